Source: an optimization exercise on an open RTL-to-GDS flow (aim: small area). Production flows keep margins and buffers that such runs may drop. Where RTL was checked, it was by simulation tests only, not by an equivalence proof against the original. Order is by start time. A run may have started before the one above it ended, and the first run may already hold edits. The series may have gaps, and a smaller design here may also do less where the tests do not look. No functional check of the RTL was part of runs 2 and 3. In runs 11 to 19 the design's own scripts or RTL, not TritonCTS, make the clock network. The clock input has no modelled driver; a real chip could not lean on it and would need a root buffer or a full tree.

File: design/flow/design.v
`timescale 1ns / 1ps
module SegmentDisplay(
    input clk,
    input rst,  
    input [3:0] input3, input0,
    output reg [3:0] an, 
    output reg [6:0] seg
    );
    reg [18:0] counter;
    parameter max = 10000;  
    reg currentan;  
    reg [7:0] segoutput0, segoutput1;  
    wire [3:0] twodisplay [1:0];  
    assign twodisplay[0] = input0;
    assign twodisplay[1] = input3;
    parameter zero = 7'b1000000;
    parameter one = 7'b1111001;
    parameter two = 7'b0100100;
    parameter three = 7'b0110000;
    parameter four = 7'b0011001;
    parameter five = 7'b0010010;
    parameter six = 7'b0000010;
    parameter seven = 7'b1111000;
    parameter eight = 7'b0000000;
    parameter nine = 7'b0011000;
    parameter ten = 7'b0001000;
    parameter eleven = 7'b0000011;
    parameter twelve = 7'b1000110; 
    parameter thirteen = 7'b0100001; 
    parameter fourteen = 7'b0000110;
    parameter fifteen = 7'b0001110;
    always @(posedge clk) begin
      if (rst) begin
        counter <= 0;
        currentan <= 0;
        segoutput0 <= 0;
        segoutput1 <= 0;
        an <= 4'b1111;
        seg <= 7'b1111111;
      end else begin
        if (counter < max) begin  
            counter <= counter + 1;
                           end 
        else               begin  
            currentan <= ~currentan;  
            counter <= 0;
                           end
    case (twodisplay[currentan]) 
        0: if (currentan) segoutput1 <= zero;  else segoutput0 <= zero;
        1: if (currentan) segoutput1 <= one;   else segoutput0 <= one; 
        2: if (currentan) segoutput1 <= two;   else segoutput0 <= two;
        3: if (currentan) segoutput1 <= three; else segoutput0 <= three;
        4: if (currentan) segoutput1 <= four;  else segoutput0 <= four;
        5: if (currentan) segoutput1 <= five;  else segoutput0 <= five;
        6: if (currentan) segoutput1 <= six;   else segoutput0 <= six;
        7: if (currentan) segoutput1 <= seven; else segoutput0 <= seven;
        8: if (currentan) segoutput1 <= eight; else segoutput0 <= eight;
        9: if (currentan) segoutput1 <= nine;  else segoutput0 <= nine;
    endcase
    case(currentan)  
        0: begin
            an <= 4'b1110;
            seg <= segoutput0;
           end 
        1: begin
            an <= 4'b0111;
            seg <= segoutput1;
           end
    endcase
      end
  end   
endmodule
`timescale 1ns / 1ps
module stoplightGame #(parameter SECOND = 32_768 - 1)
       (input [15:0] sw,  
        input clk, rst, btnC, btnR, btnL,  
        output [6:0] seg,  
        output [3:0] an,  
        output reg [15:0] led);  
    reg startFlag;  
    reg playingFlag;  
    reg [3:0] d0;
    reg [3:0] d3;
    reg [1:0] blink;
    reg secondwin;
    reg [3:0] state; 
    parameter idle = 4'b0000; 
    parameter pattern1 = 4'b0001;
    parameter pattern2 = 4'b0010;
    parameter pattern3 = 4'b0011;
    parameter victory = 4'b0100;
    parameter defeat = 4'b0101;
    parameter finish = 4'b0110;
    reg [26:0] counter;  
    reg [26:0] counter1;  
    reg [26:0] counter2;  
    reg [26:0] counter3;  
    reg [4:0] x; 
    reg [4:0] y;
    wire playing_now = btnR ? ~playingFlag : playingFlag;
    SegmentDisplay SD (.clk(clk), .rst(rst), .input0(d0), .input3(d3), .an(an), .seg(seg));               
    always @(posedge clk) begin
      if (rst) begin
        startFlag <= 0;
        playingFlag <= 0;
        d0 <= 0;
        d3 <= 0;
        blink <= 0;
        secondwin <= 0;
        state <= idle;
        counter <= 0;
        counter1 <= 0;
        counter2 <= 0;
        counter3 <= 0;
        x <= 1;
        y <= 0;
        led <= 0;
      end else
        case (state) 
            idle: begin
                 d3 <= 0;  
                 d0 <= 0;  
            if (btnC) begin        
                startFlag <= 1; 
                      end
            if (startFlag == 0) begin  
               if (counter < SECOND/2) begin
                        led[0] <= 1;
                        led[2] <= 1;
                        led[4] <= 1;
                        led[6] <= 1;
                        led[8] <= 1;
                        led[10] <= 1;
                        led[12] <= 1;
                        led[14] <= 1;
                        led[1] <= 0;
                        led[3] <= 0;
                        led[5] <= 0;
                        led[7] <= 0;
                        led[9] <= 0;
                        led[11] <= 0;
                        led[13] <= 0;
                        led[15] <= 0;                        
                                          end
                    else begin
                        led[0] <= 0;
                        led[2] <= 0;
                        led[4] <= 0;
                        led[6] <= 0;
                        led[8] <= 0;
                        led[10] <= 0;
                        led[12] <= 0;
                        led[14] <= 0;
                        led[1] <= 1;
                        led[3] <= 1;
                        led[5] <= 1;
                        led[7] <= 1;
                        led[9] <= 1;
                        led[11] <= 1;
                        led[13] <= 1;
                        led[15] <= 1;
                         end
                                end 
                else                  begin
                        state <= pattern1;
                                      end
                if (counter < SECOND) begin
                        counter <= counter + 1;
                                          end
                else begin
                        counter <= 0;
                     end
           end  
        pattern1: begin 
                 d3 <= 8;  
                 d0 <= 1;  
                 playingFlag <= 1;  
             if (btnR) begin 
                if (y == 8) begin  
                    counter <= 0;
                    blink <= 0;
                    secondwin <= 0;
                    state <= victory;
                            end
                else begin         
                    counter <= 0;
                    blink <= 0;
                    state <= defeat;
                     end                   
                                       end
                        led[0] <= 0;
                        led[2] <= 0;
                        led[4] <= 0;
                        led[6] <= 0;
                        led[8] <= 0;
                        led[10] <= 0;
                        led[12] <= 0;
                        led[14] <= 0;
                        led[1] <= 0;
                        led[3] <= 0;
                        led[5] <= 0;
                        led[7] <= 0;
                        led[9] <= 0;
                        led[11] <= 0;
                        led[13] <= 0;
                        led[15] <= 0;
              if (playing_now == 1) begin  
                   if (counter1 < SECOND/8) begin  
                        counter1 <= counter1 + 1;
                        led[y] <= 1;  
                        led[x] <= 0;  
                                              end
                   else                         begin
                        counter1 <= 0;
                        led[y] <= 0;
                        led[x] <= 1;
                        x <= (x + 5'd1 == 5'd16) ? 5'd0 : x + 5'd1;
                        y <= (y + 5'd1 == 5'd16) ? 5'd0 : y + 5'd1;                        
                                                end  
                                   end  
                               end  
          pattern2: begin
                 d3 <= 8;  
                 d0 <= 2;  
                 playingFlag <= 1;  
              if (btnR) begin 
                    if (y == 8) begin
                        counter <= 0;
                        blink <= 0;        
                        secondwin <= 1;            
                        state <= victory;
                                end
                    else begin
                        counter <= 0;
                        blink <= 0; 
                        state <= defeat;
                       end                   
                          end
                        led[0] <= 0;
                        led[2] <= 0;
                        led[4] <= 0;
                        led[6] <= 0;
                        led[8] <= 0;
                        led[10] <= 0;
                        led[12] <= 0;
                        led[14] <= 0;
                        led[1] <= 0;
                        led[3] <= 0;
                        led[5] <= 0;
                        led[7] <= 0;
                        led[9] <= 0;
                        led[11] <= 0;
                        led[13] <= 0;
                        led[15] <= 0;
              if (playing_now == 1) begin  
                   if (counter2 < SECOND/16) begin  
                        counter2 <= counter2 + 1;
                        led[y] <= 1;  
                        led[x] <= 0;  
                                              end
                   else                         begin
                        counter2 <= 0;
                        led[y] <= 0;
                        led[x] <= 1;
                        x <= (x + 5'd1 == 5'd16) ? 5'd0 : x + 5'd1;
                        y <= (y + 5'd1 == 5'd16) ? 5'd0 : y + 5'd1;                        
                                                end  
                                   end  
                               end  
         pattern3: begin 
                 d3 <= 8;  
                 d0 <= 3;  
                 playingFlag <= 1;  
          if (btnR) begin  
                if (y == 8) begin 
                    counter <= 0;
                    blink <= 0;
                    state <= finish;
                            end
              else begin 
                    counter <= 0;
                    blink <= 0;
                    state <= defeat;
                   end                   
                    end
                        led[0] <= 0;
                        led[2] <= 0;
                        led[4] <= 0;
                        led[6] <= 0;
                        led[8] <= 0;
                        led[10] <= 0;
                        led[12] <= 0;
                        led[14] <= 0;
                        led[1] <= 0;
                        led[3] <= 0;
                        led[5] <= 0;
                        led[7] <= 0;
                        led[9] <= 0;
                        led[11] <= 0;
                        led[13] <= 0;
                        led[15] <= 0;
              if (playing_now == 1) begin  
                   if (counter3 < SECOND/24) begin  
                        counter3 <= counter3 + 1;
                        led[y] <= 1;  
                        led[x] <= 0;  
                                              end
                   else                         begin
                        counter3 <= 0;
                        led[y] <= 0;
                        led[x] <= 1;
                        x <= (x + 5'd1 == 5'd16) ? 5'd0 : x + 5'd1;
                        y <= (y + 5'd1 == 5'd16) ? 5'd0 : y + 5'd1;                        
                                                end  
                                   end  
                               end  
          victory: begin
                    if (counter < SECOND/2) begin
                        led[0] <= 1;
                        led[2] <= 1;
                        led[4] <= 1;
                        led[6] <= 1;
                        led[8] <= 1;
                        led[10] <= 1;
                        led[12] <= 1;
                        led[14] <= 1;
                        led[1] <= 1;
                        led[3] <= 1;
                        led[5] <= 1;
                        led[7] <= 1;
                        led[9] <= 1;
                        led[11] <= 1;
                        led[13] <= 1;
                        led[15] <= 1;
                                          end
                    else begin
                        led[0] <= 0;
                        led[2] <= 0;
                        led[4] <= 0;
                        led[6] <= 0;
                        led[8] <= 0;
                        led[10] <= 0;
                        led[12] <= 0;
                        led[14] <= 0;
                        led[1] <= 0;
                        led[3] <= 0;
                        led[5] <= 0;
                        led[7] <= 0;
                        led[9] <= 0;
                        led[11] <= 0;
                        led[13] <= 0;
                        led[15] <= 0;
                         end
                if (counter < SECOND) begin
                        counter <= counter + 1;
                                          end
                else begin
                        counter <= 0;
                        blink <= blink + 1;  
                        if (blink == 2) begin
                            if (secondwin == 1) begin                                
                                state <= pattern3;
                                                end
                          else begin
                                state <= pattern2;
                               end
                                        end
                     end
                                end  
      finish: begin
                  d0 <= 4;
                  if (btnL) begin
                        startFlag <= 0;
                        state <= idle;
                            end
                  if (counter < SECOND/4) begin
                        led[0] <= 1;
                        led[2] <= 1;
                        led[4] <= 1;
                        led[6] <= 1;
                        led[8] <= 1;
                        led[10] <= 1;
                        led[12] <= 1;
                        led[14] <= 1;
                        led[1] <= 1;
                        led[3] <= 1;
                        led[5] <= 1;
                        led[7] <= 1;
                        led[9] <= 1;
                        led[11] <= 1;
                        led[13] <= 1;
                        led[15] <= 1;
                                          end
                    else begin
                        led[0] <= 0;
                        led[2] <= 0;
                        led[4] <= 0;
                        led[6] <= 0;
                        led[8] <= 0;
                        led[10] <= 0;
                        led[12] <= 0;
                        led[14] <= 0;
                        led[1] <= 0;
                        led[3] <= 0;
                        led[5] <= 0;
                        led[7] <= 0;
                        led[9] <= 0;
                        led[11] <= 0;
                        led[13] <= 0;
                        led[15] <= 0;
                         end
                if (counter < SECOND/2) begin
                        counter <= counter + 1;
                                          end
                else begin
                        counter <= 0;
                     end
                                 end  
      defeat: begin
                    if (counter < SECOND/4) begin
                        led[y] <= 1;  
                                          end
                    else begin
                        led[y] <= 0;
                         end
                if (counter < SECOND/2) begin
                        counter <= counter + 1;
                                          end
                else begin
                        counter <= 0;
                        blink <= blink + 1;  
                        if (blink == 3) begin
                            startFlag <= 0;
                            state <= idle;
                                        end
                     end
                            end
                        endcase  
   end   
endmodule
File: design/flow/run.sh
#!/bin/bash
# synth_recipe.tcl (not shown) runs the flow's synth.tcl, then flattens the netlist and writes it again
# the make line also repeats each setting of config.mk as NAME=value (left out here)
make -C /OpenROAD-flow-scripts/flow DESIGN_CONFIG=/design/flow/config.mk WORK_HOME=/design/flow/orfs CLKGATE_MAP_FILE= SYNTH_SCRIPT=/design/flow/synth_recipe.tcl finish
File: design/flow/config.mk
export PLATFORM = sky130hd
export DESIGN_NAME = stoplightGame
export DESIGN_NICKNAME = stoplightGame
export VERILOG_FILES = /design/flow/design.v
export SDC_FILE = /design/flow/constraint.sdc
export NUM_CORES = 4
export LEC_CHECK = 0
export CAP_MARGIN = 20
export CORE_MARGIN = 2
export CORE_UTILIZATION = 40
export SLEW_MARGIN = 20
File: design/flow/constraint.sdc
create_clock -name core_clock -period 10.0 [get_ports {clk}]
set_input_delay 2.0000 -clock core_clock [delete_from_list [all_inputs] [get_ports {clk}]]
set_output_delay 2.0000 -clock core_clock [all_outputs]
set_load 0.01 [all_outputs]
==> results of run 1 <==
==> how the worst max path moves through the flow <==
| stage | end | depth (start not counted) |
|---|---|---|
| finish | led[10]$_SDFFE_PP0P_ | 8 |
| global route | counter2[18]$_SDFFE_PP0P_ | 8 |
| CTS | led[10]$_SDFFE_PP0P_ | 8 |
| detailed placement | counter2[18]$_SDFFE_PP0P_ | 8 |
| global placement | led[10]$_SDFFE_PP0P_ | 8 |
| floorplan | led[2]$_SDFFE_PP0P_ | 9 |
==> synth_stat cells (5+ instances only) <==
cell type	number	share of area, %
dfxtp_1	189	42
nor2_1	180	7.6
nand2_1	103	4.3
a21oi_1	62	3.5
nand3_1	51	2.9
xor2_1	43	4.2
o21ai_0	34	1.9
clkbuf_1	31	1.3
a31oi_1	26	1.8
inv_1	24	1.0
nand4_1	23	1.6
and3_1	22	1.5
a221oi_1	19	1.9
nor4_1	18	1.3
nor3_1	17	0.95
and2_1	16	1.1
xnor2_1	16	1.6
ha_1	15	2.1
mux2i_1	15	1.7
o211ai_1	15	1.3
nor2b_1	13	0.91
or3_1	13	0.91
nand2b_1	9	0.63
and4_1	7	0.69
o31ai_1	7	0.59
a211oi_1	6	0.51
a41oi_1	6	0.59
buf_1	6	0.25
buf_2	6	0.34
buf_4	6	0.51
or2_2	6	0.42
a311oi_1	5	0.49
o21a_1	5	0.42
o21ai_1	5	0.28
==> through the flow <==
stage,instance area [µm²],cells,hold WS [ns],setup slack (ns)
2_1_floorplan,8936,1088,0.4295,6.248
3_3_place_gp,9371,1350,0.4412,5.172
3_5_place_dp,9371,1350,0.4447,5.175
4_1_cts,9980,1382,0.4663,5.614
5_1_grt,9980,1382,0.4765,5.327
6_report,9980,1382,0.4605,5.634
==> flip-flops by register name, indices dropped and copies added, names as in the netlist, 2 cells and up <==
register,count
counter1,27
counter2,27
counter3,27
counter,27
SD.counter,19
led,16
SD.seg,7
SD.segoutput0,7
SD.segoutput1,7
x,5
y,5
d0,3
state,3
SD.an,2
blink,2
==> metal layers <==
layer	vias up	routed length, µm
li1	3870	-
met1	3482	9433
met2	107	8639
met3	23	573
met4	0	295
met5	-	0
==> area by class of cell <==
type	count	area [µm²]	area share (%)
Tap cell	280	350.3	3.511
Multi-Input combinational cell	824	4832	48.42
Sequential cell	189	3784	37.91
Timing Repair Buffer	33	315.3	3.159
Clock buffer	18	439.2	4.401
Clock inverter	14	168.9	1.693
Inverter	24	90.09	0.9027
==> worst max-delay path, cell delays in order <==
cell and delay (ns):
clkdlybuf4s50_1 0.60, xnor2_2 0.26, nor4_2 0.53, o21ai_1 0.28
o211ai_2 0.39, and2_1 0.25, a221oi_1 0.09, a221oi_1 0.30
==> cell families (layout without fill, tap and decap cells) <==
logic type,after synthesis,in the layout,share of synthesized area [%]
DFF,189,189,42.43
muxes,16,16,1.810
buffers and inverters,75,89,3.592
adders and majority gates,15,15,2.105
AOI/OAI and AO/OA,224,224,16.42
xor gates and xnor gates,60,60,5.977
and+or+nand+nor,502,502,27.59
other,2,7,0.08422
==> results.txt, run 1 <==
global-route wire length before repair ~33000 µm; period utilisation layout between 40% and 50%; crit path capture type flop; Async SR Flop Fraction 0%; WL per Instance about 14 µm; RSZ-0062 raised after global routing no; die extent in x 153.3 µm; Initial Utilization 40.86%; max_cap viols 0; post-synthesis instance area a little under 9000 µm²; most frequent cells in the layout dfxtp_1 (189), nor2_1 (180), nand2_1 (103); Hold Startpoint SD.segoutput1[4]$_SDFFE_PP0P_; Ant. Diodes 0; commonest non-fill, non-tap cell in the layout dfxtp_1; CTS H-tree lvls 4; Critical Path Fanout Max 17; Routed WL about 19000 µm; Endpoint, Worst Hold SD.segoutput1[4]$_SDFFE_PP0P_; clk_skew ~0.012 ns; clock transition at the registers of the reported paths 0.08 ns; Distinct cells, synth 72; gr busiest metal met2; Slew headroom between 30% and 40%; clock latency on the worst-skew pair 0.44 ns; Worst Reg-to-Reg Cells 6; Overflow after GRT 0; Core Region 21820 µm²; vias per cell ~5.4; Mapped Cells 1083; achievable frequency between 0.2 and 0.25 GHz; Tightest Pin Transition around 0.97 ns; CP arrival approximately 4.7 ns; Final min period 4.366 ns; CTS root buf clkbuf_16; met1 Usage GRT 22.11%; Final Core Density 45.73%; # setup viols final 0; status timing/DRC/antenna clean; Layout area overhead 11.91%; sequential share of the synthesized area 42.43%; Critical Path RT ~10 ns; max-slew violations 0; met2 usage a little over a quarter; IO buf count 29; worst min path class flop to flop; drc violations 0; First DRT Iteration DRCs 380; CTS tree done; setup bufs post-CTS 0; number of flops mapped to enable cells by yosys 0; Net count, final between 1000 and 1500; die height around 150 µm; total CTS buffers 17; Die ar. between 20000 and 25000 µm²; Reg2Reg Setup Slack 6.77 ns; num rows 54; Vias 7482; vias in the first global route 7097; Clock Path Buffers 2; FF-to-FF End led[3]$_SDFFE_PP0P_; reg2reg start state[2]$_SDFFE_PP0P_; Avg Cell Area, Syn around 8 µm²; Synth warnings 2; layout cell share with drive strength beyond 1 roughly 5.3%; Layout fillers approximately 2200; Post-CTS Resized 0; initial antenna violation count 0; TritonRoute pass-1 iters 5; antenna-violating nets left 0; hold path depth 1; CP startpoint kind input pin; Post-synth top flop dfxtp_1; Crit Path Class input pin to flop; Crit. Startpoint btnR; final setup TNS 0 ns; Final GP Congestion ~0.80; met3 track demand over resource ~3.2%; Final Hold Vio Count 0; clock sink count 189; Post-CTS Hold Fix Bufs 0; synthesized flop and latch total 189; largest net degree at the start of global routing 50; HPWL Detailed 12780 µm; I/O pin total 48; Total Routing Usage GR between 10% and 20%
Power of run 1 is not shown: the default activity estimate is doubtful for this run.
==> run 2, diff against run 1 <==
==> design/flow/design.v (replaced) <==
module SegmentDisplay(
    input clk,
    input rst,  
    input [2:0] d0,  
    output [3:0] an,
    output reg [6:0] seg
    );
    localparam [2:0] D8  = 3'd5;
    localparam [2:0] BLK = 3'd7;
    localparam [13:0] DS0 = 14'd13637, DMASK = 14'd15967, DLAST = 14'd64;
    reg [13:0] counter;
    reg        currentan;
    reg [2:0]  so0;       
    reg        so1;       
    reg [2:0]  s;         
    reg        cap;       
    always @(posedge clk) begin
        if (rst) begin
            counter <= DS0;
            currentan <= 0;
            so0 <= D8;
            so1 <= 1'b1;
            s <= BLK;
        end else begin
            if ((counter & DMASK) == DLAST) begin
                counter <= DS0;
                currentan <= ~currentan;
            end else
                counter <= {counter[12:0], counter[13] ^ counter[0]};
            if (currentan) so1 <= (d0 != 3'd0);
            else           so0 <= d0;
            s <= currentan ? (so1 ? D8 : 3'd0) : so0;
        end
        cap <= currentan;
    end
    wire blank = (s == BLK);
    assign an = {blank | ~cap, 2'b11, blank | cap};
    always @(*) begin
        case (s)
            3'd0: seg = 7'b1000000;
            3'd1: seg = 7'b1111001;
            3'd2: seg = 7'b0100100;
            3'd3: seg = 7'b0110000;
            3'd4: seg = 7'b0011001;
            D8:   seg = 7'b0000000;
            default: seg = 7'b1111111;
        endcase
    end
endmodule
module stoplightGame #(parameter SECOND = 32_768 - 1)
       (input [15:0] sw,
        input clk, rst, btnC, btnR, btnL,
        output [6:0] seg,
        output [3:0] an,
        output [15:0] led);
    localparam [2:0] IDLE0 = 3'd0, IDLE1 = 3'd1, P1 = 3'd2, P2 = 3'd3,
                     P3 = 3'd4, VIC = 3'd5, DEF = 3'd6, FIN = 3'd7;
    reg [2:0]  state;
    reg        pf;         
    reg [2:0]  d0;         
    reg [1:0]  blink;
    localparam [13:0] LS0 = 14'd928, LMASK = 14'd16361, LLAST = 14'd289;
    reg [13:0] L;
    reg [1:0]  H;
    reg [11:0] c1;
    reg [10:0] c2;
    reg [10:0] c3;
    reg [3:0]  y;
    reg        oh, pe, po;  
    wire is_p = (state == P1) | (state == P2) | (state == P3);
    wire playing = btnR ^ pf;
    wire c1max = &c1;
    wire c2max = &c2;
    wire c3max = (c3 == 11'd1365);
    wire step = playing & ((state == P1 & c1max) | (state == P2 & c2max) | (state == P3 & c3max));
    wire last = (L & LMASK) == LLAST;
    wire A = ~H[1] & ~(H[0] & last);    
    wire B = ~H[0] & ~last;             
    wire wrap_full = &H & last;
    wire wrap_half = H[0] & last;
    SegmentDisplay SD (.clk(clk), .rst(rst), .d0(d0), .an(an), .seg(seg));
    always @(posedge clk) begin
        if (rst) begin
            state <= IDLE0;
            pf <= 0;
            d0 <= 0;
            L <= LS0; H <= 0;
            c1 <= 0; c2 <= 0; c3 <= 0;
            y <= 0;
            oh <= 0; pe <= 0; po <= 0;
        end else begin
            L <= last ? LS0 : {L[12:0], L[13] ^ L[0]};
            H <= H + last;
            case (state)
            IDLE0: begin
                d0 <= 0;
                if (btnC) state <= IDLE1;
                oh <= 0; pe <= A; po <= ~A;
            end
            IDLE1: begin
                d0 <= 0;
                state <= P1;
            end
            P1, P2, P3: begin
                d0 <= (state == P1) ? 3'd1 : (state == P2) ? 3'd2 : 3'd3;
                pf <= 1;
                if (btnR) begin
                    L <= LS0; H <= 0;
                    blink <= 0;
                    state <= (y != 4'd8) ? DEF : (state == P3) ? FIN : VIC;
                end
                oh <= playing; pe <= 0; po <= 0;
                if (playing) begin
                    if (state == P1) c1 <= c1 + 1'b1;
                    if (state == P2) c2 <= c2 + 1'b1;
                    if (state == P3) c3 <= c3max ? 11'd0 : c3 + 1'b1;
                end
                if (step) y <= y + 1'b1;
            end
            VIC: begin
                oh <= 0; pe <= A; po <= A;
                if (wrap_full) begin
                    blink <= blink + 1'b1;
                    if (blink == 2'd2) state <= d0[1] ? P3 : P2;
                end
            end
            FIN: begin
                d0 <= 3'd4;
                oh <= 0; pe <= B; po <= B;
                H[1] <= 0;
                if (btnL) state <= IDLE0;
            end
            DEF: begin
                oh <= B; pe <= 0; po <= 0;
                H[1] <= 0;
                if (wrap_half) begin
                    blink <= blink + 1'b1;
                    if (blink == 2'd3) state <= IDLE0;
                end
            end
            endcase
        end
    end
    genvar i;
    generate for (i = 0; i < 16; i = i + 1) begin : g_led
        assign led[i] = (oh & (y == i)) | ((i % 2 == 0) ? pe : po);
    end endgenerate
endmodule
==> run 2 against run 1 <==
  * Register-to-register slack improved by 0.61 ns
  * Still clean
  * Via count fell by 57%
  * Global-route usage fell by 1.8 points
  * First-iteration DRC count fell by 62%
  * Non-clock buffer count fell by 3
  * Final area fell by 53%
  * Clock skew fell by 0.0020 ns
  * Count of clock-buffer cells in the layout fell by 8
  * Cell count fell by 55%
  * Synthesized cell count fell by 57%
  * Worst setup slack improved by 0.30 ns
  * Wire length fell by 57%
==> results.txt, run 2 <==
Crit Path Class input pin to flop; post-synthesis instance area 4204 µm² (-53%); number of flops mapped to enable cells by yosys 2 (+2); max-slew violations 0 (unchanged); Initial Utilization 40.91% (+0.045 points); die extent in x 106.5 µm (-31%); Layout area overhead 12.68%; achievable frequency 0.2457 GHz (+7.3%); Post-CTS Resized 0 (unchanged); vias in the first global route 3000 (-58%); period utilisation layout 40.70% (-3.0 points); Routed WL 8108 µm (-57%); Hold Worst Slack 0.4157 ns (-0.04479 ns); commonest non-fill, non-tap cell in the layout dfxtp_1; clk_skew 0.01019 ns (-0.002027 ns); WL per Instance 13.08 µm (-4.6%); Vias 3202 (-57%); largest registers L: 14 flops, SD.counter: 14 flops, c1: 12 flops; top-area cell type share of the netlist area 41.43% (-1.0 points); Tightest Pin Transition 1.014 ns (+0.04105 ns); Async SR Flop Fraction 0% (unchanged); global-route wire length before repair 13690 µm (-59%); CP arrival 4.36 ns (-0.35 ns); max_cap viols 0 (unchanged); Mapped Cells 464 (-57%); initial antenna violation count 0 (unchanged); I/O pin total 48 (unchanged); Clock Path Buffers 2 (unchanged); First DRT Iteration DRCs 143 (-62%); status timing/DRC/antenna clean; Distinct cells, synth 61 (-15%); clock sink count 89 (-53%); clock transition at the registers of the reported paths 0.09 ns (about the same); layout cell share with drive strength beyond 1 7.851% (+2.6 points); top cells by area, synth dfxtp_1 (41%), nor2_1 (4.7%), xor2_1 (4.2%); Avg Cell Area, Syn 9.060 µm² (+10%); sequential share of the synthesized area 42.86% (+0.43 points); num rows 37 (-31%); CTS H-tree lvls 3 (-1); clock latency on the worst-skew pair 0.36 ns (-0.08 ns); Finished Cell Area 4737 µm² (-53%); crit path capture type flop; most frequent cells after synthesis dfxtp_1 (87), nor2_1 (53), nand2_1 (27), nand3_1 (20), xor2_1 (20); Net count, final 513 (-54%); IO buf count 29 (unchanged); # setup viols final 0 (unchanged); total CTS buffers 9 (-8); Final Hold Vio Count 0 (unchanged); biggest area consumer among synthesized cells dfxtp_1; Synth warnings 2 (unchanged); Final GP Congestion 0.7692 (-4.4%); Post-CTS Hold Fix Bufs 0 (unchanged); TritonRoute pass-1 iters 4 (-1); CTS root buf clkbuf_8; Slew headroom 32.32% (-2.7 points); CP startpoint kind input pin; Critical Path Fanout Max 12 (-5); HPWL Detailed 5629 µm (-56%); Post-synth top flop dfxtp_1; CTS tree done; die height 106.5 µm (-31%); vias per cell 5.165 (-4.6%); setup bufs post-CTS 0 (unchanged); Final min period 4.070 ns (-0.2968 ns); most frequent cells in the layout dfxtp_1 (87), nor2_1 (53), clkdlybuf4s50_1 (28); DP Area 4527 µm² (-52%); antenna-violating nets left 0 (unchanged); worst min path class flop to flop; Critical Path RT 10.29 ns (-0.05 ns); drc violations 0 (unchanged); Total Routing Usage GR 14.86% (-1.8 points); Core Region 10280 µm² (-53%); synthesized flop and latch total 89 (-53%); Die ar. 11350 µm² (-52%); final setup TNS 0 ns (unchanged); Ant. Diodes 0 (unchanged); largest net degree at the start of global routing 51 (+2.0%); Final Core Density 46.09% (+0.36 points); RSZ-0062 raised after global routing no; Overflow after GRT 0 (unchanged); Layout fillers 1009 (-54%); count leader, synth dfxtp_1
## run 2: cell types whose count changed after synthesis, sizes merged, moves of 14 or more
cell | before | now
a21oi | 62 | 14
a221oi | 19 | 0
a31oi | 26 | 3
and3 | 22 | 8
clkbuf | 32 | 14
dfxtp | 189 | 87
nand2 | 103 | 28
nand3 | 51 | 21
nor2 | 181 | 53
nor4 | 22 | 5
o211ai | 16 | 0
o21ai | 40 | 16
xor2 | 43 | 20
## run 2: metal layers
metal / wire length [µm] / up-vias / track usage (%)
met3: 253 / 6 / 5.089
met4: 78 / 0 / 4.082
met5: 0 / - / 0
met1: 3861 / 1507 / 18.54
met2: 3914 / 38 / 24.45
li1: - / 1651 / -
## run 2: kinds of logic (layout without fill, tap and decap cells)
logic type	count (synthesis)	after routing	share of synthesized area, %
AO/OA/AOI/OAI	67	67	11.28
other	1	2	0.08920
XOR/XNOR	35	35	7.470
AND/OR/NAND/NOR	207	207	27.53
multiplexers	8	8	1.964
flip-flops	89	89	42.86
adder cells (fa/ha/maj)	13	13	3.869
buffers and inverters	44	63	4.940
## run 2: cell type report
type,instances,area [µm²],share of cell area (%)
multi-input combinational,332,2198,46.41
timing repair buffer,30,292.8,6.181
inverter,17,63.81,1.347
clock inverter,6,72.57,1.532
tap,136,170.2,3.592
clock buffer,10,137.6,2.905
sequential,89,1802,38.03
## run 2: worst paths after layout
kind / endpoint / depth (start not counted) / slack [ns] / from
worst max register to register: c3[1]$_SDFFE_PP0P_ / 5 / 7.38 / state[2]$_SDFFE_PP0P_
worst max-delay path: c3[1]$_SDFFE_PP0P_ / 6 / 5.93 / btnR
worst min-delay path: SD.counter[6]$_SDFF_PP1_ / 1 / 0.42 / SD.counter[5]$_SDFF_PP0_
worst min register to register: SD.counter[6]$_SDFF_PP1_ / 1 / 0.42 / SD.counter[5]$_SDFF_PP0_
## run 2: per-stage QoR
stage / worst slack (ns) / std cells
floorplan: 6.662 / 465
global placement: 5.579 / 604
detailed placement: 5.495 / 604
CTS: 5.894 / 620
global route: 5.751 / 620
finish: 5.930 / 620
## run 2: critical path: stages
cell and delay [ns]:
clkdlybuf4s50_1 0.60, xnor2_2 0.80, nor3_2 0.24, nand3_2 0.18
nand2_1 0.25, a211oi_1 0.27
Power of run 2 is not shown: the default activity estimate is doubtful for this run.
==> run 3, diff against run 2 <==
--- a/design/flow/design.v
+++ b/design/flow/design.v
@@ -62,16 +62,19 @@
     localparam [13:0] LS0 = 14'd928, LMASK = 14'd16361, LLAST = 14'd289;
     reg [13:0] L;
     reg [1:0]  H;
-    reg [11:0] c1;
-    reg [10:0] c2;
-    reg [10:0] c3;
+    reg [12:0] c1;    
+    wire c1max = (c1 & 13'd6654) == 13'd432;
+    wire c1_fb = ~(c1[0] ^ c1[12]);
+    reg [11:0] c2;    
+    wire c2max = (c2 & 12'd4062) == 12'd976;
+    wire c2_fb = ~(c2[0] ^ c2[11]);
+    reg [10:0] c3;    
+    wire c3max = (c3 & 11'd1471) == 11'd173;
+    wire c3_fb = ~(c3[0] ^ c3[10]);
     reg [3:0]  y;
     reg        oh, pe, po;  
     wire is_p = (state == P1) | (state == P2) | (state == P3);
     wire playing = btnR ^ pf;
-    wire c1max = &c1;
-    wire c2max = &c2;
-    wire c3max = (c3 == 11'd1365);
     wire step = playing & ((state == P1 & c1max) | (state == P2 & c2max) | (state == P3 & c3max));
     wire last = (L & LMASK) == LLAST;
     wire A = ~H[1] & ~(H[0] & last);    
@@ -111,9 +114,9 @@
                 end
                 oh <= playing; pe <= 0; po <= 0;
                 if (playing) begin
-                    if (state == P1) c1 <= c1 + 1'b1;
-                    if (state == P2) c2 <= c2 + 1'b1;
-                    if (state == P3) c3 <= c3max ? 11'd0 : c3 + 1'b1;
+                    if (state == P1) c1 <= c1max ? 13'd0 : {c1[11:0], c1_fb};
+                    if (state == P2) c2 <= c2max ? 12'd0 : {c2[10:0], c2_fb};
+                    if (state == P3) c3 <= c3max ? 11'd0 : {c3[9:0], c3_fb};
                 end
                 if (step) y <= y + 1'b1;
             end
--- a/design/flow/config.mk
+++ b/design/flow/config.mk
@@ -8,4 +8,6 @@
 export CAP_MARGIN = 20
 export CORE_MARGIN = 2
 export CORE_UTILIZATION = 40
+export CTS_CLUSTER_DIAMETER = 100
+export CTS_CLUSTER_SIZE = 30
 export SLEW_MARGIN = 20
==> run 3 against run 2 <==
  * Still clean
  * Sequential share of layout area up 3.3 points
  * Critical path depth unchanged
  * Clock skew up 0.00082 ns
  * Critical endpoint is now c1[0]$_SDFFE_PP0P_
  * Highest routed layer unchanged
==> results.txt, run 3 <==
setup bufs post-CTS 0 (unchanged); antenna-violating nets left 0 (unchanged); WL per Instance 12.33 µm (-5.7%); layout cell share with drive strength beyond 1 6.637% (-1.2 points); vias per cell 4.950 (-4.1%); Core Region 9639 µm² (-6.2%); Final Hold Vio Count 0 (unchanged); total CTS buffers 9 (unchanged); crit path capture type flop; Routed WL 7213 µm (-11%); largest registers L: 14 flops, SD.counter: 14 flops, c1: 13 flops; CTS root buf clkbuf_8; status timing/DRC/antenna clean; Critical Path Fanout Max 14 (+2); Layout fillers 964 (-4.5%); clock latency on the worst-skew pair 0.36 ns (about the same); Layout area overhead 13.46%; Critical Path RT 10.29 ns (about the same); Ant. Diodes 0 (unchanged); Post-CTS Hold Fix Bufs 0 (unchanged); Total Routing Usage GR 14.44% (-0.42 points); clock sink count 91 (+2.2%); CTS tree done; number of flops mapped to enable cells by yosys 2 (unchanged); IO buf count 29 (unchanged); Synth Area in Compound Gates 13.49% (+2.2 points); CP arrival 4.33 ns (-0.03 ns); Finished Cell Area 4452 µm² (-6.0%); simple-gate share of the synthesized area 26.37% (-1.2 points); period utilisation layout 40.43% (-0.27 points); Synth warnings 2 (unchanged); Final min period 4.043 ns (-0.02669 ns); achievable frequency 0.2473 GHz (+0.66%); commonest non-fill, non-tap cell in the layout dfxtp_1; synthesized flop and latch total 91 (+2.2%); post-synthesis instance area 3924 µm² (-6.7%); Clock Path Buffers 2 (unchanged); most frequent cells in the layout dfxtp_1 (89), nor2_1 (54), nand2_1 (52); HPWL Detailed 4863 µm (-14%); I/O pin total 48 (unchanged); DP Area 4279 µm² (-5.5%); largest family of logic cells by synthesized area simple AND/OR/NAND/NOR gates; CTS H-tree lvls 3 (unchanged); Avg Cell Area, Syn 9.146 µm² (+0.95%); Async SR Flop Fraction 0% (unchanged); clock transition at the registers of the reported paths 0.08 ns (about the same); Initial Utilization 40.71% (-0.20 points); num rows 36 (-2.7%); top-area cell type share of the netlist area 45.41% (+4.0 points); Distinct cells, synth 59 (-3.3%); Crit Path Class input pin to flop; Final GP Congestion 0.8034 (+4.4%); Mapped Cells 429 (-7.5%); die extent in x 103.0 µm (-3.3%); Net count, final 477 (-7.0%); First DRT Iteration DRCs 88 (-38%); Slew headroom 33.28% (+0.96 points); mux share of post-synthesis cell area 3.827% (+1.9 points); TritonRoute pass-1 iters 4 (unchanged); max-slew violations 0 (unchanged); worst min path class flop to flop; post-synthesis xor/xnor area fraction 1.977% (-5.5 points); RSZ-0062 raised after global routing no; Tightest Pin Transition 0.9994 ns (-0.01438 ns); die height 103.0 µm (-3.3%); Die ar. 10620 µm² (-6.4%); initial antenna violation count 0 (unchanged); top cells by area, synth dfxtp_1 (45%), nor2_1 (5.2%), nand2_1 (5.0%); biggest area consumer among synthesized cells dfxtp_1; global-route wire length before repair 12030 µm (-12%); Overflow after GRT 0 (unchanged); drc violations 0 (unchanged); Post-CTS Resized 0 (unchanged); largest net degree at the start of global routing 67 (+31%); clk_skew 0.01101 ns (+0.0008203 ns); sequential share of the synthesized area 46.94% (+4.1 points); Vias 2896 (-9.6%); final setup TNS 0 ns (unchanged); # setup viols final 0 (unchanged); vias in the first global route 2661 (-11%); max_cap viols 0 (unchanged); Post-synth top flop dfxtp_1; Final Core Density 46.18% (+0.092 points); most frequent cells after synthesis dfxtp_1 (89), nor2_1 (54), nand2_1 (52), a22oi_1 (20), nand2b_1 (18); Post-Synth Adder-Cell Area 3.125% (-0.74 points); CP startpoint kind input pin; count leader, synth dfxtp_1
==> run 3: changes by cell type after synthesis, sizes merged, moves of 5 or more <==
cell   change
nand3     -18
a22oi     +19
mux2i      +9
nand2     +24
a41o      -10
xnor2      -9
o21ai      -5
xor2      -18
nor3      -13
nand4      -8
a31o       -6
==> run 3: per-stage QoR <==
| step | instances | worst slack (ns) | hold slack (ns) |
|---|---|---|---|
| 2_1_floorplan | 430 | 6.689 | 0.3290 |
| 3_3_place_gp | 569 | 5.599 | 0.3881 |
| 3_5_place_dp | 569 | 5.592 | 0.3925 |
| 4_1_cts | 585 | 5.970 | 0.4129 |
| 5_1_grt | 585 | 5.762 | 0.4389 |
| 6_report | 585 | 5.957 | 0.4099 |
==> run 3: area by class of cell <==
| class | count | area [µm²] | share of cell area, % |
|---|---|---|---|
| Clock inverter | 3 | 23.77 | 0.5340 |
| Inverter | 15 | 56.30 | 1.265 |
| Sequential cell | 91 | 1842 | 41.37 |
| Multi-Input combinational cell | 300 | 1922 | 43.17 |
| Timing Repair Buffer | 30 | 292.8 | 6.577 |
| Clock buffer | 13 | 148.9 | 3.345 |
| Tap cell | 133 | 166.4 | 3.738 |
==> run 3: path summary, 6_finish.rpt <==
path,startpoint,end,slack (ns),depth (start not counted)
setup / recovery,btnR,c1[0]$_SDFFE_PP0P_,5.96,6
hold / removal,SD.counter[5]$_SDFF_PP0_,SD.counter[6]$_SDFF_PP1_,0.41,1
setup reg to reg,state[1]$_SDFFE_PP0P_,c1[0]$_SDFFE_PP0P_,7.26,5
hold reg to reg,SD.counter[5]$_SDFF_PP0_,SD.counter[6]$_SDFF_PP1_,0.41,1
==> run 3: cell families after synthesis <==
group                    Yosys count
adder cells (fa/ha/maj)           10
flip-flops                        91
AND/OR/NAND/NOR                  191
other                              1
multiplexers                      15
XOR/XNOR                           8
AO/OA/AOI/OAI                     74
buffers and inverters             39
==> run 3: per-layer routing <==
layer,track usage [%],vias to the layer above,wire [µm]
met2,23.28,48,3260
met1,18.41,1328,3543
met4,8.502,0,184
li1,-,1509,-
met3,2.034,11,225
met5,0,-,0
==> run 3: worst max-delay path: stages <==
cell and delay [ns]:
clkdlybuf4s50_1 0.66, xor2_2 0.31, nand2_1 0.43, a31oi_4 0.42
or3b_1 0.38, a21oi_1 0.12
Power of run 3 is not shown: the default activity estimate is doubtful for this run.
==> run 4, diff against run 3 <==
==> design/flow/design.v (replaced) <==
module SegmentDisplay(
    input clk,
    input rst,  
    input [2:0] d0,  
    output [3:0] an,
    output reg [6:0] seg
    );
    localparam [2:0] D8  = 3'd5;
    localparam [2:0] BLK = 3'd7;
    localparam [13:0] DS0 = 14'd13637, DMASK = 14'd15967, DLAST = 14'd64;
    reg [13:0] counter;
    reg        currentan;
    reg [2:0]  so0;       
    reg        so1;       
    reg [2:0]  s;         
    reg        cap;       
    always @(posedge clk) begin
        if (rst) begin
            counter <= DS0;
            currentan <= 0;
            so0 <= D8;
            so1 <= 1'b1;
            s <= BLK;
        end else begin
            if ((counter & DMASK) == DLAST) begin
                counter <= DS0;
                currentan <= ~currentan;
            end else
                counter <= {counter[12:0], counter[13] ^ counter[0]};
            if (currentan) so1 <= (d0 != 3'd0);
            else           so0 <= d0;
            s <= currentan ? (so1 ? D8 : 3'd0) : so0;
        end
        cap <= currentan;
    end
    wire blank = (s == BLK);
    assign an = {blank | ~cap, 2'b11, blank | cap};
    always @(*) begin
        case (s)
            3'd0: seg = 7'b1000000;
            3'd1: seg = 7'b1111001;
            3'd2: seg = 7'b0100100;
            3'd3: seg = 7'b0110000;
            3'd4: seg = 7'b0011001;
            D8:   seg = 7'b0000000;
            default: seg = 7'b1111111;
        endcase
    end
endmodule
module stoplightGame #(parameter SECOND = 32_768 - 1)
       (input [15:0] sw,
        input clk, rst, btnC, btnR, btnL,
        output [6:0] seg,
        output [3:0] an,
        output [15:0] led);
    localparam [2:0] IDLE0 = 3'b000, VIC = 3'b001, DEF = 3'b010, FIN = 3'b011,
                     IDLE1 = 3'b100, P1 = 3'b101, P2 = 3'b110, P3 = 3'b111;
    reg [2:0]  state;
    reg        pf;         
    reg [2:0]  d0;
    reg [3:0]  E;
    reg [3:0]  y;
    reg        oh, pe, po;
    localparam [13:0] LS0 = 14'd928, LMASK = 14'd16361, LLAST = 14'd289;
    reg [13:0] L;
    wire last = (L & LMASK) == LLAST;
    reg [12:0] c1;
    reg [11:0] c2;
    reg [10:0] c3;
    wire c1max = (c1 & 13'd6654) == 13'd432;
    wire c2max = (c2 & 12'd4062) == 12'd976;
    wire c3max = (c3 & 11'd1471) == 11'd173;
    wire is_p = state[2] & (state[1] | state[0]);
    wire playing = btnR ^ pf;
    wire en1 = playing & (state == P1);
    wire en2 = playing & (state == P2);
    wire en3 = playing & (state == P3);
    wire step = (en1 & c1max) | (en2 & c2max) | (en3 & c3max);
    wire ld1 = rst | (en1 & c1max), ld2 = rst | (en2 & c2max), ld3 = rst | (en3 & c3max);
    wire h1 = en1 & ~ld1, g1 = ~en1 & ~ld1;
    wire h2 = en2 & ~ld2, g2 = ~en2 & ~ld2;
    wire h3 = en3 & ~ld3, g3 = ~en3 & ~ld3;
    wire [12:0] s1 = {c1[11:0], ~(c1[12] ^ c1[0])};
    wire [11:0] s2 = {c2[10:0], ~(c2[11] ^ c2[0])};
    wire [10:0] s3 = {c3[9:0], ~(c3[10] ^ c3[0])};
    wire [12:0] n1;
    wire [11:0] n2;
    wire [10:0] n3;
    genvar j;
    generate
        for (j = 0; j < 13; j = j + 1) begin : g_c1 sel2 m (.h(h1), .g(g1), .a(s1[j]), .b(c1[j]), .y(n1[j])); end
        for (j = 0; j < 12; j = j + 1) begin : g_c2 sel2 m (.h(h2), .g(g2), .a(s2[j]), .b(c2[j]), .y(n2[j])); end
        for (j = 0; j < 11; j = j + 1) begin : g_c3 sel2 m (.h(h3), .g(g3), .a(s3[j]), .b(c3[j]), .y(n3[j])); end
    endgenerate
    wire A = ~E[1] & ~(E[0] & last);    
    wire B = ~E[0] & ~last;             
    wire done = E[3] & E[1] & E[0] & last;  
    wire press = is_p & btnR;
    SegmentDisplay SD (.clk(clk), .rst(rst), .d0(d0), .an(an), .seg(seg));
    always @(posedge clk) begin
        if (rst | press) begin
            L <= LS0;
            E <= {1'b0, y != 4'd8, 2'b00};
        end else begin
            L <= last ? LS0 : {L[12:0], L[13] ^ L[0]};
            E <= E + last;
            if (state == FIN) E[1] <= 1'b0;
        end
        c1 <= n1; c2 <= n2; c3 <= n3;
        if (rst) y <= 0; else if (step) y <= y + 1'b1;
        if (rst) pf <= 0; else if (is_p) pf <= 1'b1;
        if (rst) begin
            state <= IDLE0;
            d0 <= 0;
            oh <= 0; pe <= 0; po <= 0;
        end else begin
            case (state)
            IDLE0: begin
                d0 <= 0;
                if (btnC) state <= IDLE1;
                oh <= 0; pe <= A; po <= ~A;
            end
            IDLE1: begin
                d0 <= 0;
                state <= P1;
            end
            P1, P2, P3: begin
                d0 <= {1'b0, state[1:0]};
                if (btnR) state <= (y != 4'd8) ? DEF : (state == P3) ? FIN : VIC;
                oh <= playing; pe <= 0; po <= 0;
            end
            VIC: begin
                oh <= 0; pe <= A; po <= A;
                if (done) state <= {2'b11, d0[1]};
            end
            FIN: begin
                d0 <= 3'd4;
                oh <= 0; pe <= B; po <= B;
                if (btnL) state <= IDLE0;
            end
            DEF: begin
                oh <= B; pe <= 0; po <= 0;
                if (done) state <= IDLE0;
            end
            endcase
        end
    end
    genvar i;
    generate for (i = 0; i < 16; i = i + 1) begin : g_led
        assign led[i] = (oh & (y == i)) | ((i % 2 == 0) ? pe : po);
    end endgenerate
endmodule
module sel2(input h, g, a, b, output y);
    assign y = (h & a) | (g & b);
endmodule
--- a/design/flow/config.mk
+++ b/design/flow/config.mk
@@ -8,6 +8,6 @@
 export CAP_MARGIN = 20
 export CORE_MARGIN = 2
 export CORE_UTILIZATION = 40
-export CTS_CLUSTER_DIAMETER = 100
-export CTS_CLUSTER_SIZE = 30
 export SLEW_MARGIN = 20
+export SYNTH_HIERARCHICAL = 1
+export SYNTH_MINIMUM_KEEP_SIZE = 0
==> run 4 against run 3 <==
  * Still clean
  * Synthesized cell count fell by 13%
  * Clock skew fell by 0.0055 ns
  * Sequential share of layout area fell by 0.067 points
  * Die area fell by 3.0%
  * Core utilization rose by 1.5 points
  * Count of clock-buffer cells in the layout fell by 2
  * Hold slack improved by 0.0017 ns
  * Cell count fell by 8.9%
  * Sequential cell count did not move
==> results.txt, run 4 <==
status timing/DRC/antenna clean; CTS H-tree lvls 3 (unchanged); count leader, synth dfxtp_1; Initial Utilization 41.12% (+0.42 points); Tightest Pin Transition 0.7892 ns (-0.2102 ns); Final Hold Vio Count 0 (unchanged); clock transition at the registers of the reported paths 0.09 ns (about the same); TritonRoute pass-1 iters 4 (unchanged); global-route wire length before repair 12210 µm (+1.5%); max_cap viols 0 (unchanged); Final GP Congestion 0.7388 (-8.0%); Post-CTS Resized 0 (unchanged); Avg Cell Area, Syn 10.19 µm² (+11%); Die ar. 10300 µm² (-3.0%); most frequent cells in the layout dfxtp_1 (91), a22o_1 (36), clkdlybuf4s50_1 (29); layout cell share with drive strength beyond 1 9.901% (+3.3 points); Distinct cells, synth 60 (+1.7%); die height 101.5 µm (-1.5%); Core Region 9240 µm² (-4.1%); commonest non-fill, non-tap cell in the layout dfxtp_1; CTS tree done; Vias 2806 (-3.1%); clk_skew 0.005473 ns (-0.005534 ns); top-area cell type share of the netlist area 47.94% (+2.5 points); achievable frequency 0.2458 GHz (-0.62%); number of flops mapped to enable cells by yosys 0 (-2); # setup viols final 0 (unchanged); top cells by area, synth dfxtp_1 (48%), a22o_1 (8.3%), ha_1 (3.3%); Hold Startpoint L[4]$_SDFF_PP0_; clock latency on the worst-skew pair 0.35 ns (about the same); crit path capture type output port; synthesized flop and latch total 91 (unchanged); IO buf count 29 (unchanged); fin worst setup slack 5.932 ns (-0.02512 ns); final setup TNS 0 ns (unchanged); FF-to-FF End c1[3]$_DFF_P_; biggest area consumer among synthesized cells dfxtp_1; num rows 35 (-2.8%); total CTS buffers 9 (unchanged); dpl ws 5.497 ns (-0.09421 ns); largest registers L: 14 flops, SD.counter: 14 flops, c1: 13 flops; Endpoint, Worst Hold L[5]$_SDFF_PP1_; setup bufs post-CTS 0 (unchanged); Async SR Flop Fraction 0% (unchanged); largest net degree at the start of global routing 40 (-40%); Routed WL 7097 µm (-1.6%); most frequent cells after synthesis dfxtp_1 (91), a22o_1 (36), nor2_1 (19), inv_1 (17), and3_1 (15); Worst Reg-to-Reg Cells 4 (-1); CP startpoint kind flop; Clock Path Buffers 2 (unchanged); antenna-violating nets left 0 (unchanged); Critical Path RT 8.00 ns (-2.29 ns); Slew headroom 47.19% (+14 points); Post-CTS Hold Fix Bufs 0 (unchanged); clock sink count 91 (unchanged); Crit. Startpoint y[0]$_SDFFE_PP0P_; WL per Instance 13.32 µm (+8.0%); die extent in x 101.5 µm (-1.5%); max-slew violations 0 (unchanged); post-synthesis instance area 3800 µm² (-3.2%); Crit Path Class flop to output port; Critical Path Fanout Max 5 (-9); worst min path class flop to flop; CP arrival 2.07 ns (-2.26 ns); drc violations 0 (unchanged); vias in the first global route 2663 (+0.075%); Overflow after GRT 0 (unchanged); Final Core Density 47.73% (+1.5 points); Total Routing Usage GR 14.81% (+0.37 points); reg2reg start state[1]$_SDFFE_PP0P_; Post-synth top flop dfxtp_1; HPWL Detailed 4827 µm (-0.74%); initial antenna violation count 0 (unchanged); Net count, final 430 (-9.9%); Ant. Diodes 0 (unchanged); vias per cell 5.265 (+6.3%); CTS root buf clkbuf_8; sequential share of the synthesized area 47.94% (+1.0 points); RSZ-0062 raised after global routing no; Synth warnings 8 (+6); First DRT Iteration DRCs 104 (+18%); Reg2Reg Setup Slack 7.79 ns (+0.53 ns); Layout area overhead 16.07%; Final min period 4.068 ns (+0.02512 ns); period utilisation layout 40.68% (+0.25 points); I/O pin total 48 (unchanged); hold path depth 1 (unchanged); Hold Worst Slack 0.4116 ns (+0.001679 ns); Mapped Cells 373 (-13%)
run 4: worst max-delay path by stage:
stage,to
global placement,c3[6]$_DFF_P_
global route,led[8]
floorplan,c1[0]$_DFF_P_
CTS,c3[0]$_DFF_P_
finish,led[8]
detailed placement,c3[0]$_DFF_P_
run 4: cell type report:
cell class | count | area (µm²)
clock inverters | 5 | 62.56
fillers | 894 | 4830
well taps | 129 | 161.4
inverters | 18 | 67.56
repair buffers | 32 | 312.8
clock buffers | 11 | 141.4
multi-input cells | 247 | 1843
flip-flops and latches | 91 | 1822
run 4: cell families (layout without fill, tap and decap cells):
logic type / Yosys count / count (layout) / synth area share, %
simple gates: 120 / 120 / 20.09
compound gates: 99 / 99 / 20.42
flops: 91 / 91 / 47.94
buf+inv: 36 / 66 / 3.951
fa+ha+maj: 10 / 10 / 3.293
xor+xnor: 9 / 9 / 2.075
mux: 7 / 7 / 2.140
other cells: 1 / 2 / 0.09869
run 4: critical path: stages (launching register included):
cell and delay, ns:
dfxtp_1 0.41, inv_1 0.12, ha_1 0.25, and3_1 0.27, a21o_1 0.20, clkdlybuf4s50_1 0.47
run 4: per-stage QoR:
step / cells / area, µm²
floorplan: 374 / 3804
global placement: 517 / 4195
detailed placement: 517 / 4195
CTS: 533 / 4399
global route: 533 / 4410
finish: 533 / 4410
run 4: Yosys stat by module, one instance, submodules excluded:
module / times used / flops+latches / cells inside / area [µm²]
stoplightGame: 1 / 68 / 253 / 2609
SegmentDisplay: 1 / 23 / 84 / 875.8
sel2: 36 / 0 / 1 / 8.758
run 4: per-layer routing:
metal | global-route usage, % | share of wire, % | vias to the layer above
li1 | - | - | 1424
met4 | 5.925 | 1.5 | 0
met5 | 0 | 0 | -
met2 | 23.84 | 48 | 31
met3 | 3.727 | 2.5 | 10
met1 | 19.08 | 48 | 1341
Power of run 4 is not shown: the default activity estimate is doubtful for this run.
==> run 5, diff against run 4 <==
==> design/flow/flow/run.sh (new file) <==
#!/bin/bash
# Standard layout, with plain buf_1 cells as the port buffers.
export BUFFER_PORTS_ARGS="-buffer_cell sky130_fd_sc_hd__buf_1"
bash standard.sh > standard.log 2>&1
==> design/flow/standard.sh (new file) <==
#!/bin/bash
# synth_recipe.tcl (not shown) runs the flow's synth.tcl, then flattens the netlist and writes it again
# the make line also repeats each setting of config.mk as NAME=value (left out here)
make -C /OpenROAD-flow-scripts/flow DESIGN_CONFIG=/design/flow/config.mk WORK_HOME=/design/flow/orfs CLKGATE_MAP_FILE= SYNTH_SCRIPT=/design/flow/synth_recipe.tcl "${@:-finish}"
removed: design/flow/run.sh
==> run 5 against run 4 <==
  * Still clean on timing, DRC and antenna
  * Wire length down 0.46%
  * Clock skew rose by 0.0030 ns
  * Cell count is the same
  * Maximum frequency increased by 8.9%
  * Sequential share of layout area grew 2.0 points
  * Synthesized area unchanged
  * First-iteration DRC count grew 66%
==> results.txt, run 5 <==
worst min path class flop to flop; Clock Path Buffers 2 (unchanged); Synth warnings 8 (unchanged); largest registers L: 14 flops, SD.counter: 14 flops, c1: 13 flops; synthesized flop and latch total 91 (unchanged); Final min period 3.735 ns (-0.3330 ns); clock transition at the registers of the reported paths 0.10 ns (about the same); Distinct cells, synth 60 (unchanged); Tightest Pin Transition 1.037 ns (+0.2480 ns); status timing/DRC/antenna clean; Final GP Congestion 0.7794 (+5.5%); Core Region 9240 µm² (unchanged); setup bufs post-CTS 0 (unchanged); largest net degree at the start of global routing 40 (unchanged); clock sink count 91 (unchanged); Crit Path Class flop to output port; initial antenna violation count 0 (unchanged); total CTS buffers 9 (unchanged); WL per Instance 13.25 µm (-0.46%); layout cell share with drive strength beyond 1 9.901% (unchanged); num rows 35 (unchanged); Async SR Flop Fraction 0% (unchanged); CP startpoint kind flop; Net count, final 430 (unchanged); Endpoint, Worst Hold L[5]$_SDFF_PP1_; Critical Path RT 8.00 ns (about the same); Slew headroom 30.53% (-17 points); post-synthesis instance area 3800 µm² (unchanged); FF-to-FF End c1[6]$_DFF_P_; TritonRoute pass-1 iters 4 (unchanged); Layout area overhead 10.64%; Vias 2795 (-0.39%); vias per cell 5.244 (-0.39%); reg2reg start state[1]$_SDFFE_PP0P_; global-route wire length before repair 11980 µm (-1.9%); Overflow after GRT 0 (unchanged); RSZ-0062 raised after global routing no; Die ar. 10300 µm² (unchanged); drc violations 0 (unchanged); die height 101.5 µm (unchanged); Final Hold Vio Count 0 (unchanged); CTS root buf clkbuf_8; most frequent cells in the layout dfxtp_1 (91), a22o_1 (36), buf_1 (29); Routed WL 7064 µm (-0.46%); CP arrival 1.74 ns (-0.33 ns); Total Routing Usage GR 14.56% (-0.25 points); period utilisation layout 37.35% (-3.3 points); hold path depth 1 (unchanged); crit path capture type output port; HPWL Detailed 4766 µm (-1.3%); die extent in x 101.5 µm (unchanged); max_cap viols 0 (unchanged); Mapped Cells 373 (unchanged); Worst path slowest cell dfxtp_1; First DRT Iteration DRCs 173 (+66%); clock latency on the worst-skew pair 0.36 ns (about the same); most frequent cells after synthesis dfxtp_1 (91), a22o_1 (36), nor2_1 (19), inv_1 (17), and3_1 (15); max-slew violations 0 (unchanged); sequential share of the synthesized area 47.94% (unchanged); Critical Path Fanout Max 5 (unchanged); vias in the first global route 2597 (-2.5%); Worst Reg-to-Reg Cells 4 (unchanged); clk_skew 0.008474 ns (+0.003000 ns); Hold Startpoint L[4]$_SDFF_PP0_; count leader, synth dfxtp_1; CTS H-tree lvls 3 (unchanged); Avg Cell Area, Syn 10.19 µm² (unchanged); Post-CTS Hold Fix Bufs 0 (unchanged); Initial Utilization 41.12% (unchanged); # setup viols final 0 (unchanged); Reg2Reg Setup Slack 7.80 ns (about the same); achievable frequency 0.2677 GHz (+8.9%); I/O pin total 48 (unchanged); number of flops mapped to enable cells by yosys 0 (unchanged); largest stage delay on the critical path 0.40 ns (-0.07 ns); commonest non-fill, non-tap cell in the layout dfxtp_1; final setup TNS 0 ns (unchanged); top cells by area, synth dfxtp_1 (48%), a22o_1 (8.3%), ha_1 (3.3%); CTS tree done; Post-synth top flop dfxtp_1; crit-path cells inv_1 > ha_1 > and3_1 > a21o_1 > buf_1; Ant. Diodes 0 (unchanged); IO buf count 29 (unchanged); biggest area consumer among synthesized cells dfxtp_1; top-area cell type share of the netlist area 47.94% (unchanged); antenna-violating nets left 0 (unchanged); Post-CTS Resized 0 (unchanged); Hold Worst Slack 0.4167 ns (+0.005130 ns)
-- run 5: cell count changes in the layout (fill, tap and decap cells not counted), sizes merged --
cell           before  now
clkbuf             11    9
bufinv              1    0
clkdlybuf4s50      29    0
inv                17   20
buf                 3   32
-- run 5: metrics by stage --
stage | std cells | setup WS (ns) | utilization, % | area [µm²]
floorplan | 374 | 6.394 | - | 3804
global placement | 517 | 5.934 | 43.44 | 4014
detailed placement | 517 | 5.878 | 43.44 | 4014
CTS | 533 | 6.237 | 45.44 | 4199
global route | 533 | 6.121 | 45.50 | 4204
finish | 533 | 6.265 | 45.50 | 4204
-- run 5: worst max-delay path, delay by kind of cell, from the launching register on --
kind | cells | cell delay, ns
DFF | 1 | 0.40
and+or+nand+nor | 1 | 0.28
adders and majority gates | 1 | 0.26
buffers and inverters | 2 | 0.23
AOI/OAI and AO/OA | 1 | 0.20
-- run 5: per-module statistics from Yosys, one instance, submodules excluded --
module | cell area [µm²] | flip-flops and latches | copies in the design | cells
sel2 | 8.758 | 0 | 36 | 1
SegmentDisplay | 875.8 | 23 | 1 | 84
stoplightGame | 2609 | 68 | 1 | 253
-- run 5: how the worst max path moves through the flow --
stage	from	endpoint	slack, ns	cells past startpoint
after floorplan	btnR	c1[0]$_DFF_P_	6.39	4
after global placement	btnR	c3[6]$_DFF_P_	5.93	6
after CTS	y[0]$_SDFFE_PP0P_	led[8]	6.24	5
after detailed placement	btnR	c3[7]$_DFF_P_	5.88	6
after global routing	y[0]$_SDFFE_PP0P_	led[8]	6.12	5
final	y[0]$_SDFFE_PP0P_	led[8]	6.26	5
-- run 5: area by class of cell --
cell class,instances,area (µm²)
clock inverter,7,61.31
inverter,18,67.56
multi-input combinational,247,1837
sequential,91,1822
tap,129,161.4
clock buffer,9,123.9
timing repair buffer,32,131.4
fill,882,5036
-- run 5: cell families after synthesis --
kind of cell             share of synthesized area (%)
AO/OA/AOI/OAI                                    20.42
XOR/XNOR                                         2.075
adder cells (fa/ha/maj)                          3.293
buffers and inverters                            3.951
flip-flops                                       47.94
multiplexers                                     2.140
other                                          0.09869
AND/OR/NAND/NOR                                  20.09
-- run 5: layer usage --
layer	wire, µm	global-route usage (%)	vias to the layer above
li1	-	-	1423
met1	3526	18.50	1318
met2	3181	22.77	43
met3	242	4.900	11
met4	113	5.925	0
met5	0	0	-
Power of run 5 is not shown: the default activity estimate is doubtful for this run.
==> run 6, diff against run 5 <==
==> design/flow/flow/run.sh (replaced) <==
#!/bin/bash
# Standard layout, with plain buf_1 cells as the port buffers and the
# synthesized logic cells swapped to their smallest drive strength after
# floorplan (the placement repair re-sizes what needs it).
export BUFFER_PORTS_ARGS="-buffer_cell sky130_fd_sc_hd__buf_1"
export POST_FLOORPLAN_TCL="$PWD/flow/downsize.tcl"
bash standard.sh > standard.log 2>&1
==> design/flow/flow/downsize.tcl (new file) <==
# Swap every logic cell to the smallest cell of the same function (same name
# up to the drive-strength suffix). Repair later in the flow re-sizes any cell
# that then breaks slew, capacitance or timing limits.
set db [ord::get_db]
set block [ord::get_db_block]
set masters [dict create]
foreach lib [$db getLibs] {
  foreach m [$lib getMasters] {
    dict set masters [$m getName] $m
  }
}
set dont_use $::env(DONT_USE_CELLS)
set n 0
foreach inst [$block getInsts] {
  set m [$inst getMaster]
  set name [$m getName]
  if {![regexp {^(sky130_fd_sc_hd__[a-z0-9]+)_([0-9]+)$} $name -> base drive]} { continue }
  if {[regexp {^sky130_fd_sc_hd__(df|edf|sdf|dl|tap|fill|decap|conb|clk|diode)} $base]} { continue }
  set best $m
  set barea [expr {[$m getWidth] * [$m getHeight]}]
  foreach d {0 1 2} {
    set cand "${base}_$d"
    if {![dict exists $masters $cand]} { continue }
    set skip 0
    foreach pat $dont_use { if {[string match $pat $cand]} { set skip 1 } }
    if {$skip} { continue }
    set cm [dict get $masters $cand]
    set a [expr {[$cm getWidth] * [$cm getHeight]}]
    if {$a < $barea} { set best $cm; set barea $a }
  }
  if {$best ne $m} {
    $inst swapMaster $best
    incr n
  }
}
puts "downsize: swapped $n cells"
==> run 6 against run 5 <==
  * Still clean on timing, DRC and antenna
  * Cell count unchanged
  * Core utilization shrank 0.83 points
  * Synthesized area unchanged
  * Critical path type unchanged
  * Highest routed layer unchanged
==> results.txt, run 6 <==
status timing/DRC/antenna clean; biggest area consumer among synthesized cells dfxtp_1; post-synthesis instance area 3800 µm² (unchanged); Final min period 3.718 ns (-0.01738 ns); I/O pin total 48 (unchanged); sequential share of the synthesized area 47.94% (unchanged); IO buf count 29 (unchanged); Hold Worst Slack 0.4089 ns (-0.007862 ns); Total Routing Usage GR 14.03% (-0.53 points); Overflow after GRT 0 (unchanged); largest net degree at the start of global routing 40 (unchanged); HPWL Detailed 4513 µm (-5.3%); fin worst setup slack 6.282 ns (+0.01738 ns); clk_skew 0.01626 ns (+0.007789 ns); Crit Path Class flop to output port; top cells by area, synth dfxtp_1 (48%), a22o_1 (8.3%), ha_1 (3.3%); layout cell share with drive strength beyond 1 7.673% (-2.2 points); Post-CTS Hold Fix Bufs 0 (unchanged); Clock Path Buffers 2 (unchanged); antenna-violating nets left 0 (unchanged); CTS root buf clkbuf_8; most frequent cells in the layout dfxtp_1 (91), a22o_1 (36), buf_1 (29); vias per cell 5.285 (+0.79%); crit path capture type output port; RSZ-0062 raised after global routing no; setup bufs post-CTS 0 (unchanged); max_cap viols 0 (unchanged); Multi-input gate area 1764 µm² (-4.0%); CTS H-tree lvls 3 (unchanged); dpl ws 5.870 ns (-0.008070 ns); Vias 2817 (+0.79%); CTS tree done; Layout fillers 896 (+1.6%); max-slew violations 0 (unchanged); CP startpoint kind flop; synthesized flop and latch total 91 (unchanged); total CTS buffers 9 (unchanged); num rows 35 (unchanged); # setup viols final 0 (unchanged); First DRT Iteration DRCs 95 (-45%); clock latency on the worst-skew pair 0.36 ns (about the same); Tightest Pin Transition 0.7751 ns (-0.2622 ns); Reg2Reg Setup Slack 7.77 ns (-0.03 ns); final setup TNS 0 ns (unchanged); Distinct cells, synth 60 (unchanged); die height 101.5 µm (unchanged); initial antenna violation count 0 (unchanged); Async SR Flop Fraction 0% (unchanged); FF+latch area 1822 µm² (unchanged); clock sink count 91 (unchanged); Initial Utilization 41.12% (unchanged); Layout area overhead 8.627%; Critical Path RT 8.00 ns (about the same); drc violations 0 (unchanged); Die ar. 10300 µm² (unchanged); die extent in x 101.5 µm (unchanged); top-area cell type share of the netlist area 47.94% (unchanged); Critical Path Fanout Max 5 (unchanged); most frequent cells after synthesis dfxtp_1 (91), a22o_1 (36), nor2_1 (19), inv_1 (17), and3_1 (15); Slew headroom 48.14% (+18 points); number of flops mapped to enable cells by yosys 0 (unchanged); Routed WL 6763 µm (-4.3%); Net count, final 431 (+0.23%); Core Region 9240 µm² (unchanged); WL per Instance 12.69 µm (-4.3%); Post-CTS Resized 0 (unchanged); worst min path class flop to flop; clock transition at the registers of the reported paths 0.10 ns (about the same); commonest non-fill, non-tap cell in the layout dfxtp_1; CP arrival 1.72 ns (-0.02 ns); Mapped Cells 373 (unchanged); Post-synth top flop dfxtp_1; Synth warnings 8 (unchanged); count leader, synth dfxtp_1; vias in the first global route 2511 (-3.3%); Ant. Diodes 0 (unchanged); TritonRoute pass-1 iters 5 (+1); Final GP Congestion 0.7549 (-3.1%); achievable frequency 0.2690 GHz (+0.47%); Final Hold Vio Count 0 (unchanged); Avg Cell Area, Syn 10.19 µm² (unchanged); global-route wire length before repair 11640 µm (-2.8%); largest registers L: 14 flops, SD.counter: 14 flops, c1: 13 flops; period utilisation layout 37.18% (-0.17 points)
[run 6: cell types whose count changed in the layout (fill, tap and decap cells not counted)]
cell     delta
nor4_1      +3
mux2_1      +2
mux2_4      -2
nor4_4      -2
or4b_1      +2
or4b_4      -2
a31oi_1     +1
a31oi_2     -1
buf_4       +1
inv_8       -1
nor4_2      -1
nor4b_1     +1
nor4b_4     -1
[run 6: path summary, 6_finish.rpt]
check,start,to,cells past startpoint
worst max-delay path,y[0]$_SDFFE_PP0P_,led[8],5
worst min-delay path,SD.counter[5]$_SDFF_PP0_,SD.counter[6]$_SDFF_PP1_,1
worst max register to register,L[0]$_SDFF_PP0_,pe$_SDFFE_PP0P_,9
worst min register to register,SD.counter[5]$_SDFF_PP0_,SD.counter[6]$_SDFF_PP1_,1
[run 6: cells by family after synthesis]
group	count (synthesis)	share of synthesized area, %
AOI/OAI and AO/OA	99	20.42
xor gates and xnor gates	9	2.075
adders and majority gates	10	3.293
buffers and inverters	36	3.951
DFF	91	47.94
muxes	7	2.140
other	1	0.09869
and+or+nand+nor	120	20.09
[run 6: Yosys stat by module (local to each module, per instance)]
module,cell area [µm²],copies in the design,cells inside
stoplightGame,2609,1,253
sel2,8.758,36,1
SegmentDisplay,875.8,1,84
[run 6: critical path, stage by stage (launching register included)]
cell	delay (ns)
dfxtp_1	0.39
inv_1	0.10
ha_1	0.26
and3_1	0.28
a21o_1	0.20
buf_1	0.12
[run 6: metal layers]
layer	share of wire, %	global-route usage (%)	up-vias
li1	-	-	1428
met3	3.7	2.761	11
met5	0	0	-
met4	1.6	6.861	0
met2	43	21.75	52
met1	51	18.71	1326
[run 6: layout make-up]
class | instances | share of cell area (%)
multi-input cells | 247 | 42.74
clock buffers | 9 | 3.001
flip-flops and latches | 91 | 44.13
well taps | 129 | 3.910
clock inverters | 6 | 1.212
inverters | 18 | 1.637
repair buffers | 33 | 3.365
[run 6: through the flow]
stage | cells | area [µm²] | util, %
5_1_grt | 533 | 4128 | 44.67
3_3_place_gp | 518 | 3949 | 42.74
4_1_cts | 533 | 4123 | 44.62
6_report | 533 | 4128 | 44.67
3_5_place_dp | 518 | 3949 | 42.74
2_1_floorplan | 374 | 3804 | -
Power of run 6 is not shown: the default activity estimate is doubtful for this run.
==> run 7, diff against run 6 <==
==> design/flow/flow/run.sh (replaced) <==
#!/bin/bash
# Standard layout, with plain buf_1 cells as the port buffers and a clock tree without dummy loads.
export BUFFER_PORTS_ARGS="-buffer_cell sky130_fd_sc_hd__buf_1"
export CTS_ARGS="-sink_clustering_enable -repair_clock_nets -dont_use_dummy_load -sink_clustering_size 30 -sink_clustering_max_diameter 100"
bash standard.sh > standard.log 2>&1
removed: design/flow/flow/downsize.tcl
==> run 7 against run 6 <==
  * Hold slack lost 0.011 ns
  * Final area grew 0.36%
  * Synthesized area is the same
  * Via count shrank 0.64%
  * Non-clock buffer count shrank 1
  * Maximum frequency is essentially flat
  * First-iteration DRC count grew 120%
  * Synthesized cell count is the same
  * Largest cell class is now multi-input gates
==> results.txt, run 7 <==
status timing/DRC/antenna clean; total CTS buffers 9 (unchanged); max_cap viols 0 (unchanged); clock latency on the worst-skew pair 0.34 ns (-0.02 ns); Avg Cell Area, Syn 10.19 µm² (unchanged); largest stage delay on the critical path 0.39 ns (about the same); vias per cell 5.321 (+0.68%); mux share of post-synthesis cell area 2.140% (unchanged); top cells by area, synth dfxtp_1 (48%), a22o_1 (8.3%), ha_1 (3.3%); Post-CTS Resized 0 (unchanged); CP arrival 1.72 ns (about the same); clock transition at the registers of the reported paths 0.08 ns (-0.02 ns); Hold Startpoint L[4]$_SDFF_PP0_; post-synthesis xor/xnor area fraction 2.074% (unchanged); TritonRoute pass-1 iters 4 (-1); Synth Area in Compound Gates 20.41% (unchanged); Core Region 9240 µm² (unchanged); Async SR Flop Fraction 0% (unchanged); clk_skew 0.01602 ns (-0.0002471 ns); Final Hold Vio Count 0 (unchanged); die height 101.5 µm (unchanged); reg2reg start state[1]$_SDFFE_PP0P_; max-slew violations 0 (unchanged); synthesized flop and latch total 91 (unchanged); Layout area overhead 9.022%; WL per Instance 13.47 µm (+6.1%); number of flops mapped to enable cells by yosys 0 (unchanged); crit-path cells inv_1 > ha_1 > and3_1 > a21o_1 > buf_1; count leader, synth dfxtp_1; Critical Path RT 8.00 ns (about the same); Crit path depth 5 (unchanged); CP delay by family, top flip-flops; layout cell share with drive strength beyond 1 8.312% (+0.64 points); IO buf count 29 (unchanged); CP startpoint kind flop; I/O pin total 48 (unchanged); Endpoint, Worst Hold L[5]$_SDFF_PP1_; Final GP Congestion 0.7794 (+3.2%); most frequent cells after synthesis dfxtp_1 (91), a22o_1 (36), nor2_1 (19), inv_1 (17), and3_1 (15); Critical Path Fanout Max 5 (unchanged); hold path depth 1 (unchanged); achievable frequency 0.2691 GHz (about the same); HPWL Detailed 4766 µm (+5.6%); Post-CTS Hold Fix Bufs 0 (unchanged); Routed WL 7083 µm (+4.7%); CTS tree done; largest registers L: 14 flops, SD.counter: 14 flops, c1: 13 flops; CTS H-tree lvls 3 (unchanged); Net count, final 430 (-0.23%); FF-to-FF End c1[6]$_DFF_P_; simple-gate share of the synthesized area 20.09% (unchanged); Initial Utilization 41.12% (unchanged); vias in the first global route 2613 (+4.1%); antenna-violating nets left 0 (unchanged); drc violations 0 (unchanged); commonest non-fill, non-tap cell in the layout dfxtp_1; Worst path slowest cell dfxtp_1; First DRT Iteration DRCs 206 (+120%); Post-Synth Adder-Cell Area 3.293% (unchanged); largest family of logic cells by synthesized area compound AO/OA/AOI/OAI gates; Mapped Cells 373 (unchanged); Crit Path Class flop to output port; sequential share of the synthesized area 47.94% (unchanged); top-area cell type share of the netlist area 47.94% (unchanged); initial antenna violation count 0 (unchanged); Tightest Pin Transition 1.038 ns (+0.2628 ns); crit path buf inv count 2 (unchanged); largest net degree at the start of global routing 40 (unchanged); final setup TNS 0 ns (unchanged); global-route wire length before repair 12010 µm (+3.1%); Worst Reg-to-Reg Cells 4 (-5); biggest area consumer among synthesized cells dfxtp_1; Ant. Diodes 0 (unchanged); Reg2Reg Setup Slack 7.79 ns (+0.02 ns); Synth warnings 8 (unchanged); Slew headroom 30.48% (-18 points); crit path capture type output port; Total Routing Usage GR 14.59% (+0.56 points); Vias 2799 (-0.64%); die extent in x 101.5 µm (unchanged); Post-synth top flop dfxtp_1; period utilisation layout 37.16% (about the same); Final min period 3.716 ns (-0.001860 ns); setup bufs post-CTS 0 (unchanged); num rows 35 (unchanged); # setup viols final 0 (unchanged); clock sink count 91 (unchanged); worst min path class flop to flop; Die ar. 10300 µm² (unchanged); RSZ-0062 raised after global routing no; post-synthesis instance area 3800 µm² (unchanged); Overflow after GRT 0 (unchanged); CTS root buf clkbuf_8; Clock Path Buffers 2 (unchanged); Distinct cells, synth 60 (unchanged); most frequent cells in the layout dfxtp_1 (91), a22o_1 (36), buf_1 (29)
[run 7: cell types whose count changed in the layout (fill, tap and decap cells not counted), sizes merged]
| cell | delta |
|---|---|
| buf | -1 |
| clkinv | -2 |
| clkinvlp | -2 |
| inv | -2 |
[run 7: area by class of cell]
type                    count  area [µm²]
flip-flops and latches     91        1822
well taps                 129       161.4
inverters                  18       67.56
fillers                   893        5097
clock buffers               9       123.9
multi-input cells         247        1837
repair buffers             32       131.4
[run 7: worst max path at each step]
stage / startpoint / end
after detailed placement: btnR / c3[7]$_DFF_P_
after floorplan: btnR / c1[0]$_DFF_P_
after CTS: btnR / c3[4]$_DFF_P_
after global routing: y[0]$_SDFFE_PP0P_ / led[8]
after global placement: btnR / c3[6]$_DFF_P_
final: y[0]$_SDFFE_PP0P_ / led[8]
[run 7: per-layer routing]
layer	vias up	GRT usage [%]	wire length [µm]
met5	-	0	0
met4	0	6.237	124
met3	9	4.969	284
met2	58	22.62	3219
met1	1321	18.54	3454
li1	1411	-	-
[run 7: Yosys stat by module (local to each module, per instance)]
module          cell area [µm²]  flops+latches  copies in the design
SegmentDisplay            875.8             23                     1
sel2                      8.758              0                    36
stoplightGame              2609             68                     1
[run 7: kinds of logic after synthesis]
logic type,count (synthesis)
flip-flops,91
other,1
AO/OA/AOI/OAI,99
buffers and inverters,36
multiplexers,7
XOR/XNOR,9
adder cells (fa/ha/maj),10
AND/OR/NAND/NOR,120
[run 7: through the flow]
stage | cell area [µm²] | cells | setup slack [ns] | util [%] | hold WS (ns)
after floorplan | 3804 | 374 | 6.394 | - | 0.3612
final | 4143 | 526 | 6.284 | 44.83 | 0.3975
after CTS | 4138 | 526 | 6.226 | 44.78 | 0.3955
after global placement | 4014 | 517 | 5.934 | 43.44 | 0.3904
after global routing | 4143 | 526 | 6.136 | 44.83 | 0.4285
after detailed placement | 4014 | 517 | 5.878 | 43.44 | 0.3936
Power of run 7 is not shown: the default activity estimate is doubtful for this run.
==> run 8, diff against run 7 <==
==> design/flow/flow/run.sh (replaced) <==
#!/bin/bash
# Standard layout, with plain buf_1 cells as the port buffers and a clock tree without dummy loads.
export BUFFER_PORTS_ARGS="-buffer_cell sky130_fd_sc_hd__buf_1"
export CTS_ARGS="-repair_clock_nets -dont_use_dummy_load -root_buf sky130_fd_sc_hd__clkbuf_16 -buf_list sky130_fd_sc_hd__clkbuf_8"
export POST_FLOORPLAN_TCL="$PWD/flow/downsize.tcl"
bash standard.sh > standard.log 2>&1
==> design/flow/flow/downsize.tcl (new file) <==
# Swap every logic cell to the smallest cell of the same function (same name
# up to the drive-strength suffix). Repair later in the flow re-sizes any cell
# that then breaks slew, capacitance or timing limits.
set db [ord::get_db]
set block [ord::get_db_block]
set masters [dict create]
foreach lib [$db getLibs] {
  foreach m [$lib getMasters] {
    dict set masters [$m getName] $m
  }
}
set dont_use $::env(DONT_USE_CELLS)
set n 0
foreach inst [$block getInsts] {
  set m [$inst getMaster]
  set name [$m getName]
  if {![regexp {^(sky130_fd_sc_hd__[a-z0-9]+)_([0-9]+)$} $name -> base drive]} { continue }
  if {[regexp {^sky130_fd_sc_hd__(df|edf|sdf|dl|tap|fill|decap|conb|clk|diode)} $base]} { continue }
  set best $m
  set barea [expr {[$m getWidth] * [$m getHeight]}]
  foreach d {0 1 2} {
    set cand "${base}_$d"
    if {![dict exists $masters $cand]} { continue }
    set skip 0
    foreach pat $dont_use { if {[string match $pat $cand]} { set skip 1 } }
    if {$skip} { continue }
    set cm [dict get $masters $cand]
    set a [expr {[$cm getWidth] * [$cm getHeight]}]
    if {$a < $barea} { set best $cm; set barea $a }
  }
  if {$best ne $m} {
    $inst swapMaster $best
    incr n
  }
}
puts "downsize: swapped $n cells"
==> run 8 against run 7 <==
  * Still clean on timing, DRC and antenna
  * Critical path depth stayed put
  * Core utilization is 0.39 points higher
  * Sequential share of layout area is 0.38 points lower
  * Clock skew is 0.0049 ns higher
  * Sequential cell count stayed put
  * Maximum frequency is 0.71% higher
  * Highest routed layer unchanged
==> results.txt, run 8 <==
CP startpoint kind flop; die extent in x 101.5 µm (unchanged); met2 usage 21.45% (-1.2 points); sequential share of the synthesized area 47.94% (unchanged); WL per Instance 12.81 µm (-4.9%); drc violations 0 (unchanged); CP delay by family, top flip-flops; HPWL Detailed 4513 µm (-5.3%); num rows 35 (unchanged); clock transition at the registers of the reported paths 0.07 ns (about the same); synthesized flop and latch total 91 (unchanged); status timing/DRC/antenna clean; Worst Reg-to-Reg Cells 9 (+5); Layout area overhead 9.977%; largest net degree at the start of global routing 40 (unchanged); vias in the first global route 2505 (-4.1%); count leader, synth dfxtp_1; Die ar. 10300 µm² (unchanged); clock sink count 91 (unchanged); gr busiest metal met2; period utilisation layout 36.90% (-0.26 points); top-area cell type share of the netlist area 47.94% (unchanged); layout cell share with drive strength beyond 1 6.281% (-2.0 points); crit-path cells inv_1 > ha_1 > and3_1 > a21o_1 > buf_1; Critical Path Fanout Max 5 (unchanged); post-synthesis instance area 3800 µm² (unchanged); worst min path class flop to flop; initial antenna violation count 0 (unchanged); top cells by area, synth dfxtp_1 (48%), a22o_1 (8.3%), ha_1 (3.3%); fin worst setup slack 6.310 ns (+0.02603 ns); largest stage delay on the critical path 0.38 ns (about the same); most frequent cells after synthesis dfxtp_1 (91), a22o_1 (36), nor2_1 (19), inv_1 (17), and3_1 (15); RSZ-0062 raised after global routing no; Finished Cell Area 4179 µm² (+0.88%); Post-CTS Hold Fix Bufs 0 (unchanged); Critical Path RT 8.00 ns (about the same); Total Routing Usage GR 14.11% (-0.48 points); Initial Utilization 41.12% (unchanged); Overflow after GRT 0 (unchanged); global-route wire length before repair 11620 µm (-3.2%); CP arrival 1.69 ns (-0.03 ns); number of flops mapped to enable cells by yosys 0 (unchanged); achievable frequency 0.2710 GHz (+0.71%); Routed WL 6751 µm (-4.7%); CTS tree done; Clock Path Buffers 2 (unchanged); biggest area consumer among synthesized cells dfxtp_1; largest registers L: 14 flops, SD.counter: 14 flops, c1: 13 flops; Mapped Cells 373 (unchanged); Final min period 3.690 ns (-0.02603 ns); Hold Startpoint SD.counter[5]$_SDFF_PP0_; final setup TNS 0 ns (unchanged); DP Area 3949 µm² (-1.6%); First DRT Iteration DRCs 105 (-49%); Async SR Flop Fraction 0% (unchanged); TritonRoute pass-1 iters 4 (unchanged); hold path depth 1 (unchanged); clk_skew 0.02091 ns (+0.004897 ns); commonest non-fill, non-tap cell in the layout dfxtp_1; FF-to-FF End pe$_SDFFE_PP0P_; vias per cell 5.307 (-0.26%); Avg Cell Area, Syn 10.19 µm² (unchanged); Distinct cells, synth 60 (unchanged); Final Hold Vio Count 0 (unchanged); met3 track demand over resource 3.382% (-1.6 points); Crit Path Class flop to output port; IO buf count 29 (unchanged); dpl ws 5.870 ns (-0.008070 ns); reg2reg start L[0]$_SDFF_PP0_; Endpoint, Worst Hold SD.counter[6]$_SDFF_PP1_; CTS root buf clkbuf_16; Core Region 9240 µm² (unchanged); Reg2Reg Setup Slack 7.78 ns (about the same); clock latency on the worst-skew pair 0.34 ns (about the same); crit path buf inv count 2 (unchanged); Worst path slowest cell dfxtp_1; Slew headroom 49.07% (+19 points); # setup viols final 0 (unchanged); antenna-violating nets left 0 (unchanged); met1 Usage GRT 18.82% (+0.28 points); Synth warnings 8 (unchanged); die height 101.5 µm (unchanged); I/O pin total 48 (unchanged); max-slew violations 0 (unchanged); Vias 2797 (-0.071%); Final GP Congestion 0.7549 (-3.1%); max_cap viols 0 (unchanged); Post-synth top flop dfxtp_1; Final Core Density 45.23% (+0.39 points); Tightest Pin Transition 0.7611 ns (-0.2768 ns); Net count, final 431 (+0.23%); most frequent cells in the layout dfxtp_1 (91), a22o_1 (36), buf_1 (29); Layout fillers 888 (-0.56%); total CTS buffers 9 (unchanged); CTS H-tree lvls 3 (unchanged); crit path capture type output port; setup bufs post-CTS 0 (unchanged); Ant. Diodes 0 (unchanged); Post-CTS Resized 0 (unchanged)
[run 8: worst max path at each step]
stage	slack, ns	end	startpoint	cells past startpoint
after floorplan	6.39	c1[0]$_DFF_P_	btnR	4
after global placement	5.90	c3[6]$_DFF_P_	btnR	5
after detailed placement	5.87	c3[0]$_DFF_P_	btnR	5
after CTS	6.21	c3[0]$_DFF_P_	btnR	5
after global routing	6.18	led[8]	y[0]$_SDFFE_PP0P_	5
final	6.31	led[8]	y[0]$_SDFFE_PP0P_	5
[run 8: layer usage]
metal  vias to the layer above  share of wire (%)
li1                       1418                  -
met1                      1323                 52
met2                        47                 43
met3                         9                3.3
met4                         0                1.7
met5                         -                  0
[run 8: area by class of cell]
type	instances	area [µm²]	area share, %
multi-input cells	247	1764	42.22
repair buffers	33	138.9	3.323
inverters	18	67.56	1.617
flip-flops and latches	91	1822	43.59
clock buffers	9	225.2	5.389
well taps	129	161.4	3.862
[run 8: kinds of logic after synthesis]
kind of cell / count (synthesis) / synth area share [%]
AO/OA/AOI/OAI: 99 / 20.42
AND/OR/NAND/NOR: 120 / 20.09
buffers and inverters: 36 / 3.951
multiplexers: 7 / 2.140
other: 1 / 0.09869
flip-flops: 91 / 47.94
XOR/XNOR: 9 / 2.075
adder cells (fa/ha/maj): 10 / 3.293
[run 8: per-module statistics from Yosys, one instance, submodules excluded]
module,flip-flops and latches,copies in the design,area [µm²],cells
SegmentDisplay,23,1,875.8,84
sel2,0,36,8.758,1
stoplightGame,68,1,2609,253
[run 8: stage by stage]
stage	hold WS [ns]	instances
after detailed placement	0.3961	518
after floorplan	0.3612	374
final	0.4039	527
after CTS	0.4079	527
after global placement	0.3941	518
after global routing	0.4201	527
Power of run 8 is not shown: the default activity estimate is doubtful for this run.
==> run 9, diff against run 8 <==
==> design/flow/flow/run.sh (replaced) <==
#!/bin/bash
# Standard layout, except: plain buf_1 cells as the port buffers, a clock
# tree without dummy loads, and the synthesized logic cells swapped to their
# smallest drive strength after floorplan (placement repair re-sizes any
# cell that needs it).
export BUFFER_PORTS_ARGS="-buffer_cell sky130_fd_sc_hd__buf_1"
export CTS_ARGS="-sink_clustering_enable -repair_clock_nets -dont_use_dummy_load"
export POST_FLOORPLAN_TCL="$PWD/flow/downsize.tcl"
bash standard.sh > standard.log 2>&1
==> run 9 against run 8 <==
  * Still clean
  * Die area stayed put
  * Global-route usage is 0.21 points lower
  * Via count is 0.18% lower
  * Worst setup slack worse by 0.033 ns
  * Final area is 2.4% lower
  * Sequential share of layout area is 1.1 points higher
==> results.txt, run 9 <==
status timing/DRC/antenna clean; vias in the first global route 2497 (-0.32%); most frequent cells after synthesis dfxtp_1 (91), a22o_1 (36), nor2_1 (19), inv_1 (17), and3_1 (15); Ant. Diodes 0 (unchanged); reg2reg start L[0]$_SDFF_PP0_; CP arrival 1.72 ns (+0.03 ns); Routed WL 6779 µm (+0.41%); Final GP Congestion 0.7549 (unchanged); Mapped Cells 373 (unchanged); Final min period 3.723 ns (+0.03288 ns); num rows 35 (unchanged); RSZ-0062 raised after global routing no; fin worst setup slack 6.277 ns (-0.03288 ns); max_cap viols 0 (unchanged); antenna-violating nets left 0 (unchanged); biggest area consumer among synthesized cells dfxtp_1; clk_skew 0.03222 ns (+0.01130 ns); Crit. Startpoint y[0]$_SDFFE_PP0P_; Core Region 9240 µm² (unchanged); clock transition at the registers of the reported paths 0.10 ns (+0.03 ns); sequential share of the synthesized area 47.94% (unchanged); vias per cell 5.298 (-0.18%); IO buf count 29 (unchanged); top cells by area, synth dfxtp_1 (48%), a22o_1 (8.3%), ha_1 (3.3%); Overflow after GRT 0 (unchanged); Hold Startpoint SD.counter[5]$_SDFF_PP0_; Tightest Pin Transition 0.7812 ns (+0.02016 ns); # setup viols final 0 (unchanged); Net count, final 431 (unchanged); setup bufs post-CTS 0 (unchanged); initial antenna violation count 0 (unchanged); Critical Path Fanout Max 5 (unchanged); clock latency on the worst-skew pair 0.36 ns (+0.02 ns); max-slew violations 0 (unchanged); Async SR Flop Fraction 0% (unchanged); CTS H-tree lvls 3 (unchanged); Post-synth top flop dfxtp_1; die height 101.5 µm (unchanged); most frequent cells in the layout dfxtp_1 (91), a22o_1 (36), buf_1 (29); top-area cell type share of the netlist area 47.94% (unchanged); crit path capture type output port; Total Routing Usage GR 13.90% (-0.21 points); CTS tree done; CTS root buf clkbuf_8; synthesized flop and latch total 91 (unchanged); total CTS buffers 9 (unchanged); Synth warnings 8 (unchanged); TritonRoute pass-1 iters 4 (unchanged); Crit Path Class flop to output port; dpl ws 5.870 ns (unchanged); Final Hold Vio Count 0 (unchanged); Die ar. 10300 µm² (unchanged); commonest non-fill, non-tap cell in the layout dfxtp_1; Distinct cells, synth 60 (unchanged); Post-CTS Hold Fix Bufs 0 (unchanged); First DRT Iteration DRCs 96 (-8.6%); Critical Path RT 8.00 ns (about the same); Clock Path Buffers 2 (unchanged); layout cell share with drive strength beyond 1 6.281% (unchanged); WL per Instance 12.86 µm (+0.41%); largest net degree at the start of global routing 40 (unchanged); Vias 2792 (-0.18%); clock sink count 91 (unchanged); final setup TNS 0 ns (unchanged); post-synthesis instance area 3800 µm² (unchanged); count leader, synth dfxtp_1; die extent in x 101.5 µm (unchanged); I/O pin total 48 (unchanged); drc violations 0 (unchanged); Avg Cell Area, Syn 10.19 µm² (unchanged); Layout Cells excl Fill 527 (unchanged); largest registers L: 14 flops, SD.counter: 14 flops, c1: 13 flops; dpl cells 518 (unchanged); Slew headroom 47.73% (-1.3 points); CP startpoint kind flop; Post-CTS Resized 0 (unchanged); number of flops mapped to enable cells by yosys 0 (unchanged); achievable frequency 0.2686 GHz (-0.88%); global-route wire length before repair 11560 µm (-0.53%); Hold Worst Slack 0.4044 ns (+0.0005390 ns); worst min path class flop to flop; period utilisation layout 37.23% (+0.33 points); HPWL Detailed 4513 µm (unchanged); Layout area overhead 7.310%; Initial Utilization 41.12% (unchanged)
==> run 9: cell types whose count changed in the layout (fill, tap and decap cells not counted) <==
cell and delta:
clkbuf_16 -9, clkbuf_8 +9
==> run 9: cell families (layout without fill, tap and decap cells) <==
| group | after synthesis | after routing | share of synthesized area (%) |
|---|---|---|---|
| AND/OR/NAND/NOR | 120 | 120 | 20.09 |
| AO/OA/AOI/OAI | 99 | 99 | 20.42 |
| flip-flops | 91 | 91 | 47.94 |
| buffers and inverters | 36 | 60 | 3.951 |
| adder cells (fa/ha/maj) | 10 | 10 | 3.293 |
| XOR/XNOR | 9 | 9 | 2.075 |
| multiplexers | 7 | 7 | 2.140 |
| other | 1 | 2 | 0.09869 |
==> run 9: worst max-delay path: stages (launching register included) <==
cell	delay (ns)
dfxtp_1	0.40
inv_1	0.11
ha_1	0.26
and3_1	0.28
a21o_1	0.20
buf_1	0.12
==> run 9: stage by stage <==
stage / area [µm²] / util, %
2_1_floorplan: 3804 / -
6_report: 4078 / 44.13
3_3_place_gp: 3949 / 42.74
4_1_cts: 4073 / 44.08
3_5_place_dp: 3949 / 42.74
5_1_grt: 4078 / 44.13
==> run 9: path summary, 6_finish.rpt <==
check,endpoint,slack [ns],cells past startpoint
worst max-delay path,led[8],6.28,5
worst max register to register,pe$_SDFFE_PP0P_,7.74,9
worst min-delay path,SD.counter[6]$_SDFF_PP1_,0.40,1
worst min register to register,SD.counter[6]$_SDFF_PP1_,0.40,1
==> run 9: area by class of cell <==
cell class              count  area (µm²)
clock buffers               9       123.9
inverters                  18       67.56
well taps                 129       161.4
flip-flops and latches     91        1822
fillers                   899        5162
repair buffers             33       138.9
multi-input cells         247        1764
==> run 9: modules after synthesis (local to each module, per instance) <==
module          copies in the design  flops+latches  area [µm²]  cells inside
sel2                              36              0       8.758             1
SegmentDisplay                     1             23       875.8            84
stoplightGame                      1             68        2609           253
==> run 9: routing by layer <==
metal / global-route usage, % / share of wire (%) / vias to the layer above
li1: - / - / 1418
met1: 18.67 / 52 / 1312
met2: 21.65 / 43 / 51
met3: 2.761 / 3.2 / 11
met4: 6.237 / 1.7 / 0
met5: 0 / 0 / -
Power of run 9 is not shown: the default activity estimate is doubtful for this run.
==> run 10, diff against run 9 <==
==> design/flow/design.v (replaced) <==
module SegmentDisplay(
    input clk,
    input rst,  
    input [2:0] d0,  
    output [3:0] an,
    output [6:0] seg
    );
    reg [13:0] cp;        
    reg        currentan;
    reg [2:0]  so0;       
    reg        so1;       
    reg [2:0]  s;         
    reg        cap;       
    wire [13:0] cp_n;
    wire [2:0] so0_n, s_n;
    wire so1_n, ca_n;
    dcount DC (.rst(rst), .cp(cp), .ca(currentan), .cp_n(cp_n), .ca_n(ca_n));
    dispnext DN (.rst(rst), .ca(currentan), .d0(d0), .so0(so0), .so1(so1),
                 .so0_n(so0_n), .so1_n(so1_n), .s_n(s_n));
    segdec DEC (.s(s), .cap(cap), .seg(seg), .an(an));
    always @(posedge clk) begin
        cp <= cp_n;
        currentan <= ca_n;
        so0 <= so0_n;
        so1 <= so1_n;
        s <= s_n;
        cap <= currentan;
    end
endmodule
module dcount(input rst, input [13:0] cp, input ca, output [13:0] cp_n, output ca_n);
    localparam [13:0] DS0 = 14'd13637, DMASK = 14'd15967, DLAST = 14'd64;
    localparam [13:0] DPOL = 14'b10101010101010;
    wire [13:0] counter = cp ^ DPOL;
    wire dlast = (counter & DMASK) == DLAST;
    assign cp_n = ((rst | dlast) ? DS0 : {counter[12:0], counter[13] ^ counter[0]}) ^ DPOL;
    assign ca_n = ~rst & (ca ^ dlast);
endmodule
module dispnext(input rst, ca, input [2:0] d0, so0, input so1,
                output [2:0] so0_n, s_n, output so1_n);
    assign so0_n = rst ? 3'd5 : ca ? so0 : d0;
    assign so1_n = rst | (ca ? (d0 != 3'd0) : so1);
    assign s_n = rst ? 3'd7 : ca ? (so1 ? 3'd5 : 3'd0) : so0;
endmodule
module segdec(input [2:0] s, input cap, output reg [6:0] seg, output [3:0] an);
    wire blank = (s == 3'd7);
    assign an = {blank | ~cap, 2'b11, blank | cap};
    always @(*) begin
        case (s)
            3'd0: seg = 7'b1000000;
            3'd1: seg = 7'b1111001;
            3'd2: seg = 7'b0100100;
            3'd3: seg = 7'b0110000;
            3'd4: seg = 7'b0011001;
            3'd5: seg = 7'b0000000;
            default: seg = 7'b1111111;
        endcase
    end
endmodule
module stoplightGame #(parameter SECOND = 32_768 - 1)
       (input [15:0] sw,
        input clk, rst, btnC, btnR, btnL,
        output [6:0] seg,
        output [3:0] an,
        output [15:0] led);
    reg [2:0]  state;
    reg        pf;
    reg [2:0]  d0;
    reg [3:0]  E;
    reg [3:0]  y;
    reg        oh, pen, pon;    
    reg [13:0] Lp;
    reg [12:0] c1;
    reg [11:0] c2;
    reg [10:0] c3;
    wire [2:0]  state_n, d0_n;
    wire        pf_n, oh_n, pen_n, pon_n;
    wire [3:0]  E_n, y_n;
    wire [13:0] Lp_n;
    wire [12:0] c1_n;
    wire [11:0] c2_n;
    wire [10:0] c3_n;
    wire last, press, en1, en2, en3, hit1, hit2, hit3;
    lcount  LC (.rst(rst), .press(press), .Lp(Lp), .Lp_n(Lp_n), .last(last));
    stepcnt #(.N(13), .MASK(13'd6654), .LAST(13'd432)) C1 (.rst(rst), .en(en1), .c(c1), .c_n(c1_n), .hit(hit1));
    stepcnt #(.N(12), .MASK(12'd4062), .LAST(12'd976)) C2 (.rst(rst), .en(en2), .c(c2), .c_n(c2_n), .hit(hit2));
    stepcnt #(.N(11), .MASK(11'd1471), .LAST(11'd173)) C3 (.rst(rst), .en(en3), .c(c3), .c_n(c3_n), .hit(hit3));
    control CT (.rst(rst), .btnC(btnC), .btnR(btnR), .btnL(btnL),
                .state(state), .pf(pf), .d0(d0), .E(E), .y(y), .oh(oh), .pen(pen), .pon(pon),
                .last(last), .hit1(hit1), .hit2(hit2), .hit3(hit3),
                .state_n(state_n), .pf_n(pf_n), .d0_n(d0_n), .E_n(E_n), .y_n(y_n),
                .oh_n(oh_n), .pen_n(pen_n), .pon_n(pon_n),
                .press(press), .en1(en1), .en2(en2), .en3(en3));
    leddec  LD (.oh(oh), .pen(pen), .pon(pon), .y(y), .led(led));
    SegmentDisplay SD (.clk(clk), .rst(rst), .d0(d0), .an(an), .seg(seg));
    always @(posedge clk) begin
        state <= state_n;
        pf <= pf_n;
        d0 <= d0_n;
        E <= E_n;
        y <= y_n;
        oh <= oh_n; pen <= pen_n; pon <= pon_n;
        Lp <= Lp_n;
        c1 <= c1_n; c2 <= c2_n; c3 <= c3_n;
    end
endmodule
module control(
    input rst, btnC, btnR, btnL,
    input [2:0] state, input pf, input [2:0] d0, input [3:0] E, input [3:0] y,
    input oh, pen, pon, last, hit1, hit2, hit3,
    output reg [2:0] state_n, output pf_n, output reg [2:0] d0_n, output reg [3:0] E_n,
    output [3:0] y_n, output reg oh_n, output pen_n, pon_n,
    output press, en1, en2, en3);
    localparam [2:0] IDLE0 = 3'b000, VIC = 3'b001, DEF = 3'b010, FIN = 3'b011,
                     IDLE1 = 3'b100, P1 = 3'b101, P2 = 3'b110, P3 = 3'b111;
    wire pe = ~pen, po = ~pon;
    reg pe_n, po_n;
    assign pen_n = ~pe_n, pon_n = ~po_n;
    wire is_p = state[2] & (state[1] | state[0]);
    wire playing = btnR ^ pf;
    assign en1 = playing & (state == P1);
    assign en2 = playing & (state == P2);
    assign en3 = playing & (state == P3);
    wire step = hit1 | hit2 | hit3;
    assign press = is_p & btnR;
    wire A = ~E[1] & ~(E[0] & last);        
    wire B = ~E[0] & ~last;                 
    wire done = E[3] & E[1] & E[0] & last;  
    ynext YN (.rst(rst), .step(step), .y(y), .y_n(y_n));
    wire [3:0] E_n_w;
    enext EN (.rst(rst), .press(press), .fin(state == FIN), .last(last), .y(y), .E(E), .E_n(E_n_w));
    assign pf_n = ~rst & (pf | is_p);
    always @(*) begin
        E_n = E_n_w;
        state_n = state; d0_n = d0; oh_n = oh; pe_n = pe; po_n = po;
        case (state)
        IDLE0: begin
            d0_n = 0;
            if (btnC) state_n = IDLE1;
            oh_n = 0; pe_n = A; po_n = ~A;
        end
        IDLE1: begin
            d0_n = 0;
            state_n = P1;
        end
        VIC: begin
            oh_n = 0; pe_n = A; po_n = A;
            if (done) state_n = {2'b11, d0[1]};
        end
        FIN: begin
            d0_n = 3'd4;
            oh_n = 0; pe_n = B; po_n = B;
            if (btnL) state_n = IDLE0;
        end
        DEF: begin
            oh_n = B; pe_n = 0; po_n = 0;
            if (done) state_n = IDLE0;
        end
        default: begin  
            d0_n = {1'b0, state[1:0]};
            if (btnR) state_n = (y != 4'd8) ? DEF : (state == P3) ? FIN : VIC;
            oh_n = playing; pe_n = 0; po_n = 0;
        end
        endcase
        if (rst) begin
            state_n = IDLE0; d0_n = 0; oh_n = 0; pe_n = 0; po_n = 0;
        end
    end
endmodule
module lcount(input rst, press, input [13:0] Lp, output [13:0] Lp_n, output last);
    localparam [13:0] LS0 = 14'd928, LMASK = 14'd16361, LLAST = 14'd289;
    localparam [13:0] LPOL = 14'b01010101010101;
    wire [13:0] L = Lp ^ LPOL;
    assign last = (L & LMASK) == LLAST;
    assign Lp_n = ((rst | press | last) ? LS0 : {L[12:0], L[13] ^ L[0]}) ^ LPOL;
endmodule
module stepcnt #(parameter N = 13, parameter [N-1:0] MASK = 0, parameter [N-1:0] LAST = 0)
    (input rst, en, input [N-1:0] c, output [N-1:0] c_n, output hit);
    assign hit = en & ((c & MASK) == LAST);
    wire ld = rst | hit;
    wire h = en & ~ld, g = ~en & ~ld;
    wire [N-1:0] s = {c[N-2:0], ~(c[N-1] ^ c[0])};
    genvar j;
    generate for (j = 0; j < N; j = j + 1) begin : g_b
        sel2 m (.h(h), .g(g), .a(s[j]), .b(c[j]), .y(c_n[j]));
    end endgenerate
endmodule
module sel2(input h, g, a, b, output y);
    assign y = (h & a) | (g & b);
endmodule
module leddec(input oh, pen, pon, input [3:0] y, output [15:0] led);
    wire [3:0] lo_n, hi_n;
    genvar i;
    generate for (i = 0; i < 4; i = i + 1) begin : g_pre
        assign lo_n[i] = ~(oh & (y[1:0] == i));
        assign hi_n[i] = ~(y[3:2] == i);
    end
    for (i = 0; i < 16; i = i + 1) begin : g_led
        oai21 m (.a1(lo_n[i % 4]), .a2(hi_n[i / 4]), .b1((i % 2 == 0) ? pen : pon), .y(led[i]));
    end endgenerate
endmodule
module oai21(input a1, a2, b1, output y);
    assign y = ~((a1 | a2) & b1);
endmodule
module ynext(input rst, step, input [3:0] y, output [3:0] y_n);
    assign y_n = rst ? 4'd0 : y + step;
endmodule
module enext(input rst, press, fin, last, input [3:0] y, input [3:0] E, output reg [3:0] E_n);
    always @(*) begin
        if (rst | press) E_n = {1'b0, y != 4'd8, 2'b00};
        else begin
            E_n = E + last;
            if (fin) E_n[1] = 1'b0;
        end
    end
endmodule
==> run 10 against run 9 <==
  * Non-clock buffer count decreased by 1
  * Synthesized area shrank 5.9%
  * Core utilization shrank 0.21 points
  * Sequential share of layout area is 3.1 points higher
  * Maximum frequency rose by 1.8%
  * Global-route usage hardly changed
  * Via count decreased by 8.6%
  * Hold slack worse by 0.036 ns
  * Cell count down 8.5%
  * Synthesized cell count down 8.0%
  * Highest routed layer unchanged
==> results.txt, run 10 <==
clock latency on the worst-skew pair 0.35 ns (about the same); most frequent cells in the layout dfxtp_1 (91), a22o_1 (36), buf_1 (29); CTS H-tree lvls 3 (unchanged); num rows 34 (-2.9%); Multi-input gate area 1562 µm² (-11%); period utilisation layout 36.57% (-0.66 points); WL per Instance 13.12 µm (+2.0%); Tightest Pin Transition 0.9049 ns (+0.1236 ns); Layout area overhead 6.541%; post-synthesis instance area 3577 µm² (-5.9%); Post-synth top flop dfxtp_1; largest registers Lp: 14 flops, SD.cp: 14 flops, c1: 13 flops; achievable frequency 0.2735 GHz (+1.8%); setup bufs post-CTS 0 (unchanged); worst min path class flop to flop; global-route wire length before repair 10980 µm (-5.0%); Ant. Diodes 0 (unchanged); vias in the first global route 2391 (-4.2%); largest net degree at the start of global routing 39 (-2.5%); HPWL Detailed 4285 µm (-5.1%); count leader, synth dfxtp_1; Worst Reg-to-Reg Cells 7 (-2); Final min period 3.657 ns (-0.06619 ns); Critical Path Fanout Max 6 (+1); Post-CTS Resized 0 (unchanged); max-slew violations 0 (unchanged); top cells by area, synth dfxtp_1 (51%), a22o_1 (8.8%), o21ai_1 (2.7%); First DRT Iteration DRCs 154 (+60%); Final Hold Vio Count 0 (unchanged); top-area cell type share of the netlist area 50.93% (+3.0 points); Final GP Congestion 0.7115 (-5.7%); vias per cell 5.297 (about the same); Critical Path RT 10.22 ns (+2.22 ns); Synth warnings 11 (+3); Slew headroom 38.88% (-8.8 points); die height 98.57 µm (-2.9%); Async SR Flop Fraction 0% (unchanged); commonest non-fill, non-tap cell in the layout dfxtp_1; FF-to-FF End y[3]$_DFF_P_; drc violations 0 (unchanged); Layout fillers 864 (-3.9%); sequential share of the synthesized area 50.93% (+3.0 points); crit-path cells buf_1 > xor2_1 > nand2_1 > nor2_1 > and4bb_1 > and4_1 > or3_1 > ha_1 > nand3_1 > mux2_1; max_cap viols 0 (unchanged); Net count, final 401 (-7.0%); Routed WL 6325 µm (-6.7%); CTS tree done; synthesized flop and latch total 91 (unchanged); die extent in x 98.57 µm (-2.9%); Final Core Density 43.92% (-0.21 points); Distinct cells, synth 60 (unchanged); Initial Utilization 41.22% (+0.096 points); gr busiest metal met2; final setup TNS 0 ns (unchanged); # setup viols final 0 (unchanged); RSZ-0062 raised after global routing no; Core Region 8678 µm² (-6.1%); layout cell share with drive strength beyond 1 4.813% (-1.5 points); Clock Path Buffers 2 (unchanged); met1 Usage GRT 18.05% (-0.62 points); Overflow after GRT 0 (unchanged); Layout Cells excl Fill 482 (-8.5%); FF+latch area 1822 µm² (unchanged); TritonRoute pass-1 iters 5 (+1); status timing/DRC/antenna clean; worst setup path endpoint y[3]$_DFF_P_; met3 track demand over resource 5.177% (+2.4 points); clock sink count 91 (unchanged); reg2reg start state[0]$_DFF_P_; CP delay by family, top simple AND/OR/NAND/NOR gates; most frequent cells after synthesis dfxtp_1 (91), a22o_1 (36), nand2_1 (23), nor2_1 (22), o21ai_1 (19); largest stage delay on the critical path 0.32 ns (-0.08 ns); Worst path slowest cell mux2_1; hold path depth 1 (unchanged); clock transition at the registers of the reported paths 0.09 ns (about the same); met2 usage 21.51% (-0.14 points); total CTS buffers 9 (unchanged); Reg2Reg Setup Slack 7.60 ns (-0.14 ns); Crit path depth 10 (+5); CP startpoint kind input pin; dpl cells 473 (-8.7%); Post-CTS Hold Fix Bufs 0 (unchanged); initial antenna violation count 0 (unchanged); IO buf count 29 (unchanged); biggest area consumer among synthesized cells dfxtp_1; CTS root buf clkbuf_8; Crit. Startpoint btnR; Die ar. 9715 µm² (-5.6%); Crit Path Class input pin to flop; crit path buf inv count 1 (-1); I/O pin total 48 (unchanged); clk_skew 0.02556 ns (-0.006654 ns); Vias 2553 (-8.6%); Avg Cell Area, Syn 10.43 µm² (+2.4%); number of flops mapped to enable cells by yosys 0 (unchanged); antenna-violating nets left 0 (unchanged); Total Routing Usage GR 13.87% (-0.021 points); DP Area 3687 µm² (-6.6%); CP arrival 3.88 ns (+2.16 ns); crit path capture type flop; Finished Cell Area 3811 µm² (-6.5%); Mapped Cells 343 (-8.0%)
==> run 10: cell type report <==
| cell class | instances | area share, % |
|---|---|---|
| flip-flops and latches | 91 | 47.80 |
| multi-input cells | 232 | 40.97 |
| inverters | 10 | 0.9849 |
| clock buffers | 9 | 3.250 |
| well taps | 108 | 3.546 |
| repair buffers | 32 | 3.447 |
==> run 10: worst min-delay path by stage <==
| stage | start | to | slack, ns |
|---|---|---|---|
| after CTS | Lp[4]$_DFF_P_ | Lp[5]$_DFF_P_ | 0.37 |
| after global routing | SD.cp[8]$_DFF_P_ | SD.cp[9]$_DFF_P_ | 0.39 |
| after floorplan | SD.cp[5]$_DFF_P_ | SD.cp[6]$_DFF_P_ | 0.34 |
| final | SD.cp[11]$_DFF_P_ | SD.cp[12]$_DFF_P_ | 0.37 |
| after detailed placement | SD.cp[8]$_DFF_P_ | SD.cp[9]$_DFF_P_ | 0.35 |
| after global placement | SD.cp[8]$_DFF_P_ | SD.cp[9]$_DFF_P_ | 0.35 |
==> run 10: logic make-up after synthesis <==
| kind of cell | Yosys count | share of synthesized area, % |
|---|---|---|
| other | 1 | 0.1048 |
| AOI/OAI and AO/OA | 90 | 18.96 |
| adders and majority gates | 4 | 1.399 |
| muxes | 6 | 1.889 |
| buffers and inverters | 21 | 3.288 |
| xor gates and xnor gates | 10 | 2.449 |
| DFF | 91 | 50.93 |
| and+or+nand+nor | 120 | 20.99 |
==> run 10: through the flow <==
step	worst slack, ns	hold WS [ns]
floorplan	6.235	0.3434
global route	6.170	0.3856
CTS	6.328	0.3737
detailed placement	5.972	0.3530
global placement	5.998	0.3462
finish	6.343	0.3685
==> run 10: per-module statistics from Yosys (local to each module, per instance), a selection <==
module / copies in the design / cells inside / flops+latches
leddec: 1 / 8 / 0
enext: 1 / 12 / 0
sel2: 36 / 1 / 0
SegmentDisplay: 1 / 23 / 23
dcount: 1 / 24 / 0
control: 1 / 69 / 0
lcount: 1 / 22 / 0
ynext: 1 / 10 / 0
stoplightGame: 1 / 68 / 68
dispnext: 1 / 17 / 0
oai21: 16 / 1 / 0
segdec: 1 / 15 / 0
==> run 10: routing by layer <==
metal / part of all wire, % / up-vias
met1: 49 / 1208
li1: - / 1309
met4: 1.1 / 0
met3: 3.7 / 8
met5: 0 / -
met2: 46 / 28
Power of run 10 is not shown: the default activity estimate is doubtful for this run.
==> run 11, diff against run 10 <==
==> design/flow/flow/run.sh (replaced) <==
#!/bin/bash
# Standard layout, except: plain buf_1 cells as the port buffers, the
# synthesized logic cells swapped to their smallest drive strength after
# floorplan (placement repair re-sizes any cell that needs it), and a flat
# clock tree of a few clock buffers in place of the one CTS builds.
export BUFFER_PORTS_ARGS="-buffer_cell sky130_fd_sc_hd__buf_1"
export CTS_ARGS="-sink_clustering_enable -repair_clock_nets -dont_use_dummy_load"
export POST_FLOORPLAN_TCL="$PWD/flow/downsize.tcl"
export MY_CLK_TARGET_PS=115
export POST_CTS_TCL="$PWD/flow/clocktree.tcl"
bash standard.sh > standard.log 2>&1
==> design/flow/flow/clocktree.tcl (new file) <==
# Replace the clock tree that CTS built with a flatter one: the clock port
# drives NLEAF clock buffers, each driving the flip-flops of one region of the
# die (the flip-flops split into NLEAF groups of equal size by position).
set block [ord::get_db_block]
set db [ord::get_db]
set nleaf 4
set leafcell sky130_fd_sc_hd__clkbuf_4
if {[info exists ::env(MY_CLK_NLEAF)]} { set nleaf $::env(MY_CLK_NLEAF) }
if {[info exists ::env(MY_CLK_LEAF)]} { set leafcell $::env(MY_CLK_LEAF) }
set target 110.0
if {[info exists ::env(MY_CLK_TARGET_PS)]} { set target $::env(MY_CLK_TARGET_PS) }
set sizes {sky130_fd_sc_hd__clkbuf_2 sky130_fd_sc_hd__clkbuf_4 sky130_fd_sc_hd__clkbuf_8 sky130_fd_sc_hd__clkbuf_16}
set clknet [$block findNet clk]

# flip-flop clock pins
set sinks {}
foreach inst [$block getInsts] {
  set mname [[$inst getMaster] getName]
  if {[string match "sky130_fd_sc_hd__df*" $mname] || [string match "sky130_fd_sc_hd__edf*" $mname]} {
    set it [$inst findITerm CLK]
    set bb [$inst getBBox]
    lappend sinks [list $it [expr {([$bb xMin] + [$bb xMax]) / 2}] [expr {([$bb yMin] + [$bb yMax]) / 2}]]
  }
}
puts "clocktree: [llength $sinks] flip-flops"

# remove the CTS buffers and their nets
set old {}
foreach inst [$block getInsts] {
  set n [$inst getName]
  if {[string match "clkbuf_*" $n] || [string match "clkload*" $n]} { lappend old $inst }
}
foreach s $sinks { [lindex $s 0] disconnect }
set oldnets {}
foreach inst $old {
  foreach it [$inst getITerms] {
    set net [$it getNet]
    if {$net ne "NULL" && $net ne "" && [$net getName] ne "clk"} { lappend oldnets $net }
    $it disconnect
  }
  odb::dbInst_destroy $inst
}
foreach net [lsort -unique $oldnets] {
  if {[llength [$net getITerms]] == 0} { odb::dbNet_destroy $net }
}
puts "clocktree: removed [llength $old] buffers"

# split the sinks: first by x into columns, then each column by y
proc split_groups {items key n} {
  set items [lsort -integer -index $key $items]
  set res {}
  set total [llength $items]
  for {set i 0} {$i < $n} {incr i} {
    set a [expr {$i * $total / $n}]
    set b [expr {($i + 1) * $total / $n - 1}]
    lappend res [lrange $items $a $b]
  }
  return $res
}
set ncol [expr {$nleaf >= 4 ? 2 : 1}]
set nrow [expr {$nleaf / $ncol}]
set groups {}
foreach col [split_groups $sinks 1 $ncol] {
  foreach g [split_groups $col 2 $nrow] { lappend groups $g }
}

# optional root buffer between the clock port and the leaf buffers
set leafin $clknet
if {[info exists ::env(MY_CLK_ROOT)]} {
  set sx 0; set sy 0
  foreach s $sinks { incr sx [lindex $s 1]; incr sy [lindex $s 2] }
  set root [odb::dbInst_create $block [$db findMaster $::env(MY_CLK_ROOT)] "clkbuf_root"]
  $root setLocation [expr {$sx / [llength $sinks]}] [expr {$sy / [llength $sinks]}]
  $root setPlacementStatus PLACED
  set leafin [odb::dbNet_create $block "clknet_root"]
  $leafin setSigType CLOCK
  [$root findITerm A] connect $clknet
  [$root findITerm X] connect $leafin
}
set master [$db findMaster $leafcell]
set i 0
foreach g $groups {
  set sx 0; set sy 0
  foreach s $g { incr sx [lindex $s 1]; incr sy [lindex $s 2] }
  set cx [expr {$sx / [llength $g]}]
  set cy [expr {$sy / [llength $g]}]
  set buf [odb::dbInst_create $block $master "clkbuf_leaf_$i"]
  $buf setLocation $cx $cy
  $buf setPlacementStatus PLACED
  set net [odb::dbNet_create $block "clknet_leaf_$i"]
  $net setSigType CLOCK
  [$buf findITerm A] connect $leafin
  [$buf findITerm X] connect $net
  foreach s $g { [lindex $s 0] connect $net }
  puts "clocktree: buffer $i drives [llength $g] flip-flops"
  incr i
}
global_connect
detailed_placement

# worst slew (ps) at the flip-flop clock pins on a net
proc net_worst_slew {netname} {
  set w 0.0
  foreach pin [get_pins -of_objects [get_nets $netname] -filter "direction == input"] {
    foreach e {rise fall} { foreach a {max min} {
      set s [get_property $pin slew_${a}_$e]
      if {[string is double -strict $s] && $s > $w} { set w $s }
    }}
  }
  return [expr {$w * 1000.0}]
}
# size each leaf buffer: the smallest whose estimated sink slew meets the target
set_propagated_clock [all_clocks]
for {set k 0} {$k < $i} {incr k} {
  foreach sz $sizes {
    replace_cell clkbuf_leaf_$k $sz
    estimate_parasitics -placement
    set w [net_worst_slew clknet_leaf_$k]
    if {$w <= $target} { break }
  }
  puts "clocktree: leaf $k $sz slew [format %.1f $w] ps"
}
detailed_placement
check_placement -verbose
estimate_parasitics -placement
report_clock_skew
--- a/design/flow/config.mk
+++ b/design/flow/config.mk
@@ -7,7 +7,7 @@
 export LEC_CHECK = 0
 export CAP_MARGIN = 20
 export CORE_MARGIN = 2
-export CORE_UTILIZATION = 40
+export CORE_UTILIZATION = 65
 export SLEW_MARGIN = 20
 export SYNTH_HIERARCHICAL = 1
 export SYNTH_MINIMUM_KEEP_SIZE = 0
==> run 11 against run 10 <==
  * Global-route usage grew 6.6 points
  * Register-to-register slack better by 0.10 ns
  * Synthesized area did not move
  * Critical path depth unchanged
  * Hold slack gained 0.0020 ns
  * Clock skew shrank 0.019 ns
  * Core utilization rose by 25 points
  * Critical endpoint unchanged
  * Worst setup slack got worse by 0.19 ns
  * Maximum frequency is 4.9% lower
  * Die area shrank 37%
  * Cell count decreased by 8.5%
  * Highest routed layer unchanged
  * Sequential share of layout area grew 0.88 points
==> results.txt, run 11 <==
Die ar. 6113 µm² (-37%); Finished Cell Area 3742 µm² (-1.8%); Synth warnings 11 (unchanged); CP delay by family, top simple AND/OR/NAND/NOR gates; DP Area 3642 µm² (-1.2%); HPWL Detailed 4145 µm (-3.3%); Final min period 3.846 ns (+0.1896 ns); post-synthesis instance area 3577 µm² (unchanged); Slew headroom 38.93% (+0.046 points); sequential share of the synthesized area 50.93% (unchanged); Critical Path Fanout Max 6 (unchanged); Critical Path RT 10.04 ns (-0.18 ns); global-route wire length before repair 10400 µm (-5.3%); biggest area consumer among synthesized cells dfxtp_1; Avg Cell Area, Syn 10.43 µm² (unchanged); clock sink count 91 (unchanged); max_cap viols 0 (unchanged); largest net degree at the start of global routing 39 (unchanged); top cells by area, synth dfxtp_1 (51%), a22o_1 (8.8%), o21ai_1 (2.7%); Vias 2551 (-0.078%); synthesized flop and latch total 91 (unchanged); Ant. Diodes 0 (unchanged); vias in the first global route 2357 (-1.4%); clock latency on the worst-skew pair 0.15 ns (-0.20 ns); drc violations 0 (unchanged); Crit path depth 10 (unchanged); initial antenna violation count 0 (unchanged); Tightest Pin Transition 0.9042 ns (-0.0006881 ns); largest registers Lp: 14 flops, SD.cp: 14 flops, c1: 13 flops; Core Region 5405 µm² (-38%); Distinct cells, synth 60 (unchanged); worst min path class flop to flop; Routed WL 5909 µm (-6.6%); hold path depth 1 (unchanged); TritonRoute pass-1 iters 4 (-1); First DRT Iteration DRCs 113 (-27%); count leader, synth dfxtp_1; Crit Path Class input pin to flop; crit path buf inv count 1 (unchanged); antenna-violating nets left 0 (unchanged); vias per cell 5.785 (+9.2%); final setup TNS 0 ns (unchanged); Async SR Flop Fraction 0% (unchanged); crit-path cells buf_1 > xor2_1 > nand2_1 > nor2_1 > and4bb_1 > and4_1 > or3_1 > ha_1 > nand3_1 > mux2_1; Post-synth top flop dfxtp_1; Overflow after GRT 0 (unchanged); clock transition at the registers of the reported paths 0.08 ns (about the same); IO buf count 29 (unchanged); Total Routing Usage GR 20.47% (+6.6 points); num rows 27 (-21%); commonest non-fill, non-tap cell in the layout dfxtp_1; Layout area overhead 4.617%; Worst path slowest cell mux2_1; RSZ-0062 raised after global routing no; die extent in x 78.19 µm (-21%); Worst Reg-to-Reg Cells 8 (+1); # setup viols final 0 (unchanged); Mapped Cells 343 (unchanged); Initial Utilization 66.18% (+25 points); WL per Instance 13.40 µm (+2.1%); most frequent cells in the layout dfxtp_1 (91), a22o_1 (36), buf_1 (29); layout cell share with drive strength beyond 1 3.523% (-1.3 points); achievable frequency 0.2600 GHz (-4.9%); CP arrival 3.89 ns (about the same); crit path capture type flop; Hold Worst Slack 0.3705 ns (+0.001987 ns); die height 78.19 µm (-21%); period utilisation layout 38.46% (+1.9 points); most frequent cells after synthesis dfxtp_1 (91), a22o_1 (36), nand2_1 (23), nor2_1 (22), o21ai_1 (19); max-slew violations 0 (unchanged); dpl cells 437 (-7.6%); clk_skew 0.006882 ns (-0.01868 ns); CP startpoint kind input pin; status timing/DRC/antenna clean; Net count, final 396 (-1.2%); top-area cell type share of the netlist area 50.93% (unchanged); number of flops mapped to enable cells by yosys 0 (unchanged); I/O pin total 48 (unchanged); Final Hold Vio Count 0 (unchanged); largest stage delay on the critical path 0.31 ns (about the same); Layout fillers 456 (-47%); Final GP Congestion 0.7998 (+12%); Layout Cells excl Fill 441 (-8.5%)
[run 11: cell counts after synthesis]
Identical to the previous run, type by type.
[run 11: layout make-up]
class	count	area, µm²	area share, %
Buffer	4	100.1	2.675
Inverter	10	37.54	1.003
Multi-Input combinational cell	232	1562	41.73
Sequential cell	91	1822	48.68
Tap cell	72	90.09	2.407
Timing Repair Buffer	32	131.4	3.511
[run 11: final timing paths]
path                     from               end  slack [ns]
max                      btnR      y[3]$_DFF_P_        6.15
min          SD.cp[8]$_DFF_P_  SD.cp[9]$_DFF_P_        0.37
max reg2reg  state[0]$_DFF_P_      y[2]$_DFF_P_        7.70
min reg2reg  SD.cp[8]$_DFF_P_  SD.cp[9]$_DFF_P_        0.37
[run 11: cells by family (layout without fill, tap and decap cells)]
| logic type | Yosys count | after routing | synth area share (%) |
|---|---|---|---|
| compound gates | 90 | 90 | 18.96 |
| xor+xnor | 10 | 10 | 2.449 |
| fa+ha+maj | 4 | 4 | 1.399 |
| buf+inv | 21 | 46 | 3.288 |
| flops | 91 | 91 | 50.93 |
| mux | 6 | 6 | 1.889 |
| other cells | 1 | 2 | 0.1048 |
| simple gates | 120 | 120 | 20.99 |
[run 11: Yosys stat by module (local to each module, per instance), excerpt]
module	flops+latches	cells	times used
dispnext	0	17	1
sel2	0	1	36
stoplightGame	68	68	1
lcount	0	22	1
leddec	0	8	1
control	0	69	1
SegmentDisplay	23	23	1
[run 11: through the flow]
stage	setup WS (ns)	util [%]
2_1_floorplan	6.235	-
3_3_place_gp	6.034	67.38
3_5_place_dp	6.000	67.38
5_1_grt	5.909	69.24
6_report	6.154	69.24
[run 11: worst reg2reg max path: stages (launching register included)]
cell and delay, ns:
dfxtp_1 0.64, nor2b_1 0.19, and3_1 0.24, and4_1 0.15, or3_1 0.36, ha_1 0.20
ha_1 0.19, xnor2_1 0.16, nor2_1 0.05
[run 11: routing by layer]
layer	vias up	GRT usage, %	part of all wire [%]
li1	1306	-	-
met1	1207	27.23	48
met2	31	34.40	48
met3	7	3.218	2.7
met5	-	0	0
met4	0	6.491	1.4
Power of run 11 is not shown: the default activity estimate is doubtful for this run.
==> run 12, diff against run 11 <==
--- a/design/flow/config.mk
+++ b/design/flow/config.mk
@@ -7,7 +7,7 @@
 export LEC_CHECK = 0
 export CAP_MARGIN = 20
 export CORE_MARGIN = 2
-export CORE_UTILIZATION = 65
+export CORE_UTILIZATION = 40
 export SLEW_MARGIN = 20
 export SYNTH_HIERARCHICAL = 1
 export SYNTH_MINIMUM_KEEP_SIZE = 0
==> run 12 against run 11 <==
  * Maximum frequency rose by 0.20%
  * Critical path depth stayed put
  * Worst setup slack improved by 0.0078 ns
  * Sequential share of layout area shrank 0.58 points
  * Synthesized area stayed put
  * Clock skew decreased by 0.0014 ns
==> results.txt, run 12 <==
clk_skew 0.005441 ns (-0.001441 ns); top sig layer met4; antenna-violating nets left 0 (unchanged); Crit Path Class input pin to flop; count leader, synth dfxtp_1; drc violations 0 (unchanged); Endpoint, Worst Hold SD.cp[9]$_DFF_P_; die extent in x 98.57 µm (+26%); Initial Utilization 41.22% (-25 points); Overflow after GRT 0 (unchanged); Slew headroom 38.65% (-0.28 points); sequential share of the synthesized area 50.93% (unchanged); Finished Cell Area 3787 µm² (+1.2%); met1 WL 3215 µm (+13%); Critical Path RT 10.04 ns (about the same); vias in the first global route 2353 (-0.17%); clock transition at the registers of the reported paths 0.08 ns (about the same); Reg2Reg Setup Slack 7.60 ns (-0.10 ns); DR WL met2 2792 µm (-0.78%); Async SR Flop Fraction 0% (unchanged); post-synthesis instance area 3577 µm² (unchanged); clock latency on the worst-skew pair 0.15 ns (about the same); Die ar. 9715 µm² (+59%); Final Core Density 43.64% (-26 points); Hold Startpoint SD.cp[8]$_DFF_P_; CP arrival 3.88 ns (about the same); Routed WL 6302 µm (+6.7%); Distinct cells, synth 60 (unchanged); Vias 2530 (-0.82%); hold path depth 1 (unchanged); synthesized flop and latch total 91 (unchanged); DP Area 3687 µm² (+1.2%); die height 98.57 µm (+26%); WL per Instance 13.21 µm (-1.4%); crit path capture type flop; top-area cell type share of the netlist area 50.93% (unchanged); num rows 34 (+26%); IO buf count 29 (unchanged); Mapped Cells 343 (unchanged); max_cap viols 0 (unchanged); largest net degree at the start of global routing 39 (unchanged); I/O pin total 48 (unchanged); achievable frequency 0.2605 GHz (+0.20%); largest registers Lp: 14 flops, SD.cp: 14 flops, c1: 13 flops; reg2reg start state[0]$_DFF_P_; vias per cell 5.304 (-8.3%); Avg Cell Area, Syn 10.43 µm² (unchanged); RSZ-0062 raised after global routing no; Tightest Pin Transition 0.9083 ns (+0.004086 ns); Critical Path Fanout Max 6 (unchanged); # setup viols final 0 (unchanged); Ant. Diodes 0 (unchanged); number of flops mapped to enable cells by yosys 0 (unchanged); Worst Reg-to-Reg Cells 7 (-1); Final min period 3.838 ns (-0.007800 ns); global-route wire length before repair 10790 µm (+3.8%); Core Region 8678 µm² (+61%); TritonRoute pass-1 iters 4 (unchanged); max-slew violations 0 (unchanged); Net count, final 396 (unchanged); most frequent cells after synthesis dfxtp_1 (91), a22o_1 (36), nand2_1 (23), nor2_1 (22), o21ai_1 (19); top cells by area, synth dfxtp_1 (51%), a22o_1 (8.8%), o21ai_1 (2.7%); status timing/DRC/antenna clean; final setup TNS 0 ns (unchanged); initial antenna violation count 0 (unchanged); Post-synth top flop dfxtp_1; Final Hold Vio Count 0 (unchanged); layout cell share with drive strength beyond 1 3.523% (unchanged); clock sink count 91 (unchanged); Synth warnings 11 (unchanged); Layout fillers 855 (+88%); Layout area overhead 5.876%; biggest area consumer among synthesized cells dfxtp_1; Final GP Congestion 0.7115 (-11%); FF-to-FF End y[3]$_DFF_P_; worst min path class flop to flop; First DRT Iteration DRCs 114 (+0.88%); CP startpoint kind input pin; commonest non-fill, non-tap cell in the layout dfxtp_1; HPWL Detailed 4285 µm (+3.4%); met3 wire length 241 µm (+53%); period utilisation layout 38.38% (-0.078 points); Total Routing Usage GR 13.34% (-7.1 points); most frequent cells in the layout dfxtp_1 (91), a22o_1 (36), buf_1 (29)
==> run 12: cell counts in the layout (fill, tap and decap cells not counted) <==
Identical to the previous run, type by type.
==> run 12: through the flow <==
step | std cells | setup WS, ns | hold WS [ns]
floorplan | 344 | 6.235 | 0.3434
global placement | 473 | 5.998 | 0.3462
detailed placement | 473 | 5.972 | 0.3530
global route | 477 | 5.973 | 0.3848
finish | 477 | 6.162 | 0.3691
==> run 12: area by class of cell <==
cell class | instances | area, µm² | share of cell area (%)
Multi-Input combinational cell | 232 | 1562 | 41.23
Sequential cell | 91 | 1822 | 48.10
Buffer | 4 | 100.1 | 2.643
Tap cell | 108 | 135.1 | 3.568
Inverter | 10 | 37.54 | 0.9911
Timing Repair Buffer | 32 | 131.4 | 3.469
==> run 12: per-module statistics from Yosys (local to each module, per instance), excerpt <==
module | cells inside | cell area (µm²) | flip-flops and latches
SegmentDisplay | 23 | 460.4 | 23
ynext | 10 | 85.08 | 0
dcount | 24 | 148.9 | 0
sel2 | 1 | 8.758 | 0
oai21 | 1 | 5.005 | 0
control | 69 | 430.4 | 0
segdec | 15 | 102.6 | 0
enext | 12 | 100.1 | 0
leddec | 8 | 51.30 | 0
==> run 12: worst max-delay path by stage <==
stage / to / start / slack (ns) / cells after the start
global route: y[3]$_DFF_P_ / btnR / 5.97 / 10
finish: y[3]$_DFF_P_ / btnR / 6.16 / 10
detailed placement: y[3]$_DFF_P_ / btnR / 5.97 / 10
global placement: y[3]$_DFF_P_ / btnR / 6.00 / 10
floorplan: c1[0]$_DFF_P_ / btnR / 6.23 / 6
==> run 12: per-layer routing <==
metal	global-route usage, %	up-vias
li1	-	1299
met1	18.14	1207
met2	20.93	21
met3	4.326	3
met4	2.845	0
met5	0	-
==> run 12: cell families after synthesis <==
group                    synth area share, %
AO/OA/AOI/OAI                          18.96
XOR/XNOR                               2.449
adder cells (fa/ha/maj)                1.399
buffers and inverters                  3.288
flip-flops                             50.93
multiplexers                           1.889
other                                 0.1048
AND/OR/NAND/NOR                        20.99
==> run 12: worst max-delay path, cell delays in order <==
cell and delay, ns:
buf_1 0.22, xor2_1 0.25, nand2_1 0.12, nor2_1 0.21, and4bb_1 0.23, and4_1 0.18, or3_1 0.10, ha_1 0.16
nand3_1 0.09, mux2_1 0.32
Power of run 12 is not shown: the default activity estimate is doubtful for this run.
==> run 13, diff against run 12 <==
--- a/design/flow/design.v
+++ b/design/flow/design.v
@@ -37,9 +37,9 @@
 endmodule
 module dispnext(input rst, ca, input [2:0] d0, so0, input so1,
                 output [2:0] so0_n, s_n, output so1_n);
-    assign so0_n = rst ? 3'd5 : ca ? so0 : d0;
+    assign so0_n = rst ? 3'd4 : ca ? so0 : d0;
     assign so1_n = rst | (ca ? (d0 != 3'd0) : so1);
-    assign s_n = rst ? 3'd7 : ca ? (so1 ? 3'd5 : 3'd0) : so0;
+    assign s_n = rst ? 3'd7 : ca ? (so1 ? 3'd4 : 3'd0) : so0;
 endmodule
 module segdec(input [2:0] s, input cap, output reg [6:0] seg, output [3:0] an);
     wire blank = (s == 3'd7);
@@ -50,8 +50,8 @@
             3'd1: seg = 7'b1111001;
             3'd2: seg = 7'b0100100;
             3'd3: seg = 7'b0110000;
-            3'd4: seg = 7'b0011001;
-            3'd5: seg = 7'b0000000;
+            3'd6: seg = 7'b0011001;
+            3'd4: seg = 7'b0000000;
             default: seg = 7'b1111111;
         endcase
     end
@@ -147,7 +147,7 @@
             if (done) state_n = {2'b11, d0[1]};
         end
         FIN: begin
-            d0_n = 3'd4;
+            d0_n = 3'd6;  
             oh_n = 0; pe_n = B; po_n = B;
             if (btnL) state_n = IDLE0;
         end
@@ -157,7 +157,7 @@
         end
         default: begin  
             d0_n = {1'b0, state[1:0]};
-            if (btnR) state_n = (y != 4'd8) ? DEF : (state == P3) ? FIN : VIC;
+            if (btnR) state_n = (y != 4'd10) ? DEF : (state == P3) ? FIN : VIC;
             oh_n = playing; pe_n = 0; po_n = 0;
         end
         endcase
@@ -188,6 +188,7 @@
     assign y = (h & a) | (g & b);
 endmodule
 module leddec(input oh, pen, pon, input [3:0] y, output [15:0] led);
+    localparam [63:0] CODE = {4'd8, 4'd12, 4'd14, 4'd15, 4'd7, 4'd11, 4'd5, 4'd10, 4'd13, 4'd6, 4'd3, 4'd9, 4'd4, 4'd2, 4'd1, 4'd0};
     wire [3:0] lo_n, hi_n;
     genvar i;
     generate for (i = 0; i < 4; i = i + 1) begin : g_pre
@@ -195,18 +196,23 @@
         assign hi_n[i] = ~(y[3:2] == i);
     end
     for (i = 0; i < 16; i = i + 1) begin : g_led
-        oai21 m (.a1(lo_n[i % 4]), .a2(hi_n[i / 4]), .b1((i % 2 == 0) ? pen : pon), .y(led[i]));
+        oai21 m (.a1(lo_n[CODE[4*i +: 4] % 4]), .a2(hi_n[CODE[4*i +: 4] / 4]), .b1((i % 2 == 0) ? pen : pon), .y(led[i]));
     end endgenerate
 endmodule
 module oai21(input a1, a2, b1, output y);
     assign y = ~((a1 | a2) & b1);
 endmodule
 module ynext(input rst, step, input [3:0] y, output [3:0] y_n);
-    assign y_n = rst ? 4'd0 : y + step;
+    wire h = step & ~rst, g = ~step & ~rst;
+    wire [3:0] s = {y[2:0], y[3] ^ y[2] ^ (y[2:0] == 3'd0)};
+    genvar j;
+    generate for (j = 0; j < 4; j = j + 1) begin : g_b
+        sel2 m (.h(h), .g(g), .a(s[j]), .b(y[j]), .y(y_n[j]));
+    end endgenerate
 endmodule
 module enext(input rst, press, fin, last, input [3:0] y, input [3:0] E, output reg [3:0] E_n);
     always @(*) begin
-        if (rst | press) E_n = {1'b0, y != 4'd8, 2'b00};
+        if (rst | press) E_n = {1'b0, y != 4'd10, 2'b00};
         else begin
             E_n = E + last;
             if (fin) E_n[1] = 1'b0;
==> run 13 against run 12 <==
  * Still clean on timing, DRC and antenna
  * First-iteration DRC count decreased by 14%
  * Final area decreased by 0.33%
  * Core utilization increased by 0.070 points
  * Largest cell class unchanged
==> results.txt, run 13 <==
most frequent cells after synthesis dfxtp_1 (91), a22o_1 (40), nand2_1 (25), o21ai_1 (19), nor2_1 (18); Net count, final 390 (-1.5%); IO buf count 29 (unchanged); max-slew violations 0 (unchanged); Tightest Pin Transition 0.8943 ns (-0.01392 ns); CP arrival 3.82 ns (-0.06 ns); HPWL Detailed 4251 µm (-0.78%); count leader, synth dfxtp_1; final setup TNS 0 ns (unchanged); met2 usage 21.50% (+0.56 points); Critical Path RT 10.05 ns (about the same); Crit. Startpoint btnR; synthesized flop and latch total 91 (unchanged); largest registers Lp: 14 flops, SD.cp: 14 flops, c1: 13 flops; worst min path class flop to flop; clock transition at the registers of the reported paths 0.09 ns (about the same); Critical Path Fanout Max 11 (+5); Final Hold Vio Count 0 (unchanged); Layout fillers 847 (-0.94%); Final Core Density 43.71% (+0.070 points); antenna-violating nets left 0 (unchanged); worst setup path endpoint c3[6]$_DFF_P_; Reg2Reg Setup Slack 7.67 ns (+0.07 ns); simple-gate share of the synthesized area 21.06% (+0.074 points); clock latency on the worst-skew pair 0.16 ns (about the same); largest family of logic cells by synthesized area simple AND/OR/NAND/NOR gates; post-synthesis xor/xnor area fraction 1.979% (-0.47 points); crit path buf inv count 1 (unchanged); Synth Area in Compound Gates 19.68% (+0.72 points); Distinct cells, synth 64 (+6.7%); TritonRoute pass-1 iters 4 (unchanged); period utilisation layout 37.70% (-0.68 points); commonest non-fill, non-tap cell in the layout dfxtp_1; Layout area overhead 6.608%; sequential share of the synthesized area 51.45% (+0.52 points); global-route wire length before repair 10580 µm (-2.0%); Avg Cell Area, Syn 10.45 µm² (+0.15%); Worst path slowest cell a41oi_1; First DRT Iteration DRCs 98 (-14%); Die ar. 9621 µm² (-0.97%); CP startpoint kind input pin; WL per Instance 13.17 µm (-0.31%); max_cap viols 0 (unchanged); Async SR Flop Fraction 0% (unchanged); Core Region 8636 µm² (-0.49%); Post-synth top flop dfxtp_1; Synth warnings 11 (unchanged); fin worst setup slack 6.230 ns (+0.06836 ns); Crit Path Class input pin to flop; CP delay by family, top compound AO/OA/AOI/OAI gates; Slew headroom 39.59% (+0.94 points); Mapped Cells 339 (-1.2%); met3 track demand over resource 3.221% (-1.1 points); crit-path cells buf_1 > xor2_1 > nand2_1 > nor2_1 > and4bb_1 > a41oi_1 > a22o_1; top-area cell type share of the netlist area 51.45% (+0.52 points); mux share of post-synthesis cell area 2.120% (+0.23 points); reg2reg start state[0]$_DFF_P_; biggest area consumer among synthesized cells dfxtp_1; FF+latch area 1822 µm² (unchanged); Crit path depth 7 (-3); layout cell share with drive strength beyond 1 4.110% (+0.59 points); largest net degree at the start of global routing 37 (-5.1%); # setup viols final 0 (unchanged); dpl ws 6.038 ns (+0.06614 ns); number of flops mapped to enable cells by yosys 0 (unchanged); gr busiest metal met2; Hold Worst Slack 0.3699 ns (+0.0007630 ns); vias per cell 5.378 (+1.4%); Final GP Congestion 0.7317 (+2.8%); Worst Reg-to-Reg Cells 5 (-2); Final min period 3.770 ns (-0.06836 ns); Ant. Diodes 0 (unchanged); num rows 34 (unchanged); Overflow after GRT 0 (unchanged); die extent in x 98.09 µm (-0.49%); I/O pin total 48 (unchanged); status timing/DRC/antenna clean; post-synthesis instance area 3541 µm² (-1.0%); top cells by area, synth dfxtp_1 (51%), a22o_1 (9.9%), o21ai_1 (2.7%); Initial Utilization 41.00% (-0.22 points); die height 98.09 µm (-0.49%); FF-to-FF End c3[6]$_DFF_P_; RSZ-0062 raised after global routing no; initial antenna violation count 0 (unchanged); most frequent cells in the layout dfxtp_1 (91), a22o_1 (40), buf_1 (29); met1 Usage GRT 17.06% (-1.1 points); largest stage delay on the critical path 0.40 ns (+0.08 ns); drc violations 0 (unchanged); Multi-input gate area 1553 µm² (-0.56%); Post-Synth Adder-Cell Area 0.7067% (-0.69 points); achievable frequency 0.2653 GHz (+1.8%); clk_skew 0.01083 ns (+0.005391 ns); Vias 2544 (+0.55%); Routed WL 6230 µm (-1.1%); vias in the first global route 2370 (+0.72%); crit path capture type flop; Total Routing Usage GR 12.95% (-0.38 points); clock sink count 91 (unchanged)
-- run 13: cell count changes after synthesis, moves of 3 or more --
cell	before	now
a22o_1	36	40
buf_2	1	4
nor2_1	22	18
nor2b_1	8	5
nor4_1	0	3
xnor2_1	9	6
-- run 13: final cells by class --
cell class / instances / area share (%)
Sequential cell: 91 / 48.26
Buffer: 4 / 2.652
Inverter: 9 / 0.8949
Timing Repair Buffer: 32 / 3.480
Tap cell: 108 / 3.580
Multi-Input combinational cell: 229 / 41.13
-- run 13: metal layers --
metal  vias up  wire [µm]
met2        13       2821
met3         4        140
li1       1305          -
met1      1222       3207
met4         0         61
met5         -          0
-- run 13: logic make-up after synthesis --
group / Yosys count
mux: 7
compound gates: 92
simple gates: 118
other cells: 1
flops: 91
fa+ha+maj: 2
xor+xnor: 8
buf+inv: 20
-- run 13: stage by stage --
step | instance area, µm² | std cells
floorplan | 3545 | 340
global placement | 3675 | 469
detailed placement | 3675 | 469
global route | 3775 | 473
finish | 3775 | 473
-- run 13: worst min-delay path by stage --
stage,startpoint,endpoint,slack [ns],cells past startpoint
floorplan,SD.cp[5]$_DFF_P_,SD.cp[6]$_DFF_P_,0.34,1
global placement,SD.cp[8]$_DFF_P_,SD.cp[9]$_DFF_P_,0.35,1
detailed placement,SD.cp[7]$_DFF_P_,SD.cp[8]$_DFF_P_,0.35,1
global route,Lp[9]$_DFF_P_,Lp[10]$_DFF_P_,0.40,1
finish,SD.cp[8]$_DFF_P_,SD.cp[9]$_DFF_P_,0.37,1
-- run 13: per-module statistics from Yosys, one instance, submodules excluded, a selection --
| module | cells inside | flip-flops and latches |
|---|---|---|
| SegmentDisplay | 23 | 23 |
| control | 68 | 0 |
| dcount | 24 | 0 |
| dispnext | 15 | 0 |
| enext | 12 | 0 |
| lcount | 22 | 0 |
| leddec | 8 | 0 |
| oai21 | 1 | 0 |
| segdec | 16 | 0 |
| sel2 | 1 | 0 |
| stoplightGame | 68 | 68 |
| ynext | 4 | 0 |
Power of run 13 is not shown: the default activity estimate is doubtful for this run.
==> run 14, diff against run 13 <==
--- a/design/flow/config.mk
+++ b/design/flow/config.mk
@@ -5,9 +5,9 @@
 export SDC_FILE = /design/flow/constraint.sdc
 export NUM_CORES = 4
 export LEC_CHECK = 0
-export CAP_MARGIN = 20
+export CAP_MARGIN = 0
 export CORE_MARGIN = 2
 export CORE_UTILIZATION = 40
-export SLEW_MARGIN = 20
+export SLEW_MARGIN = 0
 export SYNTH_HIERARCHICAL = 1
 export SYNTH_MINIMUM_KEEP_SIZE = 0
==> run 14 against run 13 <==
  * Critical path depth unchanged
  * Still clean
  * Highest routed layer unchanged
  * Worst setup slack unchanged
  * Global-route usage unchanged
  * Register-to-register slack about the same
  * Synthesized cell count unchanged
  * Core utilization unchanged
==> results.txt, run 14 <==
HPWL Detailed 4251 µm (unchanged); I/O pin total 48 (unchanged); clock latency on the worst-skew pair 0.16 ns (about the same); TritonRoute pass-1 iters 4 (unchanged); IO buf count 29 (unchanged); Layout fillers 847 (unchanged); RSZ-0062 raised after global routing no; Async SR Flop Fraction 0% (unchanged); die extent in x 98.09 µm (unchanged); clk_skew 0.01083 ns (unchanged); Initial Utilization 41.00% (unchanged); Die ar. 9621 µm² (unchanged); Final GP Congestion 0.7317 (unchanged); count leader, synth dfxtp_1; most frequent cells after synthesis dfxtp_1 (91), a22o_1 (40), nand2_1 (25), o21ai_1 (19), nor2_1 (18); worst min path class flop to flop; CP arrival 3.82 ns (about the same); max_cap viols 0 (unchanged); top cells by area, synth dfxtp_1 (51%), a22o_1 (9.9%), o21ai_1 (2.7%); num rows 34 (unchanged); synthesized flop and latch total 91 (unchanged); die height 98.09 µm (unchanged); Final min period 3.770 ns (unchanged); clock sink count 91 (unchanged); CP startpoint kind input pin; drc violations 0 (unchanged); Critical Path Fanout Max 11 (unchanged); First DRT Iteration DRCs 98 (unchanged); initial antenna violation count 0 (unchanged); commonest non-fill, non-tap cell in the layout dfxtp_1; worst setup path endpoint c3[6]$_DFF_P_; Ant. Diodes 0 (unchanged); hold path depth 1 (unchanged); final setup TNS 0 ns (unchanged); biggest area consumer among synthesized cells dfxtp_1; Overflow after GRT 0 (unchanged); most frequent cells in the layout dfxtp_1 (91), a22o_1 (40), buf_1 (29); WL per Instance 13.17 µm (unchanged); largest registers Lp: 14 flops, SD.cp: 14 flops, c1: 13 flops; FF+latch area 1822 µm² (unchanged); post-synthesis instance area 3541 µm² (unchanged); Critical Path RT 10.05 ns (about the same); FF-to-FF End c3[6]$_DFF_P_; status timing/DRC/antenna clean; Core Region 8636 µm² (unchanged); Crit Path Class input pin to flop; Mapped Cells 339 (unchanged); Crit. Startpoint btnR; Vias 2544 (unchanged); largest stage delay on the critical path 0.40 ns (about the same); Post-synth top flop dfxtp_1; Synth warnings 11 (unchanged); top-area cell type share of the netlist area 51.45% (unchanged); Slew headroom 39.59% (unchanged); Final Hold Vio Count 0 (unchanged); dpl cells 469 (unchanged); global-route wire length before repair 10580 µm (unchanged); Avg Cell Area, Syn 10.45 µm² (unchanged); layout cell share with drive strength beyond 1 4.110% (unchanged); # setup viols final 0 (unchanged); reg2reg start state[0]$_DFF_P_; achievable frequency 0.2653 GHz (unchanged); max-slew violations 0 (unchanged); Worst path slowest cell a41oi_1; Distinct cells, synth 64 (unchanged); Worst Reg-to-Reg Cells 5 (unchanged); Tightest Pin Transition 0.8943 ns (unchanged); Total Routing Usage GR 12.95% (unchanged); Hold Worst Slack 0.3699 ns (unchanged); vias in the first global route 2370 (unchanged); Layout area overhead 6.608% (unchanged); sequential share of the synthesized area 51.45% (unchanged); Final Core Density 43.71% (unchanged); clock transition at the registers of the reported paths 0.09 ns (about the same); largest net degree at the start of global routing 37 (unchanged); Layout Cells excl Fill 473 (unchanged); antenna-violating nets left 0 (unchanged); number of flops mapped to enable cells by yosys 0 (unchanged); period utilisation layout 37.70% (unchanged); Multi-input gate area 1553 µm² (unchanged); crit path capture type flop; crit-path cells buf_1 > xor2_1 > nand2_1 > nor2_1 > and4bb_1 > a41oi_1 > a22o_1; Reg2Reg Setup Slack 7.67 ns (about the same); Net count, final 390 (unchanged); Routed WL 6230 µm (unchanged); vias per cell 5.378 (unchanged)
run 14: worst min-delay path by stage:
stage	slack, ns	endpoint	start
after floorplan	0.34	SD.cp[6]$_DFF_P_	SD.cp[5]$_DFF_P_
final	0.37	SD.cp[9]$_DFF_P_	SD.cp[8]$_DFF_P_
after global placement	0.35	SD.cp[9]$_DFF_P_	SD.cp[8]$_DFF_P_
after detailed placement	0.35	SD.cp[8]$_DFF_P_	SD.cp[7]$_DFF_P_
after global routing	0.40	Lp[10]$_DFF_P_	Lp[9]$_DFF_P_
run 14: logic make-up after synthesis:
family / Yosys count / synth area share [%]
xor+xnor: 8 / 1.979
mux: 7 / 2.120
other cells: 1 / 0.1059
simple gates: 118 / 21.06
compound gates: 92 / 19.68
fa+ha+maj: 2 / 0.7066
buf+inv: 20 / 2.897
flops: 91 / 51.45
run 14: per-stage QoR:
| step | instance area (µm²) | setup slack [ns] |
|---|---|---|
| floorplan | 3545 | 6.312 |
| global placement | 3675 | 6.095 |
| detailed placement | 3675 | 6.038 |
| global route | 3775 | 6.028 |
| finish | 3775 | 6.230 |
run 14: modules after synthesis (local to each module, per instance), a selection:
module,times used,area (µm²)
stoplightGame,1,1361
SegmentDisplay,1,460.4
control,1,424.2
dcount,1,148.9
lcount,1,128.9
dispnext,1,113.9
enext,1,101.3
segdec,1,90.09
leddec,1,51.30
ynext,1,26.28
sel2,40,8.758
oai21,16,5.005
run 14: cell type report:
cell class              count  area share (%)
plain buffers               4           2.652
repair buffers             32           3.480
inverters                   9          0.8949
well taps                 108           3.580
flip-flops and latches     91           48.26
multi-input cells         229           41.13
run 14: worst max-delay path, delay by kind of cell:
family / cells / cell delay (ns)
buf+inv: 1 / 0.21
xor+xnor: 1 / 0.23
simple gates: 3 / 0.59
compound gates: 2 / 0.78
run 14: layer usage:
layer	global-route usage (%)	vias up	routed length, µm
met1	17.06	1222	3207
li1	-	1305	-
met3	3.221	4	140
met4	3.098	0	61
met5	0	-	0
met2	21.50	13	2821
Power of run 14 is not shown: the default activity estimate is doubtful for this run.
==> run 15, diff against run 14 <==
--- a/design/flow/design.v
+++ b/design/flow/design.v
@@ -37,9 +37,22 @@
 endmodule
 module dispnext(input rst, ca, input [2:0] d0, so0, input so1,
                 output [2:0] so0_n, s_n, output so1_n);
-    assign so0_n = rst ? 3'd4 : ca ? so0 : d0;
-    assign so1_n = rst | (ca ? (d0 != 3'd0) : so1);
-    assign s_n = rst ? 3'd7 : ca ? (so1 ? 3'd4 : 3'd0) : so0;
+    wire can = ~ca;
+    wire hc = ~(can | rst), hd = ~(ca | rst);
+    wire nz = |d0;
+    a221o m0 (.a1(ca), .a2(so0[2]), .b1(can), .b2(d0[2]), .c1(rst), .y(so0_n[2]));
+    sel2  m1 (.h(hc), .a(so0[1]), .g(hd), .b(d0[1]), .y(so0_n[1]));
+    sel2  m2 (.h(hc), .a(so0[0]), .g(hd), .b(d0[0]), .y(so0_n[0]));
+    a221o m3 (.a1(ca), .a2(nz), .b1(can), .b2(so1), .c1(rst), .y(so1_n));
+    a221o m4 (.a1(ca), .a2(so1), .b1(can), .b2(so0[2]), .c1(rst), .y(s_n[2]));
+    a21o  m5 (.a1(can), .a2(so0[1]), .b1(rst), .y(s_n[1]));
+    a21o  m6 (.a1(can), .a2(so0[0]), .b1(rst), .y(s_n[0]));
+endmodule
+module a221o(input a1, a2, b1, b2, c1, output y);
+    assign y = (a1 & a2) | (b1 & b2) | c1;
+endmodule
+module a21o(input a1, a2, b1, output y);
+    assign y = (a1 & a2) | b1;
 endmodule
 module segdec(input [2:0] s, input cap, output reg [6:0] seg, output [3:0] an);
     wire blank = (s == 3'd7);
@@ -110,12 +123,11 @@
     output reg [2:0] state_n, output pf_n, output reg [2:0] d0_n, output reg [3:0] E_n,
     output [3:0] y_n, output reg oh_n, output pen_n, pon_n,
     output press, en1, en2, en3);
-    localparam [2:0] IDLE0 = 3'b000, VIC = 3'b001, DEF = 3'b010, FIN = 3'b011,
-                     IDLE1 = 3'b100, P1 = 3'b101, P2 = 3'b110, P3 = 3'b111;
+    localparam [2:0] IDLE0 = 3'd5, VIC = 3'd1, DEF = 3'd3, FIN = 3'd0, IDLE1 = 3'd4, P1 = 3'd2, P2 = 3'd7, P3 = 3'd6;
     wire pe = ~pen, po = ~pon;
     reg pe_n, po_n;
     assign pen_n = ~pe_n, pon_n = ~po_n;
-    wire is_p = state[2] & (state[1] | state[0]);
+    wire is_p = (state == P1) | (state == P2) | (state == P3);
     wire playing = btnR ^ pf;
     assign en1 = playing & (state == P1);
     assign en2 = playing & (state == P2);
@@ -144,7 +156,7 @@
         end
         VIC: begin
             oh_n = 0; pe_n = A; po_n = A;
-            if (done) state_n = {2'b11, d0[1]};
+            if (done) state_n = d0[1] ? P3 : P2;
         end
         FIN: begin
             d0_n = 3'd6;  
@@ -155,8 +167,8 @@
             oh_n = B; pe_n = 0; po_n = 0;
             if (done) state_n = IDLE0;
         end
-        default: begin  
-            d0_n = {1'b0, state[1:0]};
+        P1, P2, P3: begin
+            d0_n = (state == P1) ? 3'd1 : (state == P2) ? 3'd2 : 3'd3;
             if (btnR) state_n = (y != 4'd10) ? DEF : (state == P3) ? FIN : VIC;
             oh_n = playing; pe_n = 0; po_n = 0;
         end
--- a/design/flow/config.mk
+++ b/design/flow/config.mk
@@ -5,9 +5,9 @@
 export SDC_FILE = /design/flow/constraint.sdc
 export NUM_CORES = 4
 export LEC_CHECK = 0
-export CAP_MARGIN = 0
+export CAP_MARGIN = 20
 export CORE_MARGIN = 2
 export CORE_UTILIZATION = 40
-export SLEW_MARGIN = 0
+export SLEW_MARGIN = 20
 export SYNTH_HIERARCHICAL = 1
 export SYNTH_MINIMUM_KEEP_SIZE = 0
==> run 15 against run 14 <==
  * Core utilization up 0.85 points
  * Highest routed layer unchanged
  * Global-route usage is 0.15 points higher
  * Maximum frequency down 1.3%
  * Critical path depth decreased by 1
  * Still clean on timing, DRC and antenna
  * Sequential cell count unchanged
  * Register-to-register slack lost 0.03 ns
  * Cell count fell by 2.5%
==> results.txt, run 15 <==
initial antenna violation count 0 (unchanged); Synth warnings 11 (unchanged); I/O pin total 48 (unchanged); Reg2Reg Setup Slack 7.64 ns (-0.03 ns); post-synthesis instance area 3455 µm² (-2.4%); die extent in x 96.93 µm (-1.2%); Vias 2452 (-3.6%); Critical Path Fanout Max 11 (unchanged); CP startpoint kind input pin; Final Hold Vio Count 0 (unchanged); clock sink count 91 (unchanged); Mapped Cells 328 (-3.2%); TritonRoute pass-1 iters 4 (unchanged); global-route wire length before repair 10490 µm (-0.84%); num rows 33 (-2.9%); count leader, synth dfxtp_1; most frequent cells after synthesis dfxtp_1 (91), a22o_1 (43), nand2_1 (24), nor2_1 (19), o21ai_1 (17); Net count, final 381 (-2.3%); final setup TNS 0 ns (unchanged); crit path capture type flop; HPWL Detailed 4077 µm (-4.1%); DP Area 3598 µm² (-2.1%); max-slew violations 0 (unchanged); biggest area consumer among synthesized cells dfxtp_1; antenna-violating nets left 0 (unchanged); Critical Path RT 10.05 ns (about the same); Worst Reg-to-Reg Cells 5 (unchanged); # setup viols final 0 (unchanged); clock transition at the registers of the reported paths 0.08 ns (about the same); largest net degree at the start of global routing 36 (-2.7%); worst min path class flop to flop; Finished Cell Area 3699 µm² (-2.0%); Core Region 8299 µm² (-3.9%); top cells by area, synth dfxtp_1 (53%), a22o_1 (11%), nand2_1 (2.6%); layout cell share with drive strength beyond 1 3.371% (-0.74 points); Slew headroom 38.24% (-1.3 points); Hold Startpoint SD.cp[8]$_DFF_P_; First DRT Iteration DRCs 124 (+27%); clock latency on the worst-skew pair 0.15 ns (about the same); Final GP Congestion 0.7211 (-1.4%); Crit. Startpoint btnR; achievable frequency 0.2618 GHz (-1.3%); sequential share of the synthesized area 52.73% (+1.3 points); number of flops mapped to enable cells by yosys 0 (unchanged); Distinct cells, synth 57 (-11%); drc violations 0 (unchanged); IO buf count 29 (unchanged); status timing/DRC/antenna clean; Avg Cell Area, Syn 10.53 µm² (+0.83%); WL per Instance 12.89 µm (-2.2%); FF-to-FF End c3[6]$_DFF_P_; die height 96.93 µm (-1.2%); Routed WL 5940 µm (-4.7%); vias per cell 5.319 (-1.1%); synthesized flop and latch total 91 (unchanged); Initial Utilization 41.63% (+0.62 points); Layout area overhead 7.063%; Ant. Diodes 0 (unchanged); Overflow after GRT 0 (unchanged); most frequent cells in the layout dfxtp_1 (91), a22o_1 (43), buf_1 (29); top-area cell type share of the netlist area 52.73% (+1.3 points); hold path depth 1 (unchanged); period utilisation layout 38.19% (+0.49 points); Final min period 3.819 ns (+0.04943 ns); Tightest Pin Transition 0.9143 ns (+0.01993 ns); clk_skew 0.005402 ns (-0.005431 ns); Crit Path Class input pin to flop; commonest non-fill, non-tap cell in the layout dfxtp_1; Endpoint, Worst Hold SD.cp[9]$_DFF_P_; Async SR Flop Fraction 0% (unchanged); reg2reg start state[1]$_DFF_P_; max_cap viols 0 (unchanged); RSZ-0062 raised after global routing no; vias in the first global route 2226 (-6.1%); Die ar. 9395 µm² (-2.3%); Total Routing Usage GR 13.11% (+0.15 points); Post-synth top flop dfxtp_1; largest registers Lp: 14 flops, SD.cp: 14 flops, c1: 13 flops; CP arrival 3.87 ns (+0.05 ns)
[run 15: cell count changes after synthesis, sizes merged, moves of 3 or more]
cell / delta
a211o: -3
a221o: +3
a22o: +3
and3: +3
buf: -4
nor4: -3
o211ai: +3
o21ai: -3
[run 15: critical path, cell delays in order]
cell and delay (ns):
buf_1 0.22, xor2_1 0.34, and3_1 0.28, and4bb_1 0.23
a41oi_1 0.41, a22o_1 0.38
[run 15: per-module statistics from Yosys, one instance, submodules excluded, excerpt]
module,cell area [µm²],flops+latches,cells inside,copies in the design
a21o,7.507,0,1,2
enext,101.3,0,12,1
control,369.1,0,61,1
leddec,51.30,0,8,1
SegmentDisplay,460.4,23,23,1
dispnext,20.02,0,4,1
lcount,128.9,0,22,1
dcount,148.9,0,24,1
segdec,90.09,0,16,1
oai21,5.005,0,1,16
stoplightGame,1361,68,68,1
a221o,10.01,0,1,3
[run 15: cell type report]
class	instances	area (µm²)
buffer	4	100.1
fill	787	4601
inverter	10	37.54
sequential	91	1822
timing repair buffer	32	131.4
tap	105	131.4
multi-input combinational	219	1476
[run 15: per-stage QoR]
| stage | hold slack, ns | utilization [%] | setup WS [ns] | instances |
|---|---|---|---|---|
| after floorplan | 0.3434 | - | 6.314 | 329 |
| after global placement | 0.3463 | 43.36 | 6.081 | 457 |
| after detailed placement | 0.3513 | 43.36 | 6.055 | 457 |
| after global routing | 0.3849 | 44.57 | 5.991 | 461 |
| final | 0.3701 | 44.57 | 6.181 | 461 |
[run 15: how the worst max path moves through the flow]
stage	end	slack, ns
6_report	c3[6]$_DFF_P_	6.18
2_1_floorplan	c2[0]$_DFF_P_	6.31
3_5_place_dp	c3[6]$_DFF_P_	6.06
3_3_place_gp	c3[6]$_DFF_P_	6.08
5_1_grt	c3[6]$_DFF_P_	5.99
[run 15: cell families after synthesis]
family | count (synthesis) | share of synthesized area (%)
DFF | 91 | 52.73
AOI/OAI and AO/OA | 92 | 20.64
buffers and inverters | 19 | 2.752
other | 1 | 0.1086
xor gates and xnor gates | 10 | 2.535
adders and majority gates | 2 | 0.7243
and+or+nand+nor | 110 | 19.56
muxes | 3 | 0.9417
[run 15: layer usage]
metal | GRT usage, % | wire length, µm
met1 | 18.92 | 3117
met2 | 19.93 | 2596
met3 | 2.384 | 152
met4 | 4.009 | 74
met5 | 0 | 0
Power of run 15 is not shown: the default activity estimate is doubtful for this run.
==> run 16, diff against run 15 <==
--- a/design/flow/flow/run.sh
+++ b/design/flow/flow/run.sh
@@ -7,5 +7,6 @@
 export CTS_ARGS="-sink_clustering_enable -repair_clock_nets -dont_use_dummy_load"
 export POST_FLOORPLAN_TCL="$PWD/flow/downsize.tcl"
 export MY_CLK_TARGET_PS=115
+export MY_CLK_NLEAF=3
 export POST_CTS_TCL="$PWD/flow/clocktree.tcl"
 bash standard.sh > standard.log 2>&1
--- a/design/flow/config.mk
+++ b/design/flow/config.mk
@@ -8,6 +8,7 @@
 export CAP_MARGIN = 20
 export CORE_MARGIN = 2
 export CORE_UTILIZATION = 40
+export GPL_TIMING_DRIVEN = 0
 export SLEW_MARGIN = 20
 export SYNTH_HIERARCHICAL = 1
 export SYNTH_MINIMUM_KEEP_SIZE = 0
==> run 16 against run 15 <==
  * Still clean
  * Via count grew 1.2%
  * Synthesized cell count stayed put
  * Sequential cell count unchanged
  * Final area up 0.20%
  * Critical path depth unchanged
  * Register-to-register slack worse by 0.15 ns
  * Synthesized area unchanged
  * Worst setup slack got worse by 0.044 ns
  * Clock skew increased by 0.0026 ns
  * Core utilization up 0.090 points
  * First-iteration DRC count is 4.8% higher
  * Die area unchanged
  * Highest routed layer unchanged
==> results.txt, run 16 <==
Multi-input gate area 1489 µm² (+0.85%); Post-Synth Adder-Cell Area 0.7244% (unchanged); Layout area overhead 7.280%; Async SR Flop Fraction 0% (unchanged); crit path capture type flop; period utilisation layout 38.64% (+0.44 points); drc violations 0 (unchanged); global-route wire length before repair 10520 µm (+0.32%); Mapped Cells 328 (unchanged); mux share of post-synthesis cell area 0.9417% (unchanged); Avg Cell Area, Syn 10.53 µm² (unchanged); Final min period 3.864 ns (+0.04436 ns); Worst Reg-to-Reg Cells 7 (+2); simple-gate share of the synthesized area 19.56% (unchanged); CP startpoint kind input pin; Endpoint, Worst Hold SD.cp[6]$_DFF_P_; CP arrival 3.98 ns (+0.11 ns); achievable frequency 0.2588 GHz (-1.1%); clk_skew 0.008010 ns (+0.002608 ns); Distinct cells, synth 57 (unchanged); count leader, synth dfxtp_1; Crit Path Class input pin to flop; vias per cell 5.313 (-0.12%); top-area cell type share of the netlist area 52.73% (unchanged); die extent in x 96.93 µm (unchanged); Net count, final 387 (+1.6%); largest family of logic cells by synthesized area compound AO/OA/AOI/OAI gates; FF+latch area 1822 µm² (unchanged); max-slew violations 0 (unchanged); Initial Utilization 41.63% (unchanged); Finished Cell Area 3706 µm² (+0.20%); sequential share of the synthesized area 52.73% (unchanged); Total Routing Usage GR 13.06% (-0.045 points); most frequent cells after synthesis dfxtp_1 (91), a22o_1 (43), nand2_1 (24), nor2_1 (19), o21ai_1 (17); most frequent cells in the layout dfxtp_1 (91), a22o_1 (43), buf_1 (34); post-synthesis xor/xnor area fraction 2.535% (unchanged); layout cell share with drive strength beyond 1 3.315% (-0.056 points); Critical Path Fanout Max 12 (+1); RSZ-0062 raised after global routing no; Critical Path RT 10.12 ns (+0.07 ns); number of flops mapped to enable cells by yosys 0 (unchanged); biggest area consumer among synthesized cells dfxtp_1; Layout fillers 826 (+5.0%); max_cap viols 0 (unchanged); status timing/DRC/antenna clean; IO buf count 29 (unchanged); largest net degree at the start of global routing 32 (-11%); Die ar. 9395 µm² (unchanged); Tightest Pin Transition 0.9196 ns (+0.005306 ns); Final Hold Vio Count 0 (unchanged); WL per Instance 13.26 µm (+2.9%); Slew headroom 37.89% (-0.36 points); Post-synth top flop dfxtp_1; final setup TNS 0 ns (unchanged); HPWL Detailed 4353 µm (+6.8%); Vias 2481 (+1.2%); die height 96.93 µm (unchanged); DP Area 3631 µm² (+0.90%); I/O pin total 48 (unchanged); Hold Startpoint SD.cp[5]$_DFF_P_; # setup viols final 0 (unchanged); initial antenna violation count 0 (unchanged); synthesized flop and latch total 91 (unchanged); Synth warnings 11 (unchanged); largest registers Lp: 14 flops, SD.cp: 14 flops, c1: 13 flops; vias in the first global route 2272 (+2.1%); antenna-violating nets left 0 (unchanged); Routed WL 6193 µm (+4.3%); FF-to-FF End c2[2]$_DFF_P_; Reg2Reg Setup Slack 7.49 ns (-0.15 ns); top cells by area, synth dfxtp_1 (53%), a22o_1 (11%), nand2_1 (2.6%); worst min path class flop to flop; Final GP Congestion 0.7592 (+5.3%); num rows 33 (unchanged); Synth Area in Compound Gates 20.64% (unchanged); post-synthesis instance area 3455 µm² (unchanged); clock latency on the worst-skew pair 0.17 ns (+0.02 ns); Overflow after GRT 0 (unchanged); hold path depth 1 (unchanged); reg2reg start state[2]$_DFF_P_; clock transition at the registers of the reported paths 0.11 ns (+0.03 ns); First DRT Iteration DRCs 130 (+4.8%); clock sink count 91 (unchanged); Ant. Diodes 0 (unchanged); commonest non-fill, non-tap cell in the layout dfxtp_1; TritonRoute pass-1 iters 4 (unchanged); Core Region 8299 µm² (unchanged)
==> run 16: cell families after synthesis <==
group / Yosys count
simple gates: 110
mux: 3
buf+inv: 19
compound gates: 92
flops: 91
fa+ha+maj: 2
other cells: 1
xor+xnor: 10
==> run 16: worst max-delay path by stage <==
stage | from | to | slack [ns] | cells after the start
floorplan | btnR | c2[0]$_DFF_P_ | 6.31 | 5
global placement | btnR | c2[6]$_DFF_P_ | 5.64 | 6
detailed placement | btnR | c2[2]$_DFF_P_ | 5.98 | 6
global route | btnR | c2[5]$_DFF_P_ | 5.96 | 6
finish | btnR | c2[2]$_DFF_P_ | 6.14 | 6
==> run 16: routing by layer <==
layer	vias to the layer above	GRT usage [%]	wire, µm	part of all wire [%]
met1	1164	18.86	3256	53
li1	1280	-	-	-
met5	-	0	0	0
met2	32	20.30	2730	44
met3	5	2.095	140	2.3
met4	0	3.575	65	1.0
==> run 16: through the flow <==
step | hold slack [ns] | setup WS [ns] | utilization (%) | instances
after global routing | 0.3926 | 5.962 | 44.66 | 467
after global placement | 0.3463 | 5.640 | 43.49 | 463
after floorplan | 0.3434 | 6.314 | - | 329
final | 0.3689 | 6.136 | 44.66 | 467
after detailed placement | 0.3498 | 5.976 | 43.75 | 464
==> run 16: layout make-up <==
type / instances / share of cell area [%]
well taps: 105 / 3.545
flip-flops and latches: 91 / 49.16
plain buffers: 12 / 2.937
multi-input cells: 219 / 40.18
repair buffers: 30 / 3.174
inverters: 10 / 1.013
==> run 16: critical path, stage by stage <==
cell and delay (ns):
buf_1 0.23, xor2_1 0.35, nor3b_1 0.39, inv_1 0.09, a311oi_2 0.66, a22o_1 0.26
==> run 16: modules after synthesis (local to each module, per instance), excerpt <==
module          times used  area (µm²)
a221o                    3       10.01
sel2                    42       8.758
a21o                     2       7.507
ynext                    1       26.28
enext                    1       101.3
leddec                   1       51.30
oai21                   16       5.005
SegmentDisplay           1       460.4
dispnext                 1       20.02
stoplightGame            1        1361
segdec                   1       90.09
dcount                   1       148.9
lcount                   1       128.9
control                  1       369.1
Power of run 16 is not shown: the default activity estimate is doubtful for this run.
==> run 17, diff against run 16 <==
--- a/design/flow/config.mk
+++ b/design/flow/config.mk
@@ -8,7 +8,6 @@
 export CAP_MARGIN = 20
 export CORE_MARGIN = 2
 export CORE_UTILIZATION = 40
-export GPL_TIMING_DRIVEN = 0
 export SLEW_MARGIN = 20
 export SYNTH_HIERARCHICAL = 1
 export SYNTH_MINIMUM_KEEP_SIZE = 0
==> run 17 against run 16 <==
  * Cell count shrank 1.5%
  * First-iteration DRC count shrank 15%
  * Sequential cell count is the same
  * Global-route usage shrank 0.26 points
  * Synthesized area is the same
  * Wire length shrank 4.9%
  * Register-to-register slack gained 0.19 ns
  * Synthesized cell count is the same
  * Clock skew grew 0.0024 ns
  * Via count shrank 1.3%
  * Maximum frequency grew 2.6%
  * Critical path depth is the same
  * Largest cell class unchanged
==> results.txt, run 17 <==
top cells by area, synth dfxtp_1 (53%), a22o_1 (11%), nand2_1 (2.6%); antenna-violating nets left 0 (unchanged); top-area cell type share of the netlist area 52.73% (unchanged); Critical Path RT 10.07 ns (-0.05 ns); reg2reg start state[1]$_DFF_P_; clock latency on the worst-skew pair 0.17 ns (about the same); vias per cell 5.322 (+0.17%); largest net degree at the start of global routing 36 (+13%); global-route wire length before repair 10410 µm (-1.1%); Distinct cells, synth 57 (unchanged); final setup TNS 0 ns (unchanged); most frequent cells in the layout dfxtp_1 (91), a22o_1 (43), buf_1 (29); crit-path cells buf_1 > xor2_1 > and3_1 > and4bb_1 > a41oi_1 > a22o_1; Avg Cell Area, Syn 10.53 µm² (unchanged); max_cap viols 0 (unchanged); vias in the first global route 2215 (-2.5%); Worst Reg-to-Reg Cells 5 (-2); Initial Utilization 41.63% (unchanged); status timing/DRC/antenna clean; Mapped Cells 328 (unchanged); Final min period 3.767 ns (-0.09698 ns); Crit Path Class input pin to flop; Multi-input gate area 1476 µm² (-0.84%); Net count, final 380 (-1.8%); crit path capture type flop; Synth warnings 11 (unchanged); Worst path slowest cell a41oi_1; largest registers Lp: 14 flops, SD.cp: 14 flops, c1: 13 flops; Final Hold Vio Count 0 (unchanged); biggest area consumer among synthesized cells dfxtp_1; largest stage delay on the critical path 0.39 ns (-0.27 ns); Async SR Flop Fraction 0% (unchanged); Post-synth top flop dfxtp_1; synthesized flop and latch total 91 (unchanged); hold path depth 1 (unchanged); max-slew violations 0 (unchanged); most frequent cells after synthesis dfxtp_1 (91), a22o_1 (43), nand2_1 (24), nor2_1 (19), o21ai_1 (17); Routed WL 5892 µm (-4.9%); clk_skew 0.01039 ns (+0.002376 ns); Slew headroom 40.76% (+2.9 points); initial antenna violation count 0 (unchanged); I/O pin total 48 (unchanged); Ant. Diodes 0 (unchanged); FF+latch area 1822 µm² (unchanged); HPWL Detailed 4077 µm (-6.3%); TritonRoute pass-1 iters 4 (unchanged); Vias 2448 (-1.3%); CP startpoint kind input pin; Core Region 8299 µm² (unchanged); Layout fillers 796 (-3.6%); post-synthesis instance area 3455 µm² (unchanged); clock sink count 91 (unchanged); First DRT Iteration DRCs 111 (-15%); number of flops mapped to enable cells by yosys 0 (unchanged); Overflow after GRT 0 (unchanged); period utilisation layout 37.67% (-0.97 points); drc violations 0 (unchanged); Total Routing Usage GR 12.80% (-0.26 points); Hold Worst Slack 0.3767 ns (+0.007781 ns); RSZ-0062 raised after global routing no; Hold Startpoint SD.cp[7]$_DFF_P_; num rows 33 (unchanged); die height 96.93 µm (unchanged); count leader, synth dfxtp_1; die extent in x 96.93 µm (unchanged); Die ar. 9395 µm² (unchanged); Crit. Startpoint btnR; commonest non-fill, non-tap cell in the layout dfxtp_1; Tightest Pin Transition 0.8770 ns (-0.04261 ns); achievable frequency 0.2655 GHz (+2.6%); CP arrival 3.84 ns (-0.14 ns); sequential share of the synthesized area 52.73% (unchanged); # setup viols final 0 (unchanged); clock transition at the registers of the reported paths 0.11 ns (about the same); Final GP Congestion 0.7211 (-5.0%); layout cell share with drive strength beyond 1 3.099% (-0.22 points); Layout area overhead 6.338%; worst min path class flop to flop; IO buf count 29 (unchanged); Critical Path Fanout Max 11 (-1); WL per Instance 12.81 µm (-3.4%)
-- run 17: kinds of logic (layout without fill, tap and decap cells) --
| kind of cell | count (synthesis) | count (layout) | share of synthesized area, % |
|---|---|---|---|
| AO/OA/AOI/OAI | 92 | 92 | 20.64 |
| XOR/XNOR | 10 | 10 | 2.535 |
| adder cells (fa/ha/maj) | 2 | 2 | 0.7243 |
| buffers and inverters | 19 | 45 | 2.752 |
| flip-flops | 91 | 91 | 52.73 |
| multiplexers | 3 | 3 | 0.9417 |
| other | 1 | 2 | 0.1086 |
| AND/OR/NAND/NOR | 110 | 110 | 19.56 |
-- run 17: modules after synthesis, one instance, submodules excluded, excerpt --
module / cell area, µm² / flops+latches / copies in the design / cells
dcount: 148.9 / 0 / 1 / 24
control: 369.1 / 0 / 1 / 61
a221o: 10.01 / 0 / 3 / 1
oai21: 5.005 / 0 / 16 / 1
ynext: 26.28 / 0 / 1 / 4
SegmentDisplay: 460.4 / 23 / 1 / 23
dispnext: 20.02 / 0 / 1 / 4
a21o: 7.507 / 0 / 2 / 1
enext: 101.3 / 0 / 1 / 12
lcount: 128.9 / 0 / 1 / 22
stoplightGame: 1361 / 68 / 1 / 68
sel2: 8.758 / 0 / 42 / 1
segdec: 90.09 / 0 / 1 / 16
leddec: 51.30 / 0 / 1 / 8
-- run 17: metal layers --
layer | up-vias | global-route usage [%] | part of all wire, %
li1 | 1271 | - | -
met3 | 6 | 1.734 | 2.6
met1 | 1138 | 19.00 | 53
met4 | 0 | 3.034 | 1.0
met5 | - | 0 | 0
met2 | 33 | 19.71 | 43
-- run 17: worst paths after layout --
| path | slack (ns) | to |
|---|---|---|
| worst max-delay path | 6.23 | c3[6]$_DFF_P_ |
| worst min-delay path | 0.38 | SD.cp[8]$_DFF_P_ |
| worst max register to register | 7.68 | c3[6]$_DFF_P_ |
| worst min register to register | 0.38 | SD.cp[8]$_DFF_P_ |
-- run 17: per-stage QoR --
| step | util (%) | worst slack, ns | area, µm² | cells |
|---|---|---|---|---|
| 2_1_floorplan | - | 6.314 | 3458 | 329 |
| 3_3_place_gp | 43.36 | 6.081 | 3598 | 457 |
| 3_5_place_dp | 43.36 | 6.055 | 3598 | 457 |
| 5_1_grt | 44.26 | 6.019 | 3674 | 460 |
| 6_report | 44.26 | 6.233 | 3674 | 460 |
-- run 17: area by class of cell --
class	instances	share of cell area (%)
sequential	91	49.59
tap	105	3.576
buffer	3	2.044
timing repair buffer	32	3.576
multi-input combinational	219	40.19
inverter	10	1.022
-- run 17: worst max-delay path, delay by kind of cell --
family | cells | cell delay (ns)
AO/OA/AOI/OAI | 2 | 0.77
XOR/XNOR | 1 | 0.34
buffers and inverters | 1 | 0.22
AND/OR/NAND/NOR | 2 | 0.51
Power of run 17 is not shown: the default activity estimate is doubtful for this run.
==> run 18, diff against run 17 <==
--- a/design/flow/flow/run.sh
+++ b/design/flow/flow/run.sh
@@ -8,5 +8,6 @@
 export POST_FLOORPLAN_TCL="$PWD/flow/downsize.tcl"
 export MY_CLK_TARGET_PS=115
 export MY_CLK_NLEAF=3
+export POST_RESIZE_TCL="$PWD/flow/downsize.tcl"
 export POST_CTS_TCL="$PWD/flow/clocktree.tcl"
 bash standard.sh > standard.log 2>&1
==> run 18 against run 17 <==
  * Global-route usage decreased by 0.34 points
  * Final area decreased by 0.27%
  * Cell count unchanged
  * Core utilization decreased by 0.12 points
  * Critical path depth unchanged
  * Wire length decreased by 2.3%
  * Sequential share of layout area increased by 0.14 points
  * Worst setup slack got worse by 0.0070 ns
  * Critical endpoint is now c3[9]$_DFF_P_
  * Largest cell class unchanged
==> results.txt, run 18 <==
sequential share of the synthesized area 52.73% (unchanged); RSZ-0062 raised after global routing no; max-slew violations 0 (unchanged); CP startpoint kind input pin; most frequent cells in the layout dfxtp_1 (91), a22o_1 (43), buf_1 (31); largest net degree at the start of global routing 36 (unchanged); top cells by area, synth dfxtp_1 (53%), a22o_1 (11%), nand2_1 (2.6%); global-route wire length before repair 10190 µm (-2.1%); clk_skew 0.004577 ns (-0.005809 ns); Avg Cell Area, Syn 10.53 µm² (unchanged); Vias 2473 (+1.0%); Async SR Flop Fraction 0% (unchanged); worst min path class flop to flop; antenna-violating nets left 0 (unchanged); commonest non-fill, non-tap cell in the layout dfxtp_1; largest registers Lp: 14 flops, SD.cp: 14 flops, c1: 13 flops; Post-synth top flop dfxtp_1; Final Hold Vio Count 0 (unchanged); TritonRoute pass-1 iters 5 (+1); drc violations 0 (unchanged); count leader, synth dfxtp_1; period utilisation layout 37.74% (+0.070 points); Mapped Cells 328 (unchanged); Crit Path Class input pin to flop; Core Region 8299 µm² (unchanged); vias per cell 5.376 (+1.0%); First DRT Iteration DRCs 119 (+7.2%); Hold Worst Slack 0.3748 ns (-0.001858 ns); achievable frequency 0.2650 GHz (-0.19%); Ant. Diodes 0 (unchanged); Layout area overhead 6.048%; Net count, final 380 (unchanged); I/O pin total 48 (unchanged); Initial Utilization 41.63% (unchanged); IO buf count 29 (unchanged); post-synthesis instance area 3455 µm² (unchanged); Die ar. 9395 µm² (unchanged); HPWL Detailed 4081 µm (about the same); clock sink count 91 (unchanged); Final min period 3.774 ns (+0.007040 ns); Tightest Pin Transition 0.8885 ns (+0.01153 ns); Final GP Congestion 0.7211 (unchanged); num rows 33 (unchanged); final setup TNS 0 ns (unchanged); Critical Path RT 10.07 ns (about the same); die extent in x 96.93 µm (unchanged); initial antenna violation count 0 (unchanged); Routed WL 5755 µm (-2.3%); number of flops mapped to enable cells by yosys 0 (unchanged); vias in the first global route 2178 (-1.7%); most frequent cells after synthesis dfxtp_1 (91), a22o_1 (43), nand2_1 (24), nor2_1 (19), o21ai_1 (17); Synth warnings 11 (unchanged); top-area cell type share of the netlist area 52.73% (unchanged); Total Routing Usage GR 12.46% (-0.34 points); biggest area consumer among synthesized cells dfxtp_1; Layout fillers 814 (+2.3%); Critical Path Fanout Max 11 (unchanged); CP arrival 3.85 ns (about the same); synthesized flop and latch total 91 (unchanged); clock transition at the registers of the reported paths 0.11 ns (about the same); # setup viols final 0 (unchanged); die height 96.93 µm (unchanged); clock latency on the worst-skew pair 0.17 ns (about the same); Distinct cells, synth 57 (unchanged); WL per Instance 12.51 µm (-2.3%); status timing/DRC/antenna clean; max_cap viols 0 (unchanged); Overflow after GRT 0 (unchanged); Slew headroom 39.99% (-0.78 points); layout cell share with drive strength beyond 1 2.535% (-0.56 points); crit path capture type flop
==> run 18: area by class of cell <==
| class | instances | area (µm²) | area share [%] |
|---|---|---|---|
| Sequential cell | 91 | 1822 | 49.73 |
| Timing Repair Buffer | 32 | 121.4 | 3.313 |
| Buffer | 3 | 75.07 | 2.049 |
| Inverter | 10 | 37.54 | 1.025 |
| Tap cell | 105 | 131.4 | 3.586 |
| Multi-Input combinational cell | 219 | 1476 | 40.30 |
==> run 18: worst paths after layout <==
path                    startpoint  slack [ns]  cells past startpoint          endpoint
setup / recovery              btnR        6.23                      6     c3[9]$_DFF_P_
hold / removal    SD.cp[5]$_DFF_P_        0.37                      1  SD.cp[6]$_DFF_P_
hold reg to reg   SD.cp[5]$_DFF_P_        0.37                      1  SD.cp[6]$_DFF_P_
setup reg to reg  state[1]$_DFF_P_        7.66                      5     c3[9]$_DFF_P_
==> run 18: cell families after synthesis <==
group	count (synthesis)	synth area share [%]
other	1	0.1086
adders and majority gates	2	0.7243
AOI/OAI and AO/OA	92	20.64
muxes	3	0.9417
and+or+nand+nor	110	19.56
buffers and inverters	19	2.752
xor gates and xnor gates	10	2.535
DFF	91	52.73
==> run 18: through the flow <==
step,utilization (%),instance area [µm²],worst slack (ns),cells
5_1_grt,44.14,3664,5.880,460
3_5_place_dp,43.22,3587,5.877,457
2_1_floorplan,-,3458,6.314,329
3_3_place_gp,43.36,3598,6.081,457
6_report,44.14,3664,6.226,460
==> run 18: Yosys stat by module (local to each module, per instance), a selection <==
| module | flops+latches | cell area (µm²) |
|---|---|---|
| enext | 0 | 101.3 |
| SegmentDisplay | 23 | 460.4 |
| ynext | 0 | 26.28 |
| sel2 | 0 | 8.758 |
| oai21 | 0 | 5.005 |
| a221o | 0 | 10.01 |
| lcount | 0 | 128.9 |
| stoplightGame | 68 | 1361 |
| dispnext | 0 | 20.02 |
| a21o | 0 | 7.507 |
| segdec | 0 | 90.09 |
| control | 0 | 369.1 |
| leddec | 0 | 51.30 |
==> run 18: metal layers <==
layer / vias to the layer above / global-route usage, % / wire (µm)
met5: - / 0 / 0
met1: 1167 / 18.64 / 3037
met3: 4 / 1.734 / 148
met2: 35 / 19.02 / 2522
met4: 0 / 2.925 / 47
li1: 1267 / - / -
==> run 18: worst max-delay path, stage by stage <==
cell      delay, ns
buf_1          0.22
xor2_1         0.35
and3_1         0.28
and4bb_1       0.23
a41oi_1        0.40
a22o_1         0.37
Power of run 18 is not shown: the default activity estimate is doubtful for this run.
==> run 19, diff against run 18 <==
--- a/design/flow/design.v
+++ b/design/flow/design.v
@@ -222,12 +222,11 @@
         sel2 m (.h(h), .g(g), .a(s[j]), .b(y[j]), .y(y_n[j]));
     end endgenerate
 endmodule
-module enext(input rst, press, fin, last, input [3:0] y, input [3:0] E, output reg [3:0] E_n);
-    always @(*) begin
-        if (rst | press) E_n = {1'b0, y != 4'd10, 2'b00};
-        else begin
-            E_n = E + last;
-            if (fin) E_n[1] = 1'b0;
-        end
-    end
-endmodule
+module enext(input rst, press, fin, last, input [3:0] y, input [3:0] E, output [3:0] E_n);
+    wire ld = rst | press;
+    wire t1 = E[0] & last, t2 = t1 & E[1], t3 = t2 & E[2];
+    assign E_n[0] = ~ld & (E[0] ^ last);
+    assign E_n[1] = ~ld & ~fin & (E[1] ^ t1);
+    assign E_n[2] = ld ? (y != 4'd10) : (E[2] ^ t2);
+    assign E_n[3] = ~ld & (E[3] ^ t3);
+endmodule
--- a/design/flow/flow/run.sh
+++ b/design/flow/flow/run.sh
@@ -1,7 +1,8 @@
 #!/bin/bash
 # Standard layout, except: plain buf_1 cells as the port buffers, the
 # synthesized logic cells swapped to their smallest drive strength after
-# floorplan (placement repair re-sizes any cell that needs it), and a flat
+# floorplan and again after placement repair (later repair re-sizes any cell
+# that needs it), and a flat
 # clock tree of a few clock buffers in place of the one CTS builds.
 export BUFFER_PORTS_ARGS="-buffer_cell sky130_fd_sc_hd__buf_1"
 export CTS_ARGS="-sink_clustering_enable -repair_clock_nets -dont_use_dummy_load"
==> run 19 against run 18 <==
  * Sequential cell count stayed put
  * Maximum frequency is 1.1% lower
  * Via count is 0.57% lower
  * Still clean
  * Core utilization is 0.11 points lower
  * Register-to-register slack worse by 0.02 ns
==> results.txt, run 19 <==
Initial Utilization 41.53% (-0.090 points); num rows 33 (unchanged); post-synthesis instance area 3447 µm² (-0.22%); Final GP Congestion 0.7547 (+4.7%); max_cap viols 0 (unchanged); mux share of post-synthesis cell area 0.6534% (-0.29 points); Crit Path Class input pin to flop; Layout fillers 791 (-2.8%); layout cell share with drive strength beyond 1 2.833% (+0.30 points); max-slew violations 0 (unchanged); clk_skew 0.007367 ns (+0.002789 ns); largest stage delay on the critical path 0.40 ns (about the same); top-area cell type share of the netlist area 52.85% (+0.11 points); Ant. Diodes 0 (unchanged); reg2reg start state[1]$_DFF_P_; Net count, final 379 (-0.26%); initial antenna violation count 0 (unchanged); clock sink count 91 (unchanged); gr busiest metal met2; Critical Path Fanout Max 11 (unchanged); number of flops mapped to enable cells by yosys 0 (unchanged); commonest non-fill, non-tap cell in the layout dfxtp_1; Synth Area in Compound Gates 20.69% (+0.045 points); Synth warnings 10 (-1); crit-path cells buf_1 > xor2_1 > and3_1 > and4bb_1 > a41oi_1 > a22o_1; die extent in x 96.83 µm (-0.10%); largest net degree at the start of global routing 35 (-2.8%); clock latency on the worst-skew pair 0.17 ns (about the same); I/O pin total 48 (unchanged); Slew headroom 39.99% (about the same); Layout Cells excl Fill 458 (-0.43%); biggest area consumer among synthesized cells dfxtp_1; Layout area overhead 6.026% (about the same); Final Core Density 44.04% (-0.11 points); status timing/DRC/antenna clean; Total Routing Usage GR 12.43% (-0.030 points); Core Region 8299 µm² (unchanged); simple-gate share of the synthesized area 19.31% (-0.25 points); achievable frequency 0.2621 GHz (-1.1%); TritonRoute pass-1 iters 6 (+1); largest registers Lp: 14 flops, SD.cp: 14 flops, c1: 13 flops; WL per Instance 12.70 µm (+1.5%); count leader, synth dfxtp_1; met1 Usage GRT 17.82% (-0.82 points); most frequent cells after synthesis dfxtp_1 (91), a22o_1 (43), nand2_1 (24), nor2_1 (19), o21ai_1 (17); Die ar. 9376 µm² (-0.21%); clock transition at the registers of the reported paths 0.11 ns (about the same); synthesized flop and latch total 91 (unchanged); crit path capture type flop; worst min path class flop to flop; most frequent cells in the layout dfxtp_1 (91), a22o_1 (43), buf_1 (31); vias in the first global route 2222 (+2.0%); Worst Reg-to-Reg Cells 5 (unchanged); Overflow after GRT 0 (unchanged); Routed WL 5816 µm (+1.1%); Distinct cells, synth 57 (unchanged); dpl cells 455 (-0.44%); Mapped Cells 326 (-0.61%); top cells by area, synth dfxtp_1 (53%), a22o_1 (11%), nand2_1 (2.6%); First DRT Iteration DRCs 125 (+5.0%); Tightest Pin Transition 0.8884 ns (-0.0001096 ns); sequential share of the synthesized area 52.85% (+0.11 points); Final Hold Vio Count 0 (unchanged); Critical Path RT 10.06 ns (about the same); Post-synth top flop dfxtp_1; crit path buf inv count 1 (unchanged); CP delay by family, top compound AO/OA/AOI/OAI gates; period utilisation layout 38.15% (+0.42 points); Async SR Flop Fraction 0% (unchanged); CP startpoint kind input pin; antenna-violating nets left 0 (unchanged); Worst path slowest cell a41oi_1; # setup viols final 0 (unchanged); Reg2Reg Setup Slack 7.64 ns (-0.02 ns); global-route wire length before repair 10090 µm (-1.0%); Final min period 3.815 ns (+0.04156 ns); Post-Synth Adder-Cell Area 1.089% (+0.36 points); Avg Cell Area, Syn 10.57 µm² (+0.39%); HPWL Detailed 4092 µm (+0.27%); Hold Worst Slack 0.3763 ns (+0.001488 ns); Endpoint, Worst Hold SD.cp[9]$_DFF_P_; final setup TNS 0 ns (unchanged); hold path depth 1 (unchanged); die height 96.83 µm (-0.10%); Vias 2459 (-0.57%); RSZ-0062 raised after global routing no; largest family of logic cells by synthesized area compound AO/OA/AOI/OAI gates; vias per cell 5.369 (-0.13%); Hold Startpoint SD.cp[8]$_DFF_P_; drc violations 0 (unchanged); CP arrival 3.88 ns (+0.03 ns); met2 usage 19.76% (+0.75 points); met3 track demand over resource 1.734% (unchanged); post-synthesis xor/xnor area fraction 2.541% (+0.0055 points); FF-to-FF End c3[8]$_DFF_P_; IO buf count 29 (unchanged)
## run 19: cell types whose count changed in the layout (fill, tap and decap cells not counted), sizes merged
cell,change
nand4bb,+1
ha,+1
mux2i,-1
nand3,-1
nor4bb,-1
nor3b,-1
## run 19: cell families (layout without fill, tap and decap cells)
family | Yosys count | after routing
other cells | 1 | 2
compound gates | 92 | 92
simple gates | 108 | 108
xor+xnor | 10 | 10
fa+ha+maj | 3 | 3
flops | 91 | 91
mux | 2 | 2
buf+inv | 19 | 45
## run 19: final cells by class
type	instances	area [µm²]	share of cell area, %
Tap cell	105	131.4	3.595
Buffer	3	75.07	2.054
Sequential cell	91	1822	49.85
Multi-Input combinational cell	217	1468	40.16
Inverter	10	37.54	1.027
Timing Repair Buffer	32	121.4	3.321
## run 19: per-module statistics from Yosys, one instance, submodules excluded, excerpt
module,area [µm²],flip-flops and latches,cells,copies in the design
a21o,7.507,0,1,2
sel2,8.758,0,1,42
dispnext,20.02,0,4,1
control,369.1,0,61,1
a221o,10.01,0,1,3
stoplightGame,1361,68,68,1
## run 19: worst max-delay path by stage
stage,from,depth (start not counted),to,slack (ns)
2_1_floorplan,btnR,5,c2[0]$_DFF_P_,6.31
3_3_place_gp,btnR,6,c3[8]$_DFF_P_,6.08
3_5_place_dp,rst,4,c1[3]$_DFF_P_,5.89
5_1_grt,btnR,6,c3[8]$_DFF_P_,6.02
6_report,btnR,6,c3[8]$_DFF_P_,6.18
## run 19: through the flow
step,setup slack [ns],instance area [µm²]
2_1_floorplan,6.314,3451
3_5_place_dp,5.892,3578
5_1_grt,6.018,3655
3_3_place_gp,6.081,3590
6_report,6.185,3655
## run 19: routing by layer
layer  wire [µm]  up-vias
li1            -     1264
met1        3042     1162
met2        2570       30
met3         140        3
met4          62        0
met5           0        -
Power of run 19 is not shown: the default activity estimate is doubtful for this run.

-- re-timing with driven ports --
How much do the figures lean on ideal ports? The routed layouts below were timed once more, with nothing changed but the port constraints.
Step 1 assumes that a clkbuf_16 drives the clock port and a buf_2 every other input.
Step 2 adds t to the input delays and takes it off the output delays; t is the mean of the earliest and latest rising clock arrival at the registers after step 1. Input paths then give back, and output paths get back, about the clock's delay inside the block.
Slacks: ideal / step 1 / step 2; pairs: ideal / step 1.
| run | shift t [ns] | slack for setup (ns) | clock arrival spread, ns | slew at the worst register clock pin (ns) | worst data-port slew with drivers (ns) |
|---|---|---|---|---|---|
| run 1 | 0.472 | 5.634 / 5.643 / 5.171 | 0.014 / 0.014 | 0.08 / 0.08 | 0.04 |
| run 2 | 0.389 | 5.930 / 5.939 / 5.551 | 0.011 / 0.011 | 0.09 / 0.09 | 0.03 |
| run 3 | 0.392 | 5.957 / 5.957 / 5.565 | 0.011 / 0.011 | 0.09 / 0.09 | 0.04 |
| run 4 | 0.381 | 5.932 / 5.900 / 5.890 | 0.008 / 0.008 | 0.09 / 0.09 | 0.05 |
| run 5 | 0.386 | 6.265 / 6.233 / 6.231 | 0.008 / 0.009 | 0.10 / 0.10 | 0.04 |
| run 6 | 0.383 | 6.282 / 6.251 / 6.227 | 0.017 / 0.017 | 0.10 / 0.10 | 0.03 |
| run 7 | 0.373 | 6.284 / 6.252 / 6.216 | 0.026 / 0.026 | 0.09 / 0.09 | 0.04 |
| run 8 | 0.363 | 6.310 / 6.276 / 6.225 | 0.022 / 0.021 | 0.07 / 0.07 | 0.03 |
| run 9 | 0.373 | 6.277 / 6.247 / 6.227 | 0.033 / 0.032 | 0.10 / 0.10 | 0.03 |
| run 10 | 0.368 | 6.343 / 6.326 / 5.957 | 0.027 / 0.027 | 0.09 / 0.09 | 0.05 |
| run 11 | 0.222 | 6.154 / 6.185 / 5.963 | 0.007 / 0.008 | 0.08 / 0.08 | 0.04 |
| run 12 | 0.230 | 6.162 / 6.194 / 5.964 | 0.006 / 0.006 | 0.09 / 0.09 | 0.05 |
| run 13 | 0.229 | 6.230 / 6.282 / 6.053 | 0.011 / 0.011 | 0.09 / 0.09 | 0.03 |
| run 14 | 0.229 | 6.230 / 6.282 / 6.053 | 0.011 / 0.011 | 0.09 / 0.09 | 0.03 |
| run 15 | 0.224 | 6.181 / 6.235 / 6.011 | 0.006 / 0.006 | 0.09 / 0.09 | 0.03 |
| run 16 | 0.227 | 6.136 / 6.175 / 5.948 | 0.008 / 0.008 | 0.11 / 0.11 | 0.03 |
| run 17 | 0.225 | 6.233 / 6.271 / 6.047 | 0.010 / 0.011 | 0.11 / 0.11 | 0.03 |
| run 18 | 0.225 | 6.226 / 6.264 / 6.039 | 0.006 / 0.007 | 0.11 / 0.11 | 0.03 |
| run 19 | 0.224 | 6.185 / 6.223 / 5.999 | 0.009 / 0.009 | 0.11 / 0.11 | 0.03 |
After both steps setup and hold are still met in every run listed. For run 1, which loses most, drivers alone change the setup slack by +0.009 ns; drivers and shift together by -0.463 ns.
